From an optimization exercise on the open Yosys and OpenROAD flow, aimed at small area; shortcuts taken in it are not production practice. RTL that was checked went through simulation tests only; none was proved equivalent to the original. Runs are listed by start time; runs that overlapped did not see each other's results, and the first one shown may already differ from the original design. Some runs may be left out. An edit can pass the tests and still lose a function that they never use. Function not checked in runs 9 and 10: the RTL went through the layout flow alone. In runs 13, 15, 16 and 18 to 26 the design's own scripts or RTL, not TritonCTS, make the clock network. The flow treats the clock pin as an ideal source. Dropping or thinning the clock tree relies on that and would not hold on a real chip.

==> design.v <==
`timescale 1ns / 1ps
module moving_average # (
    parameter integer in_bits = 16,
    parameter integer out_bits = 16,
    parameter integer log2_samples = 8
    )(
    input wire [in_bits-1:0] in_data,
    input wire clk,
    input wire rst,  
    output wire [out_bits-1:0] out_data
    );
    localparam integer samples = 2**log2_samples;
    localparam integer reg_bits = in_bits+log2_samples;
    reg [reg_bits-1:0] in_data2;
    reg [reg_bits-1:0] buffer [samples-1:0];
    reg [reg_bits-1:0] out_data2;
    genvar i;
    generate
    for(i = 0; i < samples-1; i = i+1) begin : gen_buffer
        always @(posedge clk) begin
            if(rst) begin
                buffer[i][reg_bits-1:0] <= {(reg_bits){1'b0}};
            end
            else begin
                buffer[i][reg_bits-1:0] <= buffer[i+1][reg_bits-1:0];
            end
        end
    end
    endgenerate
    always @(posedge clk) begin
        if(rst) begin
            in_data2 <= {(reg_bits){1'b0}};
            buffer[samples-1][reg_bits-1:0] <= {(reg_bits){1'b0}};
            out_data2 <= {(reg_bits){1'b0}};
        end
        else begin
            in_data2 <= {{(log2_samples+1){in_data[in_bits-1]}}, in_data[in_bits-2:0]};
            buffer[samples-1][reg_bits-1:0] <= in_data2;
            out_data2 <= out_data2 + in_data2 - buffer[0][reg_bits-1:0];
        end
    end
    assign out_data = {out_data2[reg_bits-1],out_data2[reg_bits-3:reg_bits-out_bits-1]};
endmodule
==> run.sh <==
#!/bin/bash
# synth_recipe.tcl (not shown) runs the flow's synth.tcl, then flattens the netlist and writes it again
# the make line also repeats each setting of config.mk as NAME=value (left out here)
make -C /OpenROAD-flow-scripts/flow DESIGN_CONFIG=/design/flow/config.mk WORK_HOME=/design/flow/orfs CLKGATE_MAP_FILE= SYNTH_SCRIPT=/design/flow/synth_recipe.tcl finish
==> config.mk <==
export PLATFORM = sky130hd
export DESIGN_NAME = moving_average
export DESIGN_NICKNAME = moving_average
export VERILOG_FILES = /design/flow/design.v
export SDC_FILE = /design/flow/constraint.sdc
export NUM_CORES = 4
export LEC_CHECK = 0
export CAP_MARGIN = 20
export CORE_MARGIN = 2
export CORE_UTILIZATION = 50
export SLEW_MARGIN = 20
==> constraint.sdc <==
create_clock -name core_clock -period 8.0 [get_ports {clk}]
set_input_delay 1.6000 -clock core_clock [delete_from_list [all_inputs] [get_ports {clk}]]
set_output_delay 1.6000 -clock core_clock [all_outputs]
set_load 0.01 [all_outputs]
==> results.json, run 1 <==
{
  "wl_um": 139700,
  "cap_viol_max_count": 0,
  "slowest_delay_ns": 0.86,
  "synthFlopType": "dfxtp_1",
  "finalCritPeriodShare": 0.4628,
  "ys_top_cells_by_area": "dfxtp_1 74%, nor2b_1 23%, clkbuf_1 1.5%",
  "hold_violations": 0,
  "syn-num-nets": 9107,
  "globalRouteOverflowTotal": 0,
  "yosysTopAreaCellShare": 0.7351,
  "rsz0062_at_grt": "false",
  "grt_max_degree": 240,
  "criticalPathCategory": "flop to output port",
  "postRouteAntennaNets": 0,
  "syn_area_per_cell_um2": 12.46,
  "grt_pass1_wl_um": 244600,
  "first_pass_iters": 4,
  "grt.total_usage": 0.1227,
  "slew_violations": 0,
  "drt-initial-drc-count": 2197,
  "avgViaCountPerCell": 4.204,
  "placed_area_mm2": 0.1153,
  "synthesis.area_mm2": 0.1126,
  "row_count": 174,
  "cp_max_fo": 2,
  "yosysWarnings": 2,
  "drive_gt1_frac": 0.07505,
  "gp_congestion": 0.7260,
  "port_buffers": 33,
  "yosysMostFrequentCell": "dfxtp_1",
  "fin_setup_tns_ns": 0,
  "dpl.hpwl_um": 65350,
  "crit_path_end_kind": "output port",
  "synth_common_cells": "4136 x dfxtp_1, 4109 x nor2b_1, 458 x clkbuf_1",
  "hold_class": "flop to flop",
  "area.growth.synth_to_final_pct": 14.30,
  "final_area_mm2": 0.1288,
  "holdBufCountCts": 0,
  "num_io_pins": 34,
  "clock_path_buffers": 4,
  "required_ns": 6.40,
  "start_util": 0.5018,
  "clk_latency_ns": 0.93,
  "htree_levels": 5,
  "synth_edf_count": 0,
  "ys_ff_latch": 4136,
  "final_cells": 12335,
  "crit_family": "buffers and inverters",
  "synthArstFlopShare": 0,
  "tightest_slew_ns": 1.168,
  "status": "timing/DRC/antenna clean",
  "pre_cts_slack_ns": 4.151,
  "post_cts_buffers": 0,
  "core_mm2": 0.2245,
  "synth-seq-area-share": 0.7351,
  "wire_per_inst_um": 11.33,
  "drcViolationCount": 0,
  "path_buf_inv": 1,
  "post-route-min-period_ns": 3.702,
  "cp.arrival_ns": 2.10,
  "yosysTopAreaCell": "dfxtp_1",
  "startpoint_type": "flop",
  "antenna_found_initial": 2,
  "yosysUniqueCellTypes": 56,
  "die_w_um": 478.6,
  "dp.cells": 11624,
  "clkSinkCount": 4136,
  "cts_resized": 0,
  "setup_violations": 0,
  "cts_tree": "yes",
  "slowest_stage": "clkdlybuf4s50_1",
  "cts_root_buffer": "clkbuf_16",
  "cts.clk_slew.worst_paths_ns": 0.06,
  "final_nets": 9100,
  "cts_inserted_buffers": 400,
  "layout_setup_ws_ns": 4.298,
  "num_vias": 51859,
  "finalClockSkew_ns": 0.04790,
  "max_freq_mhz": 270.1,
  "dieArea_mm2": 0.2291,
  "slew_headroom": 0.2213,
  "die_h_um": 478.6,
  "syn-instance-count": 9041,
  "grt_pass1_vias": 50604,
  "path_cells": "clkdlybuf4s50_1"
}
[final timing paths]
kind,to,depth (start not counted),slack [ns],startpoint
worst max-delay path,out_data[13],1,4.30,out_data2[20]
worst max register to register,out_data2[20],10,4.74,in_data2[2]
worst min register to register,buffer[2][0],1,0.41,buffer[3][0]
worst min-delay path,buffer[2][0],1,0.41,buffer[3][0]
[per-stage QoR]
stage | utilization | hold WS, ns
6_report | 0.5736 | 0.4055
5_1_grt | 0.5736 | 0.4167
4_1_cts | 0.5736 | 0.4072
3_5_place_dp | 0.5137 | 0.4204
3_3_place_gp | 0.5137 | 0.4156
2_1_floorplan | - | 0.4138
[layout make-up]
cell class / count / area (um2)
clock buffers: 566 / 11710
inverters: 87 / 326.6
flip-flops and latches: 4136 / 82800
diodes: 3 / 7.507
clock inverters: 142 / 1724
multi-input cells: 4338 / 27650
well taps: 2992 / 3744
fillers: 18255 / 95700
repair buffers: 71 / 799.5
[registers in the layout, indices dropped and copies added (netlist names)]
signal     flops
buffer      4096
in_data2      16
out_data2     24
[logic make-up after synthesis]
logic type / synth area share
AND/OR/NAND/NOR: 0.2321
XOR/XNOR: 0.001011
AO/OA/AOI/OAI: 0.004810
adder cells (fa/ha/maj): 0.006865
flip-flops: 0.7351
multiplexers: 0.0006775
buffers and inverters: 0.01948
[layout by cell type (no fill, tap or decap), types with 7 or more instances in the layout]
| master | synthesis | layout |
|---|---|---|
| ha_1 | 25 | 25 |
| clkinv_2 | 0 | 82 |
| o21ai_0 | 13 | 13 |
| xnor2_1 | 7 | 7 |
| nor2_1 | 45 | 45 |
| clkinvlp_4 | 0 | 11 |
| clkbuf_16 | 0 | 402 |
| bufinv_16 | 0 | 36 |
| clkbuf_8 | 0 | 103 |
| inv_1 | 87 | 87 |
| clkdlybuf4s50_1 | 0 | 32 |
| nand2_1 | 9 | 9 |
| buf_4 | 17 | 24 |
| clkbuf_1 | 458 | 61 |
| fa_1 | 23 | 23 |
| nor2b_1 | 4109 | 4109 |
| a21oi_1 | 21 | 21 |
| dfxtp_1 | 4136 | 4136 |
| buf_12 | 0 | 13 |
[layer usage]
metal | part of all wire | global-route usage
met2 | 0.39 | 0.1685
met5 | 0 | 0
met1 | 0.54 | 0.1863
met4 | 0.032 | 0.04732
met3 | 0.036 | 0.02728
Power of run 1 is not shown: the default activity estimate is doubtful for this run.
==> run 2, diff against run 1 <==
==> design.v (replaced) <==
`timescale 1ns / 1ps
module moving_average # (
    parameter integer in_bits = 16,
    parameter integer out_bits = 16,
    parameter integer log2_samples = 8
    )(
    input wire [in_bits-1:0] in_data,
    input wire clk,
    input wire rst,  
    output wire [out_bits-1:0] out_data
    );
    localparam integer samples = 2**log2_samples;
    localparam integer reg_bits = in_bits+log2_samples;
    localparam integer depth = samples+1;    
    reg [depth*in_bits-1:0] line;
    reg [log2_samples:0] fill;               
    reg [reg_bits-1:0] sum;
    wire [in_bits-1:0] newest = line[in_bits-1:0];
    wire [in_bits-1:0] oldest = line[depth*in_bits-1:(depth-1)*in_bits];
    wire add_new = |fill;
    wire sub_old = (fill == depth);
    wire [reg_bits-1:0] add_val = add_new ? {{log2_samples{newest[in_bits-1]}}, newest} : {reg_bits{1'b0}};
    wire [reg_bits-1:0] sub_val = sub_old ? {{log2_samples{oldest[in_bits-1]}}, oldest} : {reg_bits{1'b0}};
    always @(posedge clk) begin
        line <= {line[(depth-1)*in_bits-1:0], in_data};
    end
    always @(posedge clk) begin
        if (rst) begin
            fill <= {(log2_samples+1){1'b0}};
            sum <= {reg_bits{1'b0}};
        end
        else begin
            if (!sub_old)
                fill <= fill + 1'b1;
            sum <= sum + add_val - sub_val;
        end
    end
    assign out_data = {sum[reg_bits-1], sum[reg_bits-3:reg_bits-out_bits-1]};
endmodule
==> results.json, run 2 <==
{
  "syn-instance-count": 4547,
  "cts_resized": 0,
  "crit_path_end_kind": "flop",
  "grt_max_degree": 41,
  "synth_edf_count": 0,
  "layout_commonest_cell": "dfxtp_1",
  "core_mm2": 0.1698,
  "r2r_end": "sum[22]",
  "tightest_slew_ns": 0.7383,
  "synthFlopType": "dfxtp_1",
  "dieArea_mm2": 0.1748,
  "yosysMostFrequentCell": "dfxtp_1",
  "first_pass_iters": 4,
  "yosysWarnings": 1,
  "wl_um": 92140,
  "area.growth.synth_to_final_pct": 18.16,
  "fin_setup_tns_ns": 0,
  "drcViolationCount": 0,
  "syn-num-nets": 4615,
  "yosysTopAreaCellShare": 0.9677,
  "startpoint_type": "flop",
  "cts_inserted_buffers": 377,
  "die_w_um": 418.1,
  "wl_met2_um": 33680,
  "cts.clk_slew.worst_paths_ns": 0.06,
  "grt_pass1_wl_um": 153800,
  "syn_area_per_cell_um2": 18.86,
  "grt_pass1_vias": 29688,
  "highest_layer": "met4",
  "clk_latency_ns": 0.94,
  "reg.largest.list": "line: 4112 flops, sum: 24 flops, fill: 9 flops",
  "status": "timing/DRC/antenna clean",
  "row_count": 151,
  "clkSinkCount": 4145,
  "die_h_um": 418.1,
  "yosys.area_share.adder": 0.009309,
  "start_util": 0.5049,
  "top_register": "line",
  "ys_top_cells_by_area": "dfxtp_1 97%, fa_1 0.54%, ha_1 0.39%",
  "cts_root_buffer": "clkbuf_16",
  "htree_levels": 5,
  "slew_headroom": 0.5066,
  "required_ns": 8.78,
  "hold_violations": 0,
  "antenna_found_initial": 6,
  "muxShareOfSynthArea": 0.0007587,
  "ys_ff_latch": 4145,
  "synthesis.area_mm2": 0.08575,
  "min_from": "line[2447]",
  "slowest_stage": "nand2_1",
  "path_cells": "inv_1, ha_1, nor4b_1, nand2_1, nand2_1, fa_1, inv_1, ha_1, a21o_1, o21bai_1, a221oi_2, o21ai_1, a211oi_1, mux2_2",
  "grt.total_usage": 0.1094,
  "globalRouteOverflowTotal": 0,
  "mostFrequentLayoutCells": "4145 x dfxtp_1, 381 x clkbuf_16, 88 x clkbuf_8",
  "worstReg2RegStart": "fill[0]",
  "finalCritPeriodShare": 0.5894,
  "dpl.hpwl_um": 43750,
  "synth_top_family_by_area": "adder cells",
  "cap_viol_max_count": 0,
  "cp.arrival_ns": 5.50,
  "setup_violations": 0,
  "rsz0062_at_grt": "false",
  "dr_wl_met3_um": 4610,
  "min_to": "line[2463]",
  "wire_per_inst_um": 12.39,
  "num_vias": 29171,
  "wl_met1_um": 50350,
  "crit_family": "simple AND/OR/NAND/NOR gates",
  "synthArstFlopShare": 0,
  "drive_gt1_frac": 0.1172,
  "hold_class": "flop to flop",
  "ff2ff_setup_slack_ns": 3.28,
  "synth_common_cells": "4145 x dfxtp_1, 77 x inv_1, 33 x nand2_1, 33 x nor2_1, 27 x ha_1",
  "port_buffers": 33,
  "synth-seq-area-share": 0.9677,
  "largest_reg_flops": 4112,
  "clock_path_buffers": 4,
  "synthSimpleGateAreaFrac": 0.008667,
  "path_buf_inv": 2,
  "cp_max_fo": 15,
  "max_freq_mhz": 212.1,
  "cts_tree": "yes",
  "synth-xor-area-share": 0.001707,
  "synth_compound_gate_area_share": 0.006493,
  "whs_path_depth": 0,
  "gp_congestion": 0.6762,
  "postRouteAntennaNets": 0,
  "post_cts_buffers": 0,
  "criticalPathCategory": "flop to flop",
  "drt-initial-drc-count": 1027,
  "yosysTopAreaCell": "dfxtp_1",
  "num_io_pins": 34,
  "final_nets": 4998,
  "finalClockSkew_ns": 0.06178,
  "reg2reg_depth": 14,
  "slowest_delay_ns": 0.62,
  "slew_violations": 0,
  "avgViaCountPerCell": 3.924,
  "yosysUniqueCellTypes": 56,
  "post-route-min-period_ns": 4.716,
  "holdBufCountCts": 0
}
-- run 2: cell types whose count changed after synthesis, moves of 5 or more --
cell,delta
nor2_1,-12
dfxtp_1,+9
o21a_1,+5
and2_1,+14
clkbuf_1,-447
inv_1,-10
and3_1,+5
nand3_1,+10
nor3_1,+11
nand2_1,+24
nor2b_1,-4103
-- run 2: metal layers --
| layer | track usage | vias up |
|---|---|---|
| met4 | 0.05697 | 0 |
| met5 | 0 | - |
| li1 | - | 14900 |
| met2 | 0.1374 | 432 |
| met1 | 0.1656 | 13539 |
| met3 | 0.03508 | 300 |
-- run 2: how the worst max path moves through the flow --
stage	startpoint	cells past startpoint	end
finish	fill[0]	14	sum[22]
global route	fill[0]	14	sum[20]
CTS	fill[0]	14	sum[20]
detailed placement	fill[0]	14	sum[20]
global placement	fill[0]	14	sum[20]
floorplan	fill[2]	14	sum[22]
-- run 2: layout make-up --
type / count / area, um2
Timing Repair Buffer: 34 / 337.8
Antenna cell: 2 / 5.005
Tap cell: 2218 / 2775
Inverter: 77 / 289.0
Clock buffer: 536 / 11000
Clock inverter: 127 / 1633
Fill cell: 12456 / 68520
Sequential cell: 4145 / 82980
Multi-Input combinational cell: 295 / 2310
-- run 2: through the flow --
stage | hold WS, ns | instance area (um2) | instances | util | worst slack (ns)
finish | 0.2923 | 101300 | 7434 | 0.5966 | 3.284
global placement | 0.3096 | 88690 | 6769 | 0.5222 | 3.208
global route | 0.2972 | 101300 | 7432 | 0.5965 | 2.805
CTS | 0.2908 | 101300 | 7432 | 0.5965 | 3.140
detailed placement | 0.3121 | 88690 | 6769 | 0.5222 | 3.219
floorplan | 0.3096 | 85750 | 4547 | - | 4.111
-- run 2: kinds of logic after synthesis --
logic type / Yosys count
AOI/OAI and AO/OA: 77
buffers and inverters: 107
muxes: 6
DFF: 4145
and+or+nand+nor: 147
xor gates and xnor gates: 15
adders and majority gates: 50
Power of run 2 is not shown: the default activity estimate is doubtful for this run.
==> run 3, diff against run 2 <==
--- a/config.mk
+++ b/config.mk
@@ -10,2 +10,4 @@
 export CORE_UTILIZATION = 50
+export CTS_CLUSTER_DIAMETER = 100
+export CTS_CLUSTER_SIZE = 32
 export SLEW_MARGIN = 20
==> results.json, run 3 <==
{
  "core_mm2": 0.1698,
  "ys_top_cells_by_area": "dfxtp_1 97%, fa_1 0.54%, ha_1 0.39%",
  "clkSinkCount": 4145,
  "dieArea_mm2": 0.1748,
  "wire_per_inst_um": 12.39,
  "globalRouteOverflowTotal": 0,
  "post_cts_buffers": 0,
  "final_nets": 4769,
  "avgViaCountPerCell": 3.940,
  "cp_max_fo": 15,
  "slew_headroom": 0.5150,
  "synthArstFlopShare": 0,
  "cts.clk_slew.worst_paths_ns": 0.11,
  "port_buffers": 33,
  "largest_reg_flops": 4112,
  "htree_levels": 4,
  "synth_edf_count": 0,
  "criticalPathCategory": "flop to flop",
  "clk_latency_ns": 0.82,
  "yosysMostFrequentCell": "dfxtp_1",
  "synthesis.area_mm2": 0.08575,
  "status": "timing/DRC/antenna clean",
  "drive_gt1_frac": 0.03817,
  "yosysTopAreaCellShare": 0.9677,
  "setup_violations": 0,
  "wl_met1_um": 49250,
  "hold_class": "flop to flop",
  "finalCritPeriodShare": 0.5865,
  "postRouteAntennaNets": 0,
  "holdBufCountCts": 0,
  "synth-seq-area-share": 0.9677,
  "antenna_found_initial": 7,
  "cts_resized": 0,
  "mostFrequentLayoutCells": "4145 x dfxtp_1, 153 x clkbuf_16, 77 x inv_1",
  "dpl.hpwl_um": 43750,
  "cp.arrival_ns": 5.38,
  "dp.cells": 6769,
  "fillers": 13155,
  "highest_layer": "met4",
  "max_freq_mhz": 213.1,
  "wl_met2_um": 30800,
  "num_io_pins": 34,
  "cts_inserted_buffers": 148,
  "grt_max_degree": 41,
  "cts_root_buffer": "clkbuf_16",
  "syn-instance-count": 4547,
  "rsz0062_at_grt": "false",
  "post-route-min-period_ns": 4.692,
  "clock_path_buffers": 3,
  "die_h_um": 418.1,
  "yosysWarnings": 1,
  "yosysUniqueCellTypes": 56,
  "num_vias": 27330,
  "wl_um": 85920,
  "gp_congestion": 0.6762,
  "multi_input_area_mm2": 0.002310,
  "row_count": 151,
  "syn-num-nets": 4615,
  "drcViolationCount": 0,
  "synth_common_cells": "4145 x dfxtp_1, 77 x inv_1, 33 x nand2_1, 33 x nor2_1, 27 x ha_1",
  "reg.largest.list": "line: 4112 flops, sum: 24 flops, fill: 9 flops",
  "slew_violations": 0,
  "die_w_um": 418.1,
  "grt_pass1_wl_um": 142600,
  "tightest_slew_ns": 0.7258,
  "drt-initial-drc-count": 1282,
  "syn_area_per_cell_um2": 18.86,
  "area.growth.synth_to_final_pct": 8.099,
  "hold_violations": 0,
  "layout_commonest_cell": "dfxtp_1",
  "final_cells": 6936,
  "start_util": 0.5049,
  "grt.total_usage": 0.1017,
  "grt_pass1_vias": 26752,
  "yosysTopAreaCell": "dfxtp_1",
  "synthFlopType": "dfxtp_1",
  "startpoint_type": "flop",
  "dr_wl_met3_um": 3555,
  "required_ns": 8.69,
  "first_pass_iters": 4,
  "cts_tree": "yes",
  "finalClockSkew_ns": 0.03299,
  "fin_setup_tns_ns": 0,
  "top_register": "line",
  "cap_viol_max_count": 0,
  "ys_ff_latch": 4145,
  "seq_area_mm2": 0.08298,
  "crit_path_end_kind": "flop"
}
## run 3: path summary, 6_finish.rpt
| path | start | endpoint | slack, ns | cells past startpoint |
|---|---|---|---|---|
| worst max-delay path | fill[0] | sum[20] | 3.31 | 14 |
| worst max register to register | fill[0] | sum[20] | 3.31 | 14 |
| worst min register to register | line[3425] | line[3441] | 0.31 | 0 |
| worst min-delay path | line[3425] | line[3441] | 0.31 | 0 |
## run 3: final cells by class
cell class,instances,area share
inverters,77,0.003118
multi-input cells,295,0.02492
clock buffers,153,0.04130
repair buffers,34,0.003644
diodes,2,0.00005399
clock inverters,12,0.001876
well taps,2218,0.02994
flip-flops and latches,4145,0.8952
## run 3: cell families after synthesis
kind of cell | share of synthesized area
compound gates | 0.006493
fa+ha+maj | 0.009309
simple gates | 0.008667
xor+xnor | 0.001707
buf+inv | 0.005413
mux | 0.0007587
flops | 0.9677
## run 3: stage by stage
step | area, um2 | util | hold WS, ns | worst slack (ns)
detailed placement | 88690 | 0.5222 | 0.3121 | 3.219
global placement | 88690 | 0.5222 | 0.3096 | 3.208
global route | 92690 | 0.5457 | 0.3155 | 2.809
floorplan | 85750 | - | 0.3096 | 4.111
CTS | 92690 | 0.5457 | 0.3047 | 3.165
finish | 92700 | 0.5458 | 0.3067 | 3.308
## run 3: layer usage
layer  global-route usage  vias up
met5                    0        -
met4              0.03885        0
met3              0.02708      158
met2               0.1294      209
met1               0.1620    12816
li1                     -    14147
## run 3: critical path, cell delays in order (launching register included)
cell	delay, ns
dfxtp_1	0.37
inv_1	0.10
ha_1	0.15
nor4b_1	0.53
nand2_1	0.61
nand2_1	0.27
fa_1	0.43
inv_1	0.11
fa_1	0.23
a21o_1	0.14
and4_1	0.29
o21ai_1	0.14
a32oi_1	0.60
a41oi_1	0.23
mux2_1	0.34
Power of run 3 is not shown: the default activity estimate is doubtful for this run.
==> run 4, diff against run 3 <==
--- a/config.mk
+++ b/config.mk
@@ -9,5 +9,5 @@
 export CORE_MARGIN = 2
-export CORE_UTILIZATION = 50
-export CTS_CLUSTER_DIAMETER = 100
-export CTS_CLUSTER_SIZE = 32
+export CORE_UTILIZATION = 70
+export CTS_CLUSTER_DIAMETER = 80
+export CTS_CLUSTER_SIZE = 26
 export SLEW_MARGIN = 20
==> results.json, run 4 <==
{
  "slowest_delay_ns": 0.57,
  "row_count": 128,
  "yosysUniqueCellTypes": 56,
  "synth-seq-area-share": 0.9677,
  "cts.clk_slew.worst_paths_ns": 0.09,
  "mostFrequentLayoutCells": "4145 x dfxtp_1, 184 x clkbuf_16, 77 x inv_1",
  "criticalPathCategory": "flop to flop",
  "synthArstFlopShare": 0,
  "path_buf_inv": 2,
  "max_freq_mhz": 221.7,
  "die_w_um": 354.0,
  "hold_violations": 0,
  "globalRouteOverflowTotal": 0,
  "slowest_stage": "nand2_1",
  "avgViaCountPerCell": 4.299,
  "grt_pass1_vias": 27246,
  "yosysWarnings": 1,
  "status": "timing/DRC/antenna clean",
  "cts_resized": 0,
  "clkSinkCount": 4145,
  "reg2reg_depth": 14,
  "path_cells": "inv_1, ha_1, nor4b_1, nand2_1, nand2_1, fa_1, inv_1, fa_1, a21o_1, and4_1, o21ai_1, a32oi_1, a41oi_1, mux2_1",
  "startpoint_type": "flop",
  "worstSetupStartpoint": "fill[0]",
  "dieArea_mm2": 0.1253,
  "cts_root_buffer": "clkbuf_16",
  "synth_common_cells": "4145 x dfxtp_1, 77 x inv_1, 33 x nand2_1, 33 x nor2_1, 27 x ha_1",
  "placed_area_mm2": 0.08795,
  "first_pass_iters": 4,
  "cp.arrival_ns": 5.18,
  "drcViolationCount": 0,
  "clk_latency_ns": 0.79,
  "grt_pass1_wl_um": 140600,
  "syn-instance-count": 4547,
  "synthFlopType": "dfxtp_1",
  "port_buffers": 33,
  "seq_area_mm2": 0.08298,
  "layout_setup_ws_ns": 3.490,
  "crit_family": "simple AND/OR/NAND/NOR gates",
  "reg.largest.list": "line: 4112 flops, sum: 24 flops, fill: 9 flops",
  "synthesis.area_mm2": 0.08575,
  "rsz0062_at_grt": "false",
  "yosysTopAreaCell": "dfxtp_1",
  "slew_violations": 0,
  "final_nets": 4798,
  "postRouteAntennaNets": 0,
  "setup_violations": 0,
  "multi_input_area_mm2": 0.002310,
  "final_area_mm2": 0.09262,
  "synth_edf_count": 0,
  "syn_area_per_cell_um2": 18.86,
  "n_antenna_cell": 0,
  "grt.total_usage": 0.1387,
  "post_cts_buffers": 0,
  "tightest_slew_ns": 0.6635,
  "core_mm2": 0.1217,
  "drt-initial-drc-count": 1598,
  "clock_path_buffers": 3,
  "fin_setup_tns_ns": 0,
  "fillers": 6895,
  "wire_per_inst_um": 13.21,
  "cap_viol_max_count": 0,
  "num_vias": 27368,
  "ys_ff_latch": 4145,
  "crit_path_end_kind": "flop",
  "cp.depth": 14,
  "r2r_end": "sum[20]",
  "layout_commonest_cell": "dfxtp_1",
  "required_ns": 8.67,
  "wl_um": 84070,
  "top_register": "line",
  "slew_headroom": 0.5514,
  "largest_reg_flops": 4112,
  "finalClockSkew_ns": 0.01856,
  "antenna_found_initial": 5,
  "die_h_um": 354.0,
  "cts_inserted_buffers": 177,
  "worstReg2RegStart": "fill[0]",
  "yosysMostFrequentCell": "dfxtp_1",
  "syn-num-nets": 4615,
  "htree_levels": 4,
  "grt_max_degree": 41,
  "cp_max_fo": 15,
  "hold_class": "flop to flop",
  "ys_top_cells_by_area": "dfxtp_1 97%, fa_1 0.54%, ha_1 0.39%",
  "holdBufCountCts": 0,
  "dpl.hpwl_um": 39850,
  "num_io_pins": 34,
  "yosysTopAreaCellShare": 0.9677,
  "endpoint": "sum[20]",
  "post-route-min-period_ns": 4.510,
  "cts_tree": "yes",
  "pre_cts_slack_ns": 3.515,
  "gp_congestion": 0.7457,
  "drive_gt1_frac": 0.04324,
  "area.growth.synth_to_final_pct": 8.004,
  "finalCritPeriodShare": 0.5638,
  "ff2ff_setup_slack_ns": 3.49,
  "start_util": 0.7045
}
[run 4: cell counts after synthesis]
Identical to the previous run, type by type.
[run 4: worst min-delay path by stage]
stage	start	cells past startpoint	slack, ns	endpoint
final	line[55]	0	0.32	line[71]
after global routing	line[3610]	0	0.33	line[3626]
after CTS	line[3595]	0	0.32	line[3611]
after detailed placement	line[1080]	0	0.31	line[1096]
after global placement	line[3027]	0	0.31	line[3043]
after floorplan	line[984]	0	0.31	line[1000]
[run 4: layout make-up]
cell class | count | share of cell area
inverter | 77 | 0.003121
timing repair buffer | 34 | 0.003648
multi-input combinational | 295 | 0.02494
clock inverter | 6 | 0.0006890
sequential | 4145 | 0.8959
tap | 1625 | 0.02195
clock buffer | 184 | 0.04971
[run 4: stage by stage]
step / utilization / std cells / hold WS, ns
6_report: 0.7609 / 6366 / 0.3184
5_1_grt: 0.7609 / 6366 / 0.3266
4_1_cts: 0.7609 / 6366 / 0.3218
3_5_place_dp: 0.7226 / 6176 / 0.3121
3_3_place_gp: 0.7226 / 6176 / 0.3096
2_1_floorplan: - / 4547 / 0.3096
[run 4: cells by family (layout without fill, tap and decap cells)]
| logic type | count (synthesis) | count (layout) | share of synthesized area |
|---|---|---|---|
| muxes | 6 | 6 | 0.0007587 |
| and+or+nand+nor | 147 | 147 | 0.008667 |
| adders and majority gates | 50 | 50 | 0.009309 |
| DFF | 4145 | 4145 | 0.9677 |
| buffers and inverters | 107 | 301 | 0.005413 |
| xor gates and xnor gates | 15 | 15 | 0.001707 |
| AOI/OAI and AO/OA | 77 | 77 | 0.006493 |
[run 4: worst register-to-register path: stages, from the launching register on]
cell and delay [ns]:
dfxtp_1 0.36, inv_1 0.10, ha_1 0.14, nor4b_1 0.55, nand2_1 0.57, nand2_1 0.23, fa_1 0.42, inv_1 0.11
fa_1 0.23, a21o_1 0.14, and4_1 0.27, o21ai_1 0.13, a32oi_1 0.55, a41oi_1 0.24, mux2_1 0.34
[run 4: metal layers]
metal  global-route usage  vias up  share of wire
li1                     -    14225              -
met1               0.2337    12670           0.58
met2               0.1726      297           0.35
met3              0.03052      176          0.040
met4              0.05237        0          0.026
met5                    0        -              0
Power of run 4 is not shown: the default activity estimate is doubtful for this run.
==> run 5, diff against run 4 <==
--- a/config.mk
+++ b/config.mk
@@ -10,4 +10,4 @@
 export CORE_UTILIZATION = 70
-export CTS_CLUSTER_DIAMETER = 80
-export CTS_CLUSTER_SIZE = 26
+export CTS_CLUSTER_DIAMETER = 60
+export CTS_CLUSTER_SIZE = 34
 export SLEW_MARGIN = 20
==> results.json, run 5 <==
{
  "status": "timing/DRC/antenna clean",
  "hold_violations": 0,
  "postRouteAntennaNets": 0,
  "finalClockSkew_ns": 0.03804,
  "synth_edf_count": 0,
  "synthesis.area_mm2": 0.08575,
  "crit_path_end_kind": "flop",
  "dp.cells": 6176,
  "syn_area_per_cell_um2": 18.86,
  "dieArea_mm2": 0.1253,
  "cts_root_buffer": "clkbuf_16",
  "post-route-min-period_ns": 4.474,
  "cap_viol_max_count": 0,
  "cp.arrival_ns": 5.14,
  "finalCritPeriodShare": 0.5592,
  "syn-num-nets": 4615,
  "area.growth.synth_to_final_pct": 7.930,
  "synth-seq-area-share": 0.9677,
  "dpl.hpwl_um": 39850,
  "synthArstFlopShare": 0,
  "rsz0062_at_grt": "false",
  "criticalPathCategory": "flop to flop",
  "htree_levels": 4,
  "grt.total_usage": 0.1372,
  "layout_commonest_cell": "dfxtp_1",
  "cts_resized": 0,
  "clock_path_buffers": 3,
  "yosysUniqueCellTypes": 56,
  "yosysTopAreaCellShare": 0.9677,
  "hold_class": "flop to flop",
  "slew_headroom": 0.5552,
  "mostFrequentLayoutCells": "4145 x dfxtp_1, 159 x clkbuf_16, 77 x inv_1",
  "die_h_um": 354.0,
  "fin_setup_tns_ns": 0,
  "drcViolationCount": 0,
  "reg2reg_depth": 14,
  "cts_inserted_buffers": 148,
  "yosysTopAreaCell": "dfxtp_1",
  "worstSetupStartpoint": "fill[0]",
  "slew_violations": 0,
  "startpoint_type": "flop",
  "final_cells": 6387,
  "core_mm2": 0.1217,
  "grt_pass1_vias": 26652,
  "holdBufCountCts": 0,
  "max_freq_mhz": 223.5,
  "required_ns": 8.67,
  "num_io_pins": 34,
  "worstReg2RegStart": "fill[0]",
  "wire_per_inst_um": 13.18,
  "r2r_end": "sum[20]",
  "clk_latency_ns": 0.78,
  "row_count": 128,
  "synth_common_cells": "4145 x dfxtp_1, 77 x inv_1, 33 x nand2_1, 33 x nor2_1, 27 x ha_1",
  "cts.clk_slew.worst_paths_ns": 0.11,
  "first_pass_iters": 4,
  "wl_um": 84170,
  "drt-initial-drc-count": 1475,
  "ff2ff_setup_slack_ns": 3.53,
  "cts_tree": "yes",
  "post_cts_buffers": 0,
  "globalRouteOverflowTotal": 0,
  "avgViaCountPerCell": 4.256,
  "grt_max_degree": 41,
  "clkSinkCount": 4145,
  "final_nets": 4769,
  "cp_max_fo": 15,
  "endpoint": "sum[20]",
  "num_vias": 27186,
  "tightest_slew_ns": 0.6580,
  "die_w_um": 354.0,
  "synthFlopType": "dfxtp_1",
  "setup_violations": 0,
  "drive_gt1_frac": 0.04495,
  "largest_reg_flops": 4112,
  "grt_pass1_wl_um": 138900,
  "antenna_found_initial": 4,
  "yosysMostFrequentCell": "dfxtp_1",
  "hold_slack_ns": 0.3214,
  "start_util": 0.7045,
  "syn-instance-count": 4547,
  "ys_top_cells_by_area": "dfxtp_1 97%, fa_1 0.54%, ha_1 0.39%",
  "gp_congestion": 0.7457,
  "top_register": "line",
  "port_buffers": 33,
  "reg.largest.list": "line: 4112 flops, sum: 24 flops, fill: 9 flops",
  "yosysWarnings": 1,
  "ys_ff_latch": 4145
}
[run 5: cell counts after synthesis]
No cell type changed its count.
[run 5: worst min path at each step]
| stage | from | end | slack [ns] | depth (start not counted) |
|---|---|---|---|---|
| 6_report | line[4015] | line[4031] | 0.32 | 0 |
| 3_5_place_dp | line[1080] | line[1096] | 0.31 | 0 |
| 2_1_floorplan | line[984] | line[1000] | 0.31 | 0 |
| 4_1_cts | line[2308] | line[2324] | 0.32 | 0 |
| 5_1_grt | line[232] | line[248] | 0.33 | 0 |
| 3_3_place_gp | line[3027] | line[3043] | 0.31 | 0 |
[run 5: cell families after synthesis]
family / Yosys count / synth area share
flip-flops: 4145 / 0.9677
AND/OR/NAND/NOR: 147 / 0.008667
buffers and inverters: 107 / 0.005413
AO/OA/AOI/OAI: 77 / 0.006493
adder cells (fa/ha/maj): 50 / 0.009309
XOR/XNOR: 15 / 0.001707
multiplexers: 6 / 0.0007587
[run 5: stage by stage]
| stage | setup slack, ns | util | instance area [um2] |
|---|---|---|---|
| 2_1_floorplan | 4.111 | - | 85750 |
| 3_3_place_gp | 3.555 | 0.7226 | 87950 |
| 3_5_place_dp | 3.515 | 0.7226 | 87950 |
| 4_1_cts | 3.503 | 0.7604 | 92550 |
| 5_1_grt | 3.109 | 0.7604 | 92550 |
| 6_report | 3.526 | 0.7604 | 92550 |
[run 5: worst max-delay path, cell delays in order, from the launching register on]
cell and delay [ns]:
dfxtp_1 0.37, inv_1 0.10, ha_1 0.14, nor4b_1 0.55, nand2_1 0.58, nand2_1 0.24, fa_1 0.42, inv_1 0.07
ha_1 0.27, a21o_1 0.21, and4_1 0.24, o21ai_1 0.23, a32oi_1 0.27, a41oi_1 0.35, mux2_1 0.34
[run 5: area by class of cell]
class	count	area (um2)
multi-input cells	295	2310
repair buffers	34	337.8
inverters	77	289.0
fillers	6911	29160
well taps	1625	2033
clock buffers	177	4116
diodes	1	2.502
clock inverters	33	485.5
flip-flops and latches	4145	82980
[run 5: metal layers]
metal | routed length (um) | share of wire | GRT usage
met3 | 3157 | 0.038 | 0.03026
met5 | 0 | 0 | 0
met2 | 29390 | 0.35 | 0.1705
met1 | 49620 | 0.59 | 0.2334
met4 | 2006 | 0.024 | 0.04669
Power of run 5 is not shown: the default activity estimate is doubtful for this run.
==> run 6, diff against run 5 <==
--- a/config.mk
+++ b/config.mk
@@ -9,5 +9,5 @@
 export CORE_MARGIN = 2
-export CORE_UTILIZATION = 70
-export CTS_CLUSTER_DIAMETER = 60
-export CTS_CLUSTER_SIZE = 34
+export CORE_UTILIZATION = 75
+export CTS_CLUSTER_DIAMETER = 50
+export CTS_CLUSTER_SIZE = 38
 export SLEW_MARGIN = 20
==> results.json, run 6 <==
{
  "synthSimpleGateAreaFrac": 0.008667,
  "clock_path_buffers": 3,
  "ys_top_cells_by_area": "dfxtp_1 97%, fa_1 0.54%, ha_1 0.39%",
  "pre_cts_slack_ns": 3.554,
  "yosysMostFrequentCell": "dfxtp_1",
  "synth_compound_gate_area_share": 0.006493,
  "error": "[ERROR DPL-0033] detailed placement checks failed during check placement.",
  "num_io_pins": 34,
  "synth-xor-area-share": 0.001707,
  "synth-seq-area-share": 0.9677,
  "yosysUniqueCellTypes": 56,
  "yosysTopAreaCellShare": 0.9677,
  "cts_resized": 0,
  "holdBufCountCts": 0,
  "cts_inserted_buffers": 163,
  "yosys.area_share.adder": 0.009309,
  "syn-instance-count": 4547,
  "synthesis.area_mm2": 0.08575,
  "post_cts_buffers": 0,
  "htree_levels": 4,
  "die_h_um": 342.1,
  "syn-num-nets": 4615,
  "row_count": 124,
  "synth_top_family_by_area": "adder cells",
  "dp.cells": 6063,
  "synth_common_cells": "4145 x dfxtp_1, 77 x inv_1, 33 x nand2_1, 33 x nor2_1, 27 x ha_1",
  "synthFlopType": "dfxtp_1",
  "port_buffers": 33,
  "yosysWarnings": 1,
  "die_w_um": 342.1,
  "syn_area_per_cell_um2": 18.86,
  "flow.stopped_at": "clock tree synthesis",
  "start_util": 0.7530,
  "gp_congestion": 0.7482,
  "clkSinkCount": 4145,
  "muxShareOfSynthArea": 0.0007587,
  "status": "stopped before the end",
  "yosysTopAreaCell": "dfxtp_1",
  "synthArstFlopShare": 0,
  "dpl.hpwl_um": 45290,
  "cts_root_buffer": "clkbuf_16",
  "ys_ff_latch": 4145,
  "synth_edf_count": 0
}
run 6: worst max-delay path by stage:
stage	endpoint	startpoint	depth (start not counted)	slack, ns
after detailed placement	sum[20]	fill[0]	14	3.55
after global placement	sum[20]	fill[0]	14	3.62
after floorplan	sum[22]	fill[2]	14	4.11
run 6: cell families after synthesis:
| family | count (synthesis) |
|---|---|
| AO/OA/AOI/OAI | 77 |
| XOR/XNOR | 15 |
| adder cells (fa/ha/maj) | 50 |
| buffers and inverters | 107 |
| flip-flops | 4145 |
| multiplexers | 6 |
| AND/OR/NAND/NOR | 147 |
run 6: stage by stage:
stage	cell area [um2]	hold slack, ns
detailed placement	87810	0.3121
global placement	87810	0.3101
floorplan	85750	0.3096
==> run 7, diff against run 6 <==
--- a/design.v
+++ b/design.v
@@ -15,3 +15,3 @@
     reg [depth*in_bits-1:0] line;
-    reg [log2_samples:0] fill;               
+    reg [log2_samples:0] fill;
     reg [reg_bits-1:0] sum;
@@ -19,8 +19,28 @@
     wire [in_bits-1:0] oldest = line[depth*in_bits-1:(depth-1)*in_bits];
-    wire add_new = |fill;
-    wire sub_old = (fill == depth);
-    wire [reg_bits-1:0] add_val = add_new ? {{log2_samples{newest[in_bits-1]}}, newest} : {reg_bits{1'b0}};
-    wire [reg_bits-1:0] sub_val = sub_old ? {{log2_samples{oldest[in_bits-1]}}, oldest} : {reg_bits{1'b0}};
+    wire sub_old = fill[log2_samples];
+    wire [in_bits:0] da = {newest[in_bits-1], newest};
+    wire [in_bits:0] db = ~({(in_bits+1){sub_old}} & {oldest[in_bits-1], oldest});
+    wire [in_bits+1:0] dc;
+    wire [in_bits:0] diff;
+    assign dc[0] = 1'b1;
+    genvar i;
+    generate
+    for (i = 0; i <= in_bits; i = i+1) begin : gen_diff
+        assign diff[i] = da[i] ^ db[i] ^ dc[i];
+        assign dc[i+1] = (da[i] & db[i]) | (dc[i] & (da[i] ^ db[i]));
+    end
+    endgenerate
+    wire [reg_bits-1:0] sb = {{(reg_bits-in_bits-1){diff[in_bits]}}, diff};
+    wire [reg_bits:0] sc;
+    wire [reg_bits-1:0] next;
+    assign sc[0] = 1'b0;
+    generate
+    for (i = 0; i < reg_bits; i = i+1) begin : gen_sum
+        assign next[i] = sum[i] ^ sb[i] ^ sc[i];
+        assign sc[i+1] = (sum[i] & sb[i]) | (sc[i] & (sum[i] ^ sb[i]));
+    end
+    endgenerate
     always @(posedge clk) begin
-        line <= {line[(depth-1)*in_bits-1:0], in_data};
+        line[depth*in_bits-1:in_bits] <= line[(depth-1)*in_bits-1:0];
+        line[in_bits-1:0] <= rst ? {in_bits{1'b0}} : in_data;
     end
@@ -32,5 +52,6 @@
         else begin
-            if (!sub_old)
-                fill <= fill + 1'b1;
-            sum <= sum + add_val - sub_val;
+            fill[log2_samples-1:0] <= fill[log2_samples-1:0] + 1'b1;
+            if (&fill[log2_samples-1:0])
+                fill[log2_samples] <= 1'b1;
+            sum <= next;
         end
--- a/config.mk
+++ b/config.mk
@@ -9,5 +9,5 @@
 export CORE_MARGIN = 2
-export CORE_UTILIZATION = 75
-export CTS_CLUSTER_DIAMETER = 50
-export CTS_CLUSTER_SIZE = 38
+export CORE_UTILIZATION = 50
+export CTS_CLUSTER_DIAMETER = 100
+export CTS_CLUSTER_SIZE = 32
 export SLEW_MARGIN = 20
==> results.json, run 7 <==
{
  "ys_ff_latch": 4145,
  "top_register": "line",
  "port_buffers": 33,
  "cts.clk_slew.worst_paths_ns": 0.11,
  "yosysMostFrequentCell": "dfxtp_1",
  "ys_top_cells_by_area": "dfxtp_1 98%, fa_1 0.88%, inv_1 0.19%",
  "setup_violations": 6,
  "num_io_pins": 34,
  "syn-num-nets": 4394,
  "synthArstFlopShare": 0,
  "slew_headroom": 0.5811,
  "hold_violations": 0,
  "pre_cts_slack_ns": -1.638,
  "avgViaCountPerCell": 3.845,
  "post-route-min-period_ns": 9.559,
  "gp_congestion": 0.6586,
  "globalRouteOverflowTotal": 0,
  "yosysUniqueCellTypes": 22,
  "startpoint_type": "flop",
  "holdBufCountCts": 0,
  "dieArea_mm2": 0.1723,
  "cts_root_buffer": "clkbuf_16",
  "first_pass_iters": 4,
  "tightest_slew_ns": 0.6284,
  "reg.largest.list": "line: 4112 flops, sum: 24 flops, fill: 9 flops",
  "n_antenna_cell": 0,
  "max_freq_mhz": 104.6,
  "rsz0062_at_grt": "true",
  "failed_checks": "setup timing",
  "cts_tree": "yes",
  "hold_class": "flop to flop",
  "crit_path_end_kind": "flop",
  "num_vias": 25833,
  "row_count": 150,
  "final_area_mm2": 0.09144,
  "yosysWarnings": 1,
  "crit_family": "adder cells",
  "dpl.hpwl_um": 34300,
  "slowest_delay_ns": 0.54,
  "fillers": 12957,
  "mostFrequentLayoutCells": "4144 x dfxtp_1, 148 x clkbuf_16, 36 x fa_2",
  "cp.arrival_ns": 10.23,
  "utilization": 0.5456,
  "path_buf_inv": 2,
  "grt.total_usage": 0.09000,
  "finalCritPeriodShare": 1.195,
  "start_util": 0.5042,
  "cp_max_fo": 2,
  "synthesis.area_mm2": 0.08450,
  "clock_path_buffers": 3,
  "syn-instance-count": 4336,
  "placed_area_mm2": 0.08758,
  "clk_latency_ns": 0.78,
  "cap_viol_max_count": 0,
  "postRouteAntennaNets": 0,
  "grt_max_degree": 52,
  "synth-seq-area-share": 0.9820,
  "cts_inserted_buffers": 147,
  "slew_violations": 0,
  "worstReg2RegStart": "fill[8]",
  "syn_area_per_cell_um2": 19.49,
  "drt-initial-drc-count": 1276,
  "yosysTopAreaCellShare": 0.9820,
  "area.growth.synth_to_final_pct": 8.203,
  "path_common_cell": "fa_2",
  "die_h_um": 415.1,
  "synthFlopType": "dfxtp_1",
  "min_from": "line[285]",
  "final_nets": 4557,
  "synth_edf_count": 0,
  "htree_levels": 4,
  "wire_per_inst_um": 11.23,
  "layout_setup_ws_ns": -1.559,
  "slowest_stage": "fa_2",
  "status": "complete, but fails checks",
  "largest_reg_flops": 4112,
  "finalClockSkew_ns": 0.01292,
  "layout_commonest_cell": "dfxtp_1",
  "synth_common_cells": "4145 x dfxtp_1, 42 x inv_1, 37 x fa_1",
  "antenna_found_initial": 2,
  "clkSinkCount": 4145,
  "core_mm2": 0.1676,
  "required_ns": 8.67,
  "grt_pass1_vias": 25030,
  "wl_um": 75460,
  "drcViolationCount": 0,
  "worstSetupStartpoint": "fill[8]",
  "criticalPathCategory": "flop to flop",
  "yosysTopAreaCell": "dfxtp_1",
  "drive_gt1_frac": 0.04984,
  "die_w_um": 415.1,
  "ff2ff_setup_slack_ns": -1.56,
  "grt_pass1_wl_um": 128600
}
run 7: worst reg2reg max path: cells and delay by family, from the launching register on:
family | cells | cell delay [ns]
XOR/XNOR | 2 | 0.31
AND/OR/NAND/NOR | 2 | 0.19
flip-flops | 1 | 0.34
adder cells (fa/ha/maj) | 24 | 8.54
buffers and inverters | 2 | 0.07
run 7: stage by stage:
step,setup TNS (ns),hold slack [ns],cells
after floorplan,-3.245,0.3096,4336
after global placement,-5.469,0.3096,6554
after detailed placement,-5.639,0.3121,6554
after CTS,-5.445,0.3230,6718
after global routing,-6.479,0.3232,6718
final,-5.138,0.3217,6718
run 7: cell families after synthesis:
kind of cell,Yosys count,synth area share
flip-flops,4145,0.9820
buffers and inverters,66,0.003716
XOR/XNOR,5,0.0005182
AO/OA/AOI/OAI,7,0.0005478
AND/OR/NAND/NOR,73,0.004042
adder cells (fa/ha/maj),40,0.009210
run 7: path summary, 6_finish.rpt:
check	endpoint	depth (start not counted)
worst max register to register	sum[23]	30
worst min register to register	line[301]	0
worst min-delay path	line[301]	0
worst max-delay path	sum[23]	30
run 7: metal layers:
layer  vias to the layer above  GRT usage  part of all wire
met4                         0    0.03563             0.028
met3                       153    0.02400             0.040
met1                     12088     0.1523              0.61
li1                      13380          -                 -
met2                       212     0.1038              0.32
met5                         -          0                 0
run 7: timing repair:
action                     in CTS  in global routing
gates resized for setup         1                  0
setup endpoints to repair       6                  6
buffers inserted                0                  0
cloned                          0                  0
run 7: layout make-up:
type / instances / area (um2) / area share
clock inverter: 15 / 146.4 / 0.001601
sequential: 4145 / 82980 / 0.9075
timing repair buffer: 38 / 362.8 / 0.003968
inverter: 42 / 157.7 / 0.001724
clock buffer: 149 / 3707 / 0.04055
tap: 2204 / 2758 / 0.03016
multi-input combinational: 125 / 1323 / 0.01446
Power of run 7 is not shown: the default activity estimate is doubtful for this run.
==> run 8, diff against run 7 <==
--- a/config.mk
+++ b/config.mk
@@ -9,5 +9,5 @@
 export CORE_MARGIN = 2
-export CORE_UTILIZATION = 50
-export CTS_CLUSTER_DIAMETER = 100
-export CTS_CLUSTER_SIZE = 32
+export CORE_UTILIZATION = 65
+export CTS_CLUSTER_DIAMETER = 50
+export CTS_CLUSTER_SIZE = 30
 export SLEW_MARGIN = 20
==> results.json, run 8 <==
{
  "status": "complete, but fails checks",
  "failed_checks": "setup timing",
  "cts.clk_slew.worst_paths_ns": 0.10,
  "ff2ff_setup_slack_ns": -1.32,
  "synth-seq-area-share": 0.9820,
  "synth_compound_gate_area_share": 0.0005478,
  "mostFrequentLayoutCells": "4144 x dfxtp_1, 201 x clkbuf_16, 38 x inv_8",
  "slew_violations": 0,
  "cap_viol_max_count": 0,
  "die_h_um": 364.6,
  "core_mm2": 0.1293,
  "drt-initial-drc-count": 1245,
  "grt.total_usage": 0.1211,
  "first_pass_iters": 4,
  "grt_max_degree": 52,
  "yosysTopAreaCell": "dfxtp_1",
  "num_vias": 26083,
  "area.growth.synth_to_final_pct": 10.91,
  "layout_setup_ws_ns": -1.316,
  "slowest_stage": "fa_2",
  "reg2reg_depth": 30,
  "clkSinkCount": 4145,
  "layout_commonest_cell": "dfxtp_1",
  "muxShareOfSynthArea": 0,
  "top_register": "line",
  "synth-xor-area-share": 0.0005182,
  "finalCritPeriodShare": 1.165,
  "final_nets": 4601,
  "synthesis.area_mm2": 0.08450,
  "criticalPathCategory": "flop to flop",
  "gp_congestion": 0.6736,
  "globalRouteOverflowTotal": 0,
  "yosysWarnings": 1,
  "dieArea_mm2": 0.1329,
  "synth_common_cells": "4145 x dfxtp_1, 42 x inv_1, 37 x fa_1",
  "post-route-min-period_ns": 9.316,
  "avgViaCountPerCell": 4.056,
  "clock_path_buffers": 3,
  "dp.cells": 6092,
  "drcViolationCount": 0,
  "syn_area_per_cell_um2": 19.49,
  "holdBufCountCts": 0,
  "finalClockSkew_ns": 0.02444,
  "postRouteAntennaNets": 0,
  "synthFlopType": "dfxtp_1",
  "synth_edf_count": 0,
  "slew_headroom": 0.5394,
  "tightest_slew_ns": 0.6909,
  "fin_setup_tns_ns": -3.877,
  "setup_violations": 5,
  "clk_latency_ns": 0.80,
  "drive_gt1_frac": 0.08449,
  "num_io_pins": 34,
  "yosysUniqueCellTypes": 22,
  "wl_um": 77830,
  "crit_path_end_kind": "flop",
  "row_count": 132,
  "worstSetupStartpoint": "fill[8]",
  "placed_area_mm2": 0.08700,
  "syn-instance-count": 4336,
  "synthSimpleGateAreaFrac": 0.004042,
  "hold_violations": 0,
  "cp_max_fo": 2,
  "port_buffers": 33,
  "reg.largest.list": "line: 4112 flops, sum: 24 flops, fill: 9 flops",
  "slowest_delay_ns": 0.54,
  "ys_ff_latch": 4145,
  "grt_pass1_wl_um": 130100,
  "largest_reg_flops": 4112,
  "hold_class": "flop to flop",
  "cts_resized": 0,
  "r2r_end": "sum[23]",
  "syn-num-nets": 4394,
  "rsz0062_at_grt": "true",
  "cts_root_buffer": "clkbuf_16",
  "grt_pass1_vias": 25463,
  "worstReg2RegStart": "fill[8]",
  "yosys.area_share.adder": 0.009210,
  "startpoint_type": "flop",
  "final_cells": 6431,
  "ys_top_cells_by_area": "dfxtp_1 98%, fa_1 0.88%, inv_1 0.19%",
  "yosysMostFrequentCell": "dfxtp_1",
  "antenna_found_initial": 8,
  "dpl.hpwl_um": 34650,
  "cp.arrival_ns": 9.97,
  "yosysTopAreaCellShare": 0.9820,
  "final_area_mm2": 0.09372,
  "htree_levels": 4,
  "path_common_cell": "fa_2",
  "die_w_um": 364.6,
  "utilization": 0.7247,
  "cts_inserted_buffers": 191,
  "endpoint": "sum[23]",
  "start_util": 0.6535,
  "cts_tree": "yes",
  "synth_top_family_by_area": "adder cells",
  "synthArstFlopShare": 0,
  "wire_per_inst_um": 12.10,
  "max_freq_mhz": 107.3,
  "required_ns": 8.66
}
run 8: worst min path at each step:
| stage | end | cells after the start | from | slack [ns] |
|---|---|---|---|---|
| after floorplan | line[1000] | 0 | line[984] | 0.31 |
| after global placement | line[1473] | 0 | line[1457] | 0.31 |
| after detailed placement | line[1026] | 0 | line[1010] | 0.31 |
| after CTS | line[2106] | 0 | line[2090] | 0.32 |
| after global routing | line[687] | 0 | line[671] | 0.32 |
| final | line[289] | 0 | line[273] | 0.31 |
run 8: per-stage QoR:
stage          hold WS (ns)  setup WS, ns
3_3_place_gp         0.3102        -1.300
2_1_floorplan        0.3096        -1.173
6_report             0.3139        -1.316
5_1_grt              0.3198        -1.580
4_1_cts              0.3154        -1.379
3_5_place_dp         0.3121        -1.364
run 8: final cells by class:
class | instances | area [um2]
diodes | 2 | 5.005
clock buffers | 208 | 5106
clock inverters | 129 | 1608
fillers | 8023 | 35600
inverters | 42 | 157.7
multi-input cells | 125 | 1320
flip-flops and latches | 4145 | 82980
well taps | 1742 | 2180
repair buffers | 38 | 362.8
run 8: worst max-delay path: cells and delay by family (launching register included):
| family | cells | cell delay [ns] |
|---|---|---|
| XOR/XNOR | 2 | 0.29 |
| flip-flops | 1 | 0.33 |
| buffers and inverters | 2 | 0.07 |
| adder cells (fa/ha/maj) | 24 | 8.31 |
| AND/OR/NAND/NOR | 2 | 0.20 |
run 8: timing repair:
| item | CTS | global route |
|---|---|---|
| setup endpoints to repair | 5 | 6 |
| pin swaps | 0 | 2 |
| buffers inserted | 0 | 0 |
run 8: per-layer routing:
metal / routed length (um) / global-route usage
met1: 47160 / 0.2072
met2: 24480 / 0.1363
met3: 3719 / 0.03634
met4: 2440 / 0.04999
met5: 34 / 0
run 8: cell families after synthesis:
family                     Yosys count
and+or+nand+nor                     73
buffers and inverters               66
adders and majority gates           40
xor gates and xnor gates             5
AOI/OAI and AO/OA                    7
DFF                               4145
Power of run 8 is not shown: the default activity estimate is doubtful for this run.
==> run 9, diff against run 8 <==
--- a/design.v
+++ b/design.v
@@ -32,4 +32,3 @@
     endgenerate
-    wire [reg_bits-1:0] sb = {{(reg_bits-in_bits-1){diff[in_bits]}}, diff};
-    wire [reg_bits:0] sc;
+    wire [in_bits+1:0] sc;
     wire [reg_bits-1:0] next;
@@ -37,7 +36,14 @@
     generate
-    for (i = 0; i < reg_bits; i = i+1) begin : gen_sum
-        assign next[i] = sum[i] ^ sb[i] ^ sc[i];
-        assign sc[i+1] = (sum[i] & sb[i]) | (sc[i] & (sum[i] ^ sb[i]));
+    for (i = 0; i <= in_bits; i = i+1) begin : gen_sum
+        assign next[i] = sum[i] ^ diff[i] ^ sc[i];
+        assign sc[i+1] = (sum[i] & diff[i]) | (sc[i] & (sum[i] ^ diff[i]));
     end
     endgenerate
+    localparam integer hi_bits = reg_bits-in_bits-1;
+    wire [hi_bits-1:0] sum_hi = sum[reg_bits-1:in_bits+1];
+    wire [hi_bits-1:0] hi_inc = sum_hi + 1'b1;
+    wire [hi_bits-1:0] hi_dec = sum_hi - 1'b1;
+    wire up = sc[in_bits+1] & ~diff[in_bits];
+    wire down = ~sc[in_bits+1] & diff[in_bits];
+    assign next[reg_bits-1:in_bits+1] = up ? hi_inc : down ? hi_dec : sum_hi;
     always @(posedge clk) begin
--- a/config.mk
+++ b/config.mk
@@ -9,5 +9,5 @@
 export CORE_MARGIN = 2
-export CORE_UTILIZATION = 65
-export CTS_CLUSTER_DIAMETER = 50
-export CTS_CLUSTER_SIZE = 30
+export CORE_UTILIZATION = 50
+export CTS_CLUSTER_DIAMETER = 100
+export CTS_CLUSTER_SIZE = 32
 export SLEW_MARGIN = 20
==> results.json, run 9 <==
{
  "slew_violations": 0,
  "yosysWarnings": 1,
  "yosysMostFrequentCell": "dfxtp_1",
  "syn_area_per_cell_um2": 19.39,
  "die_w_um": 415.6,
  "clkSinkCount": 4145,
  "dieArea_mm2": 0.1727,
  "core_mm2": 0.1689,
  "setup_violations": 5,
  "finalCritPeriodShare": 1.032,
  "path_common_cell": "fa_2",
  "grt_max_degree": 54,
  "final_cells": 6770,
  "criticalPathCategory": "flop to flop",
  "required_ns": 8.69,
  "tightest_slew_ns": 0.4053,
  "hold_violations": 0,
  "placed_area_mm2": 0.08778,
  "layout_setup_ws_ns": -0.2596,
  "drt-initial-drc-count": 1321,
  "htree_levels": 4,
  "yosysUniqueCellTypes": 33,
  "synth-xor-area-share": 0.0009305,
  "fillers": 13113,
  "path_buf_inv": 4,
  "reg.largest.list": "line: 4112 flops, sum: 24 flops, fill: 9 flops",
  "grt.total_usage": 0.09408,
  "crit_path_end_kind": "flop",
  "port_buffers": 33,
  "post-route-min-period_ns": 8.260,
  "yosysTopAreaCell": "dfxtp_1",
  "first_pass_iters": 4,
  "synth_edf_count": 0,
  "clk_latency_ns": 0.80,
  "slew_headroom": 0.7289,
  "hold_class": "flop to flop",
  "globalRouteOverflowTotal": 0,
  "max_freq_mhz": 121.1,
  "yosys.area_share.adder": 0.009039,
  "cts_root_buffer": "clkbuf_16",
  "top_register": "line",
  "final_nets": 4595,
  "rsz0062_at_grt": "true",
  "gp_congestion": 0.6743,
  "failed_checks": "setup timing",
  "final_area_mm2": 0.09183,
  "synthFlopType": "dfxtp_1",
  "area.growth.synth_to_final_pct": 8.407,
  "num_io_pins": 34,
  "grt_pass1_wl_um": 132700,
  "slowest_delay_ns": 0.53,
  "synth_compound_gate_area_share": 0.001743,
  "synth-seq-area-share": 0.9795,
  "largest_reg_flops": 4112,
  "antenna_found_initial": 12,
  "syn-num-nets": 4428,
  "grt_pass1_vias": 25570,
  "dp.cells": 6600,
  "synthArstFlopShare": 0,
  "cap_viol_max_count": 0,
  "mostFrequentLayoutCells": "4144 x dfxtp_1, 151 x clkbuf_16, 35 x nor2_1",
  "fin_setup_tns_ns": -1.076,
  "cp_max_fo": 7,
  "cp.arrival_ns": 8.95,
  "muxShareOfSynthArea": 0.0001182,
  "synthesis.area_mm2": 0.08471,
  "status": "complete, but fails checks",
  "dpl.hpwl_um": 38080,
  "yosysTopAreaCellShare": 0.9795,
  "ys_ff_latch": 4145,
  "drcViolationCount": 0,
  "slowest_stage": "fa_2",
  "row_count": 151,
  "num_vias": 26161,
  "die_h_um": 415.6,
  "synthSimpleGateAreaFrac": 0.004845,
  "synth_top_family_by_area": "adder cells",
  "start_util": 0.5015,
  "startpoint_type": "flop",
  "finalClockSkew_ns": 0.02426,
  "layout_commonest_cell": "dfxtp_1",
  "holdBufCountCts": 0,
  "cts.clk_slew.worst_paths_ns": 0.11,
  "cts_tree": "yes",
  "crit_family": "adder cells",
  "ys_top_cells_by_area": "dfxtp_1 98%, fa_1 0.76%, inv_1 0.17%",
  "synth_common_cells": "4145 x dfxtp_1, 39 x inv_1, 36 x nor2_1",
  "clock_path_buffers": 3,
  "cts_inserted_buffers": 147,
  "postRouteAntennaNets": 0,
  "syn-instance-count": 4368,
  "wl_um": 79370,
  "avgViaCountPerCell": 3.864,
  "drive_gt1_frac": 0.04945,
  "ff2ff_setup_slack_ns": -0.26,
  "wire_per_inst_um": 11.72
}
## run 9: final cells by class
cell class	count	area, um2	share of cell area
repair buffers	44	431.7	0.004700
well taps	2218	2775	0.03022
clock inverters	13	155.1	0.001689
diodes	2	5.005	0.00005450
multi-input cells	158	1554	0.01692
clock buffers	151	3779	0.04115
flip-flops and latches	4145	82980	0.9036
inverters	39	153.9	0.001676
## run 9: worst paths after layout
| kind | startpoint | end | depth (start not counted) |
|---|---|---|---|
| setup / recovery | fill[8] | sum[23] | 29 |
| hold / removal | line[240] | line[256] | 0 |
| setup reg to reg | fill[8] | sum[23] | 29 |
| hold reg to reg | line[240] | line[256] | 0 |
## run 9: cell families after synthesis
logic type | Yosys count
AND/OR/NAND/NOR | 87
adder cells (fa/ha/maj) | 42
XOR/XNOR | 9
AO/OA/AOI/OAI | 19
buffers and inverters | 65
multiplexers | 1
flip-flops | 4145
## run 9: layer usage
layer	up-vias	wire length (um)	global-route usage	share of wire
li1	13515	-	-	-
met1	12224	45930	0.1515	0.58
met2	226	27610	0.1158	0.35
met3	184	3382	0.02587	0.043
met4	12	2370	0.03951	0.030
met5	-	71	0	0.00089
## run 9: what timing repair did
item,in CTS,in global routing
setup buffers,1,2
cloned,0,0
resized for setup,19,3
pin swaps,13,4
setup endpoints to repair,6,6
## run 9: per-stage QoR
stage	hold WS (ns)	worst slack (ns)	util
2_1_floorplan	0.3096	-0.01779	-
3_3_place_gp	0.3098	-0.3369	0.5197
3_5_place_dp	0.3121	-0.4349	0.5197
4_1_cts	0.3159	-0.3420	0.5434
5_1_grt	0.3279	-0.5208	0.5437
6_report	0.3127	-0.2596	0.5437
Power of run 9 is not shown: the default activity estimate is doubtful for this run.
==> run 10, diff against run 9 <==
--- a/config.mk
+++ b/config.mk
@@ -10,4 +10,5 @@
 export CORE_UTILIZATION = 50
-export CTS_CLUSTER_DIAMETER = 100
-export CTS_CLUSTER_SIZE = 32
+export CTS_BUF_LIST = sky130_fd_sc_hd__clkbuf_4
+export CTS_CLUSTER_DIAMETER = 40
+export CTS_CLUSTER_SIZE = 12
 export SLEW_MARGIN = 20
==> results.json, run 10 <==
{
  "crit_path_end_kind": "flop",
  "multi_input_area_mm2": 0.001584,
  "post-route-min-period_ns": 8.279,
  "ff2ff_setup_slack_ns": -0.28,
  "num_vias": 27964,
  "ys_ff_latch": 4145,
  "r2r_end": "sum[23]",
  "finalClockSkew_ns": 0.06040,
  "mostFrequentLayoutCells": "4144 x dfxtp_1, 473 x clkbuf_4, 35 x inv_1",
  "final_nets": 4878,
  "hold_class": "flop to flop",
  "num_io_pins": 34,
  "failed_checks": "setup timing",
  "core_mm2": 0.1689,
  "rsz0062_at_grt": "true",
  "endpoint": "sum[23]",
  "syn-num-nets": 4428,
  "postRouteAntennaNets": 0,
  "drive_gt1_frac": 0.1221,
  "status": "complete, but fails checks",
  "holdBufCountCts": 0,
  "clock_path_buffers": 4,
  "yosysMostFrequentCell": "dfxtp_1",
  "utilization": 0.5469,
  "path_common_cell": "fa_2",
  "globalRouteOverflowTotal": 0,
  "grt_pass1_vias": 28525,
  "gp_congestion": 0.6743,
  "drt-initial-drc-count": 1097,
  "first_pass_iters": 4,
  "reg.largest.list": "line: 4112 flops, sum: 24 flops, fill: 9 flops",
  "layout_setup_ws_ns": -0.2790,
  "hold_violations": 0,
  "reg2reg_depth": 29,
  "cts.clk_slew.worst_paths_ns": 0.11,
  "synthFlopType": "dfxtp_1",
  "max_freq_mhz": 120.8,
  "worstSetupStartpoint": "fill[8]",
  "slew_violations": 0,
  "whs_path_depth": 0,
  "yosysWarnings": 1,
  "worstReg2RegStart": "fill[8]",
  "cts_tree": "yes",
  "yosysTopAreaCell": "dfxtp_1",
  "yosysUniqueCellTypes": 33,
  "grt_pass1_wl_um": 142100,
  "syn-instance-count": 4368,
  "htree_levels": 5,
  "seq_area_mm2": 0.08298,
  "clk_latency_ns": 1.32,
  "synth-seq-area-share": 0.9795,
  "finalCritPeriodShare": 1.035,
  "antenna_found_initial": 14,
  "criticalPathCategory": "flop to flop",
  "synthArstFlopShare": 0,
  "drcViolationCount": 0,
  "cts_inserted_buffers": 428,
  "syn_area_per_cell_um2": 19.39,
  "setup_violations": 5,
  "synth_common_cells": "4145 x dfxtp_1, 39 x inv_1, 36 x nor2_1",
  "tightest_slew_ns": 0.5904,
  "wire_per_inst_um": 11.67,
  "grt_max_degree": 54,
  "largest_reg_flops": 4112,
  "required_ns": 9.18,
  "cap_viol_max_count": 0,
  "wl_um": 83890,
  "cp.arrival_ns": 9.46,
  "avgViaCountPerCell": 3.891,
  "clkSinkCount": 4145,
  "cts_root_buffer": "clkbuf_4",
  "synth_edf_count": 0,
  "grt.total_usage": 0.1007,
  "layout_commonest_cell": "dfxtp_1",
  "area.growth.synth_to_final_pct": 9.053,
  "cp_max_fo": 6,
  "yosysTopAreaCellShare": 0.9795,
  "port_buffers": 33,
  "startpoint_type": "flop",
  "synthesis.area_mm2": 0.08471,
  "dieArea_mm2": 0.1727,
  "dpl.hpwl_um": 38080,
  "fillers": 13274,
  "top_register": "line",
  "die_w_um": 415.6,
  "slowest_delay_ns": 0.53,
  "ys_top_cells_by_area": "dfxtp_1 98%, fa_1 0.76%, inv_1 0.17%",
  "row_count": 151,
  "die_h_um": 415.6,
  "slowest_stage": "fa_2",
  "start_util": 0.5015,
  "slew_headroom": 0.6064
}
## run 10: cell types whose count changed in the layout (fill, tap and decap cells not counted), moves of 3 or more
cell,change
bufinv_16,+12
clkbuf_16,-151
clkbuf_4,+473
clkinv_1,+31
clkinv_2,+29
clkinv_4,+3
clkinv_8,-6
clkinvlp_4,+8
diode_2,+4
inv_8,+6
## run 10: cells by family after synthesis
| family | synth area share |
|---|---|
| adders and majority gates | 0.009039 |
| DFF | 0.9795 |
| and+or+nand+nor | 0.004845 |
| xor gates and xnor gates | 0.0009304 |
| AOI/OAI and AO/OA | 0.001743 |
| muxes | 0.0001182 |
| buffers and inverters | 0.003781 |
## run 10: routing by layer
metal,track usage,wire (um),vias up
li1,-,-,14354
met2,0.1212,29370,488
met5,0,71,-
met3,0.03900,5187,270
met1,0.1524,46330,12840
met4,0.05387,2932,12
## run 10: layout make-up
cell class | count | area share
clock buffer | 473 | 0.03844
antenna | 6 | 0.0001625
sequential | 4145 | 0.8982
multi-input combinational | 158 | 0.01715
timing repair buffer | 46 | 0.004971
tap | 2218 | 0.03004
clock inverter | 101 | 0.009305
inverter | 39 | 0.001693
## run 10: critical path, delay by kind of cell (launching register included)
kind	cells	cell delay, ns
buffers and inverters	4	0.20
flip-flops	1	0.36
adder cells (fa/ha/maj)	20	6.72
AND/OR/NAND/NOR	2	0.26
AO/OA/AOI/OAI	3	0.63
## run 10: worst min path at each step
stage | start | endpoint
global placement | line[1086] | line[1102]
floorplan | line[984] | line[1000]
CTS | line[1065] | line[1081]
detailed placement | line[143] | line[159]
global route | line[892] | line[908]
finish | line[1065] | line[1081]
## run 10: through the flow
stage / cells / hold WS [ns] / worst slack (ns) / setup TNS, ns / cell area [um2]
after global placement: 6600 / 0.3098 / -0.3369 / -1.514 / 87780
after global routing: 7184 / 0.2835 / -0.5292 / -2.450 / 92380
after CTS: 7177 / 0.2667 / -0.2881 / -1.179 / 92290
after floorplan: 4368 / 0.3096 / -0.01779 / -0.01885 / 84800
final: 7186 / 0.2757 / -0.2790 / -0.9368 / 92380
after detailed placement: 6600 / 0.3121 / -0.4349 / -2.015 / 87780
## run 10: repair_timing
action / in CTS / in global routing
cloned: 0 / 0
pin swaps: 7 / 7
endpoints found under the setup margin: 6 / 6
buffers inserted: 3 / 2
resized for setup: 15 / 9
Power of run 10 is not shown: the default activity estimate is doubtful for this run.
==> run 11, diff against run 10 <==
--- a/design.v
+++ b/design.v
@@ -14,2 +14,4 @@
     localparam integer depth = samples+1;    
+    localparam integer cut = 8;              
+    localparam integer hi_bits = reg_bits-in_bits-1;
     reg [depth*in_bits-1:0] line;
@@ -17,2 +19,3 @@
     reg [reg_bits-1:0] sum;
+    reg p_diff, p_sum;                       
     wire [in_bits-1:0] newest = line[in_bits-1:0];
@@ -24,20 +27,17 @@
     wire [in_bits:0] diff;
+    wire [in_bits+1:0] sc;
+    wire [reg_bits-1:0] next;
     assign dc[0] = 1'b1;
+    assign sc[0] = 1'b0;
     genvar i;
     generate
-    for (i = 0; i <= in_bits; i = i+1) begin : gen_diff
-        assign diff[i] = da[i] ^ db[i] ^ dc[i];
-        assign dc[i+1] = (da[i] & db[i]) | (dc[i] & (da[i] ^ db[i]));
+    for (i = 0; i <= in_bits; i = i+1) begin : gen_add
+        wire dci = (i == cut) ? p_diff : dc[i];
+        wire sci = (i == cut) ? p_sum : sc[i];
+        assign diff[i] = da[i] ^ db[i] ^ dci;
+        assign dc[i+1] = (da[i] & db[i]) | (dci & (da[i] ^ db[i]));
+        assign next[i] = sum[i] ^ diff[i] ^ sci;
+        assign sc[i+1] = (sum[i] & diff[i]) | (sci & (sum[i] ^ diff[i]));
     end
     endgenerate
-    wire [in_bits+1:0] sc;
-    wire [reg_bits-1:0] next;
-    assign sc[0] = 1'b0;
-    generate
-    for (i = 0; i <= in_bits; i = i+1) begin : gen_sum
-        assign next[i] = sum[i] ^ diff[i] ^ sc[i];
-        assign sc[i+1] = (sum[i] & diff[i]) | (sc[i] & (sum[i] ^ diff[i]));
-    end
-    endgenerate
-    localparam integer hi_bits = reg_bits-in_bits-1;
     wire [hi_bits-1:0] sum_hi = sum[reg_bits-1:in_bits+1];
@@ -56,2 +56,4 @@
             sum <= {reg_bits{1'b0}};
+            p_diff <= 1'b0;
+            p_sum <= 1'b0;
         end
@@ -62,5 +64,9 @@
             sum <= next;
+            p_diff <= dc[cut];
+            p_sum <= sc[cut];
         end
     end
-    assign out_data = {sum[reg_bits-1], sum[reg_bits-3:reg_bits-out_bits-1]};
+    wire [reg_bits-cut-1:0] total_hi = sum[reg_bits-1:cut] + p_diff + p_sum;
+    wire [reg_bits-1:0] total = {total_hi, sum[cut-1:0]};
+    assign out_data = {total[reg_bits-1], total[reg_bits-3:reg_bits-out_bits-1]};
 endmodule
--- a/config.mk
+++ b/config.mk
@@ -10,5 +10,4 @@
 export CORE_UTILIZATION = 50
-export CTS_BUF_LIST = sky130_fd_sc_hd__clkbuf_4
-export CTS_CLUSTER_DIAMETER = 40
-export CTS_CLUSTER_SIZE = 12
+export CTS_CLUSTER_DIAMETER = 100
+export CTS_CLUSTER_SIZE = 32
 export SLEW_MARGIN = 20
==> results.json, run 11 <==
{
  "status": "timing/DRC/antenna clean",
  "required_ns": 8.68,
  "rsz0062_at_grt": "false",
  "syn_area_per_cell_um2": 19.36,
  "cp_max_fo": 8,
  "finalCritPeriodShare": 0.7773,
  "die_w_um": 416.0,
  "synthesis.area_mm2": 0.08489,
  "layout_setup_ws_ns": 1.782,
  "tightest_slew_ns": 0.5755,
  "yosysWarnings": 1,
  "holdBufCountCts": 0,
  "post-route-min-period_ns": 6.218,
  "syn-num-nets": 4447,
  "syn-instance-count": 4385,
  "first_pass_iters": 4,
  "layout_commonest_cell": "dfxtp_1",
  "yosysTopAreaCell": "dfxtp_1",
  "start_util": 0.5020,
  "cts_root_buffer": "clkbuf_16",
  "ys_ff_latch": 4147,
  "antenna_found_initial": 0,
  "criticalPathCategory": "flop to flop",
  "yosysTopAreaCellShare": 0.9780,
  "crit_path_end_kind": "flop",
  "htree_levels": 4,
  "ys_top_cells_by_area": "dfxtp_1 98%, fa_1 0.78%, nor2b_1 0.18%",
  "dpl.hpwl_um": 35800,
  "clk_latency_ns": 0.78,
  "postRouteAntennaNets": 0,
  "pre_cts_slack_ns": 1.821,
  "globalRouteOverflowTotal": 0,
  "slew_headroom": 0.6109,
  "hold_violations": 0,
  "final_area_mm2": 0.09191,
  "synth_edf_count": 0,
  "cap_viol_max_count": 0,
  "reg2reg_depth": 20,
  "max_freq_mhz": 160.8,
  "finalClockSkew_ns": 0.01624,
  "cp.arrival_ns": 6.89,
  "slew_violations": 0,
  "final_nets": 4621,
  "die_h_um": 416.0,
  "use_met1": 0.1496,
  "setup_violations": 0,
  "cts_inserted_buffers": 147,
  "row_count": 151,
  "synthArstFlopShare": 0,
  "whs_path_depth": 0,
  "port_buffers": 33,
  "wire_per_inst_um": 11.35,
  "largest_reg_flops": 4112,
  "cts.clk_slew.worst_paths_ns": 0.11,
  "area.growth.synth_to_final_pct": 8.270,
  "cts_tree": "yes",
  "grt.total_usage": 0.09175,
  "fillers": 13039,
  "wl_um": 77010,
  "hold_class": "flop to flop",
  "num_vias": 26273,
  "synthFlopType": "dfxtp_1",
  "grt_use_met3": 0.02159,
  "clkSinkCount": 4147,
  "top_register": "line",
  "synth_common_cells": "4147 x dfxtp_1, 39 x inv_1, 33 x fa_1",
  "cts_resized": 0,
  "drive_gt1_frac": 0.03611,
  "grt_max_degree": 43,
  "top_usage_layer": "met1",
  "seq_area_mm2": 0.08302,
  "num_io_pins": 34,
  "mostFrequentLayoutCells": "4147 x dfxtp_1, 156 x clkbuf_16, 39 x inv_1",
  "post_cts_buffers": 0,
  "drcViolationCount": 0,
  "drt-initial-drc-count": 1373,
  "clock_path_buffers": 3,
  "grt_pass1_vias": 25481,
  "grt_pass1_wl_um": 130800,
  "fin_setup_tns_ns": 0,
  "avgViaCountPerCell": 3.871,
  "core_mm2": 0.1691,
  "yosysMostFrequentCell": "dfxtp_1",
  "multi_input_area_mm2": 0.001683,
  "gp_congestion": 0.6931,
  "placed_area_mm2": 0.08796,
  "startpoint_type": "flop",
  "yosysUniqueCellTypes": 39,
  "dieArea_mm2": 0.1731,
  "synth-seq-area-share": 0.9780,
  "grtUsageMet2": 0.1123,
  "reg.largest.list": "line: 4112 flops, sum: 24 flops, fill: 9 flops"
}
-- run 11: cell count changes after synthesis, sizes merged, moves of 4 or more --
cell	previous run	this run
nor2b	19	24
nand3	3	11
and3	0	5
xnor2	4	13
xor2	5	9
buf	22	3
nor2	36	26
-- run 11: cells by family after synthesis --
kind of cell / synth area share
AOI/OAI and AO/OA: 0.001504
xor gates and xnor gates: 0.002270
adders and majority gates: 0.009403
buffers and inverters: 0.002226
DFF: 0.9780
muxes: 0.0003685
and+or+nand+nor: 0.006279
-- run 11: routing by layer --
layer | part of all wire | wire length, um | vias up
met5 | 0 | 0 | -
met4 | 0.033 | 2526 | 0
met3 | 0.035 | 2704 | 159
met2 | 0.35 | 26720 | 191
met1 | 0.59 | 45060 | 12308
li1 | - | - | 13615
-- run 11: area by class of cell --
type | instances | area share
Antenna cell | 1 | 0.00002723
Clock buffer | 156 | 0.04247
Clock inverter | 3 | 0.0004492
Inverter | 39 | 0.001593
Multi-Input combinational cell | 189 | 0.01831
Sequential cell | 4147 | 0.9033
Tap cell | 2218 | 0.03019
Timing Repair Buffer | 35 | 0.003703
-- run 11: per-stage QoR --
step	std cells	utilization	hold slack, ns
3_5_place_dp	6628	0.5202	0.3121
2_1_floorplan	4385	-	0.3096
5_1_grt	6787	0.5435	0.3206
4_1_cts	6787	0.5435	0.3226
3_3_place_gp	6628	0.5202	0.3098
6_report	6788	0.5436	0.3210
-- run 11: worst paths after layout --
kind | start | end | slack (ns)
setup reg to reg | fill[8] | sum[23] | 1.78
hold / removal | line[718] | line[734] | 0.32
hold reg to reg | line[718] | line[734] | 0.32
setup / recovery | fill[8] | sum[23] | 1.78
-- run 11: worst max-delay path: stages, from the launching register on --
cell and delay, ns:
dfxtp_1 0.34, nand2_1 0.07, fa_1 0.37, fa_1 0.39, fa_1 0.39, fa_1 0.39, fa_1 0.49, inv_1 0.05
fa_1 0.40, fa_1 0.38, fa_1 0.38, fa_1 0.37, inv_1 0.08, fa_1 0.17, ha_1 0.25, inv_1 0.20
ha_1 0.40, and2_1 0.17, o311ai_1 0.34, o211ai_2 0.15, mux2_1 0.32
Power of run 11 is not shown: the default activity estimate is doubtful for this run.
==> run 12, diff against run 11 <==
--- a/config.mk
+++ b/config.mk
@@ -9,5 +9,6 @@
 export CORE_MARGIN = 2
-export CORE_UTILIZATION = 50
+export CORE_UTILIZATION = 60
 export CTS_CLUSTER_DIAMETER = 100
 export CTS_CLUSTER_SIZE = 32
+export PLACE_DENSITY = 0.85
 export SLEW_MARGIN = 20
==> results.json, run 12 <==
{
  "status": "timing/DRC/antenna clean",
  "yosysUniqueCellTypes": 39,
  "setup_violations": 0,
  "wl_um": 93530,
  "cap_viol_max_count": 0,
  "synth_edf_count": 0,
  "clk_latency_ns": 0.79,
  "grt_max_degree": 56,
  "drt-initial-drc-count": 1239,
  "die_h_um": 380.1,
  "slowest_delay_ns": 0.50,
  "globalRouteOverflowTotal": 0,
  "tightest_slew_ns": 0.7658,
  "fin_setup_tns_ns": 0,
  "cts_tree": "yes",
  "criticalPathCategory": "flop to flop",
  "cts_inserted_buffers": 148,
  "area.growth.synth_to_final_pct": 7.817,
  "synth_common_cells": "4147 x dfxtp_1, 39 x inv_1, 33 x fa_1",
  "synthArstFlopShare": 0,
  "port_buffers": 33,
  "yosysWarnings": 1,
  "hold_class": "flop to flop",
  "min_from": "line[1877]",
  "path_cells": "nand2_1, fa_1, fa_1, inv_1, fa_1, fa_1, fa_1, fa_1, fa_1, fa_1, fa_1, inv_1, fa_1, ha_1, inv_1, ha_1, and2_1, o311ai_1, o211ai_2, mux2_1",
  "yosysTopAreaCellShare": 0.9780,
  "max_freq_mhz": 159.3,
  "slew_headroom": 0.4895,
  "finalCritPeriodShare": 0.7845,
  "ys_top_cells_by_area": "dfxtp_1 98%, fa_1 0.78%, nor2b_1 0.18%",
  "num_io_pins": 34,
  "cts_resized": 0,
  "reg.largest.list": "line: 4112 flops, sum: 24 flops, fill: 9 flops",
  "syn_area_per_cell_um2": 19.36,
  "required_ns": 8.69,
  "hold_violations": 0,
  "syn-num-nets": 4447,
  "syn-instance-count": 4385,
  "wire_per_inst_um": 14.46,
  "start_util": 0.6018,
  "fillers": 9143,
  "finalClockSkew_ns": 0.02232,
  "crit_path_end_kind": "flop",
  "avgViaCountPerCell": 4.092,
  "largest_reg_flops": 4112,
  "drcViolationCount": 0,
  "die_w_um": 380.1,
  "ys_ff_latch": 4147,
  "clock_path_buffers": 3,
  "startpoint_type": "flop",
  "drive_gt1_frac": 0.03780,
  "path_common_cell": "fa_1",
  "yosysMostFrequentCell": "dfxtp_1",
  "seq_area_mm2": 0.08302,
  "multi_input_area_mm2": 0.001683,
  "row_count": 138,
  "antenna_found_initial": 6,
  "yosysTopAreaCell": "dfxtp_1",
  "grt_pass1_wl_um": 151800,
  "clkSinkCount": 4147,
  "cts.clk_slew.worst_paths_ns": 0.12,
  "htree_levels": 4,
  "worstSetupStartpoint": "fill[8]",
  "final_nets": 4622,
  "top_register": "line",
  "gp_congestion": 0.7395,
  "holdBufCountCts": 0,
  "rsz0062_at_grt": "false",
  "cp_max_fo": 8,
  "synth-seq-area-share": 0.9780,
  "cts_root_buffer": "clkbuf_16",
  "dpl.hpwl_um": 45350,
  "grt.total_usage": 0.1321,
  "postRouteAntennaNets": 0,
  "post_cts_buffers": 0,
  "worstReg2RegStart": "fill[8]",
  "core_mm2": 0.1411,
  "grt_pass1_vias": 27859,
  "synthesis.area_mm2": 0.08489,
  "post-route-min-period_ns": 6.276,
  "slowest_stage": "fa_1",
  "mostFrequentLayoutCells": "4147 x dfxtp_1, 152 x clkbuf_16, 39 x inv_1",
  "slew_violations": 0,
  "synthFlopType": "dfxtp_1",
  "dieArea_mm2": 0.1445,
  "layout_commonest_cell": "dfxtp_1",
  "cp.arrival_ns": 6.97,
  "num_vias": 26464,
  "first_pass_iters": 4
}
-- run 12: cell count changes in the layout (fill, tap and decap cells not counted) --
cell,previous run,this run
inv_8,0,1
inv_12,0,1
inv_16,0,1
clkbuf_16,156,152
inv_6,1,10
-- run 12: metal layers --
layer / global-route usage / routed length (um)
met1: 0.1980 / 49500
met5: 0 / 7
met3: 0.02736 / 3108
met4: 0.04409 / 2204
met2: 0.1933 / 38700
-- run 12: final timing paths --
| path | slack, ns | depth (start not counted) | endpoint |
|---|---|---|---|
| max | 1.72 | 20 | sum[23] |
| min | 0.31 | 0 | line[1893] |
| max reg2reg | 1.72 | 20 | sum[23] |
| min reg2reg | 0.31 | 0 | line[1893] |
-- run 12: kinds of logic after synthesis --
kind of cell	Yosys count	synth area share
DFF	4147	0.9780
muxes	3	0.0003685
adders and majority gates	44	0.009403
buffers and inverters	49	0.002226
AOI/OAI and AO/OA	18	0.001504
xor gates and xnor gates	22	0.002270
and+or+nand+nor	102	0.006279
-- run 12: critical path, delay by kind of cell, from the launching register on --
kind                     cells  cell delay, ns
adder cells (fa/ha/maj)     12            4.44
AO/OA/AOI/OAI                2            0.51
flip-flops                   1            0.35
multiplexers                 1            0.33
buffers and inverters        3            0.30
AND/OR/NAND/NOR              2            0.24
-- run 12: stage by stage --
step / cell area [um2] / worst slack [ns] / hold slack (ns) / std cells / util
after floorplan: 84890 / 1.699 / 0.3096 / 4385 / -
after detailed placement: 87550 / 1.789 / 0.3121 / 6300 / 0.6207
after global routing: 91530 / 1.488 / 0.3171 / 6467 / 0.6488
after global placement: 87550 / 1.973 / 0.3100 / 6300 / 0.6207
after CTS: 91530 / 1.773 / 0.3129 / 6467 / 0.6488
final: 91530 / 1.724 / 0.3144 / 6468 / 0.6488
-- run 12: area by class of cell --
type / instances / share of cell area
Sequential cell: 4147 / 0.9070
Clock buffer: 152 / 0.04156
Tap cell: 1890 / 0.02584
Multi-Input combinational cell: 189 / 0.01839
Timing Repair Buffer: 35 / 0.003718
Clock inverter: 15 / 0.001832
Inverter: 39 / 0.001599
Antenna cell: 1 / 0.00002734
Power of run 12 is not shown: the default activity estimate is doubtful for this run.
==> run 13, diff against run 12 <==
==> flow/run.sh (new file) <==
#!/bin/bash
# Own layout flow: the standard flow, except that the clock tree is built by
# flow/tree.tcl (a load-balanced buffer tree) instead of TritonCTS, and the
# ports are buffered with buf_1 cells. Each stage's output goes to its own
# log here; ORFS keeps its per-step logs under orfs/logs.
set -euo pipefail
W=$(pwd)

# 1. standard synthesis, floorplan and placement
bash standard.sh BUFFER_PORTS_ARGS="-buffer_cell sky130_fd_sc_hd__buf_1" place > "$W/stage1_place.log" 2>&1

# 2. clock tree: ORFS's cts step with our cts.tcl
rm -rf "$W/scripts_cts"
cp -r "$FLOW_HOME/scripts" "$W/scripts_cts"
cp "$W/flow/cts.tcl" "$W/flow/tree.tcl" "$W/scripts_cts/"
bash standard.sh SCRIPTS_DIR="$W/scripts_cts" cts > "$W/stage2_cts.log" 2>&1

# 3. standard routing and finishing
bash standard.sh finish > "$W/stage3_finish.log" 2>&1
==> flow/cts.tcl (new file) <==
utl::set_metrics_stage "cts__{}"
source $::env(SCRIPTS_DIR)/load.tcl
source $::env(SCRIPTS_DIR)/lec_check.tcl
erase_non_stage_variables cts
load_design 3_place.odb 3_place.sdc
source_step_tcl PRE CTS

# Clone clock tree inverters next to register loads
# so cts does not try to buffer the inverted clocks.
repair_clock_inverters

proc save_progress { stage } {
  puts "Run 'make gui_$stage.odb' to load progress snapshot"
  orfs_write_db $::env(RESULTS_DIR)/$stage.odb
  orfs_write_sdc $::env(RESULTS_DIR)/$stage.sdc
}

# Clock tree: our own buffer tree instead of TritonCTS (see tree.tcl).
# Levels, leaf first: {cell initial_sinks_per_buffer max_load_pF}.
source [file join [file dirname [info script]] tree.tcl]
set_dont_use $::env(DONT_USE_CELLS)
tree_build clk {
  {sky130_fd_sc_hd__buf_4 60 0.036}
  {sky130_fd_sc_hd__buf_4 30 0.036}
  {sky130_fd_sc_hd__buf_8 30 0.058}
  {sky130_fd_sc_hd__clkbuf_16 12 0.085}
}

utl::push_metrics_stage "cts__{}__pre_repair_timing"
log_cmd estimate_parasitics -placement
if { $::env(DETAILED_METRICS) } {
  report_metrics 4 "cts pre-repair-timing"
}
utl::pop_metrics_stage

set_placement_padding -global \
  -left $::env(CELL_PAD_IN_SITES_DETAIL_PLACEMENT) \
  -right $::env(CELL_PAD_IN_SITES_DETAIL_PLACEMENT)

set result [catch { detailed_placement } msg]
if { $result != 0 } {
  save_progress 4_1_error
  error "Detailed placement failed in CTS: $msg"
}

log_cmd estimate_parasitics -placement

if { $::env(CTS_SNAPSHOTS) } {
  save_progress 4_1_pre_repair_hold_setup
}

if { !$::env(SKIP_CTS_REPAIR_TIMING) } {
  if { $::env(EQUIVALENCE_CHECK) } {
    write_eqy_verilog 4_before_rsz.v
  }
  if { $::env(LEC_CHECK) } {
    write_lec_verilog 4_before_rsz_lec.v
  }

  repair_timing_helper

  if { $::env(EQUIVALENCE_CHECK) } {
    run_equivalence_test
  }
  if { $::env(LEC_CHECK) } {
    write_lec_verilog 4_after_rsz_lec.v
    run_lec_test 4_rsz 4_before_rsz_lec.v 4_after_rsz_lec.v
  }

  set result [catch { detailed_placement } msg]
  if { $result != 0 } {
    save_progress 4_1_error
    error "Detailed placement failed in CTS: $msg"
  }

  check_placement -verbose
}

report_metrics 4 "cts final"

source_step_tcl POST CTS

orfs_write_db $::env(RESULTS_DIR)/4_1_cts.odb
orfs_write_sdc $::env(RESULTS_DIR)/4_cts.sdc
==> flow/tree.tcl (new file) <==
# Build a balanced clock buffer tree on net clk, bottom-up.
# Each level groups the current sinks into spatially compact clusters by
# recursive bisection and drives each cluster from one new buffer placed at
# its centroid. A cluster whose buffer's load (pins and placement-estimated
# wire) is above the level's limit is split into as many parts as the excess
# calls for, until none is.
# levels: list of {cell max_sinks max_load_pF}, leaf level first;
# levels are added until a single buffer remains.

proc tree_bisect {items k} {
  if {$k <= 1} { return [list $items] }
  set xs {}; set ys {}
  foreach it $items { lappend xs [lindex $it 0]; lappend ys [lindex $it 1] }
  set xs [lsort -integer $xs]; set ys [lsort -integer $ys]
  set dx [expr {[lindex $xs end] - [lindex $xs 0]}]
  set dy [expr {[lindex $ys end] - [lindex $ys 0]}]
  set idx [expr {$dx >= $dy ? 0 : 1}]
  set sorted [lsort -integer -index $idx $items]
  set k1 [expr {$k / 2}]
  set k2 [expr {$k - $k1}]
  set n [llength $sorted]
  set n1 [expr {int(round(double($n) * $k1 / $k))}]
  return [concat [tree_bisect [lrange $sorted 0 [expr {$n1 - 1}]] $k1] \
                 [tree_bisect [lrange $sorted $n1 end] $k2]]
}

set ::tree_count 0

# drive group g (list of {x y iterm}) from a new buffer of master; the
# buffer's input goes on net drv. Returns {x y inst}.
proc tree_drive {block master g lvl drv} {
  set sx 0; set sy 0
  foreach s $g { incr sx [lindex $s 0]; incr sy [lindex $s 1] }
  set cx [expr {$sx / [llength $g]}]
  set cy [expr {$sy / [llength $g]}]
  set id [incr ::tree_count]
  set inst [odb::dbInst_create $block $master "ctree_${lvl}_$id"]
  $inst setLocation [expr {$cx - [$master getWidth] / 2}] [expr {$cy - [$master getHeight] / 2}]
  $inst setPlacementStatus PLACED
  set net [odb::dbNet_create $block "ctree_net_${lvl}_$id"]
  $net setSigType CLOCK
  foreach s $g {
    set it [lindex $s 2]
    $it disconnect
    $it connect $net
  }
  [$inst findITerm X] connect $net
  [$inst findITerm A] connect $drv
  return [list $cx $cy $inst $g]
}

proc tree_slew {inst} {
  set p [get_pins -of_objects [get_cells [$inst getName]] -filter "direction==output"]
  return [expr {max([get_property $p slew_max_rise], [get_property $p slew_max_fall])}]
}

# total capacitance (pF) on the net the buffer drives
proc tree_load {inst} {
  set ::tree_name [[[$inst findITerm X] getNet] getName]
  with_output_to_variable ::tree_r { report_net -digits 6 $::tree_name }
  if {![regexp {Total capacitance: ([0-9.]+)-([0-9.]+)} $::tree_r -> a b]} {
    regexp {Total capacitance: ([0-9.]+)} $::tree_r -> b
  }
  return $b
}

proc tree_build {netname levels} {
  set db [ord::get_db]
  set block [ord::get_db_block]
  set root [$block findNet $netname]
  set_propagated_clock [all_clocks]
  set sinks {}
  foreach it [$root getITerms] {
    if {[$it getIoType] == "INPUT"} {
      set bb [[$it getInst] getBBox]
      lappend sinks [list [expr {([$bb xMin] + [$bb xMax]) / 2}] [expr {([$bb yMin] + [$bb yMax]) / 2}] $it]
    }
  }
  puts "tree: [llength $sinks] sinks on $netname"
  set lvl 0
  while {[llength $sinks] > 1} {
    set level [lindex $levels [expr {min($lvl, [llength $levels] - 1)}]]
    lassign $level cell maxn target
    set master [$db findMaster $cell]
    set n [llength $sinks]
    set k [expr {($n + $maxn - 1) / $maxn}]
    set bufs {}
    foreach g [tree_bisect $sinks $k] {
      lappend bufs [tree_drive $block $master $g $lvl $root]
    }
    # split clusters whose buffer is too slow
    for {set pass 0} {$pass < 8} {incr pass} {
      estimate_parasitics -placement
      set keep {}; set redo {}
      foreach b $bufs {
        set load [tree_load [lindex $b 2]]
        if {[llength [lindex $b 3]] > 1 && $load > $target} { lappend redo [concat $b $load] } else { lappend keep $b }
      }
      if {[llength $redo] == 0} break
      foreach b $redo {
        set m [expr {max(2, int(ceil([lindex $b 4] * 1.05 / $target)))}]
        set m [expr {min($m, [llength [lindex $b 3]])}]
        set inst [lindex $b 2]
        set g [lindex $b 3]
        set net [[$inst findITerm X] getNet]
        foreach s $g { [lindex $s 2] disconnect }
        [$inst findITerm X] disconnect
        [$inst findITerm A] disconnect
        odb::dbInst_destroy $inst
        odb::dbNet_destroy $net
        foreach h [tree_bisect $g $m] { lappend keep [tree_drive $block $master $h $lvl $root] }
      }
      set bufs $keep
    }
    set worst 0
    foreach b $bufs { set worst [expr {max($worst, [tree_load [lindex $b 2]])}] }
    puts "tree: level $lvl: [llength $bufs] x $cell, largest load $worst pF"
    set sinks {}
    foreach b $bufs { lappend sinks [list [lindex $b 0] [lindex $b 1] [[lindex $b 2] findITerm A]] }
    incr lvl
  }
  puts "tree: top buffer on $netname"
}
==> standard.sh (new file) <==
#!/bin/bash
# synth_recipe.tcl (not shown) runs the flow's synth.tcl, then flattens the netlist and writes it again
# the make line also repeats each setting of config.mk as NAME=value (left out here)
make -C /OpenROAD-flow-scripts/flow DESIGN_CONFIG=/design/flow/config.mk WORK_HOME=/design/flow/orfs CLKGATE_MAP_FILE= SYNTH_SCRIPT=/design/flow/synth_recipe.tcl "${@:-finish}"
--- a/config.mk
+++ b/config.mk
@@ -9,6 +9,3 @@
 export CORE_MARGIN = 2
-export CORE_UTILIZATION = 60
-export CTS_CLUSTER_DIAMETER = 100
-export CTS_CLUSTER_SIZE = 32
-export PLACE_DENSITY = 0.85
+export CORE_UTILIZATION = 50
 export SLEW_MARGIN = 20
removed: run.sh
==> results.json, run 13 <==
{
  "first_pass_iters": 4,
  "dpl.hpwl_um": 35900,
  "ys_ff_latch": 4147,
  "finalCritPeriodShare": 0.7731,
  "ys_top_cells_by_area": "dfxtp_1 98%, fa_1 0.78%, nor2b_1 0.18%",
  "drt-initial-drc-count": 983,
  "antenna_found_initial": 2,
  "synth_compound_gate_area_share": 0.001503,
  "path_common_cell": "fa_1",
  "yosysTopAreaCell": "dfxtp_1",
  "die_h_um": 416.0,
  "synthSimpleGateAreaFrac": 0.006279,
  "cts_resized": 0,
  "num_vias": 28160,
  "port_buffers": 33,
  "cts.clk_slew.worst_paths_ns": 0.10,
  "postRouteAntennaNets": 0,
  "yosysUniqueCellTypes": 39,
  "core_mm2": 0.1691,
  "criticalPathCategory": "flop to flop",
  "n_antenna_cell": 0,
  "syn-instance-count": 4385,
  "tightest_slew_ns": 0.7227,
  "top_register": "line",
  "reg2reg_depth": 20,
  "layout_commonest_cell": "dfxtp_1",
  "slowest_delay_ns": 0.50,
  "slew_headroom": 0.5182,
  "syn_area_per_cell_um2": 19.36,
  "slew_violations": 0,
  "yosysTopAreaCellShare": 0.9780,
  "post_cts_buffers": 0,
  "yosysWarnings": 1,
  "synth_top_family_by_area": "adder cells",
  "crit_path_end_kind": "flop",
  "fin_setup_tns_ns": 0,
  "synth-xor-area-share": 0.002270,
  "dieArea_mm2": 0.1731,
  "clk_latency_ns": 1.06,
  "grt_pass1_vias": 28994,
  "avgViaCountPerCell": 3.940,
  "globalRouteOverflowTotal": 0,
  "status": "timing/DRC/antenna clean",
  "synthFlopType": "dfxtp_1",
  "required_ns": 8.94,
  "post-route-min-period_ns": 6.185,
  "yosys.area_share.adder": 0.009403,
  "area.growth.synth_to_final_pct": 8.389,
  "path_cells": "nand2_1, fa_1, fa_1, fa_1, fa_1, fa_1, inv_1, fa_1, fa_1, fa_1, fa_1, inv_1, fa_1, ha_1, inv_1, ha_1, or4_1, a21o_1, o211ai_2, mux2_1",
  "synth_common_cells": "4147 x dfxtp_1, 39 x inv_1, 33 x fa_1",
  "syn-num-nets": 4447,
  "max_freq_mhz": 161.7,
  "die_w_um": 416.0,
  "synthesis.area_mm2": 0.08489,
  "r2r_end": "sum[23]",
  "grt_max_degree": 57,
  "hold_violations": 0,
  "num_io_pins": 34,
  "ff2ff_setup_slack_ns": 1.82,
  "yosysMostFrequentCell": "dfxtp_1",
  "drive_gt1_frac": 0.1065,
  "grt_pass1_wl_um": 141100,
  "start_util": 0.5020,
  "grt.total_usage": 0.09575,
  "slowest_stage": "or4_1",
  "synthArstFlopShare": 0,
  "muxShareOfSynthArea": 0.0003685,
  "synth-seq-area-share": 0.9780,
  "wire_per_inst_um": 11.51,
  "synth_edf_count": 0,
  "final_nets": 4993,
  "finalClockSkew_ns": 0.1090,
  "cp.arrival_ns": 7.12,
  "row_count": 151,
  "hold_class": "flop to flop",
  "gp_congestion": 0.6983,
  "worstReg2RegStart": "fill[8]",
  "rsz0062_at_grt": "false",
  "mostFrequentLayoutCells": "4147 x dfxtp_1, 490 x buf_4, 39 x inv_1",
  "holdBufCountCts": 0,
  "setup_violations": 0,
  "wl_um": 82280,
  "startpoint_type": "flop",
  "endpoint": "sum[23]",
  "largest_reg_flops": 4112,
  "reg.largest.list": "line: 4112 flops, sum: 24 flops, fill: 9 flops",
  "cap_viol_max_count": 0,
  "drcViolationCount": 0,
  "worstSetupStartpoint": "fill[8]",
  "cp_max_fo": 8
}
[run 13: worst min path at each step]
stage,from,endpoint,slack [ns],cells past startpoint
after floorplan,line[984],line[1000],0.31,0
after global placement,line[1582],line[1598],0.31,0
after detailed placement,line[1123],line[1139],0.31,0
after CTS,line[2628],line[2644],0.21,0
after global routing,line[2628],line[2644],0.22,0
final,line[2628],line[2644],0.23,0
[run 13: per-layer routing]
layer  GRT usage  vias to the layer above  share of wire
li1            -                    14283              -
met1      0.1450                    12920           0.53
met2      0.1162                      581           0.35
met3     0.03223                      372          0.069
met4     0.05670                        4          0.052
met5           0                        -        0.00040
[run 13: logic make-up (layout without fill, tap and decap cells)]
logic type,Yosys count,after routing
fa+ha+maj,44,44
xor+xnor,22,22
compound gates,18,18
flops,4147,4147
simple gates,102,102
mux,3,3
buf+inv,49,593
[run 13: worst max-delay path, delay by kind of cell, from the launching register on]
family	cells	cell delay, ns
flops	1	0.34
compound gates	2	0.24
buf+inv	3	0.34
mux	1	0.33
fa+ha+maj	12	4.25
simple gates	2	0.56
[run 13: area by class of cell]
| cell class | count | area, um2 |
|---|---|---|
| Inverter | 39 | 146.4 |
| Multi-Input combinational cell | 189 | 1683 |
| Timing Repair Buffer | 35 | 140.1 |
| Tap cell | 2218 | 2775 |
| Sequential cell | 4147 | 83020 |
| Fill cell | 13247 | 77080 |
| Buffer | 519 | 4249 |
[run 13: per-stage QoR]
step | hold slack, ns | instance area [um2] | std cells | setup slack, ns | util
floorplan | 0.3096 | 84890 | 4385 | 1.699 | -
global placement | 0.3098 | 87760 | 6628 | 1.966 | 0.5190
detailed placement | 0.3121 | 87760 | 6628 | 1.869 | 0.5190
CTS | 0.2088 | 92010 | 7147 | 1.855 | 0.5442
global route | 0.2209 | 92010 | 7147 | 1.552 | 0.5442
finish | 0.2257 | 92010 | 7147 | 1.815 | 0.5442
Power of run 13 is not shown: the default activity estimate is doubtful for this run.
==> run 14, diff against run 13 <==
==> flow/run.sh (replaced) <==
#!/bin/bash
# Own layout flow: the standard flow, with the ports buffered by buf_1 cells
# instead of the delay buffers buffer_ports picks by default. Its output goes
# to flow.log here; ORFS keeps its per-step logs under orfs/logs.
set -euo pipefail
bash standard.sh BUFFER_PORTS_ARGS="-buffer_cell sky130_fd_sc_hd__buf_1" finish > "$(pwd)/flow.log" 2>&1
--- a/config.mk
+++ b/config.mk
@@ -10,2 +10,4 @@
 export CORE_UTILIZATION = 50
+export CTS_CLUSTER_DIAMETER = 100
+export CTS_CLUSTER_SIZE = 32
 export SLEW_MARGIN = 20
removed: flow/cts.tcl
removed: flow/tree.tcl
==> results.json, run 14 <==
{
  "yosysUniqueCellTypes": 39,
  "die_h_um": 416.0,
  "grt_pass1_vias": 25842,
  "ys_ff_latch": 4147,
  "required_ns": 8.68,
  "syn-instance-count": 4385,
  "slew_violations": 0,
  "top_register": "line",
  "clk_latency_ns": 0.79,
  "gp_congestion": 0.6983,
  "rsz0062_at_grt": "false",
  "post_cts_buffers": 0,
  "post-route-min-period_ns": 6.151,
  "cp.arrival_ns": 6.83,
  "die_w_um": 416.0,
  "grt_max_degree": 57,
  "slew_headroom": 0.5248,
  "cts_resized": 0,
  "largest_reg_flops": 4112,
  "path_buf_inv": 3,
  "synthesis.area_mm2": 0.08489,
  "yosysTopAreaCell": "dfxtp_1",
  "finalCritPeriodShare": 0.7689,
  "yosysWarnings": 1,
  "grt_pass1_wl_um": 132600,
  "wire_per_inst_um": 11.43,
  "yosysTopAreaCellShare": 0.9780,
  "finalClockSkew_ns": 0.01857,
  "globalRouteOverflowTotal": 0,
  "drt-initial-drc-count": 1241,
  "reg.largest.list": "line: 4112 flops, sum: 24 flops, fill: 9 flops",
  "synthArstFlopShare": 0,
  "slowest_stage": "or4_1",
  "clock_path_buffers": 3,
  "crit_family": "adder cells",
  "status": "timing/DRC/antenna clean",
  "drive_gt1_frac": 0.03611,
  "setup_violations": 0,
  "hold_violations": 0,
  "wl_um": 77610,
  "final_cells": 6788,
  "drcViolationCount": 0,
  "cts_inserted_buffers": 147,
  "cp_max_fo": 8,
  "num_io_pins": 34,
  "dieArea_mm2": 0.1731,
  "ys_top_cells_by_area": "dfxtp_1 98%, fa_1 0.78%, nor2b_1 0.18%",
  "synthFlopType": "dfxtp_1",
  "htree_levels": 4,
  "criticalPathCategory": "flop to flop",
  "final_nets": 4621,
  "dpl.hpwl_um": 35900,
  "core_mm2": 0.1691,
  "synth-seq-area-share": 0.9780,
  "avgViaCountPerCell": 3.880,
  "row_count": 151,
  "postRouteAntennaNets": 0,
  "grt.total_usage": 0.09270,
  "crit_path_end_kind": "flop",
  "port_buffers": 33,
  "hold_class": "flop to flop",
  "num_vias": 26340,
  "final_area_mm2": 0.09171,
  "path_cells": "nand2_1, fa_1, fa_1, fa_1, inv_1, fa_1, fa_1, fa_1, fa_1, fa_1, fa_1, inv_1, fa_1, ha_1, inv_1, ha_1, or4_1, a21o_1, o211ai_2, mux2_1",
  "synth_edf_count": 0,
  "fin_setup_tns_ns": 0,
  "max_freq_mhz": 162.6,
  "fillers": 13089,
  "path_common_cell": "fa_1",
  "dp.cells": 6628,
  "placed_area_mm2": 0.08776,
  "cts_tree": "yes",
  "tightest_slew_ns": 0.7127,
  "antenna_found_initial": 2,
  "cts_root_buffer": "clkbuf_16",
  "start_util": 0.5020,
  "slowest_delay_ns": 0.50,
  "mostFrequentLayoutCells": "4147 x dfxtp_1, 156 x clkbuf_16, 39 x inv_1",
  "holdBufCountCts": 0,
  "yosysMostFrequentCell": "dfxtp_1",
  "first_pass_iters": 4,
  "layout_commonest_cell": "dfxtp_1",
  "cap_viol_max_count": 0,
  "clkSinkCount": 4147,
  "startpoint_type": "flop",
  "syn_area_per_cell_um2": 19.36,
  "cts.clk_slew.worst_paths_ns": 0.11,
  "area.growth.synth_to_final_pct": 8.034,
  "synth_common_cells": "4147 x dfxtp_1, 39 x inv_1, 33 x fa_1",
  "syn-num-nets": 4447
}
run 14: area by class of cell:
type | count | area, um2 | share of cell area
diodes | 1 | 2.502 | 0.00002729
flip-flops and latches | 4147 | 83020 | 0.9052
clock buffers | 156 | 3904 | 0.04257
repair buffers | 35 | 140.1 | 0.001528
clock inverters | 3 | 41.29 | 0.0004502
inverters | 39 | 146.4 | 0.001596
well taps | 2218 | 2775 | 0.03026
multi-input cells | 189 | 1683 | 0.01835
run 14: kinds of logic after synthesis:
logic type               Yosys count  synth area share
flip-flops                      4147            0.9780
AND/OR/NAND/NOR                  102          0.006279
buffers and inverters             49          0.002226
adder cells (fa/ha/maj)           44          0.009403
XOR/XNOR                          22          0.002270
AO/OA/AOI/OAI                     18          0.001504
multiplexers                       3         0.0003685
run 14: path summary, 6_finish.rpt:
| check | startpoint | slack, ns | depth (start not counted) | end |
|---|---|---|---|---|
| setup / recovery | fill[8] | 1.85 | 20 | sum[23] |
| hold / removal | line[578] | 0.32 | 0 | line[594] |
| hold reg to reg | line[578] | 0.32 | 0 | line[594] |
| setup reg to reg | fill[8] | 1.85 | 20 | sum[23] |
run 14: metal layers:
metal,part of all wire,track usage,up-vias
li1,-,-,13614
met1,0.58,0.1506,12334
met2,0.35,0.1144,217
met3,0.037,0.02363,175
met4,0.032,0.03815,0
met5,0,0,-
run 14: stage by stage:
step	utilization	setup WS [ns]	hold WS [ns]
floorplan	-	1.699	0.3096
global placement	0.5190	1.966	0.3098
detailed placement	0.5190	1.869	0.3121
CTS	0.5424	1.846	0.3154
global route	0.5424	1.554	0.3227
finish	0.5424	1.849	0.3193
run 14: worst register-to-register path: stages (launching register included):
cell,delay (ns)
dfxtp_1,0.34
nand2_1,0.06
fa_1,0.38
fa_1,0.39
fa_1,0.49
inv_1,0.05
fa_1,0.40
fa_1,0.39
fa_1,0.39
fa_1,0.38
fa_1,0.38
fa_1,0.38
inv_1,0.08
fa_1,0.16
ha_1,0.24
inv_1,0.20
ha_1,0.27
or4_1,0.50
a21o_1,0.18
o211ai_2,0.06
mux2_1,0.33
Power of run 14 is not shown: the default activity estimate is doubtful for this run.
==> run 15, diff against run 14 <==
==> flow/run.sh (replaced) <==
#!/bin/bash
# Own layout flow: the standard flow, except that the clock tree is built by
# flow/tree.tcl (a load-balanced buffer tree) instead of TritonCTS, and the
# ports are buffered with buf_1 cells. Each stage's output goes to its own
# log here; ORFS keeps its per-step logs under orfs/logs.
set -euo pipefail
W=$(pwd)

# 1. standard synthesis, floorplan and placement
bash standard.sh BUFFER_PORTS_ARGS="-buffer_cell sky130_fd_sc_hd__buf_1" place > "$W/stage1_place.log" 2>&1

# 2. clock tree: ORFS's cts step with our cts.tcl
rm -rf "$W/scripts_cts"
cp -r "$FLOW_HOME/scripts" "$W/scripts_cts"
cp "$W/flow/cts.tcl" "$W/flow/tree.tcl" "$W/scripts_cts/"
bash standard.sh SCRIPTS_DIR="$W/scripts_cts" cts > "$W/stage2_cts.log" 2>&1

# 3. standard routing and finishing
bash standard.sh finish > "$W/stage3_finish.log" 2>&1
==> flow/cts.tcl (new file) <==
utl::set_metrics_stage "cts__{}"
source $::env(SCRIPTS_DIR)/load.tcl
source $::env(SCRIPTS_DIR)/lec_check.tcl
erase_non_stage_variables cts
load_design 3_place.odb 3_place.sdc
source_step_tcl PRE CTS

# Clone clock tree inverters next to register loads
# so cts does not try to buffer the inverted clocks.
repair_clock_inverters

proc save_progress { stage } {
  puts "Run 'make gui_$stage.odb' to load progress snapshot"
  orfs_write_db $::env(RESULTS_DIR)/$stage.odb
  orfs_write_sdc $::env(RESULTS_DIR)/$stage.sdc
}

# Clock tree: our own buffer tree instead of TritonCTS (see tree.tcl).
# Levels, leaf first: {cell initial_sinks_per_buffer max_load_pF}.
source [file join [file dirname [info script]] tree.tcl]
set_dont_use $::env(DONT_USE_CELLS)
tree_build clk {
  {sky130_fd_sc_hd__buf_4 60 0.040}
  {sky130_fd_sc_hd__buf_8 30 0.060}
  {sky130_fd_sc_hd__clkbuf_16 12 0.090}
}

utl::push_metrics_stage "cts__{}__pre_repair_timing"
log_cmd estimate_parasitics -placement
if { $::env(DETAILED_METRICS) } {
  report_metrics 4 "cts pre-repair-timing"
}
utl::pop_metrics_stage

set_placement_padding -global \
  -left $::env(CELL_PAD_IN_SITES_DETAIL_PLACEMENT) \
  -right $::env(CELL_PAD_IN_SITES_DETAIL_PLACEMENT)

set result [catch { detailed_placement } msg]
if { $result != 0 } {
  save_progress 4_1_error
  error "Detailed placement failed in CTS: $msg"
}

log_cmd estimate_parasitics -placement

if { $::env(CTS_SNAPSHOTS) } {
  save_progress 4_1_pre_repair_hold_setup
}

if { !$::env(SKIP_CTS_REPAIR_TIMING) } {
  if { $::env(EQUIVALENCE_CHECK) } {
    write_eqy_verilog 4_before_rsz.v
  }
  if { $::env(LEC_CHECK) } {
    write_lec_verilog 4_before_rsz_lec.v
  }

  repair_timing_helper

  if { $::env(EQUIVALENCE_CHECK) } {
    run_equivalence_test
  }
  if { $::env(LEC_CHECK) } {
    write_lec_verilog 4_after_rsz_lec.v
    run_lec_test 4_rsz 4_before_rsz_lec.v 4_after_rsz_lec.v
  }

  set result [catch { detailed_placement } msg]
  if { $result != 0 } {
    save_progress 4_1_error
    error "Detailed placement failed in CTS: $msg"
  }

  check_placement -verbose
}

report_metrics 4 "cts final"

source_step_tcl POST CTS

orfs_write_db $::env(RESULTS_DIR)/4_1_cts.odb
orfs_write_sdc $::env(RESULTS_DIR)/4_cts.sdc
==> flow/tree.tcl (new file) <==
# Build a balanced clock buffer tree on net clk, bottom-up. A level may use
# inverters; the levels must then hold an even number of inverting ones.
# Each level groups the current sinks into spatially compact clusters by
# recursive bisection and drives each cluster from one new buffer placed at
# its centroid. A cluster whose buffer's load (pins and placement-estimated
# wire) is above the level's limit is split into as many parts as the excess
# calls for, until none is.
# levels: list of {cell max_sinks max_load_pF}, leaf level first;
# levels are added until a single buffer remains.

proc tree_bisect {items k} {
  if {$k <= 1} { return [list $items] }
  set xs {}; set ys {}
  foreach it $items { lappend xs [lindex $it 0]; lappend ys [lindex $it 1] }
  set xs [lsort -integer $xs]; set ys [lsort -integer $ys]
  set dx [expr {[lindex $xs end] - [lindex $xs 0]}]
  set dy [expr {[lindex $ys end] - [lindex $ys 0]}]
  set idx [expr {$dx >= $dy ? 0 : 1}]
  set sorted [lsort -integer -index $idx $items]
  set k1 [expr {$k / 2}]
  set k2 [expr {$k - $k1}]
  set n [llength $sorted]
  set n1 [expr {int(round(double($n) * $k1 / $k))}]
  return [concat [tree_bisect [lrange $sorted 0 [expr {$n1 - 1}]] $k1] \
                 [tree_bisect [lrange $sorted $n1 end] $k2]]
}

set ::tree_count 0

# drive group g (list of {x y iterm}) from a new buffer of master; the
# buffer's input goes on net drv. Returns {x y inst}.
proc tree_drive {block master g lvl drv} {
  set sx 0; set sy 0
  foreach s $g { incr sx [lindex $s 0]; incr sy [lindex $s 1] }
  set cx [expr {$sx / [llength $g]}]
  set cy [expr {$sy / [llength $g]}]
  set id [incr ::tree_count]
  set inst [odb::dbInst_create $block $master "ctree_${lvl}_$id"]
  $inst setLocation [expr {$cx - [$master getWidth] / 2}] [expr {$cy - [$master getHeight] / 2}]
  $inst setPlacementStatus PLACED
  set net [odb::dbNet_create $block "ctree_net_${lvl}_$id"]
  $net setSigType CLOCK
  foreach s $g {
    set it [lindex $s 2]
    $it disconnect
    $it connect $net
  }
  [tree_pin $inst out] connect $net
  [tree_pin $inst in] connect $drv
  return [list $cx $cy $inst $g]
}

# the signal input or output pin of a buffer or inverter
proc tree_pin {inst dir} {
  foreach it [$inst getITerms] {
    if {$dir == "out" && [$it isOutputSignal]} { return $it }
    if {$dir == "in" && [$it isInputSignal]} { return $it }
  }
  error "no $dir pin on [$inst getName]"
}

# total capacitance (pF) on the net the buffer drives
proc tree_load {inst} {
  set ::tree_name [[[tree_pin $inst out] getNet] getName]
  with_output_to_variable ::tree_r { report_net -digits 6 $::tree_name }
  if {![regexp {Total capacitance: ([0-9.]+)-([0-9.]+)} $::tree_r -> a b]} {
    regexp {Total capacitance: ([0-9.]+)} $::tree_r -> b
  }
  return $b
}

proc tree_build {netname levels} {
  set db [ord::get_db]
  set block [ord::get_db_block]
  set root [$block findNet $netname]
  set_propagated_clock [all_clocks]
  set sinks {}
  foreach it [$root getITerms] {
    if {[$it getIoType] == "INPUT"} {
      set bb [[$it getInst] getBBox]
      lappend sinks [list [expr {([$bb xMin] + [$bb xMax]) / 2}] [expr {([$bb yMin] + [$bb yMax]) / 2}] $it]
    }
  }
  puts "tree: [llength $sinks] sinks on $netname"
  set lvl 0
  while {[llength $sinks] > 1} {
    set level [lindex $levels [expr {min($lvl, [llength $levels] - 1)}]]
    lassign $level cell maxn target
    set master [$db findMaster $cell]
    set n [llength $sinks]
    set k [expr {($n + $maxn - 1) / $maxn}]
    set bufs {}
    foreach g [tree_bisect $sinks $k] {
      lappend bufs [tree_drive $block $master $g $lvl $root]
    }
    # split clusters whose buffer is too slow
    for {set pass 0} {$pass < 8} {incr pass} {
      estimate_parasitics -placement
      set keep {}; set redo {}
      foreach b $bufs {
        set load [tree_load [lindex $b 2]]
        if {[llength [lindex $b 3]] > 1 && $load > $target} { lappend redo [concat $b $load] } else { lappend keep $b }
      }
      if {[llength $redo] == 0} break
      foreach b $redo {
        set m [expr {max(2, int(ceil([lindex $b 4] * 1.05 / $target)))}]
        set m [expr {min($m, [llength [lindex $b 3]])}]
        set inst [lindex $b 2]
        set g [lindex $b 3]
        set net [[tree_pin $inst out] getNet]
        foreach s $g { [lindex $s 2] disconnect }
        [tree_pin $inst out] disconnect
        [tree_pin $inst in] disconnect
        odb::dbInst_destroy $inst
        odb::dbNet_destroy $net
        foreach h [tree_bisect $g $m] { lappend keep [tree_drive $block $master $h $lvl $root] }
      }
      set bufs $keep
    }
    set worst 0; set total 0
    foreach b $bufs { set l [tree_load [lindex $b 2]]; set worst [expr {max($worst, $l)}]; set total [expr {$total + $l}] }
    puts "tree: level $lvl: [llength $bufs] x $cell, largest load $worst pF, mean [expr {$total / [llength $bufs]}]"
    set sinks {}
    foreach b $bufs { lappend sinks [list [lindex $b 0] [lindex $b 1] [tree_pin [lindex $b 2] in]] }
    incr lvl
  }
  puts "tree: top buffer on $netname"
}
--- a/config.mk
+++ b/config.mk
@@ -9,5 +9,3 @@
 export CORE_MARGIN = 2
-export CORE_UTILIZATION = 50
-export CTS_CLUSTER_DIAMETER = 100
-export CTS_CLUSTER_SIZE = 32
+export CORE_UTILIZATION = 70
 export SLEW_MARGIN = 20
==> results.json, run 15 <==
{
  "status": "timing/DRC/antenna clean",
  "synthSimpleGateAreaFrac": 0.006279,
  "die_h_um": 352.2,
  "synth-xor-area-share": 0.002270,
  "antenna_found_initial": 2,
  "yosysUniqueCellTypes": 39,
  "cp_max_fo": 8,
  "drt-initial-drc-count": 934,
  "wire_per_inst_um": 12.48,
  "yosysTopAreaCell": "dfxtp_1",
  "grt_pass1_vias": 27775,
  "clk_latency_ns": 0.92,
  "fin_setup_tns_ns": 0,
  "syn_area_per_cell_um2": 19.36,
  "mostFrequentLayoutCells": "4147 x dfxtp_1, 353 x buf_4, 48 x buf_8",
  "top_register": "line",
  "slew_headroom": 0.6073,
  "cts.clk_slew.worst_paths_ns": 0.10,
  "postRouteAntennaNets": 0,
  "path_cells": "nand2_1, fa_1, fa_1, inv_1, fa_1, fa_1, fa_1, fa_1, fa_1, fa_1, fa_1, inv_1, fa_1, ha_1, inv_1, fa_1, a211o_1, a21o_1, o211ai_2, mux2_1",
  "max_freq_mhz": 161.2,
  "yosysTopAreaCellShare": 0.9780,
  "whs_path_depth": 0,
  "dieArea_mm2": 0.1241,
  "synth_top_family_by_area": "adder cells",
  "drcViolationCount": 0,
  "dpl.hpwl_um": 38310,
  "drive_gt1_frac": 0.08782,
  "wl_um": 80380,
  "num_io_pins": 34,
  "finalCritPeriodShare": 0.7753,
  "fillers": 7093,
  "synthesis.area_mm2": 0.08489,
  "avgViaCountPerCell": 4.261,
  "path_common_cell": "fa_1",
  "synthArstFlopShare": 0,
  "ff2ff_setup_slack_ns": 1.80,
  "slowest_delay_ns": 0.49,
  "cp.arrival_ns": 7.00,
  "criticalPathCategory": "flop to flop",
  "reg.largest.list": "line: 4112 flops, sum: 24 flops, fill: 9 flops",
  "ys_ff_latch": 4147,
  "synth_common_cells": "4147 x dfxtp_1, 39 x inv_1, 33 x fa_1",
  "cap_viol_max_count": 0,
  "utilization": 0.7562,
  "tightest_slew_ns": 0.5891,
  "slowest_stage": "fa_1",
  "crit_path_end_kind": "flop",
  "hold_violations": 0,
  "required_ns": 8.80,
  "area.growth.synth_to_final_pct": 7.010,
  "gp_congestion": 0.6913,
  "row_count": 127,
  "globalRouteOverflowTotal": 0,
  "startpoint_type": "flop",
  "post_cts_buffers": 0,
  "first_pass_iters": 4,
  "reg2reg_depth": 20,
  "ys_top_cells_by_area": "dfxtp_1 98%, fa_1 0.78%, nor2b_1 0.18%",
  "hold_slack_ns": 0.2873,
  "muxShareOfSynthArea": 0.0003685,
  "hold_class": "flop to flop",
  "holdBufCountCts": 0,
  "final_nets": 4892,
  "setup_violations": 0,
  "rsz0062_at_grt": "false",
  "yosysMostFrequentCell": "dfxtp_1",
  "grt.total_usage": 0.1309,
  "cts_resized": 0,
  "syn-num-nets": 4447,
  "slew_violations": 0,
  "core_mm2": 0.1201,
  "layout_commonest_cell": "dfxtp_1",
  "grt_pass1_wl_um": 136000,
  "synth_edf_count": 0,
  "synthFlopType": "dfxtp_1",
  "start_util": 0.7067,
  "yosysWarnings": 1,
  "largest_reg_flops": 4112,
  "grt_max_degree": 57,
  "syn-instance-count": 4385,
  "yosys.area_share.adder": 0.009403,
  "die_w_um": 352.2,
  "finalClockSkew_ns": 0.06580,
  "num_vias": 27452,
  "synth_compound_gate_area_share": 0.001503,
  "port_buffers": 33,
  "synth-seq-area-share": 0.9780,
  "post-route-min-period_ns": 6.203
}
-- run 15: cell count changes in the layout (fill, tap and decap cells not counted), sizes merged --
cell	before	now
clkinv	2	0
inv	40	39
clkbuf	157	20
diode	1	2
buf	34	433
-- run 15: layout make-up --
class / instances / area [um2] / share of cell area
plain buffers: 418 / 3831 / 0.04217
multi-input cells: 189 / 1683 / 0.01853
flip-flops and latches: 4147 / 83020 / 0.9139
repair buffers: 35 / 140.1 / 0.001543
diodes: 2 / 5.005 / 0.00005509
well taps: 1612 / 2017 / 0.02220
inverters: 39 / 146.4 / 0.001611
-- run 15: worst paths after layout --
path,endpoint,startpoint
min reg2reg,line[4090],line[4074]
max,sum[23],fill[8]
min,line[4090],line[4074]
max reg2reg,sum[23],fill[8]
-- run 15: worst max-delay path, delay by kind of cell, from the launching register on --
| family | cells | cell delay [ns] |
|---|---|---|
| AOI/OAI and AO/OA | 3 | 0.57 |
| muxes | 1 | 0.33 |
| adders and majority gates | 12 | 4.51 |
| buffers and inverters | 3 | 0.29 |
| and+or+nand+nor | 1 | 0.07 |
| DFF | 1 | 0.34 |
-- run 15: metal layers --
layer	track usage	wire, um	up-vias
met5	0	0	-
met4	0.06103	3249	0
met3	0.03369	4526	264
met2	0.1588	27570	465
met1	0.2159	45040	12630
li1	-	-	14093
-- run 15: cells by family (layout without fill, tap and decap cells) --
group / count (synthesis) / after routing
buf+inv: 49 / 492
other cells: 0 / 2
fa+ha+maj: 44 / 44
simple gates: 102 / 102
compound gates: 18 / 18
mux: 3 / 3
xor+xnor: 22 / 22
flops: 4147 / 4147
-- run 15: through the flow --
| stage | worst slack (ns) | cell area, um2 | cells |
|---|---|---|---|
| CTS | 1.789 | 90840 | 6440 |
| detailed placement | 1.758 | 87010 | 6022 |
| global placement | 1.902 | 87010 | 6022 |
| finish | 1.797 | 90840 | 6442 |
| global route | 1.482 | 90840 | 6440 |
| floorplan | 1.699 | 84890 | 4385 |
Power of run 15 is not shown: the default activity estimate is doubtful for this run.
==> run 16, diff against run 15 <==
--- a/flow/cts.tcl
+++ b/flow/cts.tcl
@@ -17,4 +17,2 @@
 
-# Clock tree: our own buffer tree instead of TritonCTS (see tree.tcl).
-# Levels, leaf first: {cell initial_sinks_per_buffer max_load_pF}.
 source [file join [file dirname [info script]] tree.tcl]
@@ -22,5 +20,5 @@
 tree_build clk {
-  {sky130_fd_sc_hd__buf_4 60 0.040}
-  {sky130_fd_sc_hd__buf_8 30 0.060}
-  {sky130_fd_sc_hd__clkbuf_16 12 0.090}
+  {sky130_fd_sc_hd__buf_4 {12 13 14 15 16} 0.042}
+  {{sky130_fd_sc_hd__buf_4 sky130_fd_sc_hd__buf_8 sky130_fd_sc_hd__clkbuf_16} {4 6 8 10 14 20} 0.055}
+  {{sky130_fd_sc_hd__buf_8 sky130_fd_sc_hd__clkbuf_16} {2 3 4 6 8} 0.090}
 }
--- a/flow/tree.tcl
+++ b/flow/tree.tcl
@@ -71,2 +71,43 @@
 
+# Build one level over sinks with clusters of at most maxn sinks, then split
+# any cluster whose load is over target. Returns the list of buffers.
+proc tree_level {block master sinks maxn target lvl root} {
+  set n [llength $sinks]
+  set k [expr {($n + $maxn - 1) / $maxn}]
+  set bufs {}
+  foreach g [tree_bisect $sinks $k] {
+    lappend bufs [tree_drive $block $master $g $lvl $root]
+  }
+  for {set pass 0} {$pass < 8} {incr pass} {
+    estimate_parasitics -placement
+    set keep {}; set redo {}
+    foreach b $bufs {
+      set load [tree_load [lindex $b 2]]
+      if {[llength [lindex $b 3]] > 1 && $load > $target} { lappend redo [concat $b $load] } else { lappend keep $b }
+    }
+    if {[llength $redo] == 0} break
+    foreach b $redo {
+      set m [expr {max(2, int(ceil([lindex $b 4] * 1.05 / $target)))}]
+      set m [expr {min($m, [llength [lindex $b 3]])}]
+      tree_undo [list $b] $root
+      foreach h [tree_bisect [lindex $b 3] $m] { lappend keep [tree_drive $block $master $h $lvl $root] }
+    }
+    set bufs $keep
+  }
+  return $bufs
+}
+
+# remove buffers, putting their sinks back on net root
+proc tree_undo {bufs root} {
+  foreach b $bufs {
+    set inst [lindex $b 2]
+    set net [[tree_pin $inst out] getNet]
+    foreach s [lindex $b 3] { [lindex $s 2] disconnect; [lindex $s 2] connect $root }
+    [tree_pin $inst out] disconnect
+    [tree_pin $inst in] disconnect
+    odb::dbInst_destroy $inst
+    odb::dbNet_destroy $net
+  }
+}
+
 proc tree_build {netname levels} {
@@ -87,37 +128,22 @@
     set level [lindex $levels [expr {min($lvl, [llength $levels] - 1)}]]
-    lassign $level cell maxn target
-    set master [$db findMaster $cell]
-    set n [llength $sinks]
-    set k [expr {($n + $maxn - 1) / $maxn}]
-    set bufs {}
-    foreach g [tree_bisect $sinks $k] {
-      lappend bufs [tree_drive $block $master $g $lvl $root]
+    lassign $level cells cands target
+    set best {}
+    set best_cost 1e30
+    foreach cell $cells {
+      set master [$db findMaster $cell]
+      set lc [get_lib_cells */$cell]
+      set area [get_property $lc area]
+      set cin [get_property [get_lib_pins */$cell/A] capacitance]
+      foreach maxn $cands {
+        set bufs [tree_level $block $master $sinks $maxn $target $lvl $root]
+        set cost [expr {[llength $bufs] * ($area + 0.25 * $cin)}]
+        if {$cost < $best_cost} { set best_cost $cost; set best [list $cell $maxn] }
+        tree_undo $bufs $root
+      }
     }
-    # split clusters whose buffer is too slow
-    for {set pass 0} {$pass < 8} {incr pass} {
-      estimate_parasitics -placement
-      set keep {}; set redo {}
-      foreach b $bufs {
-        set load [tree_load [lindex $b 2]]
-        if {[llength [lindex $b 3]] > 1 && $load > $target} { lappend redo [concat $b $load] } else { lappend keep $b }
-      }
-      if {[llength $redo] == 0} break
-      foreach b $redo {
-        set m [expr {max(2, int(ceil([lindex $b 4] * 1.05 / $target)))}]
-        set m [expr {min($m, [llength [lindex $b 3]])}]
-        set inst [lindex $b 2]
-        set g [lindex $b 3]
-        set net [[tree_pin $inst out] getNet]
-        foreach s $g { [lindex $s 2] disconnect }
-        [tree_pin $inst out] disconnect
-        [tree_pin $inst in] disconnect
-        odb::dbInst_destroy $inst
-        odb::dbNet_destroy $net
-        foreach h [tree_bisect $g $m] { lappend keep [tree_drive $block $master $h $lvl $root] }
-      }
-      set bufs $keep
-    }
+    lassign $best cell maxn
+    set bufs [tree_level $block [$db findMaster $cell] $sinks $maxn $target $lvl $root]
     set worst 0; set total 0
     foreach b $bufs { set l [tree_load [lindex $b 2]]; set worst [expr {max($worst, $l)}]; set total [expr {$total + $l}] }
-    puts "tree: level $lvl: [llength $bufs] x $cell, largest load $worst pF, mean [expr {$total / [llength $bufs]}]"
+    puts "tree: level $lvl: [llength $bufs] x $cell (clusters of $maxn), largest load $worst pF, mean [expr {$total / [llength $bufs]}]"
     set sinks {}
==> results.json, run 16 <==
{
  "status": "timing/DRC/antenna clean",
  "slew_headroom": 0.6010,
  "cap_viol_max_count": 0,
  "ys_ff_latch": 4147,
  "ys_top_cells_by_area": "dfxtp_1 98%, fa_1 0.78%, nor2b_1 0.18%",
  "synth_common_cells": "4147 x dfxtp_1, 39 x inv_1, 33 x fa_1",
  "cp.arrival_ns": 7.06,
  "cts_resized": 0,
  "num_vias": 26978,
  "criticalPathCategory": "flop to flop",
  "hold_slack_ns": 0.2790,
  "path_common_cell": "fa_1",
  "synthFlopType": "dfxtp_1",
  "area.growth.synth_to_final_pct": 5.719,
  "startpoint_type": "flop",
  "largest_reg_flops": 4112,
  "gp_congestion": 0.6913,
  "path_buf_inv": 3,
  "worstReg2RegStart": "fill[8]",
  "antenna_found_initial": 3,
  "grt_pass1_wl_um": 133100,
  "r2r_end": "sum[23]",
  "clk_latency_ns": 0.90,
  "core_mm2": 0.1201,
  "yosysMostFrequentCell": "dfxtp_1",
  "final_cells": 6374,
  "layout_commonest_cell": "dfxtp_1",
  "max_freq_mhz": 160.2,
  "cts.clk_slew.worst_paths_ns": 0.11,
  "syn-instance-count": 4385,
  "synthesis.area_mm2": 0.08489,
  "port_buffers": 33,
  "crit_family": "adder cells",
  "fin_setup_tns_ns": 0,
  "start_util": 0.7067,
  "hold_class": "flop to flop",
  "drive_gt1_frac": 0.07518,
  "first_pass_iters": 4,
  "synthArstFlopShare": 0,
  "yosysWarnings": 1,
  "postRouteAntennaNets": 0,
  "num_io_pins": 34,
  "finalCritPeriodShare": 0.7805,
  "utilization": 0.7471,
  "cp_max_fo": 8,
  "required_ns": 8.81,
  "setup_violations": 0,
  "final_nets": 4826,
  "die_h_um": 352.2,
  "post_cts_buffers": 0,
  "drt-initial-drc-count": 971,
  "avgViaCountPerCell": 4.233,
  "row_count": 127,
  "reg.largest.list": "line: 4112 flops, sum: 24 flops, fill: 9 flops",
  "syn-num-nets": 4447,
  "synth_edf_count": 0,
  "dieArea_mm2": 0.1241,
  "dpl.hpwl_um": 38310,
  "die_w_um": 352.2,
  "wl_um": 79220,
  "reg2reg_depth": 20,
  "synth-seq-area-share": 0.9780,
  "top_register": "line",
  "grt_pass1_vias": 26806,
  "grt_max_degree": 57,
  "slew_violations": 0,
  "worstSetupStartpoint": "fill[8]",
  "grt.total_usage": 0.1281,
  "yosysTopAreaCell": "dfxtp_1",
  "drcViolationCount": 0,
  "ff2ff_setup_slack_ns": 1.76,
  "slowest_stage": "fa_1",
  "yosysUniqueCellTypes": 39,
  "finalClockSkew_ns": 0.04847,
  "rsz0062_at_grt": "false",
  "dp.cells": 6022,
  "crit_path_end_kind": "flop",
  "mostFrequentLayoutCells": "4147 x dfxtp_1, 341 x buf_4, 39 x inv_1",
  "slowest_delay_ns": 0.49,
  "cp.depth": 20,
  "n_antenna_cell": 0,
  "yosysTopAreaCellShare": 0.9780,
  "wire_per_inst_um": 12.43,
  "endpoint": "sum[23]",
  "hold_violations": 0,
  "path_cells": "nand2_1, fa_1, fa_1, inv_1, fa_1, fa_1, fa_1, fa_1, fa_1, fa_1, fa_1, inv_1, fa_1, ha_1, inv_1, fa_1, a211o_1, a21o_1, o211ai_2, mux2_1",
  "tightest_slew_ns": 0.5985,
  "globalRouteOverflowTotal": 0,
  "holdBufCountCts": 0,
  "post-route-min-period_ns": 6.244,
  "syn_area_per_cell_um2": 19.36
}
[run 16: layer usage]
| metal | vias up | track usage | routed length (um) |
|---|---|---|---|
| met2 | 407 | 0.1526 | 26320 |
| met4 | 0 | 0.05453 | 2926 |
| met1 | 12377 | 0.2181 | 45580 |
| met3 | 246 | 0.03038 | 4393 |
| li1 | 13948 | - | - |
| met5 | - | 0 | 0 |
[run 16: cell type report]
class	count	area (um2)
well taps	1612	2017
multi-input cells	189	1683
flip-flops and latches	4147	83020
plain buffers	352	2740
repair buffers	35	140.1
inverters	39	146.4
fillers	7225	30380
[run 16: metrics by stage]
step,setup WS [ns],cell area (um2)
2_1_floorplan,1.699,84890
3_3_place_gp,1.902,87010
3_5_place_dp,1.758,87010
4_1_cts,1.735,89750
5_1_grt,1.418,89750
6_report,1.756,89750
[run 16: worst register-to-register path: stages, from the launching register on]
cell	delay (ns)
dfxtp_1	0.35
nand2_1	0.07
fa_1	0.39
fa_1	0.49
inv_1	0.05
fa_1	0.40
fa_1	0.42
fa_1	0.43
fa_1	0.40
fa_1	0.39
fa_1	0.39
fa_1	0.37
inv_1	0.07
fa_1	0.16
ha_1	0.21
inv_1	0.17
fa_1	0.46
a211o_1	0.31
a21o_1	0.19
o211ai_2	0.08
mux2_1	0.33
[run 16: cells by family after synthesis]
logic type	share of synthesized area
muxes	0.0003685
xor gates and xnor gates	0.002270
AOI/OAI and AO/OA	0.001504
DFF	0.9780
buffers and inverters	0.002226
and+or+nand+nor	0.006279
adders and majority gates	0.009403
[run 16: worst min path at each step]
stage	from	to	slack, ns	cells past startpoint
6_report	line[2882]	line[2898]	0.28	0
5_1_grt	line[2453]	line[2469]	0.29	0
4_1_cts	line[2453]	line[2469]	0.28	0
3_5_place_dp	line[988]	line[1004]	0.31	0
3_3_place_gp	line[893]	line[909]	0.31	0
2_1_floorplan	line[984]	line[1000]	0.31	0
Power of run 16 is not shown: the default activity estimate is doubtful for this run.
==> run 17, diff against run 16 <==
--- a/design.v
+++ b/design.v
@@ -14,3 +14,3 @@
     localparam integer depth = samples+1;    
-    localparam integer cut = 8;              
+    localparam integer cut = 12;             
     localparam integer hi_bits = reg_bits-in_bits-1;
--- a/config.mk
+++ b/config.mk
@@ -9,3 +9,3 @@
 export CORE_MARGIN = 2
-export CORE_UTILIZATION = 70
+export CORE_UTILIZATION = 80
 export SLEW_MARGIN = 20
==> results.json, run 17 <==
{
  "synthFlopType": "dfxtp_1",
  "num_io_pins": 34,
  "die_w_um": 329.7,
  "synth_edf_count": 0,
  "yosysTopAreaCellShare": 0.9784,
  "ys_ff_latch": 4147,
  "dpl.hpwl_um": 70060,
  "row_count": 119,
  "die_h_um": 329.7,
  "synthArstFlopShare": 0,
  "error": "[ERROR DPL-0033] detailed placement checks failed during check placement.",
  "syn-num-nets": 4447,
  "synth-seq-area-share": 0.9784,
  "status": "stopped before the end",
  "yosysWarnings": 1,
  "gp_congestion": 0.7137,
  "port_buffers": 33,
  "yosysUniqueCellTypes": 35,
  "synth_common_cells": "4147 x dfxtp_1, 42 x inv_1, 35 x nor2_1",
  "ys_top_cells_by_area": "dfxtp_1 98%, fa_1 0.78%, inv_1 0.19%",
  "synthesis.area_mm2": 0.08485,
  "start_util": 0.8061,
  "syn_area_per_cell_um2": 19.35,
  "yosysTopAreaCell": "dfxtp_1",
  "yosysMostFrequentCell": "dfxtp_1",
  "syn-instance-count": 4386,
  "flow.stopped_at": "detailed placement"
}
==> run 17: cell count changes after synthesis, sizes merged, moves of 3 or more <==
cell,before,now
buf,3,11
nor4,3,0
nand3,11,5
a21o,3,0
nor2,26,35
and3,5,2
inv,39,42
xnor2,13,9
clkbuf,7,4
nor3,1,4
==> run 17: logic make-up after synthesis <==
logic type	after synthesis	synth area share
compound gates	19	0.001681
xor+xnor	18	0.001858
fa+ha+maj	43	0.009260
simple gates	101	0.005913
flops	4147	0.9784
buf+inv	57	0.002787
mux	1	0.0001180
==> run 17: worst max path at each step <==
stage / from / to / slack (ns)
2_1_floorplan: fill[8] / sum[11] / 2.08
3_3_place_gp: fill[8] / sum[11] / 2.14
==> run 17: per-stage QoR <==
stage                   instances  cell area (um2)  hold slack, ns  setup WS, ns
after floorplan              4386            84850          0.3096         2.076
after global placement       5797            86660          0.3099         2.144
==> run 18, diff against run 17 <==
--- a/flow/cts.tcl
+++ b/flow/cts.tcl
@@ -42,2 +42,13 @@
 
+# Legalization moves the tree's buffers a little; split any leaf buffer that
+# it left too slow, and legalize again.
+for {set i 0} {$i < 3} {incr i} {
+  if {[tree_fixup 0.118] == 0} break
+  set result [catch { detailed_placement } msg]
+  if { $result != 0 } {
+    save_progress 4_1_error
+    error "Detailed placement failed in CTS: $msg"
+  }
+}
+
 log_cmd estimate_parasitics -placement
--- a/flow/tree.tcl
+++ b/flow/tree.tcl
@@ -75,3 +75,3 @@
   set n [llength $sinks]
-  set k [expr {($n + $maxn - 1) / $maxn}]
+  set k [expr {int(ceil(double($n) / $maxn))}]
   set bufs {}
@@ -154 +154,31 @@
 }
+
+# After legalization: split every leaf buffer (level 0) whose output slew,
+# with placement parasitics, is above maxslew (ns). Returns how many it split.
+proc tree_fixup {maxslew} {
+  set db [ord::get_db]
+  set block [ord::get_db_block]
+  estimate_parasitics -placement
+  set split 0
+  foreach inst [$block getInsts] {
+    if {![string match "ctree_0_*" [$inst getName]]} continue
+    set out [tree_pin $inst out]
+    set p [get_pins [$inst getName]/[[$out getMTerm] getName]]
+    set s [expr {max([get_property $p slew_max_rise], [get_property $p slew_max_fall])}]
+    if {$s <= $maxslew} continue
+    set net [$out getNet]
+    set g {}
+    foreach it [$net getITerms] {
+      if {$it == $out} continue
+      set bb [[$it getInst] getBBox]
+      lappend g [list [expr {([$bb xMin] + [$bb xMax]) / 2}] [expr {([$bb yMin] + [$bb yMax]) / 2}] $it]
+    }
+    if {[llength $g] < 2} continue
+    lassign [tree_bisect $g 2] g1 g2
+    set drv [[tree_pin $inst in] getNet]
+    tree_drive $block [$inst getMaster] $g2 0 $drv
+    incr split
+  }
+  puts "tree: split $split slow leaf buffers (over $maxslew ns)"
+  return $split
+}
--- a/config.mk
+++ b/config.mk
@@ -9,3 +9,3 @@
 export CORE_MARGIN = 2
-export CORE_UTILIZATION = 80
+export CORE_UTILIZATION = 70
 export SLEW_MARGIN = 20
==> results.json, run 18 <==
{
  "status": "timing/DRC/antenna clean",
  "slowest_stage": "dfxtp_1",
  "multi_input_area_mm2": 0.001598,
  "hold_slack_ns": 0.2830,
  "startpoint_type": "flop",
  "ys_ff_latch": 4147,
  "drive_gt1_frac": 0.07723,
  "drcViolationCount": 0,
  "slowest_delay_ns": 0.67,
  "slew_headroom": 0.4900,
  "post_cts_buffers": 0,
  "antenna_found_initial": 10,
  "syn-instance-count": 4386,
  "num_io_pins": 34,
  "postRouteAntennaNets": 0,
  "yosysWarnings": 1,
  "cap_viol_max_count": 0,
  "globalRouteOverflowTotal": 0,
  "yosysTopAreaCellShare": 0.9784,
  "grt_use_met3": 0.03053,
  "grt_pass1_vias": 26998,
  "final_nets": 4828,
  "seq_area_mm2": 0.08302,
  "min_to": "line[2048]",
  "clk_latency_ns": 0.94,
  "row_count": 127,
  "final_area_mm2": 0.08974,
  "hold_class": "flop to flop",
  "holdBufCountCts": 0,
  "grt_pass1_wl_um": 133600,
  "yosysMostFrequentCell": "dfxtp_1",
  "fillers": 7278,
  "reg2reg_depth": 18,
  "synthesis.area_mm2": 0.08485,
  "top_usage_layer": "met1",
  "hold_violations": 0,
  "whs_path_depth": 0,
  "avgViaCountPerCell": 4.240,
  "die_h_um": 352.2,
  "synth_edf_count": 0,
  "crit_path_end_kind": "flop",
  "synthFlopType": "dfxtp_1",
  "port_buffers": 33,
  "path_cells": "and2_1, ha_1, inv_1, fa_1, fa_1, fa_1, fa_1, fa_1, fa_1, fa_1, fa_1, fa_1, fa_1, inv_1, fa_1, inv_1, fa_1, nor2b_1",
  "cts_resized": 0,
  "worstReg2RegStart": "fill[8]",
  "core_mm2": 0.1201,
  "ys_top_cells_by_area": "dfxtp_1 98%, fa_1 0.78%, inv_1 0.19%",
  "dpl.hpwl_um": 38880,
  "largest_reg_flops": 4112,
  "use_met1": 0.2187,
  "syn-num-nets": 4447,
  "rsz0062_at_grt": "false",
  "num_vias": 27066,
  "cts.clk_slew.worst_paths_ns": 0.11,
  "drt-initial-drc-count": 1313,
  "slew_violations": 0,
  "first_pass_iters": 4,
  "synthArstFlopShare": 0,
  "min_from": "line[2032]",
  "wire_per_inst_um": 12.45,
  "tightest_slew_ns": 0.7650,
  "finalCritPeriodShare": 0.7832,
  "yosysUniqueCellTypes": 35,
  "finalClockSkew_ns": 0.08366,
  "synth-seq-area-share": 0.9784,
  "syn_area_per_cell_um2": 19.35,
  "fin_setup_tns_ns": 0,
  "dieArea_mm2": 0.1240,
  "max_freq_mhz": 159.6,
  "top_register": "line",
  "criticalPathCategory": "flop to flop",
  "r2r_end": "sum[11]",
  "path_common_cell": "fa_1",
  "yosysTopAreaCell": "dfxtp_1",
  "grt_max_degree": 56,
  "die_w_um": 352.2,
  "reg.largest.list": "line: 4112 flops, sum: 24 flops, fill: 9 flops",
  "cp.arrival_ns": 6.99,
  "setup_violations": 0,
  "placed_area_mm2": 0.08692,
  "start_util": 0.7063,
  "cp_max_fo": 17,
  "synth_common_cells": "4147 x dfxtp_1, 42 x inv_1, 35 x nor2_1",
  "grt.total_usage": 0.1290,
  "ff2ff_setup_slack_ns": 1.73,
  "area.growth.synth_to_final_pct": 5.758,
  "wl_um": 79500,
  "layout_commonest_cell": "dfxtp_1",
  "required_ns": 8.72,
  "mostFrequentLayoutCells": "4147 x dfxtp_1, 348 x buf_4, 42 x inv_1",
  "gp_congestion": 0.6967,
  "grtUsageMet2": 0.1554,
  "post-route-min-period_ns": 6.265
}
run 18: cells by family after synthesis:
kind of cell             after synthesis  synth area share
adder cells (fa/ha/maj)               43          0.009260
AND/OR/NAND/NOR                      101          0.005913
AO/OA/AOI/OAI                         19          0.001681
buffers and inverters                 57          0.002787
XOR/XNOR                              18          0.001858
flip-flops                          4147            0.9784
multiplexers                           1         0.0001180
run 18: critical path, delay by kind of cell, from the launching register on:
kind                       cells  cell delay, ns
buffers and inverters          3            0.17
and+or+nand+nor                2            0.34
adders and majority gates     13            4.95
DFF                            1            0.67
run 18: final cells by class:
cell class,instances,area share
antenna,6,0.0001673
buffer,360,0.03120
inverter,42,0.001757
multi-input combinational,182,0.01780
sequential,4147,0.9251
tap,1612,0.02248
timing repair buffer,34,0.001478
run 18: metal layers:
metal | up-vias | part of all wire
li1 | 13952 | -
met3 | 240 | 0.064
met1 | 12438 | 0.56
met5 | - | 0
met2 | 436 | 0.34
met4 | 0 | 0.035
run 18: stage by stage:
stage,setup WS [ns],std cells,utilization
4_1_cts,1.657,6377,0.7469
5_1_grt,1.415,6377,0.7469
3_5_place_dp,1.673,6017,0.7236
2_1_floorplan,2.076,4386,-
6_report,1.735,6383,0.7470
3_3_place_gp,1.738,6017,0.7236
run 18: worst max-delay path by stage:
stage / to / slack, ns / cells after the start / start
final: sum[11] / 1.73 / 18 / fill[8]
after global routing: sum[11] / 1.41 / 18 / fill[8]
after CTS: sum[11] / 1.66 / 18 / fill[8]
after detailed placement: sum[11] / 1.67 / 18 / fill[8]
after global placement: sum[11] / 1.74 / 18 / fill[8]
after floorplan: sum[11] / 2.08 / 18 / fill[8]
Power of run 18 is not shown: the default activity estimate is doubtful for this run.
==> run 19, diff against run 18 <==
--- a/flow/run.sh
+++ b/flow/run.sh
@@ -9,3 +9,3 @@
 # 1. standard synthesis, floorplan and placement
-bash standard.sh BUFFER_PORTS_ARGS="-buffer_cell sky130_fd_sc_hd__buf_1" place > "$W/stage1_place.log" 2>&1
+bash standard.sh BUFFER_PORTS_ARGS="-buffer_cell sky130_fd_sc_hd__buf_1" PRE_GLOBAL_PLACE_TCL="$W/flow/preplace.tcl" place > "$W/stage1_place.log" 2>&1
 
--- a/flow/cts.tcl
+++ b/flow/cts.tcl
@@ -19,4 +19,9 @@
 set_dont_use $::env(DONT_USE_CELLS)
+tree_release ctree_p_*
+set_propagated_clock [all_clocks]
+for {set i 0} {$i < 3} {incr i} {
+  if {[tree_fixup 0.118 ctree_p_* p] == 0} break
+  detailed_placement
+}
 tree_build clk {
-  {sky130_fd_sc_hd__buf_4 {12 13 14 15 16} 0.042}
   {{sky130_fd_sc_hd__buf_4 sky130_fd_sc_hd__buf_8 sky130_fd_sc_hd__clkbuf_16} {4 6 8 10 14 20} 0.055}
@@ -45,3 +50,3 @@
 for {set i 0} {$i < 3} {incr i} {
-  if {[tree_fixup 0.118] == 0} break
+  if {[tree_fixup 0.118 ctree_p_* p] == 0} break
   set result [catch { detailed_placement } msg]
==> flow/preplace.tcl (new file) <==
# PRE_GLOBAL_PLACE hook: split the flip-flops' clock into leaf clusters
# before global placement, so that each cluster is placed close together.
source [file join [file dirname [info script]] tree.tcl]
tree_preleaves clk sky130_fd_sc_hd__buf_4 16
--- a/flow/tree.tcl
+++ b/flow/tree.tcl
@@ -37,2 +37,5 @@
   set id [incr ::tree_count]
+  while {[$block findInst "ctree_${lvl}_$id"] != "NULL" || [$block findNet "ctree_net_${lvl}_$id"] != "NULL"} {
+    set id [incr ::tree_count]
+  }
   set inst [odb::dbInst_create $block $master "ctree_${lvl}_$id"]
@@ -155,5 +158,5 @@
 
-# After legalization: split every leaf buffer (level 0) whose output slew,
+# After legalization: split every leaf buffer (named by pattern) whose output slew,
 # with placement parasitics, is above maxslew (ns). Returns how many it split.
-proc tree_fixup {maxslew} {
+proc tree_fixup {maxslew {pattern ctree_0_*} {lvl 0}} {
   set db [ord::get_db]
@@ -163,3 +166,3 @@
   foreach inst [$block getInsts] {
-    if {![string match "ctree_0_*" [$inst getName]]} continue
+    if {![string match $pattern [$inst getName]]} continue
     set out [tree_pin $inst out]
@@ -178,3 +181,3 @@
     set drv [[tree_pin $inst in] getNet]
-    tree_drive $block [$inst getMaster] $g2 0 $drv
+    tree_drive $block [$inst getMaster] $g2 $lvl $drv
     incr split
@@ -184 +187,36 @@
 }
+
+# Before global placement: drive the sinks of net netname in clusters of
+# maxn from new buffers (named ctree_p_*), so that the placer keeps each
+# cluster together. The buffers and their nets are marked dont_touch so the
+# placement steps keep them; the clock tree step clears that.
+proc tree_preleaves {netname cell maxn} {
+  set db [ord::get_db]
+  set block [ord::get_db_block]
+  set root [$block findNet $netname]
+  set master [$db findMaster $cell]
+  set sinks {}
+  foreach it [$root getITerms] {
+    if {[$it getIoType] == "INPUT"} {
+      set bb [[$it getInst] getBBox]
+      lappend sinks [list [expr {([$bb xMin] + [$bb xMax]) / 2}] [expr {([$bb yMin] + [$bb yMax]) / 2}] $it]
+    }
+  }
+  set k [expr {int(ceil(double([llength $sinks]) / $maxn))}]
+  foreach g [tree_bisect $sinks $k] {
+    set b [tree_drive $block $master $g p $root]
+    set inst [lindex $b 2]
+    $inst setDoNotTouch 1
+    [[tree_pin $inst out] getNet] setDoNotTouch 1
+  }
+  puts "tree: $k leaf buffers ($cell) before placement, clusters of $maxn"
+}
+
+proc tree_release {pattern} {
+  foreach inst [[ord::get_db_block] getInsts] {
+    if {[string match $pattern [$inst getName]]} {
+      $inst setDoNotTouch 0
+      [[tree_pin $inst out] getNet] setDoNotTouch 0
+    }
+  }
+}
==> results.json, run 19 <==
{
  "status": "timing/DRC/antenna clean",
  "grt.total_usage": 0.1484,
  "top_register": "line",
  "wire_per_inst_um": 13.69,
  "mostFrequentLayoutCells": "4147 x dfxtp_1, 591 x buf_4, 42 x inv_1",
  "synth_top_family_by_area": "adder cells",
  "yosysWarnings": 1,
  "finalClockSkew_ns": 0.1090,
  "grt_pass1_wl_um": 150400,
  "max_freq_mhz": 166.3,
  "pre_cts_slack_ns": 1.881,
  "yosys.area_share.adder": 0.009260,
  "whs_path_depth": 0,
  "hold_slack_ns": 0.2396,
  "finalCritPeriodShare": 0.7516,
  "grt_max_degree": 56,
  "placed_area_mm2": 0.08888,
  "min_from": "line[3888]",
  "crit_path_end_kind": "flop",
  "reg.largest.list": "line: 4112 flops, sum: 24 flops, fill: 9 flops",
  "port_buffers": 33,
  "post-route-min-period_ns": 6.013,
  "syn_area_per_cell_um2": 19.35,
  "area.growth.synth_to_final_pct": 7.934,
  "clk_latency_ns": 0.98,
  "die_w_um": 352.2,
  "startpoint_type": "flop",
  "drive_gt1_frac": 0.1224,
  "r2r_end": "sum[11]",
  "postRouteAntennaNets": 0,
  "setup_violations": 0,
  "holdBufCountCts": 0,
  "yosysUniqueCellTypes": 35,
  "synth_common_cells": "4147 x dfxtp_1, 42 x inv_1, 35 x nor2_1",
  "rsz0062_at_grt": "false",
  "drt-initial-drc-count": 1228,
  "slowest_stage": "fa_1",
  "criticalPathCategory": "flop to flop",
  "ys_top_cells_by_area": "dfxtp_1 98%, fa_1 0.78%, inv_1 0.19%",
  "synthesis.area_mm2": 0.08485,
  "synthFlopType": "dfxtp_1",
  "syn-num-nets": 4447,
  "post_cts_buffers": 0,
  "row_count": 127,
  "drcViolationCount": 0,
  "globalRouteOverflowTotal": 0,
  "yosysTopAreaCell": "dfxtp_1",
  "hold_violations": 0,
  "muxShareOfSynthArea": 0.0001180,
  "die_h_um": 352.2,
  "dpl.hpwl_um": 58990,
  "synth_edf_count": 0,
  "dieArea_mm2": 0.1240,
  "min_to": "line[3904]",
  "largest_reg_flops": 4112,
  "required_ns": 8.81,
  "num_vias": 28762,
  "grt_pass1_vias": 30286,
  "path_common_cell": "fa_1",
  "synth-xor-area-share": 0.001858,
  "synthArstFlopShare": 0,
  "start_util": 0.7063,
  "hold_class": "flop to flop",
  "fin_setup_tns_ns": 0,
  "cp_max_fo": 17,
  "path_buf_inv": 4,
  "worstReg2RegStart": "fill[8]",
  "ff2ff_setup_slack_ns": 1.99,
  "core_mm2": 0.1201,
  "synth_compound_gate_area_share": 0.001681,
  "final_nets": 5073,
  "yosysTopAreaCellShare": 0.9784,
  "yosysMostFrequentCell": "dfxtp_1",
  "slowest_delay_ns": 0.49,
  "layout_setup_ws_ns": 1.987,
  "syn-instance-count": 4386,
  "antenna_found_initial": 7,
  "path_cells": "buf_4, and2_1, ha_1, inv_1, fa_1, fa_1, fa_1, fa_1, fa_1, fa_1, fa_1, fa_1, fa_1, fa_1, inv_1, fa_1, inv_1, fa_1, nor2b_1",
  "tightest_slew_ns": 0.6485,
  "cts.clk_slew.worst_paths_ns": 0.09,
  "synth-seq-area-share": 0.9784,
  "ys_ff_latch": 4147,
  "num_io_pins": 34,
  "first_pass_iters": 4,
  "cap_viol_max_count": 0,
  "avgViaCountPerCell": 4.341,
  "slew_violations": 0,
  "slew_headroom": 0.5676,
  "gp_congestion": 0.7520,
  "wl_um": 90700,
  "layout_commonest_cell": "dfxtp_1",
  "cts_resized": 0,
  "crit_family": "adder cells",
  "reg2reg_depth": 19,
  "synthSimpleGateAreaFrac": 0.005913,
  "cp.arrival_ns": 6.83,
  "final_area_mm2": 0.09159
}
run 19: worst max path at each step:
stage          endpoint     from  slack [ns]  depth (start not counted)
4_1_cts         sum[11]  fill[8]        1.96                         19
5_1_grt         sum[11]  fill[8]        1.70                         19
3_5_place_dp    sum[11]  fill[8]        1.88                         19
2_1_floorplan   sum[11]  fill[8]        2.08                         18
6_report        sum[11]  fill[8]        1.99                         19
3_3_place_gp    sum[11]  fill[8]        1.96                         19
run 19: kinds of logic after synthesis:
family	after synthesis
flops	4147
simple gates	101
buf+inv	57
fa+ha+maj	43
compound gates	19
xor+xnor	18
mux	1
run 19: routing by layer:
layer / global-route usage / wire [um] / vias to the layer above
met5: 0 / 13 / -
met4: 0.06342 / 2760 / 2
met3: 0.04316 / 4965 / 232
met2: 0.1983 / 34890 / 479
met1: 0.2267 / 48070 / 13613
li1: - / - / 14436
run 19: layout make-up:
cell class	instances	area, um2
diodes	3	7.507
flip-flops and latches	4147	83020
well taps	1612	2017
inverters	42	157.7
repair buffers	35	140.1
fillers	7012	28540
plain buffers	604	4647
multi-input cells	182	1598
run 19: worst reg2reg max path, stage by stage, from the launching register on:
cell	delay (ns)
dfxtp_1	0.32
buf_4	0.21
and2_1	0.17
ha_1	0.15
inv_1	0.05
fa_1	0.37
fa_1	0.38
fa_1	0.41
fa_1	0.39
fa_1	0.39
fa_1	0.39
fa_1	0.39
fa_1	0.40
fa_1	0.41
fa_1	0.49
inv_1	0.05
fa_1	0.37
inv_1	0.08
fa_1	0.40
nor2b_1	0.13
run 19: through the flow:
step | cells | util
2_1_floorplan | 4386 | -
3_3_place_gp | 6278 | 0.7399
3_5_place_dp | 6278 | 0.7399
4_1_cts | 6622 | 0.7623
5_1_grt | 6622 | 0.7623
6_report | 6625 | 0.7624
Power of run 19 is not shown: the default activity estimate is doubtful for this run.
==> run 20, diff against run 19 <==
--- a/flow/tree.tcl
+++ b/flow/tree.tcl
@@ -209,3 +209,6 @@
     $inst setDoNotTouch 1
-    [[tree_pin $inst out] getNet] setDoNotTouch 1
+    set net [[tree_pin $inst out] getNet]
+    $net setDoNotTouch 1
+    # a signal net for now, so that global placement weighs it
+    $net setSigType SIGNAL
   }
@@ -218,5 +221,7 @@
       $inst setDoNotTouch 0
-      [[tree_pin $inst out] getNet] setDoNotTouch 0
-    }
-  }
-}
+      set net [[tree_pin $inst out] getNet]
+      $net setDoNotTouch 0
+      $net setSigType CLOCK
+    }
+  }
+}
==> results.json, run 20 <==
{
  "status": "timing/DRC/antenna clean",
  "hold_class": "flop to flop",
  "r2r_end": "sum[11]",
  "syn-instance-count": 4386,
  "ff2ff_setup_slack_ns": 1.99,
  "die_h_um": 352.2,
  "finalCritPeriodShare": 0.7516,
  "post_cts_buffers": 0,
  "yosysTopAreaCellShare": 0.9784,
  "tightest_slew_ns": 0.6485,
  "synthSimpleGateAreaFrac": 0.005913,
  "area.growth.synth_to_final_pct": 7.934,
  "placed_area_mm2": 0.08888,
  "hold_violations": 0,
  "pre_cts_slack_ns": 1.881,
  "yosysTopAreaCell": "dfxtp_1",
  "holdBufCountCts": 0,
  "ys_top_cells_by_area": "dfxtp_1 98%, fa_1 0.78%, inv_1 0.19%",
  "synth-seq-area-share": 0.9784,
  "startpoint_type": "flop",
  "worstSetupStartpoint": "fill[8]",
  "crit_path_end_kind": "flop",
  "yosysUniqueCellTypes": 35,
  "layout_setup_ws_ns": 1.987,
  "muxShareOfSynthArea": 0.0001180,
  "synth-xor-area-share": 0.001858,
  "synthFlopType": "dfxtp_1",
  "setup_violations": 0,
  "start_util": 0.7063,
  "finalClockSkew_ns": 0.1090,
  "max_freq_mhz": 166.3,
  "slew_violations": 0,
  "avgViaCountPerCell": 4.341,
  "syn-num-nets": 4447,
  "first_pass_iters": 4,
  "cts_resized": 0,
  "antenna_found_initial": 7,
  "row_count": 127,
  "top_register": "line",
  "synthArstFlopShare": 0,
  "layout_commonest_cell": "dfxtp_1",
  "synth_top_family_by_area": "adder cells",
  "reg.largest.list": "line: 4112 flops, sum: 24 flops, fill: 9 flops",
  "synth_edf_count": 0,
  "required_ns": 8.81,
  "wl_met2_um": 34890,
  "cp.arrival_ns": 6.83,
  "fin_setup_tns_ns": 0,
  "ys_ff_latch": 4147,
  "core_mm2": 0.1201,
  "rsz0062_at_grt": "false",
  "syn_area_per_cell_um2": 19.35,
  "dieArea_mm2": 0.1240,
  "post-route-min-period_ns": 6.013,
  "num_vias": 28762,
  "wl_met1_um": 48070,
  "synthesis.area_mm2": 0.08485,
  "grt.total_usage": 0.1484,
  "worstReg2RegStart": "fill[8]",
  "clk_latency_ns": 0.98,
  "cap_viol_max_count": 0,
  "gp_congestion": 0.7520,
  "mostFrequentLayoutCells": "4147 x dfxtp_1, 591 x buf_4, 42 x inv_1",
  "dpl.hpwl_um": 58990,
  "reg2reg_depth": 19,
  "postRouteAntennaNets": 0,
  "yosys.area_share.adder": 0.009260,
  "cp_max_fo": 17,
  "yosysWarnings": 1,
  "die_w_um": 352.2,
  "largest_reg_flops": 4112,
  "endpoint": "sum[11]",
  "wire_per_inst_um": 13.69,
  "cts.clk_slew.worst_paths_ns": 0.09,
  "num_io_pins": 34,
  "globalRouteOverflowTotal": 0,
  "grt_max_degree": 56,
  "synth_compound_gate_area_share": 0.001681,
  "synth_common_cells": "4147 x dfxtp_1, 42 x inv_1, 35 x nor2_1",
  "yosysMostFrequentCell": "dfxtp_1",
  "highest_layer": "met5",
  "port_buffers": 33,
  "drt-initial-drc-count": 1228,
  "slew_headroom": 0.5676,
  "wl_um": 90700,
  "criticalPathCategory": "flop to flop",
  "drive_gt1_frac": 0.1224,
  "grt_pass1_vias": 30286,
  "dr_wl_met3_um": 4965,
  "final_nets": 5073,
  "drcViolationCount": 0,
  "final_area_mm2": 0.09159,
  "grt_pass1_wl_um": 150400
}
## run 20: cell families (layout without fill, tap and decap cells)
group	after synthesis	count (layout)
DFF	4147	4147
and+or+nand+nor	101	101
buffers and inverters	57	681
adders and majority gates	43	43
AOI/OAI and AO/OA	19	19
xor gates and xnor gates	18	18
muxes	1	1
other	0	3
## run 20: final cells by class
type / count / area [um2]
flip-flops and latches: 4147 / 83020
fillers: 7012 / 28540
plain buffers: 604 / 4647
well taps: 1612 / 2017
multi-input cells: 182 / 1598
inverters: 42 / 157.7
repair buffers: 35 / 140.1
diodes: 3 / 7.507
## run 20: metrics by stage
step | instances | hold slack, ns | util
after floorplan | 4386 | 0.3096 | -
after global placement | 6278 | 0.3097 | 0.7399
after detailed placement | 6278 | 0.3121 | 0.7399
after CTS | 6622 | 0.2063 | 0.7623
after global routing | 6622 | 0.2341 | 0.7623
final | 6625 | 0.2396 | 0.7624
## run 20: worst min-delay path by stage
stage,startpoint,end,slack (ns),cells past startpoint
final,line[3888],line[3904],0.24,0
after global routing,line[1275],line[1291],0.23,0
after CTS,line[1275],line[1291],0.21,0
after detailed placement,line[1125],line[1141],0.31,0
after global placement,line[587],line[603],0.31,0
after floorplan,line[984],line[1000],0.31,0
## run 20: critical path, stage by stage, from the launching register on
cell and delay (ns):
dfxtp_1 0.32, buf_4 0.21, and2_1 0.16, ha_1 0.15, inv_1 0.05, fa_1 0.37
fa_1 0.38, fa_1 0.41, fa_1 0.39, fa_1 0.39, fa_1 0.39, fa_1 0.39
fa_1 0.40, fa_1 0.41, fa_1 0.49, inv_1 0.05, fa_1 0.37, inv_1 0.08
fa_1 0.40, nor2b_1 0.13
## run 20: per-layer routing
metal / vias up / global-route usage
met4: 2 / 0.06342
met5: - / 0
li1: 14436 / -
met1: 13613 / 0.2267
met2: 479 / 0.1983
met3: 232 / 0.04316
Power of run 20 is not shown: the default activity estimate is doubtful for this run.
==> run 21, diff against run 20 <==
--- a/design.v
+++ b/design.v
@@ -17,3 +17,4 @@
     reg [depth*in_bits-1:0] line;
-    reg [log2_samples:0] fill;
+    reg [8:0] lfsr;
+    reg full;
     reg [reg_bits-1:0] sum;
@@ -22,3 +23,3 @@
     wire [in_bits-1:0] oldest = line[depth*in_bits-1:(depth-1)*in_bits];
-    wire sub_old = fill[log2_samples];
+    wire sub_old = full;
     wire [in_bits:0] da = {newest[in_bits-1], newest};
@@ -54,3 +55,4 @@
         if (rst) begin
-            fill <= {(log2_samples+1){1'b0}};
+            lfsr <= 9'd0;
+            full <= 1'b0;
             sum <= {reg_bits{1'b0}};
@@ -60,5 +62,5 @@
         else begin
-            fill[log2_samples-1:0] <= fill[log2_samples-1:0] + 1'b1;
-            if (&fill[log2_samples-1:0])
-                fill[log2_samples] <= 1'b1;
+            lfsr <= {lfsr[7:0], ~(lfsr[8] ^ lfsr[4])};
+            if (lfsr == 9'h0cf)
+                full <= 1'b1;
             sum <= next;
--- a/flow/run.sh
+++ b/flow/run.sh
@@ -9,3 +9,3 @@
 # 1. standard synthesis, floorplan and placement
-bash standard.sh BUFFER_PORTS_ARGS="-buffer_cell sky130_fd_sc_hd__buf_1" PRE_GLOBAL_PLACE_TCL="$W/flow/preplace.tcl" place > "$W/stage1_place.log" 2>&1
+bash standard.sh BUFFER_PORTS_ARGS="-buffer_cell sky130_fd_sc_hd__buf_1" place > "$W/stage1_place.log" 2>&1
 
--- a/flow/cts.tcl
+++ b/flow/cts.tcl
@@ -19,9 +19,4 @@
 set_dont_use $::env(DONT_USE_CELLS)
-tree_release ctree_p_*
-set_propagated_clock [all_clocks]
-for {set i 0} {$i < 3} {incr i} {
-  if {[tree_fixup 0.118 ctree_p_* p] == 0} break
-  detailed_placement
-}
 tree_build clk {
+  {sky130_fd_sc_hd__buf_4 {12 13 14 15 16} 0.042}
   {{sky130_fd_sc_hd__buf_4 sky130_fd_sc_hd__buf_8 sky130_fd_sc_hd__clkbuf_16} {4 6 8 10 14 20} 0.055}
@@ -50,3 +45,3 @@
 for {set i 0} {$i < 3} {incr i} {
-  if {[tree_fixup 0.118 ctree_p_* p] == 0} break
+  if {[tree_fixup 0.118] == 0} break
   set result [catch { detailed_placement } msg]
removed: flow/preplace.tcl
==> results.json, run 21 <==
{
  "status": "timing/DRC/antenna clean",
  "ys_top_cells_by_area": "dfxtp_1 98%, fa_1 0.78%, nor2b_1 0.23%",
  "slew_headroom": 0.3355,
  "finalCritPeriodShare": 0.7504,
  "rsz0062_at_grt": "false",
  "synthesis.area_mm2": 0.08481,
  "synthFlopType": "dfxtp_1",
  "dpl.hpwl_um": 34900,
  "syn_area_per_cell_um2": 19.40,
  "num_io_pins": 34,
  "drive_gt1_frac": 0.07841,
  "grtUsageMet2": 0.1483,
  "cp.arrival_ns": 6.75,
  "post-route-min-period_ns": 6.003,
  "num_vias": 26792,
  "cp_max_fo": 17,
  "row_count": 127,
  "crit_family": "adder cells",
  "cts.clk_slew.worst_paths_ns": 0.11,
  "gp_congestion": 0.6847,
  "layout_commonest_cell": "dfxtp_1",
  "reg.largest.list": "line: 4112 flops, sum: 24 flops, lfsr: 9 flops",
  "layout_setup_ws_ns": 1.997,
  "criticalPathCategory": "flop to flop",
  "yosysTopAreaCellShare": 0.9791,
  "drt-initial-drc-count": 1247,
  "start_util": 0.7060,
  "finalClockSkew_ns": 0.1069,
  "yosysWarnings": 1,
  "fillers": 7265,
  "grt.total_usage": 0.1235,
  "holdBufCountCts": 0,
  "wire_per_inst_um": 12.08,
  "clk_latency_ns": 0.96,
  "grt_pass1_vias": 26663,
  "syn-instance-count": 4372,
  "cap_viol_max_count": 0,
  "grt_max_degree": 56,
  "path_common_cell": "fa_1",
  "cts_resized": 0,
  "hold_slack_ns": 0.2328,
  "hold_violations": 0,
  "antenna_found_initial": 2,
  "hold_class": "flop to flop",
  "worstReg2RegStart": "full",
  "slew_violations": 0,
  "dieArea_mm2": 0.1240,
  "final_nets": 4819,
  "syn-num-nets": 4432,
  "synthArstFlopShare": 0,
  "area.growth.synth_to_final_pct": 5.794,
  "first_pass_iters": 4,
  "postRouteAntennaNets": 0,
  "wl_um": 76960,
  "avgViaCountPerCell": 4.206,
  "path_buf_inv": 4,
  "grt_pass1_wl_um": 130500,
  "path_cells": "buf_4, and2_1, ha_1, inv_1, fa_1, fa_1, fa_1, fa_1, fa_1, fa_1, fa_1, fa_1, fa_1, fa_1, inv_1, fa_1, inv_1, fa_1, nor2b_1",
  "yosysMostFrequentCell": "dfxtp_1",
  "grt_use_met3": 0.03125,
  "fin_setup_tns_ns": 0,
  "worstSetupStartpoint": "full",
  "min_from": "line[1258]",
  "largest_reg_flops": 4112,
  "synth_common_cells": "4148 x dfxtp_1, 40 x inv_1, 33 x fa_1",
  "pre_cts_slack_ns": 1.919,
  "synth_edf_count": 0,
  "top_register": "line",
  "drcViolationCount": 0,
  "utilization": 0.7469,
  "mostFrequentLayoutCells": "4148 x dfxtp_1, 353 x buf_4, 40 x inv_1",
  "globalRouteOverflowTotal": 0,
  "yosysTopAreaCell": "dfxtp_1",
  "use_met1": 0.2071,
  "slowest_delay_ns": 0.50,
  "synth-seq-area-share": 0.9791,
  "max_freq_mhz": 166.6,
  "yosysUniqueCellTypes": 39,
  "ys_ff_latch": 4148,
  "required_ns": 8.74,
  "slowest_stage": "fa_1",
  "die_w_um": 352.1,
  "post_cts_buffers": 0,
  "setup_violations": 0,
  "core_mm2": 0.1201,
  "port_buffers": 33,
  "die_h_um": 352.1,
  "crit_path_end_kind": "flop",
  "tightest_slew_ns": 0.9968,
  "startpoint_type": "flop",
  "top_usage_layer": "met1"
}
[run 21: stage by stage]
stage / cell area (um2) / std cells
2_1_floorplan: 84810 / 4372
3_3_place_gp: 86880 / 6004
3_5_place_dp: 86880 / 6004
4_1_cts: 89720 / 6369
5_1_grt: 89720 / 6369
6_report: 89720 / 6370
[run 21: logic make-up after synthesis]
logic type | after synthesis | share of synthesized area
muxes | 1 | 0.0001180
buffers and inverters | 55 | 0.002714
and+or+nand+nor | 94 | 0.006004
DFF | 4148 | 0.9791
xor gates and xnor gates | 13 | 0.001343
adders and majority gates | 42 | 0.009117
AOI/OAI and AO/OA | 19 | 0.001564
[run 21: final timing paths]
check | end | slack (ns) | cells after the start
hold / removal | line[1274] | 0.23 | 0
setup reg to reg | sum[11] | 2.00 | 19
hold reg to reg | line[1274] | 0.23 | 0
setup / recovery | sum[11] | 2.00 | 19
[run 21: layout make-up]
type	count	area [um2]	area share
Timing Repair Buffer	34	132.6	0.001478
Sequential cell	4148	83040	0.9255
Antenna cell	1	2.502	0.00002789
Buffer	365	2838	0.03163
Tap cell	1612	2017	0.02248
Inverter	41	153.9	0.001715
Multi-Input combinational cell	169	1539	0.01715
[run 21: metal layers]
metal  up-vias  wire (um)  part of all wire
met2       421      25870              0.34
met5         -          0                 0
li1      13931          -                 -
met1     12203      43990              0.57
met3       237       4132             0.054
met4         0       2961             0.038
Power of run 21 is not shown: the default activity estimate is doubtful for this run.
==> run 22, diff against run 21 <==
--- a/flow/cts.tcl
+++ b/flow/cts.tcl
@@ -21,4 +21,4 @@
   {sky130_fd_sc_hd__buf_4 {12 13 14 15 16} 0.042}
-  {{sky130_fd_sc_hd__buf_4 sky130_fd_sc_hd__buf_8 sky130_fd_sc_hd__clkbuf_16} {4 6 8 10 14 20} 0.055}
-  {{sky130_fd_sc_hd__buf_8 sky130_fd_sc_hd__clkbuf_16} {2 3 4 6 8} 0.090}
+  {{sky130_fd_sc_hd__buf_4 sky130_fd_sc_hd__buf_8 sky130_fd_sc_hd__clkbuf_16} {6 8 10 12 14 20} 0.090}
+  {{sky130_fd_sc_hd__buf_8 sky130_fd_sc_hd__clkbuf_16} {2 3 4 6 8 12} 0.200}
 }
==> results.json, run 22 <==
{
  "post-route-min-period_ns": 6.042,
  "start_util": 0.7060,
  "finalClockSkew_ns": 0.06721,
  "top_usage_layer": "met1",
  "r2r_end": "sum[11]",
  "gp_congestion": 0.6847,
  "required_ns": 8.63,
  "seq_area_mm2": 0.08304,
  "grt_max_degree": 56,
  "postRouteAntennaNets": 0,
  "drcViolationCount": 0,
  "fillers": 7287,
  "row_count": 127,
  "fin_setup_tns_ns": 0,
  "synth-seq-area-share": 0.9791,
  "cp.arrival_ns": 6.68,
  "slew_headroom": 0.3338,
  "hold_class": "flop to flop",
  "yosysTopAreaCell": "dfxtp_1",
  "area.growth.synth_to_final_pct": 5.546,
  "grt.total_usage": 0.1222,
  "synth_edf_count": 0,
  "crit_path_end_kind": "flop",
  "yosysMostFrequentCell": "dfxtp_1",
  "yosysWarnings": 1,
  "holdBufCountCts": 0,
  "num_vias": 26671,
  "antenna_found_initial": 3,
  "dieArea_mm2": 0.1240,
  "synthFlopType": "dfxtp_1",
  "slew_violations": 0,
  "min_from": "line[887]",
  "num_io_pins": 34,
  "whs_path_depth": 0,
  "grtUsageMet2": 0.1482,
  "status": "timing/DRC/antenna clean",
  "top_register": "line",
  "port_buffers": 33,
  "pre_cts_slack_ns": 1.919,
  "grt_pass1_vias": 26381,
  "worstReg2RegStart": "full",
  "setup_violations": 0,
  "die_w_um": 352.1,
  "wire_per_inst_um": 11.99,
  "wl_um": 76130,
  "use_met1": 0.2066,
  "synthArstFlopShare": 0,
  "first_pass_iters": 4,
  "mostFrequentLayoutCells": "4148 x dfxtp_1, 343 x buf_4, 40 x inv_1",
  "ys_ff_latch": 4148,
  "cap_viol_max_count": 0,
  "cp_max_fo": 17,
  "post_cts_buffers": 0,
  "avgViaCountPerCell": 4.199,
  "synthesis.area_mm2": 0.08481,
  "ff2ff_setup_slack_ns": 1.96,
  "die_h_um": 352.1,
  "final_nets": 4800,
  "yosysUniqueCellTypes": 39,
  "syn_area_per_cell_um2": 19.40,
  "reg2reg_depth": 19,
  "tightest_slew_ns": 0.9993,
  "startpoint_type": "flop",
  "yosysTopAreaCellShare": 0.9791,
  "largest_reg_flops": 4112,
  "hold_violations": 0,
  "finalCritPeriodShare": 0.7552,
  "layout_setup_ws_ns": 1.958,
  "layout_commonest_cell": "dfxtp_1",
  "multi_input_area_mm2": 0.001539,
  "drive_gt1_frac": 0.07472,
  "syn-num-nets": 4432,
  "min_to": "line[903]",
  "drt-initial-drc-count": 1251,
  "cts.clk_slew.worst_paths_ns": 0.11,
  "grt_pass1_wl_um": 129200,
  "globalRouteOverflowTotal": 0,
  "rsz0062_at_grt": "false",
  "syn-instance-count": 4372,
  "criticalPathCategory": "flop to flop",
  "cts_resized": 0,
  "clk_latency_ns": 0.84,
  "core_mm2": 0.1201,
  "grt_use_met3": 0.02748,
  "reg.largest.list": "line: 4112 flops, sum: 24 flops, lfsr: 9 flops",
  "ys_top_cells_by_area": "dfxtp_1 98%, fa_1 0.78%, nor2b_1 0.23%",
  "dpl.hpwl_um": 34900,
  "synth_common_cells": "4148 x dfxtp_1, 40 x inv_1, 33 x fa_1",
  "max_freq_mhz": 165.5
}
-- run 22: through the flow --
step	util	area [um2]	hold slack, ns	std cells
after floorplan	-	84810	0.3096	4372
after global placement	0.7232	86880	0.3096	6004
after detailed placement	0.7232	86880	0.3121	6004
after CTS	0.7451	89510	0.2627	6350
after global routing	0.7451	89510	0.2508	6350
final	0.7451	89510	0.2692	6351
-- run 22: critical path, cell delays in order, from the launching register on --
cell and delay, ns:
dfxtp_1 0.32, buf_4 0.21, and2_1 0.15, ha_1 0.14
inv_1 0.05, fa_1 0.38, fa_1 0.39, fa_1 0.39
fa_1 0.40, fa_1 0.39, fa_1 0.39, fa_1 0.39
fa_1 0.38, fa_1 0.40, fa_1 0.50, inv_1 0.05
fa_1 0.37, inv_1 0.08, fa_1 0.39, nor2b_1 0.13
-- run 22: final cells by class --
class,instances,share of cell area
multi-input cells,169,0.01719
plain buffers,346,0.02935
well taps,1612,0.02253
inverters,41,0.001719
repair buffers,34,0.001482
diodes,1,0.00002796
flip-flops and latches,4148,0.9277
-- run 22: kinds of logic after synthesis --
group,count (synthesis),synth area share
xor+xnor,13,0.001343
compound gates,19,0.001564
mux,1,0.0001180
buf+inv,55,0.002714
fa+ha+maj,42,0.009117
flops,4148,0.9791
simple gates,94,0.006004
-- run 22: layer usage --
| layer | vias up | share of wire |
|---|---|---|
| li1 | 13891 | - |
| met1 | 12194 | 0.58 |
| met2 | 375 | 0.34 |
| met3 | 207 | 0.048 |
| met4 | 4 | 0.034 |
| met5 | - | 0.00030 |
-- run 22: worst max path at each step --
| stage | startpoint | to | slack (ns) | depth (start not counted) |
|---|---|---|---|---|
| 2_1_floorplan | full | sum[11] | 2.08 | 18 |
| 3_3_place_gp | full | sum[11] | 1.98 | 19 |
| 3_5_place_dp | full | sum[11] | 1.92 | 19 |
| 4_1_cts | full | sum[11] | 1.92 | 19 |
| 5_1_grt | full | sum[11] | 1.72 | 19 |
| 6_report | full | sum[11] | 1.96 | 19 |
Power of run 22 is not shown: the default activity estimate is doubtful for this run.
==> run 23, diff against run 22 <==
--- a/flow/cts.tcl
+++ b/flow/cts.tcl
@@ -20,3 +20,3 @@
 tree_build clk {
-  {sky130_fd_sc_hd__buf_4 {12 13 14 15 16} 0.042}
+  {sky130_fd_sc_hd__buf_4 {13 14 15 16 17} 0.042 sky130_fd_sc_hd__buf_6 0.052}
   {{sky130_fd_sc_hd__buf_4 sky130_fd_sc_hd__buf_8 sky130_fd_sc_hd__clkbuf_16} {6 8 10 12 14 20} 0.090}
@@ -42,6 +42,6 @@
 
-# Legalization moves the tree's buffers a little; split any leaf buffer that
-# it left too slow, and legalize again.
+# Legalization moves the tree's buffers a little; upsize (or split) any leaf
+# buffer that it left too slow, and legalize again.
 for {set i 0} {$i < 3} {incr i} {
-  if {[tree_fixup 0.118] == 0} break
+  if {[tree_fixup 0.118 ctree_0_* 0 sky130_fd_sc_hd__buf_6] == 0} break
   set result [catch { detailed_placement } msg]
--- a/flow/tree.tcl
+++ b/flow/tree.tcl
@@ -76,3 +76,3 @@
 # any cluster whose load is over target. Returns the list of buffers.
-proc tree_level {block master sinks maxn target lvl root} {
+proc tree_level {block master sinks maxn target lvl root {upmaster NULL} {uptarget 0}} {
   set n [llength $sinks]
@@ -87,4 +87,13 @@
     foreach b $bufs {
-      set load [tree_load [lindex $b 2]]
-      if {[llength [lindex $b 3]] > 1 && $load > $target} { lappend redo [concat $b $load] } else { lappend keep $b }
+      set inst [lindex $b 2]
+      set load [tree_load $inst]
+      set up [expr {$upmaster != "NULL" && [$inst getMaster] == $upmaster}]
+      if {[llength [lindex $b 3]] > 1 && $load > ($up ? $uptarget : $target)} {
+        if {$upmaster != "NULL" && !$up && $load <= $uptarget} {
+          $inst swapMaster $upmaster
+          lappend keep $b
+        } else {
+          lappend redo [concat $b $load]
+        }
+      } else { lappend keep $b }
     }
@@ -131,3 +140,5 @@
     set level [lindex $levels [expr {min($lvl, [llength $levels] - 1)}]]
-    lassign $level cells cands target
+    lassign $level cells cands target upcell uptarget
+    set upmaster NULL
+    if {$upcell != ""} { set upmaster [$db findMaster $upcell] }
     set best {}
@@ -140,4 +151,8 @@
       foreach maxn $cands {
-        set bufs [tree_level $block $master $sinks $maxn $target $lvl $root]
-        set cost [expr {[llength $bufs] * ($area + 0.25 * $cin)}]
+        set bufs [tree_level $block $master $sinks $maxn $target $lvl $root $upmaster $uptarget]
+        set cost 0
+        foreach b $bufs {
+          set bm [[lindex $b 2] getMaster]
+          set cost [expr {$cost + [get_property [get_lib_cells */[$bm getName]] area] + 0.25 * $cin}]
+        }
         if {$cost < $best_cost} { set best_cost $cost; set best [list $cell $maxn] }
@@ -147,3 +162,3 @@
     lassign $best cell maxn
-    set bufs [tree_level $block [$db findMaster $cell] $sinks $maxn $target $lvl $root]
+    set bufs [tree_level $block [$db findMaster $cell] $sinks $maxn $target $lvl $root $upmaster $uptarget]
     set worst 0; set total 0
@@ -158,5 +173,6 @@
 
-# After legalization: split every leaf buffer (named by pattern) whose output slew,
+# After legalization: upsize to upcell (if given and not yet done), else split,
+# every leaf buffer (named by pattern) whose output slew,
 # with placement parasitics, is above maxslew (ns). Returns how many it split.
-proc tree_fixup {maxslew {pattern ctree_0_*} {lvl 0}} {
+proc tree_fixup {maxslew {pattern ctree_0_*} {lvl 0} {upcell ""}} {
   set db [ord::get_db]
@@ -171,2 +187,7 @@
     if {$s <= $maxslew} continue
+    if {$upcell != "" && [[$inst getMaster] getName] != $upcell} {
+      $inst swapMaster [$db findMaster $upcell]
+      incr split
+      continue
+    }
     set net [$out getNet]
==> results.json, run 23 <==
{
  "antenna_found_initial": 3,
  "grt.total_usage": 0.1218,
  "largest_reg_flops": 4112,
  "wl_um": 76070,
  "dieArea_mm2": 0.1240,
  "slowest_stage": "fa_1",
  "ys_ff_latch": 4148,
  "fin_setup_tns_ns": 0,
  "startpoint_type": "flop",
  "required_ns": 8.66,
  "path_cells": "buf_4, and2_1, ha_1, inv_1, fa_1, fa_1, fa_1, fa_1, fa_1, fa_1, fa_1, fa_1, fa_1, fa_1, inv_1, fa_1, inv_1, fa_1, nor2b_1",
  "holdBufCountCts": 0,
  "area.growth.synth_to_final_pct": 5.466,
  "yosysUniqueCellTypes": 39,
  "start_util": 0.7060,
  "max_freq_mhz": 164.3,
  "finalClockSkew_ns": 0.07429,
  "gp_congestion": 0.6847,
  "synth-seq-area-share": 0.9791,
  "slowest_delay_ns": 0.50,
  "grt_pass1_wl_um": 128700,
  "grt_pass1_vias": 26241,
  "die_h_um": 352.1,
  "hold_violations": 0,
  "tightest_slew_ns": 1.012,
  "dp.cells": 6004,
  "port_buffers": 33,
  "die_w_um": 352.1,
  "clk_latency_ns": 0.86,
  "syn_area_per_cell_um2": 19.40,
  "cts_resized": 0,
  "final_nets": 4780,
  "yosysMostFrequentCell": "dfxtp_1",
  "first_pass_iters": 4,
  "wire_per_inst_um": 12.01,
  "num_io_pins": 34,
  "yosysWarnings": 1,
  "top_register": "line",
  "layout_commonest_cell": "dfxtp_1",
  "cp.arrival_ns": 6.75,
  "core_mm2": 0.1201,
  "yosysTopAreaCellShare": 0.9791,
  "avgViaCountPerCell": 4.200,
  "setup_violations": 0,
  "synthesis.area_mm2": 0.08481,
  "utilization": 0.7446,
  "drive_gt1_frac": 0.07079,
  "criticalPathCategory": "flop to flop",
  "yosysTopAreaCell": "dfxtp_1",
  "path_common_cell": "fa_1",
  "slew_violations": 0,
  "cp_max_fo": 17,
  "crit_path_end_kind": "flop",
  "globalRouteOverflowTotal": 0,
  "finalCritPeriodShare": 0.7606,
  "cap_viol_max_count": 0,
  "synthArstFlopShare": 0,
  "syn-num-nets": 4432,
  "postRouteAntennaNets": 0,
  "status": "timing/DRC/antenna clean",
  "layout_setup_ws_ns": 1.915,
  "drcViolationCount": 0,
  "fillers": 7285,
  "grt_max_degree": 56,
  "cts.clk_slew.worst_paths_ns": 0.11,
  "drt-initial-drc-count": 1237,
  "row_count": 127,
  "post-route-min-period_ns": 6.085,
  "pre_cts_slack_ns": 1.919,
  "syn-instance-count": 4372,
  "synth_edf_count": 0,
  "rsz0062_at_grt": "false",
  "num_vias": 26601,
  "post_cts_buffers": 0,
  "hold_class": "flop to flop",
  "synth_common_cells": "4148 x dfxtp_1, 40 x inv_1, 33 x fa_1",
  "slew_headroom": 0.3254,
  "synthFlopType": "dfxtp_1",
  "ys_top_cells_by_area": "dfxtp_1 98%, fa_1 0.78%, nor2b_1 0.23%",
  "dpl.hpwl_um": 34900,
  "final_cells": 6334,
  "reg.largest.list": "line: 4112 flops, sum: 24 flops, lfsr: 9 flops",
  "mostFrequentLayoutCells": "4148 x dfxtp_1, 303 x buf_4, 40 x inv_1"
}
run 23: path summary, 6_finish.rpt:
kind | start | slack [ns] | cells after the start | endpoint
max | full | 1.92 | 19 | sum[11]
min | line[3813] | 0.27 | 0 | line[3829]
max reg2reg | full | 1.92 | 19 | sum[11]
min reg2reg | line[3813] | 0.27 | 0 | line[3829]
run 23: area by class of cell:
cell class	instances	area, um2	area share
repair buffers	34	132.6	0.001483
plain buffers	326	2552	0.02854
diodes	4	10.01	0.0001119
multi-input cells	169	1539	0.01721
well taps	1612	2017	0.02255
flip-flops and latches	4148	83040	0.9284
inverters	41	153.9	0.001721
run 23: kinds of logic (layout without fill, tap and decap cells):
group,after synthesis,in the layout,share of synthesized area
flops,4148,4148,0.9791
simple gates,94,94,0.006004
buf+inv,55,401,0.002714
fa+ha+maj,42,42,0.009117
compound gates,19,19,0.001564
xor+xnor,13,13,0.001343
mux,1,1,0.0001180
other cells,0,4,0
run 23: per-stage QoR:
step	hold WS [ns]	cell area (um2)
6_report	0.2667	89440
3_3_place_gp	0.3096	86880
3_5_place_dp	0.3121	86880
4_1_cts	0.2622	89430
2_1_floorplan	0.3096	84810
5_1_grt	0.2663	89430
run 23: layer usage:
metal	GRT usage	vias to the layer above	routed length, um
met4	0.05145	4	2713
met1	0.2071	12154	44060
li1	-	13857	-
met5	0	-	24
met3	0.02639	222	3600
met2	0.1475	364	25670
run 23: worst max-delay path: cells and delay by family, from the launching register on:
| kind | cells | cell delay, ns |
|---|---|---|
| adder cells (fa/ha/maj) | 13 | 4.91 |
| AND/OR/NAND/NOR | 2 | 0.28 |
| flip-flops | 1 | 0.33 |
| buffers and inverters | 4 | 0.39 |
Power of run 23 is not shown: the default activity estimate is doubtful for this run.
==> run 24, diff against run 23 <==
--- a/config.mk
+++ b/config.mk
@@ -9,3 +9,3 @@
 export CORE_MARGIN = 2
-export CORE_UTILIZATION = 70
+export CORE_UTILIZATION = 75
 export SLEW_MARGIN = 20
==> results.json, run 24 <==
{
  "status": "timing/DRC/antenna clean",
  "yosysTopAreaCell": "dfxtp_1",
  "drcViolationCount": 0,
  "post_cts_buffers": 0,
  "wire_per_inst_um": 12.82,
  "reg.largest.list": "line: 4112 flops, sum: 24 flops, lfsr: 9 flops",
  "num_io_pins": 34,
  "cp.arrival_ns": 6.53,
  "path_cells": "buf_4, nand2_1, fa_1, fa_1, fa_1, fa_1, fa_1, fa_1, fa_1, fa_1, fa_1, fa_1, inv_1, fa_1, inv_1, fa_1, nor2b_1",
  "synth-seq-area-share": 0.9791,
  "dieArea_mm2": 0.1158,
  "die_w_um": 340.3,
  "avgViaCountPerCell": 4.272,
  "synthFlopType": "dfxtp_1",
  "dp.cells": 5892,
  "startpoint_type": "flop",
  "yosysWarnings": 1,
  "top_register": "line",
  "final_nets": 4780,
  "grt_pass1_vias": 27175,
  "syn-instance-count": 4372,
  "slew_headroom": 0.3209,
  "cts.clk_slew.worst_paths_ns": 0.11,
  "start_util": 0.7549,
  "grt_max_degree": 56,
  "hold_class": "flop to flop",
  "utilization": 0.7949,
  "fillers": 5955,
  "synth_common_cells": "4148 x dfxtp_1, 40 x inv_1, 33 x fa_1",
  "drive_gt1_frac": 0.07079,
  "final_cells": 6219,
  "crit_path_end_kind": "flop",
  "num_vias": 26567,
  "clk_latency_ns": 0.81,
  "die_h_um": 340.3,
  "postRouteAntennaNets": 0,
  "layout_commonest_cell": "dfxtp_1",
  "cp_max_fo": 16,
  "row_count": 123,
  "hold_violations": 0,
  "holdBufCountCts": 0,
  "core_mm2": 0.1123,
  "post-route-min-period_ns": 5.870,
  "ys_ff_latch": 4148,
  "finalClockSkew_ns": 0.04926,
  "grt_pass1_wl_um": 133800,
  "synth_edf_count": 0,
  "gp_congestion": 0.6992,
  "globalRouteOverflowTotal": 0,
  "slowest_delay_ns": 0.49,
  "mostFrequentLayoutCells": "4148 x dfxtp_1, 302 x buf_4, 40 x inv_1",
  "finalCritPeriodShare": 0.7337,
  "criticalPathCategory": "flop to flop",
  "grt.total_usage": 0.1377,
  "antenna_found_initial": 5,
  "syn-num-nets": 4432,
  "cap_viol_max_count": 0,
  "synthesis.area_mm2": 0.08481,
  "max_freq_mhz": 170.4,
  "first_pass_iters": 4,
  "tightest_slew_ns": 1.019,
  "yosysUniqueCellTypes": 39,
  "slew_violations": 0,
  "ys_top_cells_by_area": "dfxtp_1 98%, fa_1 0.78%, nor2b_1 0.23%",
  "wl_um": 79740,
  "yosysTopAreaCellShare": 0.9791,
  "syn_area_per_cell_um2": 19.40,
  "fin_setup_tns_ns": 0,
  "cts_resized": 0,
  "drt-initial-drc-count": 937,
  "slowest_stage": "fa_1",
  "synthArstFlopShare": 0,
  "rsz0062_at_grt": "false",
  "largest_reg_flops": 4112,
  "path_common_cell": "fa_1",
  "port_buffers": 33,
  "setup_violations": 0,
  "required_ns": 8.66,
  "area.growth.synth_to_final_pct": 5.296,
  "dpl.hpwl_um": 37400,
  "yosysMostFrequentCell": "dfxtp_1"
}
==> run 24: cell counts after synthesis <==
Identical to the previous run, type by type.
==> run 24: path summary, 6_finish.rpt <==
| kind | slack, ns | cells after the start | endpoint | from |
|---|---|---|---|---|
| max | 2.13 | 17 | sum[11] | full |
| min | 0.28 | 0 | line[4068] | line[4052] |
| max reg2reg | 2.13 | 17 | sum[11] | full |
| min reg2reg | 0.28 | 0 | line[4068] | line[4052] |
==> run 24: metrics by stage <==
stage          worst slack (ns)  instance area (um2)  hold WS (ns)
2_1_floorplan             2.075                84810        0.3096
3_3_place_gp              2.153                86740        0.3098
3_5_place_dp              2.112                86740        0.3121
4_1_cts                   2.088                89300        0.2879
5_1_grt                   1.866                89300        0.2843
6_report                  2.130                89300        0.2838
==> run 24: layout make-up <==
| class | instances | area (um2) | area share |
|---|---|---|---|
| tap | 1500 | 1877 | 0.02102 |
| sequential | 4148 | 83040 | 0.9299 |
| buffer | 326 | 2556 | 0.02862 |
| inverter | 41 | 153.9 | 0.001723 |
| antenna | 1 | 2.502 | 0.00002802 |
| timing repair buffer | 34 | 132.6 | 0.001485 |
| multi-input combinational | 169 | 1539 | 0.01723 |
==> run 24: cell families (layout without fill, tap and decap cells) <==
logic type / count (synthesis) / count (layout) / share of synthesized area
other cells: 0 / 1 / 0
fa+ha+maj: 42 / 42 / 0.009117
mux: 1 / 1 / 0.0001180
flops: 4148 / 4148 / 0.9791
simple gates: 94 / 94 / 0.006004
buf+inv: 55 / 401 / 0.002714
compound gates: 19 / 19 / 0.001564
xor+xnor: 13 / 13 / 0.001343
==> run 24: critical path, delay by kind of cell (launching register included) <==
family	cells	cell delay [ns]
buffers and inverters	3	0.32
DFF	1	0.34
and+or+nand+nor	2	0.24
adders and majority gates	12	4.82
==> run 24: per-layer routing <==
metal  vias to the layer above  track usage  part of all wire
li1                      13835            -                 -
met1                     12145       0.2267              0.56
met2                       362       0.1809              0.36
met3                       219      0.02815             0.044
met4                         6      0.05112             0.032
met5                         -            0           0.00041
Power of run 24 is not shown: the default activity estimate is doubtful for this run.
==> run 25, diff against run 24 <==
--- a/config.mk
+++ b/config.mk
@@ -9,3 +9,5 @@
 export CORE_MARGIN = 2
-export CORE_UTILIZATION = 75
+export CORE_UTILIZATION = 70
+export GPL_ROUTABILITY_DRIVEN = 0
+export GPL_TIMING_DRIVEN = 0
 export SLEW_MARGIN = 20
==> results.json, run 25 <==
{
  "tightest_slew_ns": 0.6449,
  "finalCritPeriodShare": 0.8009,
  "synthesis.area_mm2": 0.08481,
  "status": "timing/DRC/antenna clean",
  "hold_class": "flop to flop",
  "cp_max_fo": 10,
  "slowest_stage": "fa_1",
  "post-route-min-period_ns": 6.408,
  "num_vias": 26437,
  "grt_pass1_wl_um": 128400,
  "yosysUniqueCellTypes": 39,
  "dpl.hpwl_um": 36810,
  "core_mm2": 0.1201,
  "first_pass_iters": 4,
  "reg2reg_depth": 18,
  "yosysMostFrequentCell": "dfxtp_1",
  "postRouteAntennaNets": 0,
  "syn-num-nets": 4432,
  "fin_setup_tns_ns": 0,
  "port_buffers": 32,
  "yosysTopAreaCell": "dfxtp_1",
  "slowest_delay_ns": 0.49,
  "syn-instance-count": 4372,
  "required_ns": 8.72,
  "synthFlopType": "dfxtp_1",
  "drcViolationCount": 0,
  "path_cells": "clkbuf_1, clkbuf_1, nand2_1, fa_1, fa_1, fa_1, fa_1, fa_1, fa_1, fa_1, fa_1, fa_1, fa_1, inv_1, fa_1, inv_1, fa_1, nor2b_1",
  "startpoint_type": "flop",
  "clk_latency_ns": 0.83,
  "min_to": "line[1153]",
  "reg.largest.list": "line: 4112 flops, sum: 24 flops, lfsr: 9 flops",
  "num_io_pins": 34,
  "dieArea_mm2": 0.1240,
  "finalClockSkew_ns": 0.07363,
  "criticalPathCategory": "flop to flop",
  "cts.clk_slew.worst_paths_ns": 0.12,
  "wire_per_inst_um": 12.05,
  "drive_gt1_frac": 0.07167,
  "top_register": "line",
  "start_util": 0.7060,
  "grt_max_degree": 15,
  "cts_resized": 0,
  "crit_path_end_kind": "flop",
  "layout_commonest_cell": "dfxtp_1",
  "hold_violations": 0,
  "slew_headroom": 0.5701,
  "yosysWarnings": 1,
  "grt.total_usage": 0.1225,
  "setup_violations": 0,
  "globalRouteOverflowTotal": 0,
  "ys_top_cells_by_area": "dfxtp_1 98%, fa_1 0.78%, nor2b_1 0.23%",
  "final_nets": 4792,
  "holdBufCountCts": 0,
  "wl_um": 76460,
  "min_from": "line[1137]",
  "synthArstFlopShare": 0,
  "slew_violations": 0,
  "synth_edf_count": 0,
  "worstReg2RegStart": "full",
  "cp.arrival_ns": 7.13,
  "yosysTopAreaCellShare": 0.9791,
  "cap_viol_max_count": 0,
  "whs_path_depth": 0,
  "path_common_cell": "fa_1",
  "max_freq_mhz": 156.1,
  "r2r_end": "sum[11]",
  "synth-seq-area-share": 0.9791,
  "grt_pass1_vias": 26250,
  "syn_area_per_cell_um2": 19.40,
  "largest_reg_flops": 4112,
  "rsz0062_at_grt": "false",
  "ys_ff_latch": 4148,
  "mostFrequentLayoutCells": "4148 x dfxtp_1, 317 x buf_4, 40 x inv_1",
  "antenna_found_initial": 3,
  "die_h_um": 352.1,
  "post_cts_buffers": 0,
  "avgViaCountPerCell": 4.165,
  "area.growth.synth_to_final_pct": 5.507,
  "synth_common_cells": "4148 x dfxtp_1, 40 x inv_1, 33 x fa_1",
  "row_count": 127,
  "ff2ff_setup_slack_ns": 1.59,
  "die_w_um": 352.1,
  "drt-initial-drc-count": 1134
}
[run 25: cell counts after synthesis]
Identical to the previous run, type by type.
[run 25: critical path, delay by kind of cell (launching register included)]
kind	cells	cell delay [ns]
adder cells (fa/ha/maj)	12	4.84
buffers and inverters	4	0.93
flip-flops	1	0.31
AND/OR/NAND/NOR	2	0.27
[run 25: layout make-up]
class                           instances  area (um2)
Inverter                               41       153.9
Timing Repair Buffer                   32       120.1
Multi-Input combinational cell        169        1539
Buffer                                340        2595
Fill cell                            7162       30650
Sequential cell                      4148       83040
Tap cell                             1612        2017
Antenna cell                            6       15.01
[run 25: metrics by stage]
step / util / setup slack, ns / hold slack, ns / std cells / area, um2
after floorplan: - / 2.075 / 0.3096 / 4372 / 84810
after global placement: 0.7238 / 1.477 / 0.3100 / 6016 / 86950
after detailed placement: 0.7238 / 1.463 / 0.3121 / 6016 / 86950
after CTS: 0.7447 / 1.517 / 0.2837 / 6342 / 89460
after global routing: 0.7447 / 1.268 / 0.2876 / 6342 / 89460
final: 0.7449 / 1.592 / 0.2878 / 6348 / 89480
[run 25: metal layers]
metal	share of wire	wire length (um)	GRT usage
met1	0.58	44400	0.2102
met2	0.34	25950	0.1477
met3	0.049	3769	0.02753
met4	0.030	2322	0.04726
met5	0.00017	13	0
[run 25: logic make-up after synthesis]
kind of cell | after synthesis | share of synthesized area
flip-flops | 4148 | 0.9791
AND/OR/NAND/NOR | 94 | 0.006004
adder cells (fa/ha/maj) | 42 | 0.009117
multiplexers | 1 | 0.0001180
XOR/XNOR | 13 | 0.001343
AO/OA/AOI/OAI | 19 | 0.001564
buffers and inverters | 55 | 0.002714
[run 25: how the worst max path moves through the flow]
stage / from / endpoint / cells past startpoint
finish: full / sum[11] / 18
detailed placement: full / sum[11] / 18
CTS: full / sum[11] / 18
floorplan: full / sum[11] / 18
global route: full / sum[11] / 18
global placement: full / sum[11] / 18
Power of run 25 is not shown: the default activity estimate is doubtful for this run.
==> run 26, diff against run 25 <==
--- a/config.mk
+++ b/config.mk
@@ -10,4 +10,4 @@
 export CORE_UTILIZATION = 70
-export GPL_ROUTABILITY_DRIVEN = 0
 export GPL_TIMING_DRIVEN = 0
+export PLACE_DENSITY_LB_ADDON = 0.0
 export SLEW_MARGIN = 20
==> results.json, run 26 <==
{
  "status": "timing/DRC/antenna clean",
  "final_nets": 4792,
  "dpl.hpwl_um": 37850,
  "clk_latency_ns": 0.83,
  "post-route-min-period_ns": 6.440,
  "yosysTopAreaCell": "dfxtp_1",
  "synthFlopType": "dfxtp_1",
  "synth-seq-area-share": 0.9791,
  "yosysTopAreaCellShare": 0.9791,
  "slew_headroom": 0.3045,
  "crit_family": "adder cells",
  "path_common_cell": "fa_1",
  "startpoint_type": "flop",
  "syn-instance-count": 4372,
  "tightest_slew_ns": 1.043,
  "hold_violations": 0,
  "slowest_delay_ns": 0.48,
  "worstReg2RegStart": "full",
  "drcViolationCount": 0,
  "required_ns": 8.65,
  "ys_ff_latch": 4148,
  "yosysMostFrequentCell": "dfxtp_1",
  "finalCritPeriodShare": 0.8050,
  "avgViaCountPerCell": 4.219,
  "r2r_end": "sum[11]",
  "area.growth.synth_to_final_pct": 5.529,
  "cp.arrival_ns": 7.09,
  "min_to": "line[363]",
  "drive_gt1_frac": 0.07167,
  "start_util": 0.7060,
  "cts_resized": 0,
  "criticalPathCategory": "flop to flop",
  "largest_reg_flops": 4112,
  "use_met1": 0.2107,
  "wire_per_inst_um": 12.17,
  "gp_congestion": 0.6930,
  "ff2ff_setup_slack_ns": 1.56,
  "whs_path_depth": 0,
  "num_vias": 26783,
  "setup_violations": 0,
  "finalClockSkew_ns": 0.05652,
  "layout_commonest_cell": "dfxtp_1",
  "synth_common_cells": "4148 x dfxtp_1, 40 x inv_1, 33 x fa_1",
  "top_register": "line",
  "syn-num-nets": 4432,
  "synth-xor-area-share": 0.001343,
  "cp_max_fo": 10,
  "postRouteAntennaNets": 0,
  "antenna_found_initial": 6,
  "grt_pass1_vias": 26583,
  "max_freq_mhz": 155.3,
  "path_cells": "clkbuf_1, clkbuf_1, nand2_1, fa_1, fa_1, fa_1, fa_1, fa_1, fa_1, fa_1, fa_1, fa_1, fa_1, inv_1, fa_1, inv_1, fa_1, nor2b_1",
  "cts.clk_slew.worst_paths_ns": 0.12,
  "slew_violations": 0,
  "synth_top_family_by_area": "adder cells",
  "port_buffers": 32,
  "grt_pass1_wl_um": 130200,
  "mostFrequentLayoutCells": "4148 x dfxtp_1, 312 x buf_4, 40 x inv_1",
  "num_io_pins": 34,
  "top_usage_layer": "met1",
  "die_h_um": 352.1,
  "grt_use_met3": 0.02856,
  "first_pass_iters": 4,
  "reg.largest.list": "line: 4112 flops, sum: 24 flops, lfsr: 9 flops",
  "reg2reg_depth": 18,
  "core_mm2": 0.1201,
  "grt.total_usage": 0.1249,
  "synthSimpleGateAreaFrac": 0.006005,
  "syn_area_per_cell_um2": 19.40,
  "post_cts_buffers": 0,
  "holdBufCountCts": 0,
  "yosysUniqueCellTypes": 39,
  "rsz0062_at_grt": "false",
  "grt_max_degree": 15,
  "drt-initial-drc-count": 1192,
  "row_count": 127,
  "grtUsageMet2": 0.1521,
  "muxShareOfSynthArea": 0.0001180,
  "crit_path_end_kind": "flop",
  "die_w_um": 352.1,
  "yosys.area_share.adder": 0.009117,
  "min_from": "line[347]",
  "synth_edf_count": 0,
  "cap_viol_max_count": 0,
  "synthArstFlopShare": 0,
  "slowest_stage": "fa_1",
  "fin_setup_tns_ns": 0,
  "dieArea_mm2": 0.1240,
  "synth_compound_gate_area_share": 0.001564,
  "path_buf_inv": 4,
  "synthesis.area_mm2": 0.08481,
  "wl_um": 77260,
  "globalRouteOverflowTotal": 0,
  "hold_class": "flop to flop",
  "ys_top_cells_by_area": "dfxtp_1 98%, fa_1 0.78%, nor2b_1 0.23%",
  "yosysWarnings": 1
}
[run 26: cell types whose count changed in the layout (fill, tap and decap cells not counted)]
cell,previous run,this run
buf_6,11,16
buf_4,317,312
[run 26: through the flow]
step | worst slack, ns | utilization | hold slack, ns | instance area [um2] | std cells
after floorplan | 2.075 | - | 0.3096 | 84810 | 4372
after global placement | 1.579 | 0.7238 | 0.3097 | 86950 | 6016
after detailed placement | 1.553 | 0.7238 | 0.3121 | 86950 | 6016
after CTS | 1.491 | 0.7449 | 0.2698 | 89480 | 6342
after global routing | 1.219 | 0.7449 | 0.2796 | 89480 | 6342
final | 1.560 | 0.7450 | 0.2846 | 89500 | 6348
[run 26: area by class of cell]
type / count / area, um2
repair buffers: 32 / 120.1
flip-flops and latches: 4148 / 83040
plain buffers: 340 / 2614
fillers: 7213 / 30630
well taps: 1612 / 2017
diodes: 6 / 15.01
inverters: 41 / 153.9
multi-input cells: 169 / 1539
[run 26: per-layer routing]
layer  up-vias  part of all wire
li1      13877                 -
met4         8             0.036
met2       362              0.34
met3       227             0.049
met5         -           0.00065
met1     12309              0.57
[run 26: worst max path at each step]
stage / startpoint / to / slack (ns) / depth (start not counted)
finish: full / sum[11] / 1.56 / 18
CTS: full / sum[11] / 1.49 / 18
detailed placement: full / sum[11] / 1.55 / 18
floorplan: full / sum[11] / 2.08 / 18
global route: full / sum[11] / 1.22 / 18
global placement: full / sum[11] / 1.58 / 18
[run 26: cell families (layout without fill, tap and decap cells)]
family	count (synthesis)	after routing
compound gates	19	19
xor+xnor	13	13
fa+ha+maj	42	42
buf+inv	55	413
flops	4148	4148
mux	1	1
other cells	0	6
simple gates	94	94
Power of run 26 is not shown: the default activity estimate is doubtful for this run.

[static timing again, ports no longer ideal]
Ports are ideal in the flow. The routed layouts listed here were re-timed in OpenROAD. Step 1, drivers: a clkbuf_16 drives clk and a buf_2 each remaining input, both assumed. Step 2 times the ports against the registers' clock, not the clock port: input delays grow and output delays shrink by t, the midpoint of the rising clock arrivals with the driver on. Slacks: ideal ports / drivers / drivers and shift; pairs: ideal ports / drivers.
run	t, ns	slack for setup (ns)	worst hold slack (ns)
run 1	0.984	4.298 / 4.217 / 4.082	0.406 / 0.406 / 0.406
run 2	0.987	3.284 / 3.284 / 3.284	0.292 / 0.292 / 0.292
run 3	0.878	3.308 / 3.308 / 3.308	0.307 / 0.307 / 0.307
run 4	0.855	3.490 / 3.490 / 3.490	0.318 / 0.318 / 0.318
run 5	0.837	3.526 / 3.526 / 3.526	0.321 / 0.321 / 0.321
run 7	0.851	-1.559 / -1.559 / -1.559	0.322 / 0.322 / 0.322
run 8	0.864	-1.316 / -1.316 / -1.316	0.314 / 0.314 / 0.314
run 9	0.857	-0.260 / -0.260 / -0.260	0.313 / 0.313 / 0.313
run 10	1.340	-0.279 / -0.279 / -0.279	0.276 / 0.276 / 0.276
run 11	0.849	1.782 / 1.782 / 1.782	0.321 / 0.321 / 0.321
run 12	0.857	1.724 / 1.724 / 1.724	0.314 / 0.314 / 0.314
run 13	1.065	1.815 / 1.815 / 1.815	0.226 / 0.226 / 0.226
run 14	0.851	1.849 / 1.849 / 1.849	0.319 / 0.319 / 0.319
run 15	0.955	1.797 / 1.797 / 1.797	0.287 / 0.287 / 0.287
run 16	0.966	1.756 / 1.756 / 1.756	0.279 / 0.279 / 0.279
run 18	0.955	1.735 / 1.735 / 1.735	0.283 / 0.283 / 0.283
run 19	0.964	1.987 / 1.987 / 1.987	0.240 / 0.240 / 0.240
run 20	0.964	1.987 / 1.987 / 1.987	0.240 / 0.240 / 0.240
run 21	0.970	1.997 / 1.997 / 1.997	0.233 / 0.233 / 0.233
run 22	0.869	1.958 / 1.958 / 1.958	0.269 / 0.269 / 0.269
run 23	0.869	1.915 / 1.915 / 1.915	0.267 / 0.267 / 0.267
run 24	0.861	2.130 / 2.130 / 2.130	0.284 / 0.284 / 0.284
run 25	0.857	1.592 / 1.592 / 1.592	0.288 / 0.288 / 0.288
run 26	0.867	1.560 / 1.560 / 1.560	0.285 / 0.285 / 0.285
The setup slack of run 1, which loses most, moves by -0.081 ns with the drivers and by -0.216 ns with both steps.
